Background: an optimization exercise with open tools, aiming at small area and a short achievable clock period. Do not read the settings as production practice.
Where RTL was checked, it was by simulation tests only, not by an equivalence proof against the original.
The runs stand in the order in which they began. Some may have run side by side, so a run need not build on the results above it, and the first need not be the original design.
Not every run is shown, and edits may drop behaviour that the tests do not exercise.
For runs 2 to 7, 9, 14, 16 and 19 to 21, only the layout was checked, not whether the RTL still works.
Power figures rest on the tool's default switching activity, not on a simulated workload.

==> design/flow/design.v <==
module FPU_Addition #(parameter BITS=32)
                        (input [BITS-1:0]A,
                         input [BITS-1:0]B,
                         input clk,
                         output reg  [BITS-1:0] result);
    reg [23:0] A_Mantissa,B_Mantissa;
    reg [23:0] Temp_Mantissa;
    reg [22:0] Mantissa;
    reg [7:0] Exponent;
    reg Sign;
    wire MSB;
    reg [7:0] A_Exponent,B_Exponent,Temp_Exponent,diff_Exponent;
    reg A_sign,B_sign,Temp_sign;
    reg [32:0] Temp;
    reg carry;
    reg [2:0] one_hot;
    reg comp;
    reg [7:0] exp_adjust;
    integer i;
    always @(posedge clk) begin
        comp =  (A[30:23] >= B[30:23])? 1'b1 : 1'b0;
        A_Mantissa = comp ? {1'b1,A[22:0]} : {1'b1,B[22:0]};
        A_Exponent = comp ? A[30:23] : B[30:23];
        A_sign = comp ? A[31] : B[31];
        B_Mantissa = comp ? {1'b1,B[22:0]} : {1'b1,A[22:0]};
        B_Exponent = comp ? B[30:23] : A[30:23];
        B_sign = comp ? B[31] : A[31];
        diff_Exponent = A_Exponent-B_Exponent;
        B_Mantissa = (B_Mantissa >> diff_Exponent);
        {carry,Temp_Mantissa} =  (A_sign ~^ B_sign)? A_Mantissa + B_Mantissa : A_Mantissa-B_Mantissa ; 
        exp_adjust = A_Exponent;
        if(carry)
            begin
                Temp_Mantissa = Temp_Mantissa>>1;
                exp_adjust = exp_adjust+1'b1;
            end
        else
            begin
            for (i = 0; i < 24; i = i + 1)
                if (!Temp_Mantissa[23])
                begin
                Temp_Mantissa = Temp_Mantissa<<1;
                exp_adjust =  exp_adjust-1'b1;
                end
            end
        Sign = A_sign;
        Mantissa = Temp_Mantissa[22:0];
        Exponent = exp_adjust;
        result = {Sign,Exponent,Mantissa};
    end
endmodule
==> design/flow/run.sh <==
#!/bin/bash
# synth_recipe.tcl (not shown) runs the flow's synth.tcl, then flattens the netlist and writes it again
# the make line also repeats each setting of config.mk as NAME=value (left out here)
make -C /OpenROAD-flow-scripts/flow DESIGN_CONFIG=/design/flow/config.mk WORK_HOME=/design/flow/orfs CLKGATE_MAP_FILE= SYNTH_SCRIPT=/design/flow/synth_recipe.tcl finish
==> design/flow/config.mk <==
export PLATFORM = sky130hd
export DESIGN_NAME = FPU_Addition
export DESIGN_NICKNAME = FPU_Addition
export VERILOG_FILES = /design/flow/design.v
export SDC_FILE = /design/flow/constraint.sdc
export NUM_CORES = 4
export LEC_CHECK = 0
export CAP_MARGIN = 20
export CORE_MARGIN = 2
export CORE_UTILIZATION = 40
export SLEW_MARGIN = 20
==> design/flow/constraint.sdc <==
create_clock -name core_clock -period 30.0 [get_ports {clk}]
set_input_delay 6.0000 -clock core_clock [delete_from_list [all_inputs] [get_ports {clk}]]
set_output_delay 6.0000 -clock core_clock [all_outputs]
set_load 0.01 [all_outputs]
==> summary.txt, run 1 <==
slowest CP cell nor2_1; vias in the first global route 15300; Setup Buffers After CTS 0; multi-input gate area in the final layout 0.0128 mm2; Tmin final 26690 ps; die area 0.0367 mm2; Final Net Count 2177; Buffers on Ports 96; Async SR Flop Fraction 0%; Placer Congestion 0.988; gr busiest metal met2; Primary FF master, synth dfxtp_1; starting density of the core 40.7%; final hold vios 0; area share of the largest cell type after synthesis 7.07%; largest cells by area after synthesis nand2_1 (7.1%), xnor2_1 (5.5%), a21oi_1 (5.2%); Clock Sinks 32; most used cell, CP ha_1; Critical Path RT 30200 ps; status timing/DRC/antenna clean; Vias/cell 6.54; Post-synth EDFFs 0; Die Height 192 um; fmax 0.0375 GHz; Antenna Cells 0; worst slew pin tran 1110 ps; post_cts resized 0; hold-fix buffers at CTS 0; Startpoint Class input port; #FFs+latches synth 32; Rel. slew slack 25.9%; clock buffers created by TritonCTS 5; RSZ-0062 raised after global routing no; routed vias 16400; Routed WL 57000 um; row count 68; HPWL Detailed 45800 um; slowest stage delay, CP 860 ps; Tcrit/Tclk final 89.0%; Die W 192 um; Worst-path clk slew 50 ps; grt ovf 0; met2 GRT Util 46.3%; crit path max fanout 73; CTS Buffer Depth 2; DRC errors left 0; Initial DRC Count 1977; Crit. End Element register; CP Class in2reg; Min-Delay Path Class in2reg; Area Growth Syn to Fin 10.9%; drt wl/cell 22.7 um; Slew Limit Fails 0; Yosys warnings 1; syn avg cell area 6.94 um2; max_cap viols 0; Sum Neg Setup Slack 0 ps; Core ar. 0.0346 mm2; mapped cell area 0.0141 mm2; cell taking the most area after synthesis nand2_1; met1 Usage GRT 44.9%; Distinct cells, synth 127; largest net degree at the start of global routing 74; fillers 3570; Ports 97; Register Area 641 um2; CTS root buf clkbuf_16; sequential element share of the synthesized area 4.55%; gr usage total 30.6%; max FFs per register 32; global-route wire length before repair 88900 um; Cells after Synth 2028; antenna violations before repair 0; layout cell share with drive strength beyond 1 10.2%; Worst EP arrival 26880 ps; Max H-tree Level 2; drt first pass iters 6; DRT antenna net count 0; CTS tree yes; Setup violations, final 0; routing usage on met3 6.21%
==> worst max-delay path: cells and delay by family <==
family	cells	cell delay (ps)
xor gates and xnor gates	5	1250
and+or+nand+nor	32	5920
buffers and inverters	6	1940
muxes	5	1770
adders and majority gates	18	5290
AOI/OAI and AO/OA	25	4670
==> per-stage QoR <==
step | util [%] | hold WS (ps) | std cells | area (um2) | worst slack (ps)
after global routing | 45.1 | 6670 | 2514 | 15600 | 1620
after global placement | 44.7 | 6740 | 2507 | 15500 | 3750
after CTS | 45.1 | 6620 | 2514 | 15600 | 3520
after floorplan | - | 6100 | 2028 | 14100 | 5460
final | 45.1 | 6570 | 2514 | 15600 | 3310
after detailed placement | 44.7 | 6740 | 2507 | 15500 | 3290
==> worst paths after layout <==
check                 slack [ps]  depth (start not counted)                  to  startpoint
worst max-delay path        3310                         91  result[30]$_DFF_P_       B[28]
worst min-delay path        6570                          3  result[31]$_DFF_P_       A[31]
==> cell type report <==
class,count,area share (%)
clock buffer,7,0.977
inverter,43,1.03
multi-input combinational,1839,82.1
sequential,32,4.10
tap,455,3.65
timing repair buffer,138,8.17
==> cell usage after synthesis, types with 17 or more instances <==
cell type and instances:
o31ai_1 18, nand3_1 85, buf_2 20, dfxtp_1 32, mux2i_1 68, or3_1 19
o211ai_1 34, nand4_1 36, a21o_1 28, o21a_1 25, nor4_1 19, o21ai_0 126
xor2_1 35, ha_1 52, nor2_1 188, xnor2_1 89, mux2_2 24, nand2b_1 18
a31oi_1 25, and2_1 27, a211oi_1 24, nand2_1 265, and3_1 20, a21oi_1 146
o21ai_1 17, clkbuf_1 68, inv_1 39, nor3_1 93, mux4_2 29
==> metal layers <==
metal  up-vias  share of wire, %
met5         -                 0
met4         0               1.8
met3        76               9.4
met2       781                42
met1      7821                47
li1       7770                 -
==> cells by family (layout without fill, tap and decap cells) <==
kind of cell | after synthesis | after routing | synth area share (%)
and+or+nand+nor | 858 | 858 | 29.7
AOI/OAI and AO/OA | 653 | 653 | 32.8
buffers and inverters | 157 | 188 | 4.97
xor gates and xnor gates | 148 | 148 | 11.1
muxes | 126 | 126 | 12.0
adders and majority gates | 54 | 54 | 4.84
DFF | 32 | 32 | 4.55
==> layout by cell type, fill, tap and decap left out, types with 9 or more instances in the layout <==
master	count
nor2_1	188
nand2_1	265
dfxtp_1	32
o31ai_1	18
o211ai_1	34
o221ai_1	11
o21a_1	25
nand3_1	85
a211oi_1	24
nor4_1	19
xnor2_1	84
a21boi_0	14
nor2b_1	11
inv_1	39
and2_1	27
o21ai_1	17
nand2b_1	18
or4_1	9
clkdlybuf4s50_1	96
a21o_1	28
mux2_2	24
o211a_1	11
a31oi_1	25
ha_1	52
mux4_2	29
and3_1	20
o21bai_1	9
or2_2	14
o22ai_1	15
a221oi_1	11
buf_4	42
xor2_1	33
xnor2_2	12
nand4_1	36
nor3_1	93
a22oi_1	10
mux2i_1	67
or3_1	19
o21ai_0	126
a21oi_1	145
Power of run 1 is not shown: default switching activity piles up to over one toggle a cycle in this logic, so the estimate is an artifact.
==> run 2: changes to the inputs <==
==> design/flow/design.v (replaced) <==
module fpa_add #(parameter W = 25)
                (input [W-1:0] a,
                 input [W-1:0] b,
                 input cin,
                 output [W-1:0] s,
                 output cout);
    localparam L = $clog2(W);
    wire [W-1:0] g [0:L];
    wire [W-1:0] p [0:L];
    wire [W-1:0] p0 = a ^ b;
    assign g[0] = (a & b) | {{(W-1){1'b0}}, p0[0] & cin};
    assign p[0] = p0;
    genvar l, i;
    generate
        for (l = 0; l < L; l = l + 1) begin : lv
            for (i = 0; i < W; i = i + 1) begin : bt
                if ((i >> l) & 1) begin : cmb
                    localparam J = ((i >> l) << l) - 1;
                    assign g[l+1][i] = g[l][i] | (p[l][i] & g[l][J]);
                    assign p[l+1][i] = p[l][i] & p[l][J];
                end else begin : pas
                    assign g[l+1][i] = g[l][i];
                    assign p[l+1][i] = p[l][i];
                end
            end
        end
    endgenerate
    assign s = p0 ^ {g[L][W-2:0], cin};
    assign cout = g[L][W-1];
endmodule
module FPU_Addition #(parameter BITS=32)
                        (input [BITS-1:0]A,
                         input [BITS-1:0]B,
                         input clk,
                         output [BITS-1:0] result);
    wire [7:0] eA = A[30:23];
    wire [7:0] eB = B[30:23];
    wire [7:0] dAB, dBA;
    wire       cAB, cBA;
    fpa_add #(8) u_dab (.a(eA), .b(~eB), .cin(1'b1), .s(dAB), .cout(cAB));
    fpa_add #(8) u_dba (.a(eB), .b(~eA), .cin(1'b1), .s(dBA), .cout(cBA));
    wire comp = cAB;                              
    wire [7:0] d = comp ? dAB : dBA;
    wire [23:0] mL = comp ? {1'b1, A[22:0]} : {1'b1, B[22:0]};
    wire [23:0] mS = comp ? {1'b1, B[22:0]} : {1'b1, A[22:0]};
    wire [7:0]  eL = comp ? eA : eB;
    wire        sL = comp ? A[31] : B[31];
    wire        sub = A[31] ^ B[31];
    wire [23:0] s0 = d[0] ? {1'b0,  mS[23:1]} : mS;
    wire [23:0] s1 = d[1] ? {2'b0,  s0[23:2]} : s0;
    wire [23:0] s2 = d[2] ? {4'b0,  s1[23:4]} : s1;
    wire [23:0] s3 = d[3] ? {8'b0,  s2[23:8]} : s2;
    wire [23:0] s4 = d[4] ? {16'b0, s3[23:16]} : s3;
    wire [23:0] mSa = (|d[7:5]) ? 24'd0 : s4;
    wire [24:0] T;
    wire        tc;
    fpa_add #(25) u_add (.a({1'b0, mL}), .b({1'b0, mSa} ^ {25{sub}}), .cin(sub),
                         .s(T), .cout(tc));
    reg [24:0] T_r;
    reg [7:0]  eL_r;
    reg        sL_r;
    always @(posedge clk) begin
        T_r  <= T;
        eL_r <= eL;
        sL_r <= sL;
    end
    reg [4:0] lz;
    integer k;
    always @(*) begin
        lz = 5'd24;
        for (k = 0; k < 24; k = k + 1)
            if (T_r[k]) lz = 5'd23 - k[4:0];
    end
    wire [23:0] Tn = T_r[23:0] << lz;
    wire [22:0] mant = T_r[24] ? T_r[23:1] : Tn[22:0];
    wire [7:0]  expo = T_r[24] ? eL_r + 8'd1 : eL_r - {3'd0, lz};
    assign result = {sL_r, expo, mant};
endmodule
==> run 2 against run 1 <==
Synthesized cell count fell by 61%. Die area fell by 52%. Setup slack improved by 14000 ps. First-iteration DRC count fell by 68%. Non-clock buffer count fell by 31. Final area fell by 50%. Via count fell by 60%. Synthesized area fell by 53%. Fmax rose by 110%. Utilization rose by 2.7 points. Wire length fell by 63%. Critical path type unchanged.
==> summary.txt, run 2 <==
Post-synth EDFFs 0 (unchanged); vias in the first global route 6178 (-60%); Die W 133 um (-31%); Synth Area in XOR/XNOR 6.32% (-4.8 points); Setup Buffers After CTS 0 (unchanged); starting density of the core 40.5% (-0.11 points); largest family of logic cells by synthesized area multiplexers; Core ar. 0.0164 mm2 (-53%); routed vias 6542 (-60%); status timing/DRC/antenna clean; drt first pass iters 6 (unchanged); ratio of total power to cell area 98.3 mW/mm2; max_cap viols 0 (unchanged); VDD IR max 0.0659 mV; most common cell after layout, fill and taps aside clkdlybuf4s50_1; Vias/cell 6.05 (-7.6%); Final Net Count 981 (-55%); largest net degree at the start of global routing 40 (-46%); Clock Sinks 34 (+6.3%); Max H-tree Level 2 (unchanged); Worst EP arrival 13020 ps (-13860 ps); DRT antenna net count 0 (unchanged); sequential element share of the synthesized area 10.2% (+5.7 points); placed inst area 0.00771 mm2 (-50%); Worst-path clk slew 50 ps (about the same); drt wl/cell 19.6 um (-13%); Rel. slew slack 37.9% (+12 points); Async SR Flop Fraction 0% (unchanged); finished layout cell area 0.00785 mm2 (-50%); hold-fix buffers at CTS 0 (unchanged); syn avg cell area 8.32 um2 (+20%); hold_ws 6360 ps (-208 ps); Ports 97 (unchanged); layout cell share with drive strength beyond 1 13.3% (+3.1 points); Cells after Synth 799 (-61%); area share of the largest cell type after synthesis 10.2% (+3.2 points); Post-Synth Adder-Cell Area 11.5% (+6.7 points); most frequent cells in the layout clkdlybuf4s50_1 (96), mux2i_1 (66), nor2_1 (63); Routed WL 21200 um (-63%); LEAKAGE 3.21 nW; HPWL Detailed 17300 um (-62%); Crit. End Element register; row count 47 (-31%); Yosys warnings 3 (+2); die area 0.0177 mm2 (-52%); Compound-Gate Fraction of Synth Area 23.5% (-9.3 points); Placer Congestion 0.927 (-6.2%); largest cells by area after synthesis dfxtp_1 (10%), mux2i_1 (9.9%), mux4_2 (8.1%); CTS Buffer Depth 2 (unchanged); grt ovf 0 (unchanged); CTS root buf clkbuf_16; Cells after DPL 1075 (-57%); Layout Cells excl Fill 1082 (-57%); routing usage on met3 2.57% (-3.6 points); DRC errors left 0 (unchanged); final setup margin 17180 ps (+13870 ps); RSZ-0062 raised after global routing no; Tcrit/Tclk final 42.7% (-46 points); Sum Neg Setup Slack 0 ps (unchanged); Die Height 133 um (-31%); Critical Path RT 30200 ps (about the same); simple-gate share of the synthesized area 16.1% (-14 points); Tmin final 12820 ps (-13870 ps); Antenna Cells 0 (unchanged); final hold vios 0 (unchanged); fmax 0.0780 GHz (+110%); antenna violations before repair 0 (unchanged); #FFs+latches synth 34 (+6.3%); Setup violations, final 0 (unchanged); worst slew pin tran 930 ps (-177 ps); most common cell in the synthesized netlist mux2i_1; cell taking the most area after synthesis dfxtp_1; post_cts resized 0 (unchanged); max FFs per register 25 (-22%); gr usage total 24.1% (-6.5 points); Startpoint Class input port; Primary FF master, synth dfxtp_1; mapped cell area 0.00665 mm2 (-53%); crit path max fanout 39 (-47%); CTS tree yes; most frequent cells after synthesis mux2i_1 (66), nor2_1 (63), nand2_1 (60); fillers 1589 (-55%); clock buffers created by TritonCTS 5 (unchanged); met1 Usage GRT 32.0% (-13 points); Area Growth Syn to Fin 18.0%; gr busiest metal met2; Slew Limit Fails 0 (unchanged); worst slack, placed 16990 ps (+13710 ps); multiplexer area fraction after synthesis 26.3% (+14 points); Min-Delay Path Class in2reg; Buffers on Ports 96 (unchanged); Distinct cells, synth 76 (-40%); global-route wire length before repair 34000 um (-62%); met2 GRT Util 40.8% (-5.5 points); Initial DRC Count 632 (-68%); CP Class in2reg
run 2: worst paths after layout:
kind / from / endpoint / cells past startpoint
setup / recovery: A[25] / T_r[24]$_DFF_P_ / 23
hold / removal: A[28] / eL_r[5]$_DFF_P_ / 3
run 2: power breakdown:
group | switching, W | internal, W | leakage [nW] | total, W
clock | 0.0000178 | 0.0000299 | 0.0694 | 0.0000476
sequential | 0.0000417 | 0.0000644 | 0.287 | 0.000106
combinational | 0.000318 | 0.000300 | 2.85 | 0.000618
total | 0.000378 | 0.000394 | 3.21 | 0.000772
run 2: through the flow:
stage | utilization [%] | power (W)
6_report | 47.8 | 0.000772
5_1_grt | 47.8 | 0.000830
4_1_cts | 47.8 | 0.000766
3_5_place_dp | 47.0 | 0.000715
3_3_place_gp | 47.0 | 0.000718
2_1_floorplan | - | 0.000499
run 2: kinds of logic after synthesis:
family / count (synthesis)
mux: 136
flops: 34
xor+xnor: 48
buf+inv: 87
fa+ha+maj: 54
compound gates: 217
simple gates: 223
run 2: layout make-up:
type                       count  area (um2)  area share (%)
sequential                    34         681            8.67
clock inverter                 2        10.0           0.128
timing repair buffer         107        1040            13.3
tap                          220         275            3.51
multi-input combinational    678        5570            71.0
clock buffer                   5         125            1.59
inverter                      36         140            1.79
run 2: critical path, cell delays in order:
cell,delay (ps)
clkdlybuf4s50_1,530
inv_1,110
ha_1,310
nor2b_1,160
o31a_2,310
o221a_4,290
nor2_8,390
buf_4,520
mux2i_4,630
a211oi_1,140
a2111oi_0,530
a221oi_1,140
xnor2_1,190
fa_1,450
a21o_1,180
a21o_1,210
a21oi_1,140
nand2b_1,150
o21ai_0,140
o41ai_1,540
o211ai_1,280
o31ai_1,440
mux2i_1,220
run 2: layer usage:
layer,wire length (um),vias up
li1,-,3128
met1,9310,3083
met2,10100,283
met3,1170,48
met4,628,0
met5,0,-
==> run 3: changes to the inputs <==
==> design/flow/flow/run.sh (new file) <==
#!/bin/bash
# Standard synthesis and layout, with the timing repair steps asked to keep
# extra setup slack so that they size and buffer the critical paths.
set -euo pipefail
MARGIN=$(cat flow/margin.txt)
bash standard.sh finish SETUP_SLACK_MARGIN=$MARGIN > standard.log 2>&1
==> design/flow/flow/margin.txt (new file) <==
19
==> design/flow/standard.sh (new file) <==
#!/bin/bash
# synth_recipe.tcl (not shown) runs the flow's synth.tcl, then flattens the netlist and writes it again
# the make line also repeats each setting of config.mk as NAME=value (left out here)
make -C /OpenROAD-flow-scripts/flow DESIGN_CONFIG=/design/flow/config.mk WORK_HOME=/design/flow/orfs CLKGATE_MAP_FILE= SYNTH_SCRIPT=/design/flow/synth_recipe.tcl "${@:-finish}"
removed: design/flow/run.sh
==> run 3 against run 2 <==
Sequential share of layout area shrank 1.1 points. Synthesized area is the same. Via count rose by 7.6%. Largest power group unchanged. Utilization grew 6.8 points. Sequential power is essentially flat. First-iteration DRC count grew 28%. Setup slack gained 1900 ps. Critical endpoint unchanged. Count of clock-buffer cells in the layout up 2. Still clean on timing, DRC and antenna. Critical path type unchanged.
==> summary.txt, run 3 <==
cell taking the most area after synthesis dfxtp_1; Max H-tree Level 2 (unchanged); HPWL Detailed 17400 um (+0.42%); Crit. End Element register; Ports 97 (unchanged); Tcrit/Tclk final 36.4% (-6.3 points); DRC errors left 0 (unchanged); hold path depth 3 (unchanged); clock buffers created by TritonCTS 5 (unchanged); Die Height 133 um (unchanged); final hold vios 0 (unchanged); max FFs per register 25 (unchanged); most frequent cells after synthesis mux2i_1 (66), nor2_1 (63), nand2_1 (60); Distinct cells, synth 76 (unchanged); most common cell after layout, fill and taps aside clkdlybuf4s50_1; most common cell in the synthesized netlist mux2i_1; Startpoint Class input port; VDD IR max 0.0571 mV (-13%); Layout Cells excl Fill 1139 (+5.3%); area share of the largest cell type after synthesis 10.2% (unchanged); Clock Sinks 34 (unchanged); Cells after DPL 1072 (-0.28%); Critical Path Source A[23]; Worst-path clk slew 50 ps (about the same); LEAKAGE 3.68 nW (+15%); CP Class in2reg; DRT antenna net count 0 (unchanged); Post-synth EDFFs 0 (unchanged); layout cell share with drive strength beyond 1 26.2% (+13 points); Primary FF master, synth dfxtp_1; Buffers on Ports 96 (unchanged); max_cap viols 0 (unchanged); Yosys warnings 3 (unchanged); CTS tree yes; starting density of the core 40.5% (unchanged); Slew Limit Fails 0 (unchanged); Vias/cell 6.18 (+2.2%); RSZ-0062 raised after global routing yes; Core ar. 0.0164 mm2 (unchanged); crit path max fanout 10 (-74%); syn avg cell area 8.32 um2 (unchanged); Sum Neg Setup Slack 0 ps (unchanged); Area Growth Syn to Fin 34.8%; Worst EP arrival 11130 ps (-1890 ps); Antenna Cells 0 (unchanged); grt ovf 0 (unchanged); largest net degree at the start of global routing 33 (-18%); vias in the first global route 6747 (+9.2%); CTS Buffer Depth 2 (unchanged); Routed WL 23900 um (+12%); Critical Path RT 30200 ps (about the same); Cells after Synth 799 (unchanged); largest cells by area after synthesis dfxtp_1 (10%), mux2i_1 (9.9%), mux4_2 (8.1%); die area 0.0177 mm2 (unchanged); ratio of total power to cell area 93.7 mW/mm2 (-4.7%); sequential element share of the synthesized area 10.2% (unchanged); CTS root buf clkbuf_16; Die W 133 um (unchanged); antenna violations before repair 0 (unchanged); Final Net Count 1037 (+5.7%); Initial DRC Count 812 (+28%); global-route wire length before repair 36900 um (+8.4%); Tmin final 10930 ps (-1890 ps); worst slew pin tran 790 ps (-140 ps); routed vias 7041 (+7.6%); Setup violations, final 0 (unchanged); #FFs+latches synth 34 (unchanged); Hold Startpoint B[29]; gr usage total 26.1% (+2.0 points); status timing/DRC/antenna clean; fmax 0.0915 GHz (+17%); drt wl/cell 21.0 um (+6.7%); Hold Path End eL_r[6]$_DFF_P_; Min-Delay Path Class in2reg; drt first pass iters 8 (+2); Async SR Flop Fraction 0% (unchanged); most frequent cells in the layout clkdlybuf4s50_1 (82), nor2_1 (59), nand2_1 (58); row count 47 (unchanged); Rel. slew slack 46.9% (+9.0 points); Placer Congestion 1.01 (+8.7%); mapped cell area 0.00665 mm2 (unchanged)
-- run 3: changes by cell type in the layout (fill, tap and decap cells not counted), moves of 7 or more --
cell             change
mux2i_1             -12
buf_4               +42
o21ai_0              -8
dlymetal6s2s_1       +8
clkdlybuf4s50_1     -14
ha_1                 -7
-- run 3: through the flow --
stage / utilization [%] / hold WS [ps] / total power, W / instance area [um2] / setup slack (ps)
final: 54.6 / 6040 / 0.000840 / 8970 / 19070
after detailed placement: 46.9 / 6650 / 0.000715 / 7700 / 16820
after CTS: 52.1 / 6170 / 0.000809 / 8550 / 18990
after global routing: 54.6 / 6070 / 0.000894 / 8970 / 18850
after global placement: 46.9 / 6650 / 0.000717 / 7700 / 16990
after floorplan: - / 6110 / 0.000499 / 6660 / 19070
-- run 3: what timing repair did --
| action | 4_1_cts | 5_1_grt |
|---|---|---|
| gates resized for setup | 79 | 64 |
| pin swaps | 25 | 30 |
| endpoints found under the hold margin | 0 | 0 |
| setup buffers | 34 | 19 |
| setup endpoints to repair | 26 | 15 |
| gates cloned | 5 | 1 |
| hold buffers | 0 | 0 |
-- run 3: how the worst max path moves through the flow --
| stage | endpoint | slack (ps) |
|---|---|---|
| 6_report | T_r[24]$_DFF_P_ | 19070 |
| 5_1_grt | T_r[24]$_DFF_P_ | 18850 |
| 4_1_cts | T_r[24]$_DFF_P_ | 18990 |
| 3_5_place_dp | T_r[24]$_DFF_P_ | 16820 |
| 3_3_place_gp | T_r[24]$_DFF_P_ | 16990 |
| 2_1_floorplan | T_r[24]$_DFF_P_ | 19070 |
-- run 3: cells by family (layout without fill, tap and decap cells) --
| family | after synthesis | in the layout | synth area share, % |
|---|---|---|---|
| buf+inv | 87 | 204 | 6.08 |
| compound gates | 217 | 217 | 23.5 |
| xor+xnor | 48 | 48 | 6.32 |
| simple gates | 223 | 225 | 16.1 |
| mux | 136 | 137 | 26.3 |
| fa+ha+maj | 54 | 54 | 11.5 |
| flops | 34 | 34 | 10.2 |
-- run 3: worst max-delay path, cell delays in order --
cell,delay (ps)
dlygate4sd2_1,260
inv_2,80
ha_4,120
fa_2,250
nor2b_4,60
o31a_4,290
o221a_4,280
nor2_8,210
buf_12,170
mux2i_4,310
buf_6,160
xor2_4,200
buf_4,150
buf_6,130
nor2_1,60
a211oi_2,220
xnor2_1,100
ha_1,360
a21o_1,210
a21oi_2,150
o21ai_1,120
nand2_1,130
o21ai_4,90
o41ai_4,240
o211ai_1,200
o31ai_2,340
mux2i_1,210
-- run 3: power by group --
group / leakage, nW / switching [W] / internal [W]
combinational: 3.32 / 0.000345 / 0.000336
clock: 0.0739 / 0.0000178 / 0.0000328
sequential: 0.287 / 0.0000439 / 0.0000646
-- run 3: layout make-up --
class | instances | area [um2]
clock buffers | 7 | 143
fillers | 1477 | 7440
multi-input cells | 681 | 6150
well taps | 220 | 275
repair buffers | 160 | 1570
flip-flops and latches | 34 | 682
inverters | 36 | 140
clock inverters | 1 | 5.00
-- run 3: per-layer routing --
layer	track usage [%]	up-vias	share of wire, %
met5	0	-	0
li1	-	3254	-
met1	34.0	3363	41
met4	8.84	0	3.3
met3	2.76	66	6.7
met2	44.9	358	49
==> run 4: changes to the inputs <==
--- a/design/flow/design.v
+++ b/design/flow/design.v
@@ -64,15 +64,20 @@
         eL_r <= eL;
         sL_r <= sL;
     end
-    reg [4:0] lz;
-    integer k;
-    always @(*) begin
-        lz = 5'd24;
-        for (k = 0; k < 24; k = k + 1)
-            if (T_r[k]) lz = 5'd23 - k[4:0];
-    end
-    wire [23:0] Tn = T_r[23:0] << lz;
-    wire [22:0] mant = T_r[24] ? T_r[23:1] : Tn[22:0];
-    wire [7:0]  expo = T_r[24] ? eL_r + 8'd1 : eL_r - {3'd0, lz};
-    assign result = {sL_r, expo, mant};
+    wire        z4 = ~|T_r[24:9];
+    wire [24:0] n4 = z4 ? {T_r[8:0], 16'd0} : T_r;
+    wire        z3 = ~|n4[24:17];
+    wire [24:0] n3 = z3 ? {n4[16:0], 8'd0} : n4;
+    wire        z2 = ~|n3[24:21];
+    wire [24:0] n2 = z2 ? {n3[20:0], 4'd0} : n3;
+    wire        z1 = ~|n2[24:23];
+    wire [24:0] n1 = z1 ? {n2[22:0], 2'd0} : n2;
+    wire        z0 = ~n1[24];
+    wire [23:0] n0 = z0 ? n1[22:0] : n1[23:1];
+    wire        tz = ~|T_r;
+    wire [4:0]  lz = {z4, z3, z2, z1, z0};
+    wire [6:0]  lo = {2'b0, eL_r[4:0]} + 7'd1 - {2'b0, lz};
+    wire [2:0]  hi = lo[6] ? eL_r[7:5] - 3'd1 : eL_r[7:5] + {2'd0, lo[5]};
+    wire [7:0]  expo = tz ? eL_r - 8'd24 : {hi, lo[4:0]};
+    assign result = {sL_r, expo, n0[22:0]};
 endmodule
==> design/flow/run.sh (new file) <==
#!/bin/bash
# synth_recipe.tcl (not shown) runs the flow's synth.tcl, then flattens the netlist and writes it again
# the make line also repeats each setting of config.mk as NAME=value (left out here)
make -C /OpenROAD-flow-scripts/flow DESIGN_CONFIG=/design/flow/config.mk WORK_HOME=/design/flow/orfs CLKGATE_MAP_FILE= SYNTH_SCRIPT=/design/flow/synth_recipe.tcl finish
removed: design/flow/flow/run.sh
removed: design/flow/flow/margin.txt
removed: design/flow/standard.sh
==> run 4 against run 3 <==
Non-clock buffer count down 57. Synthesized area down 4.3%. Fmax down 14%. Power decreased by 23%. Final cell count is 6.4% lower. Combinational power decreased by 28%. Setup slack worse by 1700 ps. Critical path type is now reg2out. Largest cell class unchanged.
==> summary.txt, run 4 <==
drt wl/cell 18.8 um (-10%); Total Power 0.000644 W (-23%); gr usage total 23.7% (-2.3 points); largest net degree at the start of global routing 47 (+42%); sequential fraction of design power 15.1% (+2.2 points); Max H-tree Level 2 (unchanged); Vias/cell 5.82 (-5.9%); hold-fix buffers at CTS 0 (unchanged); status timing/DRC/antenna clean; Clock power frac 8.9% (+2.9 points); Worst-path clk slew 50 ps (about the same); Setup Buffers After CTS 0 (-100%); Distinct cells, synth 88 (+16%); crit-path leading delay family simple AND/OR/NAND/NOR gates; Ports 97 (unchanged); ratio of total power to cell area 84.8 mW/mm2 (-9.5%); Rel. slew slack 36.9% (-10 points); CTS tree yes; Worst EP arrival 6640 ps (-4490 ps); DRT antenna net count 0 (unchanged); Int Pwr 0.000341 W (-21%); slowest stage delay, CP 740 ps (+380 ps); Cells after DPL 1058 (-1.3%); fillers 1538 (+4.1%); most common cell after layout, fill and taps aside nand2_1; worst slew pin tran 944 ps (+155 ps); most frequent cells after synthesis nand2_1 (125), ha_1 (45), nor2_1 (44); Final Net Count 973 (-6.2%); worst slack, placed 17130 ps (+309 ps); Sum Neg Setup Slack 0 ps (unchanged); Setup violations, final 0 (unchanged); #FFs+latches synth 34 (unchanged); area share of the largest cell type after synthesis 10.7% (+0.46 points); layout cell share with drive strength beyond 1 11.4% (-15 points); RSZ-0062 raised after global routing no; Initial DRC Count 453 (-44%); crit path max fanout 23 (+13); Placer Congestion 0.995 (-1.2%); Slew Limit Fails 0 (unchanged); sw frac 47.0% (-1.4 points); worst path buffer plus inverter count 5 (-1); sequential element share of the synthesized area 10.7% (+0.46 points); clock buffers created by TritonCTS 5 (unchanged); routed vias 6204 (-12%); final hold vios 0 (unchanged); HPWL Detailed 16600 um (-4.6%); LEAKAGE 3.15 nW (-14%); Layout Cells excl Fill 1066 (-6.4%); vias in the first global route 6034 (-11%); starting density of the core 40.5% (about the same); CP Class reg2out; hold_ws 6370 ps (+327 ps); Core ar. 0.0157 mm2 (-4.2%); Tcrit/Tclk final 42.1% (+5.7 points); final setup margin 17360 ps (-1710 ps); Critical Path Source T_r[21]$_DFF_P_; fmax 0.0791 GHz (-14%); Area Growth Syn to Fin 19.3%; global-route wire length before repair 31800 um (-14%); Gate power share 76.0% (-5.1 points); Clock Sinks 34 (unchanged); Worst Setup EP result[30]; Psw 0.000303 W (-26%); row count 46 (-2.1%); post_cts resized 0 (-100%); max_cap viols 0 (unchanged); DRC errors left 0 (unchanged); Die Height 130 um (-2.1%); die area 0.0169 mm2 (-4.2%); critical path depth 23 (-15%); Die W 130 um (-2.1%); Cells after Synth 778 (-2.6%); syn avg cell area 8.18 um2 (-1.7%); largest cells by area after synthesis dfxtp_1 (11%), ha_1 (8.8%), mux4_2 (8.8%); Routed WL 20000 um (-16%); Primary FF master, synth dfxtp_1; Tmin final 12640 ps (+1710 ps); Critical Path RT 24000 ps (-6200 ps); Startpoint Class register; worst path cell trace or4_4 > nor2_2 > a31oi_1 > o21a_2 > a21oi_4 > nand2_4 > inv_2 > ha_1 > inv_1 > ha_1 > inv_1 > fa_1 > inv_1 > a21oi_1 > o21bai_1 > xor2_1 > nand2_1 > ha_1 > fa_1 > xnor2_1 > a21o_1 > xnor2_1 > clkdlybuf4s50_1; Antenna Cells 0 (unchanged); Min-Delay Path Class in2reg; VDD IR max 0.0487 mV (-15%); Post-synth EDFFs 0 (unchanged); CTS root buf clkbuf_16; Yosys warnings 3 (unchanged); most common cell in the synthesized netlist nand2_1; drt first pass iters 6 (-2); antenna violations before repair 0 (unchanged); CTS Buffer Depth 2 (unchanged); Async SR Flop Fraction 0% (unchanged); cell taking the most area after synthesis dfxtp_1; grt ovf 0 (unchanged); slowest CP cell nor2_2; Crit. End Element output pin; max FFs per register 25 (unchanged); mapped cell area 0.00636 mm2 (-4.3%); Buffers on Ports 96 (unchanged); most frequent cells in the layout nand2_1 (125), clkdlybuf4s50_1 (96), nor2_1 (44), ha_1 (44)
## run 4: tightest hold or removal path, delay by kind of cell
kind,cells,cell delay (ps)
AO/OA/AOI/OAI,1,100
buffers and inverters,2,480
## run 4: logic make-up (layout without fill, tap and decap cells)
logic type	after synthesis	count (layout)	synth area share (%)
adders and majority gates	59	59	13.2
and+or+nand+nor	273	273	21.3
DFF	34	34	10.7
xor gates and xnor gates	49	49	6.74
muxes	79	79	17.9
AOI/OAI and AO/OA	203	203	24.0
buffers and inverters	81	153	6.13
## run 4: area by class of cell
| cell class | instances | area [um2] | share of cell area [%] |
|---|---|---|---|
| inverters | 42 | 158 | 2.08 |
| clock inverters | 2 | 37.5 | 0.494 |
| well taps | 216 | 270 | 3.56 |
| clock buffers | 6 | 129 | 1.70 |
| multi-input cells | 663 | 5300 | 69.9 |
| flip-flops and latches | 34 | 681 | 8.97 |
| repair buffers | 103 | 1010 | 13.3 |
## run 4: worst min path at each step
stage	start	endpoint	depth (start not counted)	slack, ps
6_report	B[30]	eL_r[7]$_DFF_P_	3	6370
5_1_grt	B[29]	eL_r[6]$_DFF_P_	3	6400
4_1_cts	B[30]	eL_r[7]$_DFF_P_	3	6360
3_5_place_dp	B[30]	eL_r[7]$_DFF_P_	3	6650
3_3_place_gp	B[29]	eL_r[6]$_DFF_P_	3	6650
2_1_floorplan	B[31]	sL_r$_DFF_P_	2	6100
## run 4: metal layers
metal	track usage, %	routed length [um]	vias to the layer above
met1	30.3	8770	2942
met2	42.5	9910	212
met4	9.11	518	0
met3	0.943	790	31
met5	0	0	-
li1	-	-	3019
## run 4: power groups by stage
stage / combinational, W / sequential, W / clock (W)
floorplan: 0.000324 / 0.0000799 / 0
global route: 0.000536 / 0.0000992 / 0.0000599
global placement: 0.000479 / 0.0000981 / 0
finish: 0.000490 / 0.0000974 / 0.0000571
CTS: 0.000488 / 0.0000968 / 0.0000589
detailed placement: 0.000486 / 0.0000978 / 0
## run 4: per-stage QoR
step                utilization, %  area, um2
finish                        48.3       7590
global route                  48.3       7590
CTS                           48.3       7590
detailed placement            47.2       7420
global placement              47.2       7420
floorplan                        -       6360
==> run 5: changes to the inputs <==
==> design/flow/flow/run.sh (new file) <==
#!/bin/bash
# Standard synthesis and layout with two changes: the port buffers are the
# small sky130_fd_sc_hd__buf_1 instead of the delay buffer buffer_ports picks
# by default, and the timing repair steps aim for extra setup slack (the
# margin in flow/margin.txt) so that they size and buffer the critical paths.
set -euo pipefail
MARGIN=$(cat flow/margin.txt)
bash standard.sh finish SETUP_SLACK_MARGIN=$MARGIN \
    "BUFFER_PORTS_ARGS=-buffer_cell sky130_fd_sc_hd__buf_1" > standard.log 2>&1
==> design/flow/flow/margin.txt (new file) <==
0
==> design/flow/standard.sh (new file) <==
#!/bin/bash
# synth_recipe.tcl (not shown) runs the flow's synth.tcl, then flattens the netlist and writes it again
# the make line also repeats each setting of config.mk as NAME=value (left out here)
make -C /OpenROAD-flow-scripts/flow DESIGN_CONFIG=/design/flow/config.mk WORK_HOME=/design/flow/orfs CLKGATE_MAP_FILE= SYNTH_SCRIPT=/design/flow/synth_recipe.tcl "${@:-finish}"
removed: design/flow/run.sh
==> run 5 against run 4 <==
Still clean on timing, DRC and antenna. Synthesized area unchanged. Setup slack better by 510 ps. Critical path depth unchanged. Synthesized cell count unchanged.
==> summary.txt, run 5 <==
Initial DRC Count 482 (+6.4%); CTS Buffer Depth 2 (unchanged); Routed WL 17700 um (-11%); final hold vios 0 (unchanged); DRT antenna net count 0 (unchanged); syn avg cell area 8.18 um2 (unchanged); area share of the largest cell type after synthesis 10.7% (unchanged); Worst EP arrival 6130 ps (-510 ps); Worst-path clk slew 40 ps (about the same); status timing/DRC/antenna clean; Crit. End Element output pin; slowest CP cell nor2_2; multi-input gate area in the final layout 0.00530 mm2 (about the same); crit path max fanout 23 (unchanged); Primary FF master, synth dfxtp_1; largest net degree at the start of global routing 47 (unchanged); max_cap viols 0 (unchanged); fillers 1640 (+6.6%); routed vias 6076 (-2.1%); utilization after layout 44.3% (-4.0 points); antenna violations before repair 0 (unchanged); grt ovf 0 (unchanged); worst slew pin tran 1070 ps (+121 ps); most common cell in the synthesized netlist nand2_1; Async SR Flop Fraction 0% (unchanged); Sum Neg Setup Slack 0 ps (unchanged); CTS tree yes; Rel. slew slack 29.0% (-7.9 points); #FFs+latches synth 34 (unchanged); post_cts resized 0 (unchanged); DR top layer met4; HPWL Detailed 14500 um (-12%); routed length on met1 8420 um (-4.0%); LEAKAGE 2.88 nW (-8.5%); routed wl met3 891 um (+13%); Setup violations, final 0 (unchanged); Setup Buffers After CTS 0 (unchanged); slowest stage delay, CP 720 ps (-20 ps); Distinct cells, synth 88 (unchanged); CTS root buf clkbuf_16; cell taking the most area after synthesis dfxtp_1; drt wl/cell 16.7 um (-11%); worst slack, placed 17630 ps (+501 ps); Placer Congestion 0.939 (-5.6%); Min-Delay Path Class in2reg; Core ar. 0.0157 mm2 (unchanged); most common cell after layout, fill and taps aside nand2_1; hold-fix buffers at CTS 0 (unchanged); starting density of the core 40.5% (unchanged); Clock Sinks 34 (unchanged); DRC errors left 0 (unchanged); Vias/cell 5.71 (-1.9%); mapped cell area 0.00636 mm2 (unchanged); most frequent cells in the layout nand2_1 (125), buf_1 (96), ha_1 (45); Area Growth Syn to Fin 9.38%; fmax 0.0825 GHz (+4.2%); worst path cell trace or4_4 > nor2_2 > a31oi_1 > o21a_2 > a21oi_4 > nand2_4 > inv_2 > ha_1 > inv_1 > ha_1 > inv_1 > fa_1 > inv_1 > a21oi_1 > o21bai_1 > xor2_1 > nand2_1 > ha_1 > fa_1 > xnor2_1 > a21o_1 > xnor2_1 > buf_1; Total Power 0.000557 W (-13%); global-route wire length before repair 28900 um (-9.3%); drt first pass iters 6 (unchanged); Register Area 681 um2 (unchanged); Antenna Cells 0 (unchanged); wire length on met2 8000 um (-19%); die area 0.0169 mm2 (unchanged); Die Height 130 um (unchanged); Post-synth EDFFs 0 (unchanged); Max H-tree Level 2 (unchanged); Buffers on Ports 96 (unchanged); most frequent cells after synthesis nand2_1 (125), ha_1 (45), nor2_1 (44); max FFs per register 25 (unchanged); largest cells by area after synthesis dfxtp_1 (11%), ha_1 (8.8%), mux4_2 (8.8%); vias in the first global route 5508 (-8.7%); Tmin final 12130 ps (-510 ps); Die W 130 um (unchanged); sequential element share of the synthesized area 10.7% (unchanged); clock buffers created by TritonCTS 5 (unchanged); ratio of total power to cell area 80.1 mW/mm2 (-5.6%); Startpoint Class register; Cells after Synth 778 (unchanged); Ports 97 (unchanged); row count 46 (unchanged); VDD IR max 0.0371 mV (-24%); CP Class reg2out; layout cell share with drive strength beyond 1 11.2% (-0.21 points); Yosys warnings 3 (unchanged); gr usage total 21.2% (-2.5 points); Tcrit/Tclk final 40.4% (-1.7 points); Slew Limit Fails 0 (unchanged); Final Net Count 973 (unchanged); final setup margin 17870 ps (+510 ps); Critical Path RT 24000 ps (about the same); RSZ-0062 raised after global routing no
[run 5: cell counts after synthesis]
Identical to the previous run, type by type.
[run 5: per-stage QoR]
step           area, um2  hold WS, ps  cells
2_1_floorplan       6360         6100    778
3_3_place_gp        6820         6290   1058
3_5_place_dp        6820         6290   1058
4_1_cts             6960         6010   1064
5_1_grt             6960         6050   1064
6_report            6960         6020   1064
[run 5: worst max-delay path, delay by kind of cell, from the launching register on]
family / cells / cell delay [ps]
xor gates and xnor gates: 3 / 470
buffers and inverters: 5 / 660
adders and majority gates: 5 / 1490
AOI/OAI and AO/OA: 6 / 1390
and+or+nand+nor: 4 / 1510
DFF: 1 / 330
[run 5: kinds of logic (layout without fill, tap and decap cells)]
logic type | Yosys count | count (layout) | synth area share, %
xor gates and xnor gates | 49 | 49 | 6.74
muxes | 79 | 79 | 17.9
AOI/OAI and AO/OA | 203 | 203 | 24.0
adders and majority gates | 59 | 59 | 13.2
buffers and inverters | 81 | 151 | 6.13
DFF | 34 | 34 | 10.7
and+or+nand+nor | 273 | 273 | 21.3
[run 5: final cells by class]
cell class              count  area share, %
clock buffers               6           1.99
inverters                  42           2.26
multi-input cells         663           76.2
flip-flops and latches     34           9.78
well taps                 216           3.88
repair buffers            103           5.93
[run 5: path summary, 6_finish.rpt]
path / start / to / cells after the start
worst min-delay path: B[29] / eL_r[6]$_DFF_P_ / 3
worst max-delay path: T_r[21]$_DFF_P_ / result[30] / 23
[run 5: where the power goes]
part / total (W) / switching [W] / leakage [nW] / internal [W]
Combinational: 0.000415 / 0.000243 / 2.53 / 0.000172
Sequential: 0.0000949 / 0.0000299 / 0.287 / 0.0000650
Clock: 0.0000475 / 0.0000157 / 0.0688 / 0.0000319
Total: 0.000557 / 0.000289 / 2.88 / 0.000269
[run 5: routing by layer]
layer  vias up  track usage, %
met1      2816            30.3
met3        27            1.15
met2       225            34.5
li1       3008               -
met5         -               0
met4         0            7.02
==> run 6: changes to the inputs <==
==> design/flow/flow/margin.txt (replaced) <==
19
==> run 6 against run 5 <==
Count of clock-buffer cells in the layout fell by 1. Utilization grew 5.9 points. Critical endpoint is now T_r[16]$_DFF_P_. Non-clock buffer count increased by 51. Sequential power is 9.6% higher. Hold slack got worse by 16 ps. Synthesized cell count did not move. Sequential cell count did not move. Setup slack better by 1200 ps. Largest power group unchanged. Combinational power grew 13%.
==> summary.txt, run 6 <==
syn avg cell area 8.18 um2 (unchanged); DRC errors left 0 (unchanged); #FFs+latches synth 34 (unchanged); LEAKAGE 3.26 nW (+13%); Cells after Synth 778 (unchanged); Setup violations, final 0 (unchanged); HPWL Detailed 14600 um (+0.78%); fillers 1533 (-6.5%); Async SR Flop Fraction 0% (unchanged); status timing/DRC/antenna clean; clock buffers created by TritonCTS 5 (unchanged); grt ovf 0 (unchanged); drt wl/cell 17.7 um (+6.0%); layout cell share with drive strength beyond 1 23.0% (+12 points); Slew Limit Fails 0 (unchanged); global-route wire length before repair 31300 um (+8.4%); die area 0.0169 mm2 (unchanged); CTS tree yes; Initial DRC Count 590 (+22%); Core ar. 0.0157 mm2 (unchanged); Vias/cell 5.81 (+1.8%); Antenna Cells 0 (unchanged); row count 46 (unchanged); most frequent cells after synthesis nand2_1 (125), ha_1 (45), nor2_1 (44); Distinct cells, synth 88 (unchanged); most common cell after layout, fill and taps aside nand2_1; Worst-path clk slew 50 ps (about the same); fmax 0.0916 GHz (+11%); Critical Path RT 30220 ps (+6220 ps); Sum Neg Setup Slack 0 ps (unchanged); Final Net Count 1030 (+5.9%); most common cell in the synthesized netlist nand2_1; finished layout cell area 0.00790 mm2 (+13%); Min-Delay Path Class in2reg; antenna violations before repair 0 (unchanged); cell taking the most area after synthesis dfxtp_1; vias in the first global route 6058 (+10%); largest net degree at the start of global routing 41 (-13%); placed inst area 0.00685 mm2 (+0.44%); Yosys warnings 3 (unchanged); drt first pass iters 5 (-1); CTS root buf clkbuf_16; gr usage total 23.1% (+1.9 points); ratio of total power to cell area 81.2 mW/mm2 (+1.4%); RSZ-0062 raised after global routing yes; Primary FF master, synth dfxtp_1; Post-synth EDFFs 0 (unchanged); Placer Congestion 0.907 (-3.4%); Ports 97 (unchanged); Worst EP arrival 11140 ps (+5010 ps); most frequent cells in the layout nand2_1 (122), buf_1 (93), buf_4 (54); Die Height 130 um (unchanged); area share of the largest cell type after synthesis 10.7% (unchanged); Clock Sinks 34 (unchanged); starting density of the core 40.5% (unchanged); Area Growth Syn to Fin 24.1%; Rel. slew slack 62.0% (+33 points); worst slew pin tran 569 ps (-496 ps); Tmin final 10920 ps (-1210 ps); Die W 130 um (unchanged); Crit. End Element register; Startpoint Class input port; largest cells by area after synthesis dfxtp_1 (11%), ha_1 (8.8%), mux4_2 (8.8%); CP Class in2reg; CTS Buffer Depth 2 (unchanged); Buffers on Ports 96 (unchanged); Tcrit/Tclk final 36.4% (-4.0 points); DRT antenna net count 0 (unchanged); final hold vios 0 (unchanged); max_cap viols 0 (unchanged); crit path max fanout 7 (-70%); Max H-tree Level 2 (unchanged); mapped cell area 0.00636 mm2 (unchanged); routed vias 6526 (+7.4%); VDD IR max 0.0429 mV (+16%); Routed WL 19800 um (+12%); max FFs per register 25 (unchanged); sequential element share of the synthesized area 10.7% (unchanged)
## run 6: cells by family (layout without fill, tap and decap cells)
family	Yosys count	in the layout	share of synthesized area (%)
adder cells (fa/ha/maj)	59	59	13.2
XOR/XNOR	49	49	6.74
flip-flops	34	34	10.7
multiplexers	79	79	17.9
AND/OR/NAND/NOR	273	277	21.3
AO/OA/AOI/OAI	203	205	24.0
buffers and inverters	81	204	6.13
## run 6: worst max-delay path, stage by stage
cell and delay, ps:
buf_8 100, ha_4 150, fa_2 390, nand3b_4 210
a211o_4 450, nand2_8 130, mux4_2 550, a222oi_1 370
buf_4 200, nor3_4 50, a221oi_2 210, xnor2_1 140
fa_2 410, a21o_1 190, a21o_1 210, a2111oi_4 350
nor4b_2 110, o21a_2 250, a21oi_4 200, fa_1 410
inv_1 50
## run 6: what timing repair did
| action | CTS | global route |
|---|---|---|
| buffers inserted | 30 | 22 |
| pin swaps | 22 | 38 |
| hold buffers | 0 | 0 |
| endpoints found under the setup margin | 19 | 17 |
| gates resized for setup | 33 | 62 |
| gates cloned | 6 | 0 |
## run 6: final cells by class
cell class / instances / area [um2] / share of cell area [%]
Multi-Input combinational cell: 669 / 5720 / 72.4
Inverter: 42 / 170 / 2.15
Clock buffer: 5 / 125 / 1.58
Sequential cell: 34 / 691 / 8.75
Tap cell: 216 / 270 / 3.42
Clock inverter: 3 / 68.8 / 0.871
Timing Repair Buffer: 154 / 852 / 10.8
## run 6: where the power goes
| part | switching (W) | total, W | internal, W |
|---|---|---|---|
| sequential | 0.0000382 | 0.000104 | 0.0000662 |
| clock | 0.0000175 | 0.0000652 | 0.0000476 |
| combinational | 0.000268 | 0.000471 | 0.000203 |
| total | 0.000324 | 0.000641 | 0.000317 |
## run 6: routing by layer
| layer | routed length (um) | up-vias | GRT usage, % |
|---|---|---|---|
| met3 | 1060 | 59 | 1.07 |
| met5 | 0 | - | 0 |
| met1 | 8680 | 3041 | 30.8 |
| met4 | 688 | 0 | 11.0 |
| met2 | 9410 | 292 | 38.7 |
| li1 | - | 3134 | - |
## run 6: worst paths after layout
| kind | start | to | slack [ps] | cells past startpoint |
|---|---|---|---|---|
| worst max-delay path | B[23] | T_r[16]$_DFF_P_ | 19080 | 21 |
| worst min-delay path | A[30] | eL_r[7]$_DFF_P_ | 6000 | 3 |
## run 6: stage by stage
step | std cells | worst slack, ps | hold slack, ps | utilization, % | total power, W
detailed placement | 1057 | 18180 | 6280 | 43.6 | 0.000514
CTS | 1101 | 18990 | 5990 | 47.6 | 0.000611
finish | 1123 | 19080 | 6000 | 50.3 | 0.000641
global route | 1123 | 18860 | 6040 | 50.3 | 0.000690
floorplan | 778 | 19010 | 6100 | - | 0.000407
global placement | 1057 | 18270 | 6280 | 43.6 | 0.000513
==> run 7: changes to the inputs <==
--- a/design/flow/design.v
+++ b/design/flow/design.v
@@ -74,10 +74,10 @@
     wire [24:0] n1 = z1 ? {n2[22:0], 2'd0} : n2;
     wire        z0 = ~n1[24];
     wire [23:0] n0 = z0 ? n1[22:0] : n1[23:1];
-    wire        tz = ~|T_r;
-    wire [4:0]  lz = {z4, z3, z2, z1, z0};
+    wire        tz = z4 & ~|T_r[8:0];
+    wire [4:0]  lz = {z4, z3, z2 & ~tz, z1 & ~tz, z0};
     wire [6:0]  lo = {2'b0, eL_r[4:0]} + 7'd1 - {2'b0, lz};
     wire [2:0]  hi = lo[6] ? eL_r[7:5] - 3'd1 : eL_r[7:5] + {2'd0, lo[5]};
-    wire [7:0]  expo = tz ? eL_r - 8'd24 : {hi, lo[4:0]};
+    wire [7:0]  expo = {hi, lo[4:0]};
     assign result = {sL_r, expo, n0[22:0]};
 endmodule
==> design/flow/flow/margin.txt (replaced) <==
0
==> run 7 against run 6 <==
Final cell count fell by 16%. Clock power is 25% lower. Sequential power is 7% lower. Die area is 8.0% lower. Wire length down 18%. Critical path depth rose by 2. Power is 14% lower. Global-route usage shrank 2.5 points. Count of clock-buffer cells in the layout up 2. Synthesized area decreased by 8.3%. Setup slack lost 1600 ps.
==> summary.txt, run 7 <==
Max H-tree Level 2 (unchanged); multi-input gate area in the final layout 0.00483 mm2 (-16%); RSZ-0062 raised after global routing no; routed vias 5411 (-17%); Sum Neg Setup Slack 0 ps (unchanged); worst slew pin tran 896 ps (+327 ps); Primary FF master, synth dfxtp_1; #FFs+latches synth 34 (unchanged); final setup margin 17450 ps (-1630 ps); Initial DRC Count 410 (-31%); Area Growth Syn to Fin 11.0%; Tmin final 12550 ps (+1630 ps); Cells after Synth 690 (-11%); hold-fix buffers at CTS 0 (unchanged); Post-synth EDFFs 0 (unchanged); vias in the first global route 5250 (-13%); critical path depth 23 (+9.5%); Clock Sinks 34 (unchanged); largest net degree at the start of global routing 67 (+63%); Setup violations, final 0 (unchanged); HPWL Detailed 13300 um (-8.9%); most common cell after layout, fill and taps aside buf_1; mapped cell area 0.00584 mm2 (-8.3%); hold_ws 6000 ps (-0.980 ps); Placer Congestion 0.913 (+0.62%); Crit. End Element register; CTS Buffer Depth 2 (unchanged); hold path depth 2 (-1); finished layout cell area 0.00648 mm2 (-18%); Final Net Count 885 (-14%); drt first pass iters 5 (unchanged); syn avg cell area 8.46 um2 (+3.4%); Setup Buffers After CTS 0 (-100%); Async SR Flop Fraction 0% (unchanged); worst path buffer plus inverter count 4 (+1); VDD IR max 0.0315 mV (-27%); worst slack, placed 17210 ps (-971 ps); Critical Path RT 30150 ps (-70 ps); Tcrit/Tclk final 41.8% (+5.4 points); DRT antenna net count 0 (unchanged); Ports 97 (unchanged); Total Power 0.000548 W (-14%); max FFs per register 25 (unchanged); Distinct cells, synth 70 (-20%); DRC errors left 0 (unchanged); CTS tree yes; Yosys warnings 3 (unchanged); die area 0.0156 mm2 (-8.0%); Core ar. 0.0144 mm2 (-8.6%); fmax 0.0797 GHz (-13%); final hold vios 0 (unchanged); Worst EP arrival 12700 ps (+1560 ps); Worst-path clk slew 50 ps (about the same); clock buffers created by TritonCTS 5 (unchanged); sequential element share of the synthesized area 11.7% (+0.96 points); gr usage total 20.6% (-2.5 points); Min-Delay Path Class in2reg; max_cap viols 0 (unchanged); area share of the largest cell type after synthesis 12.2% (+1.5 points); Vias/cell 5.71 (-1.7%); layout cell share with drive strength beyond 1 12.2% (-11 points); fillers 1453 (-5.2%); slowest stage delay, CP 680 ps (+130 ps); crit path max fanout 66 (+59); placed inst area 0.00633 mm2 (-7.6%); CTS root buf clkbuf_16; Slew Limit Fails 0 (unchanged); most common cell in the synthesized netlist mux2i_1; Register Area 681 um2 (-1.4%); antenna violations before repair 0 (unchanged); Rel. slew slack 40.3% (-22 points); Die Height 125 um (-4.1%); most frequent cells in the layout buf_1 (96), mux2i_1 (70), a21oi_1 (58); crit-path leading delay family compound AO/OA/AOI/OAI gates; Antenna Cells 0 (unchanged); most frequent cells after synthesis mux2i_1 (71), a21oi_1 (58), nand2_1 (53); Routed WL 16300 um (-18%); cell taking the most area after synthesis mux2i_1; worst path cell trace buf_1 > inv_1 > ha_1 > nor2b_1 > o31a_1 > o21ai_4 > buf_4 > mux2i_4 > buf_4 > o22ai_1 > mux2i_1 > nand2_1 > a21oi_1 > mux2i_1 > fa_1 > a21o_1 > a21o_1 > a31o_2 > a221oi_1 > o31ai_1 > or4_1 > a31oi_1 > mux2_2; Buffers on Ports 96 (unchanged); LEAKAGE 2.77 nW (-15%); largest cells by area after synthesis mux2i_1 (12%), dfxtp_1 (12%), ha_1 (9.4%); starting density of the core 40.6% (+0.12 points); Startpoint Class input port; Die W 125 um (-4.1%); drt wl/cell 17.2 um (-2.4%); global-route wire length before repair 26800 um (-14%); slowest CP cell buf_4; ratio of total power to cell area 84.6 mW/mm2 (+4.2%); CP Class in2reg; status timing/DRC/antenna clean; grt ovf 0 (unchanged); post_cts resized 0 (-100%); row count 44 (-4.3%)
run 7: cell type report:
class	instances	share of cell area, %
inverters	46	2.66
multi-input cells	571	74.5
well taps	184	3.55
clock inverters	1	0.0772
repair buffers	104	6.49
flip-flops and latches	34	10.5
clock buffers	7	2.20
run 7: cell families after synthesis:
logic type      count (synthesis)  synth area share [%]
flops                          34                  11.7
buf+inv                        85                  6.13
mux                           128                  27.8
simple gates                  176                  14.6
fa+ha+maj                      58                  14.2
compound gates                159                  18.1
xor+xnor                       50                  7.50
run 7: final timing paths:
check | startpoint | endpoint | slack [ps]
setup / recovery | A[25] | T_r[24]$_DFF_P_ | 17450
hold / removal | B[30] | eL_r[7]$_DFF_P_ | 6000
run 7: stage by stage:
step,std cells,util (%)
3_3_place_gp,939,44.1
5_1_grt,947,45.1
6_report,947,45.1
4_1_cts,947,45.1
3_5_place_dp,939,44.1
2_1_floorplan,690,-
run 7: per-layer routing:
metal | track usage (%) | wire (um)
met5 | 0 | 0
met4 | 7.58 | 345
met3 | 1.55 | 739
met2 | 35.1 | 7960
met1 | 27.3 | 7290
run 7: power by group:
part	switching, W	internal, W	total, W
clock	0.0000163	0.0000328	0.0000491
sequential	0.0000321	0.0000646	0.0000967
combinational	0.000235	0.000168	0.000402
==> run 8: changes to the inputs <==
--- a/design/flow/design.v
+++ b/design/flow/design.v
@@ -1,10 +1,9 @@
-module fpa_add #(parameter W = 25)
+module fpa_add #(parameter W = 25, parameter L = 5)
                 (input [W-1:0] a,
                  input [W-1:0] b,
                  input cin,
                  output [W-1:0] s,
                  output cout);
-    localparam L = $clog2(W);
     wire [W-1:0] g [0:L];
     wire [W-1:0] p [0:L];
     wire [W-1:0] p0 = a ^ b;
@@ -37,8 +36,8 @@
     wire [7:0] eB = B[30:23];
     wire [7:0] dAB, dBA;
     wire       cAB, cBA;
-    fpa_add #(8) u_dab (.a(eA), .b(~eB), .cin(1'b1), .s(dAB), .cout(cAB));
-    fpa_add #(8) u_dba (.a(eB), .b(~eA), .cin(1'b1), .s(dBA), .cout(cBA));
+    fpa_add #(8, 3) u_dab (.a(eA), .b(~eB), .cin(1'b1), .s(dAB), .cout(cAB));
+    fpa_add #(8, 3) u_dba (.a(eB), .b(~eA), .cin(1'b1), .s(dBA), .cout(cBA));
     wire comp = cAB;                              
     wire [7:0] d = comp ? dAB : dBA;
     wire [23:0] mL = comp ? {1'b1, A[22:0]} : {1'b1, B[22:0]};
@@ -54,7 +53,7 @@
     wire [23:0] mSa = (|d[7:5]) ? 24'd0 : s4;
     wire [24:0] T;
     wire        tc;
-    fpa_add #(25) u_add (.a({1'b0, mL}), .b({1'b0, mSa} ^ {25{sub}}), .cin(sub),
+    fpa_add #(25, 5) u_add (.a({1'b0, mL}), .b({1'b0, mSa} ^ {25{sub}}), .cin(sub),
                          .s(T), .cout(tc));
     reg [24:0] T_r;
     reg [7:0]  eL_r;
==> run 8 against run 7 <==
Fmax unchanged. Hold slack unchanged. Critical path depth unchanged. Non-clock buffer count unchanged. Sequential power about the same. Power unchanged. Critical path type unchanged. Critical endpoint unchanged. Largest cell class unchanged.
==> summary.txt, run 8 <==
Critical Path RT 30150 ps (about the same); post_cts resized 0 (unchanged); placed inst area 0.00633 mm2 (unchanged); HPWL Detailed 13300 um (unchanged); grt ovf 0 (unchanged); Tcrit/Tclk final 41.8% (unchanged); fmax 0.0797 GHz (unchanged); utilization after layout 45.1% (unchanged); Tmin final 12550 ps (unchanged); ratio of total power to cell area 84.6 mW/mm2 (unchanged); LEAKAGE 2.77 nW (unchanged); Post-synth EDFFs 0 (unchanged); max FFs per register 25 (unchanged); Sum Neg Setup Slack 0 ps (unchanged); crit path max fanout 66 (unchanged); CTS root buf clkbuf_16; Async SR Flop Fraction 0% (unchanged); Setup violations, final 0 (unchanged); Synth Area in XOR/XNOR 7.50% (unchanged); Buffers on Ports 96 (unchanged); vias in the first global route 5250 (unchanged); Routed WL 16300 um (unchanged); Post-Synth Adder-Cell Area 14.2% (unchanged); most frequent cells after synthesis mux2i_1 (71), a21oi_1 (58), nand2_1 (53); max_cap viols 0 (unchanged); Gate power share 73.4% (about the same); Layout Cells excl Fill 947 (unchanged); #FFs+latches synth 34 (unchanged); Placer Congestion 0.913 (unchanged); status timing/DRC/antenna clean; global-route wire length before repair 26800 um (unchanged); Setup Buffers After CTS 0 (unchanged); die area 0.0156 mm2 (unchanged); Worst EP arrival 12700 ps (about the same); Psw 0.000283 W (unchanged); clock buffers created by TritonCTS 5 (unchanged); Die Height 125 um (unchanged); CTS Buffer Depth 2 (unchanged); Die W 125 um (unchanged); syn avg cell area 8.46 um2 (unchanged); Min-Delay Path Class in2reg; Cells after Synth 690 (unchanged); Antenna Cells 0 (unchanged); Area Growth Syn to Fin 11.0% (unchanged); Vias/cell 5.71 (unchanged); row count 44 (unchanged); layout cell share with drive strength beyond 1 12.2% (unchanged); CP Class in2reg; largest family of logic cells by synthesized area multiplexers; gr usage total 20.6% (unchanged); sequential fraction of design power 17.6% (about the same); Cells after DPL 939 (unchanged); sw frac 51.7% (unchanged); multiplexer area fraction after synthesis 27.8% (unchanged); Total Power 0.000548 W (unchanged); Primary FF master, synth dfxtp_1; Final Net Count 885 (unchanged); Clock Sinks 34 (unchanged); final hold vios 0 (unchanged); drt first pass iters 5 (unchanged); Int Pwr 0.000265 W (unchanged); Slew Limit Fails 0 (unchanged); Compound-Gate Fraction of Synth Area 18.1% (unchanged); Crit. End Element register; largest cells by area after synthesis mux2i_1 (12%), dfxtp_1 (12%), ha_1 (9.4%); Initial DRC Count 410 (unchanged); fillers 1453 (unchanged); cell taking the most area after synthesis mux2i_1; largest net degree at the start of global routing 67 (unchanged); Ports 97 (unchanged); Rel. slew slack 40.3% (unchanged); RSZ-0062 raised after global routing no; hold-fix buffers at CTS 0 (unchanged); drt wl/cell 17.2 um (unchanged); simple-gate share of the synthesized area 14.6% (unchanged); Clock power frac 8.9% (about the same); most frequent cells in the layout buf_1 (96), mux2i_1 (70), a21oi_1 (58); antenna violations before repair 0 (unchanged); mapped cell area 0.00584 mm2 (unchanged); starting density of the core 40.6% (unchanged); DRT antenna net count 0 (unchanged); VDD IR max 0.0315 mV (unchanged); sequential element share of the synthesized area 11.7% (unchanged); Worst-path clk slew 50 ps (about the same); most common cell after layout, fill and taps aside buf_1; routed vias 5411 (unchanged); Yosys warnings 3 (unchanged); Distinct cells, synth 70 (unchanged); area share of the largest cell type after synthesis 12.2% (unchanged); Max H-tree Level 2 (unchanged); finished layout cell area 0.00648 mm2 (unchanged); CTS tree yes; worst slew pin tran 896 ps (unchanged); most common cell in the synthesized netlist mux2i_1; DRC errors left 0 (unchanged); Core ar. 0.0144 mm2 (unchanged); Startpoint Class input port
==> run 8: layer usage <==
metal	share of wire (%)	GRT usage, %	vias to the layer above
met5	0	0	-
met4	2.1	7.58	0
met3	4.5	1.55	25
met2	49	35.1	195
met1	45	27.3	2528
li1	-	-	2663
==> run 8: layout make-up <==
type	count	area, um2	share of cell area (%)
Clock buffer	7	143	2.20
Clock inverter	1	5.00	0.0772
Inverter	46	173	2.66
Multi-Input combinational cell	571	4830	74.5
Sequential cell	34	681	10.5
Tap cell	184	230	3.55
Timing Repair Buffer	104	420	6.49
==> run 8: cells by family (layout without fill, tap and decap cells) <==
family / Yosys count / after routing
xor gates and xnor gates: 50 / 50
DFF: 34 / 34
muxes: 128 / 128
adders and majority gates: 58 / 58
and+or+nand+nor: 176 / 176
buffers and inverters: 85 / 158
AOI/OAI and AO/OA: 159 / 159
==> run 8: power by group through the flow <==
| stage | clock [W] | combinational [W] | sequential (W) |
|---|---|---|---|
| finish | 0.0000491 | 0.000402 | 0.0000967 |
| global route | 0.0000526 | 0.000446 | 0.0000990 |
| CTS | 0.0000507 | 0.000403 | 0.0000961 |
| detailed placement | 0 | 0.000401 | 0.0000972 |
| global placement | 0 | 0.000395 | 0.0000968 |
| floorplan | 0 | 0.000309 | 0.0000817 |
==> run 8: worst paths after layout <==
| check | from | endpoint | slack (ps) | cells after the start |
|---|---|---|---|---|
| max | A[25] | T_r[24]$_DFF_P_ | 17450 | 23 |
| min | B[30] | eL_r[7]$_DFF_P_ | 6000 | 2 |
==> run 8: through the flow <==
step                setup WS (ps)  hold slack, ps
floorplan                   18680            6110
global placement            17400            6260
detailed placement          17210            6270
CTS                         17480            5990
global route                16920            6030
finish                      17450            6000
==> run 8: worst max-delay path: stages <==
cell and delay (ps):
buf_1 150, inv_1 110, ha_1 320, nor2b_1 150, o31a_1 290, o21ai_4 260, buf_4 680, mux2i_4 330
buf_4 400, o22ai_1 240, mux2i_1 270, nand2_1 90, a21oi_1 300, mux2i_1 150, fa_1 420, a21o_1 180
a21o_1 220, a31o_2 270, a221oi_1 530, o31ai_1 220, or4_1 460, a31oi_1 280, mux2_2 370
==> run 9: changes to the inputs <==
--- a/design/flow/design.v
+++ b/design/flow/design.v
@@ -56,11 +56,11 @@
     fpa_add #(25, 5) u_add (.a({1'b0, mL}), .b({1'b0, mSa} ^ {25{sub}}), .cin(sub),
                          .s(T), .cout(tc));
     reg [24:0] T_r;
-    reg [7:0]  eL_r;
+    reg [7:0]  E_r;                               
     reg        sL_r;
     always @(posedge clk) begin
         T_r  <= T;
-        eL_r <= eL;
+        E_r  <= eL + 8'd1;
         sL_r <= sL;
     end
     wire        z4 = ~|T_r[24:9];
@@ -75,8 +75,35 @@
     wire [23:0] n0 = z0 ? n1[22:0] : n1[23:1];
     wire        tz = z4 & ~|T_r[8:0];
     wire [4:0]  lz = {z4, z3, z2 & ~tz, z1 & ~tz, z0};
-    wire [6:0]  lo = {2'b0, eL_r[4:0]} + 7'd1 - {2'b0, lz};
-    wire [2:0]  hi = lo[6] ? eL_r[7:5] - 3'd1 : eL_r[7:5] + {2'd0, lo[5]};
-    wire [7:0]  expo = {hi, lo[4:0]};
+    wire [2:0]  k3 = lz[2:0];
+    reg  [2:0]  lo3;
+    reg         b3;
+    always @(*) begin
+        case (k3)
+            3'd0: {b3, lo3} = {1'b0, E_r[2:0]};
+            3'd1: {b3, lo3} = {1'b0, E_r[2:0]} - 4'd1;
+            3'd2: {b3, lo3} = {1'b0, E_r[2:0]} - 4'd2;
+            3'd3: {b3, lo3} = {1'b0, E_r[2:0]} - 4'd3;
+            3'd4: {b3, lo3} = {1'b0, E_r[2:0]} - 4'd4;
+            3'd5: {b3, lo3} = {1'b0, E_r[2:0]} - 4'd5;
+            3'd6: {b3, lo3} = {1'b0, E_r[2:0]} - 4'd6;
+            default: {b3, lo3} = {1'b0, E_r[2:0]} - 4'd7;
+        endcase
+    end
+    wire [4:0]  P0 = E_r[7:3];
+    wire [4:0]  P1 = E_r[7:3] - 5'd1;
+    wire [4:0]  P2 = E_r[7:3] - 5'd2;
+    wire [4:0]  P3 = E_r[7:3] - 5'd3;
+    wire [4:0]  P4 = E_r[7:3] - 5'd4;
+    reg  [4:0]  Ua, Ub;
+    always @(*) begin
+        case (lz[4:3])
+            2'd0: begin Ua = P0; Ub = P1; end
+            2'd1: begin Ua = P1; Ub = P2; end
+            2'd2: begin Ua = P2; Ub = P3; end
+            default: begin Ua = P3; Ub = P4; end
+        endcase
+    end
+    wire [7:0]  expo = {b3 ? Ub : Ua, lo3};
     assign result = {sL_r, expo, n0[22:0]};
 endmodule
--- a/design/flow/config.mk
+++ b/design/flow/config.mk
@@ -8,4 +8,5 @@
 export CAP_MARGIN = 20
 export CORE_MARGIN = 2
 export CORE_UTILIZATION = 40
+export CTS_BUF_LIST = sky130_fd_sc_hd__clkbuf_4
 export SLEW_MARGIN = 20
==> run 9 against run 8 <==
Still clean on timing, DRC and antenna. Count of clock-buffer cells in the layout is 1 lower. Final area is 11% higher. Fmax is 0.64% lower. Die area is 13% higher. Power is 6.6% higher. Synthesized cell count is 28% higher. Sequential share of layout area is 1.0 points lower. Hold slack worse by 30 ps. Sequential power is 7% higher. Critical path depth is 1 higher. Global-route usage is 2.0 points higher. Critical endpoint unchanged.
==> summary.txt, run 9 <==
worst slack, placed 17080 ps (-131 ps); VDD IR max 0.0408 mV (+30%); Worst-path clk slew 90 ps (+40 ps); HPWL Detailed 16400 um (+23%); layout cell share with drive strength beyond 1 7.52% (-4.7 points); most common cell after layout, fill and taps aside nand2_1; max_cap viols 0 (unchanged); Area Growth Syn to Fin 9.02%; DRC errors left 0 (unchanged); mapped cell area 0.00661 mm2 (+13%); Async SR Flop Fraction 0% (unchanged); slowest stage delay, CP 590 ps (-90 ps); cell taking the most area after synthesis dfxtp_1; Total Power 0.000584 W (+6.6%); sequential element share of the synthesized area 10.3% (-1.4 points); Distinct cells, synth 70 (unchanged); global-route wire length before repair 32800 um (+23%); crit-path leading delay family compound AO/OA/AOI/OAI gates; worst slew pin tran 806 ps (-90.3 ps); routed vias 6919 (+28%); Clock Sinks 34 (unchanged); worst path cell trace buf_1 > inv_1 > ha_1 > fa_1 > nor2b_1 > o211ai_1 > and3_1 > nor2_4 > buf_4 > mux4_2 > mux2i_1 > a21oi_1 > a221oi_1 > mux2i_1 > fa_1 > a21o_1 > a21o_1 > a21o_1 > a21o_1 > a311oi_1 > nor3_1 > o41a_1 > a31oi_1 > mux2i_1; Initial DRC Count 604 (+47%); most common cell in the synthesized netlist nand2_1; largest net degree at the start of global routing 40 (-40%); slowest CP cell mux4_2; Min-Delay Path Class in2reg; Die W 133 um (+6.2%); die area 0.0176 mm2 (+13%); area share of the largest cell type after synthesis 10.3% (-1.9 points); drt wl/cell 17.7 um (+2.4%); RSZ-0062 raised after global routing no; CTS root buf clkbuf_4; grt ovf 0 (unchanged); Buffers on Ports 96 (unchanged); Vias/cell 5.96 (+4.3%); max FFs per register 25 (unchanged); Setup Buffers After CTS 0 (unchanged); worst path buffer plus inverter count 3 (-1); drt first pass iters 5 (unchanged); ratio of total power to cell area 81.1 mW/mm2 (-4.1%); post_cts resized 0 (unchanged); clock buffers created by TritonCTS 5 (unchanged); Primary FF master, synth dfxtp_1; Critical Path RT 30260 ps (+110 ps); hold-fix buffers at CTS 0 (unchanged); syn avg cell area 7.50 um2 (-11%); Routed WL 20500 um (+26%); CP Class in2reg; Tmin final 12630 ps (+81.0 ps); crit path max fanout 32 (-52%); most frequent cells after synthesis nand2_1 (137), nor2_1 (59), o21ai_0 (55), xnor2_1 (55), a21oi_1 (45); Final Net Count 1064 (+20%); DRT antenna net count 0 (unchanged); final hold vios 0 (unchanged); Setup violations, final 0 (unchanged); Slew Limit Fails 0 (unchanged); Startpoint Class input port; Core ar. 0.0160 mm2 (+11%); CTS tree yes; Post-synth EDFFs 0 (unchanged); antenna violations before repair 1 (+1); gr usage total 22.6% (+2.0 points); finished layout cell area 0.00720 mm2 (+11%); placed inst area 0.00714 mm2 (+13%); Rel. slew slack 44.8% (+4.5 points); largest cells by area after synthesis dfxtp_1 (10%), mux4_2 (8.2%), ha_1 (8.1%); Sum Neg Setup Slack 0 ps (unchanged); Max H-tree Level 2 (unchanged); most used cell, CP a21o_1; utilization after layout 45.0% (-0.11 points); Die Height 133 um (+6.2%); Ports 97 (unchanged); fmax 0.0792 GHz (-0.64%); most frequent cells in the layout nand2_1 (137), buf_1 (96), nor2_1 (56); CTS Buffer Depth 2 (unchanged); Yosys warnings 3 (unchanged); #FFs+latches synth 34 (unchanged); vias in the first global route 6205 (+18%); row count 46 (+4.5%); Tcrit/Tclk final 42.1% (+0.27 points); final setup margin 17370 ps (-81.0 ps); Crit. End Element register; status timing/DRC/antenna clean; Placer Congestion 0.917 (+0.47%); LEAKAGE 2.84 nW (+2.4%); Worst EP arrival 12880 ps (+180 ps); Cells after Synth 881 (+28%); starting density of the core 41.3% (+0.65 points)
run 9: cell types whose count changed in the layout (fill, tap and decap cells not counted), sizes merged, moves of 11 or more:
cell / delta
a21oi: -15
xnor2: +14
nand2: +82
inv: -11
a211oi: +18
o21ai: +34
mux2i: -32
mux2: -27
nand3: +25
run 9: worst paths after layout:
check	from	endpoint	slack (ps)	cells past startpoint
worst max-delay path	A[23]	T_r[24]$_DFF_P_	17370	24
worst min-delay path	B[31]	sL_r$_DFF_P_	5970	3
run 9: where the power goes:
group | internal [W] | switching, W
logic | 0.000186 | 0.000273
registers | 0.0000653 | 0.0000373
clock network | 0.00000969 | 0.0000135
run 9: cell families after synthesis:
| logic type | Yosys count | synth area share, % |
|---|---|---|
| AOI/OAI and AO/OA | 249 | 25.6 |
| xor gates and xnor gates | 64 | 8.49 |
| adders and majority gates | 58 | 12.4 |
| buffers and inverters | 90 | 5.34 |
| DFF | 34 | 10.3 |
| muxes | 69 | 15.1 |
| and+or+nand+nor | 317 | 22.7 |
run 9: routing by layer:
metal / up-vias / track usage [%] / wire length (um)
li1: 3396 / - / -
met3: 33 / 1.72 / 1200
met4: 0 / 6.81 / 461
met1: 3182 / 30.8 / 9230
met2: 308 / 38.3 / 9610
met5: - / 0 / 0
run 9: cell type report:
class | instances | area (um2)
antenna | 1 | 2.50
clock buffer | 6 | 45.0
clock inverter | 2 | 8.76
fill | 1671 | 8800
inverter | 35 | 131
multi-input combinational | 757 | 5600
sequential | 34 | 681
tap | 216 | 270
timing repair buffer | 110 | 465
run 9: tightest hold or removal path, cell delays in order:
cell and delay (ps):
buf_1 140, nand2_1 80, nand2_1 50
run 9: through the flow:
step / hold slack, ps / cells
floorplan: 6130 / 881
global placement: 6310 / 1152
detailed placement: 6320 / 1152
CTS: 5950 / 1160
global route: 5990 / 1161
finish: 5970 / 1161
==> run 10: changes to the inputs <==
--- a/design/flow/design.v
+++ b/design/flow/design.v
@@ -56,11 +56,11 @@
     fpa_add #(25, 5) u_add (.a({1'b0, mL}), .b({1'b0, mSa} ^ {25{sub}}), .cin(sub),
                          .s(T), .cout(tc));
     reg [24:0] T_r;
-    reg [7:0]  E_r;                               
+    reg [7:0]  eL_r;
     reg        sL_r;
     always @(posedge clk) begin
         T_r  <= T;
-        E_r  <= eL + 8'd1;
+        eL_r <= eL;
         sL_r <= sL;
     end
     wire        z4 = ~|T_r[24:9];
@@ -75,35 +75,8 @@
     wire [23:0] n0 = z0 ? n1[22:0] : n1[23:1];
     wire        tz = z4 & ~|T_r[8:0];
     wire [4:0]  lz = {z4, z3, z2 & ~tz, z1 & ~tz, z0};
-    wire [2:0]  k3 = lz[2:0];
-    reg  [2:0]  lo3;
-    reg         b3;
-    always @(*) begin
-        case (k3)
-            3'd0: {b3, lo3} = {1'b0, E_r[2:0]};
-            3'd1: {b3, lo3} = {1'b0, E_r[2:0]} - 4'd1;
-            3'd2: {b3, lo3} = {1'b0, E_r[2:0]} - 4'd2;
-            3'd3: {b3, lo3} = {1'b0, E_r[2:0]} - 4'd3;
-            3'd4: {b3, lo3} = {1'b0, E_r[2:0]} - 4'd4;
-            3'd5: {b3, lo3} = {1'b0, E_r[2:0]} - 4'd5;
-            3'd6: {b3, lo3} = {1'b0, E_r[2:0]} - 4'd6;
-            default: {b3, lo3} = {1'b0, E_r[2:0]} - 4'd7;
-        endcase
-    end
-    wire [4:0]  P0 = E_r[7:3];
-    wire [4:0]  P1 = E_r[7:3] - 5'd1;
-    wire [4:0]  P2 = E_r[7:3] - 5'd2;
-    wire [4:0]  P3 = E_r[7:3] - 5'd3;
-    wire [4:0]  P4 = E_r[7:3] - 5'd4;
-    reg  [4:0]  Ua, Ub;
-    always @(*) begin
-        case (lz[4:3])
-            2'd0: begin Ua = P0; Ub = P1; end
-            2'd1: begin Ua = P1; Ub = P2; end
-            2'd2: begin Ua = P2; Ub = P3; end
-            default: begin Ua = P3; Ub = P4; end
-        endcase
-    end
-    wire [7:0]  expo = {b3 ? Ub : Ua, lo3};
+    wire [6:0]  lo = {2'b0, eL_r[4:0]} + 7'd1 - {2'b0, lz};
+    wire [2:0]  hi = lo[6] ? eL_r[7:5] - 3'd1 : eL_r[7:5] + {2'd0, lo[5]};
+    wire [7:0]  expo = {hi, lo[4:0]};
     assign result = {sL_r, expo, n0[22:0]};
 endmodule
==> design/flow/flow/margin.txt (replaced) <==
18
--- a/design/flow/config.mk
+++ b/design/flow/config.mk
@@ -8,5 +8,4 @@
 export CAP_MARGIN = 20
 export CORE_MARGIN = 2
 export CORE_UTILIZATION = 40
-export CTS_BUF_LIST = sky130_fd_sc_hd__clkbuf_4
 export SLEW_MARGIN = 20
==> run 10 against run 9 <==
Clock power increased by 110%. Die area is 11% lower. Highest routed layer unchanged. Critical path type unchanged. Final area shrank 8.1%. Sequential share of layout area grew 0.83 points. Sequential power down 6%.
==> summary.txt, run 10 <==
CTS tree yes; CP Class in2reg; slowest CP cell mux2_2; worst slew pin tran 915 ps (+109 ps); drt first pass iters 8 (+3); drt wl/cell 17.6 um (-0.53%); clock buffers created by TritonCTS 5 (unchanged); Distinct cells, synth 70 (unchanged); most frequent cells after synthesis mux2i_1 (71), a21oi_1 (58), nand2_1 (53); mapped cell area 0.00584 mm2 (-12%); most frequent cells in the layout buf_1 (96), mux2i_1 (70), a21oi_1 (57); sequential element share of the synthesized area 11.7% (+1.4 points); DRC errors left 0 (unchanged); vias in the first global route 5260 (-15%); Die W 125 um (-5.8%); RSZ-0062 raised after global routing yes; Rel. slew slack 39.0% (-5.7 points); Buffers on Ports 96 (unchanged); fillers 1448 (-13%); CTS Buffer Depth 2 (unchanged); Vias/cell 5.76 (-3.3%); Post-synth EDFFs 0 (unchanged); final setup margin 18330 ps (+961 ps); Tmin final 11670 ps (-961 ps); layout cell share with drive strength beyond 1 13.8% (+6.3 points); DRT antenna net count 0 (unchanged); LEAKAGE 2.84 nW (about the same); max_cap viols 0 (unchanged); Yosys warnings 3 (unchanged); Clock Sinks 34 (unchanged); slowest stage delay, CP 590 ps (about the same); die area 0.0156 mm2 (-11%); routed vias 5518 (-20%); finished layout cell area 0.00662 mm2 (-8.1%); Core ar. 0.0144 mm2 (-10%); crit path max fanout 33 (+3.1%); Ports 97 (unchanged); row count 44 (-4.3%); hold-fix buffers at CTS 0 (unchanged); largest net degree at the start of global routing 67 (+68%); Startpoint Class input port; ratio of total power to cell area 84.9 mW/mm2 (+4.7%); Initial DRC Count 464 (-23%); largest cells by area after synthesis mux2i_1 (12%), dfxtp_1 (12%), ha_1 (9.4%); HPWL Detailed 13300 um (-19%); most common cell after layout, fill and taps aside buf_1; Setup violations, final 0 (unchanged); most common cell in the synthesized netlist mux2i_1; #FFs+latches synth 34 (unchanged); grt ovf 0 (unchanged); worst path cell trace buf_1 > inv_1 > ha_1 > fa_1 > nor2b_1 > o31a_1 > o21ai_4 > buf_12 > mux2_2 > nand3_1 > o22ai_1 > a21oi_1 > a21oi_2 > mux2i_1 > fa_1 > a21o_1 > a21o_1 > a31o_2 > a221oi_2 > o31ai_1 > or4_1 > a31oi_1 > mux2_2; antenna violations before repair 0 (-1); status timing/DRC/antenna clean; Placer Congestion 0.913 (-0.47%); worst slack, placed 17210 ps (+131 ps); cell taking the most area after synthesis mux2i_1; max FFs per register 25 (unchanged); Primary FF master, synth dfxtp_1; Routed WL 16800 um (-18%); CTS root buf clkbuf_16; syn avg cell area 8.46 um2 (+13%); Async SR Flop Fraction 0% (unchanged); Slew Limit Fails 0 (unchanged); Critical Path RT 30150 ps (-110 ps); Area Growth Syn to Fin 13.4%; Tcrit/Tclk final 38.9% (-3.2 points); final hold vios 0 (unchanged); Worst EP arrival 11820 ps (-1060 ps); area share of the largest cell type after synthesis 12.2% (+1.9 points); Sum Neg Setup Slack 0 ps (unchanged); gr usage total 20.6% (-2.0 points); global-route wire length before repair 26800 um (-18%); Antenna Cells 0 (-1); Worst-path clk slew 50 ps (-40 ps); Min-Delay Path Class in2reg; VDD IR max 0.0310 mV (-24%); Die Height 125 um (-5.8%); Crit. End Element register; Max H-tree Level 2 (unchanged); placed inst area 0.00633 mm2 (-11%); Cells after Synth 690 (-22%); fmax 0.0857 GHz (+8.2%); starting density of the core 40.6% (-0.65 points); Final Net Count 896 (-16%)
run 10: changes by cell type after synthesis, moves of 25 or more:
cell      delta
nand2_1     -84
o21ai_0     -36
mux2i_1     +32
clkbuf_1    -30
mux2_2      +26
nand3_1     -25
run 10: repair_timing:
item / 4_1_cts / 5_1_grt
gates cloned: 0 / 1
buffers inserted: 0 / 10
endpoints found under the setup margin: 3 / 4
resized for setup: 4 / 5
pin swaps: 0 / 4
run 10: through the flow:
step / instances / utilization (%) / hold slack, ps / power, W
floorplan: 690 / - / 6110 / 0.000391
global placement: 939 / 44.1 / 6260 / 0.000492
detailed placement: 939 / 44.1 / 6270 / 0.000498
CTS: 947 / 45.2 / 5990 / 0.000551
global route: 958 / 46.1 / 6030 / 0.000611
finish: 958 / 46.1 / 6000 / 0.000562
run 10: cells by family after synthesis:
| family | after synthesis | synth area share [%] |
|---|---|---|
| AND/OR/NAND/NOR | 176 | 14.6 |
| AO/OA/AOI/OAI | 159 | 18.1 |
| multiplexers | 128 | 27.8 |
| buffers and inverters | 85 | 6.13 |
| adder cells (fa/ha/maj) | 58 | 14.2 |
| XOR/XNOR | 50 | 7.50 |
| flip-flops | 34 | 11.7 |
run 10: layout make-up:
class / count / area, um2 / area share (%)
clock inverter: 1 / 5.00 / 0.0756
timing repair buffer: 115 / 537 / 8.11
inverter: 46 / 173 / 2.61
multi-input combinational: 571 / 4850 / 73.3
clock buffer: 7 / 143 / 2.15
tap: 184 / 230 / 3.48
sequential: 34 / 681 / 10.3
run 10: worst paths after layout:
check              from              end  slack, ps  cells after the start
setup / recovery  A[23]  T_r[24]$_DFF_P_      18330                     23
hold / removal    B[30]  eL_r[7]$_DFF_P_       6000                      2
run 10: power breakdown:
group / leakage, nW / internal (W) / switching [W] / total (W)
Clock: 0.0739 / 0.0000328 / 0.0000163 / 0.0000491
Combinational: 2.48 / 0.000176 / 0.000240 / 0.000416
Sequential: 0.287 / 0.0000646 / 0.0000323 / 0.0000969
run 10: worst max-delay path, delay by kind of cell:
kind | cells | cell delay, ps
AOI/OAI and AO/OA | 11 | 2330
muxes | 3 | 1080
adders and majority gates | 3 | 1050
and+or+nand+nor | 3 | 940
buffers and inverters | 3 | 400
run 10: metal layers:
layer,GRT usage (%),up-vias,part of all wire [%]
met5,0,-,0
met4,7.45,0,2.4
met3,1.55,32,5.1
met2,35.4,201,49
met1,27.3,2599,44
li1,-,2686,-
==> run 11: changes to the inputs <==
==> design/flow/flow/margin.txt (replaced) <==
18.7
==> run 11 against run 10 <==
Still clean. Count of clock-buffer cells in the layout did not move. Setup slack improved by 500 ps. Sequential share of layout area down 0.89 points. Clock power is essentially flat. Synthesized area unchanged. Die area is the same. Via count rose by 4.9%. Wire length grew 4.4%. Global-route usage increased by 0.30 points. Final cell count grew 3.4%. Critical path type unchanged. Critical endpoint unchanged. Largest cell class unchanged.
==> summary.txt, run 11 <==
status timing/DRC/antenna clean; most frequent cells after synthesis mux2i_1 (71), a21oi_1 (58), nand2_1 (53); die area 0.0156 mm2 (unchanged); layout cell share with drive strength beyond 1 21.8% (+8.0 points); CTS root buf clkbuf_16; HPWL Detailed 13100 um (-1.6%); Hold Startpoint B[30]; largest cells by area after synthesis mux2i_1 (12%), dfxtp_1 (12%), ha_1 (9.4%); Sum Neg Setup Slack 0 ps (unchanged); DR top layer met4; DRC errors left 0 (unchanged); worst slew pin tran 566 ps (-349 ps); Critical Path RT 30160 ps (about the same); Max H-tree Level 2 (unchanged); Hold Path End eL_r[7]$_DFF_P_; Worst EP arrival 11320 ps (-500 ps); crit path max fanout 18 (-45%); routed length on met1 7630 um (+4.0%); max FFs per register 25 (unchanged); Vias/cell 5.84 (+1.4%); vias in the first global route 5521 (+5.0%); Clock Sinks 34 (unchanged); Yosys warnings 3 (unchanged); Area Growth Syn to Fin 24.4%; Worst-path clk slew 50 ps (about the same); Initial DRC Count 460 (-0.86%); starting density of the core 40.6% (unchanged); syn avg cell area 8.46 um2 (unchanged); routed wl met3 1010 um (+17%); final hold vios 0 (unchanged); max_cap viols 0 (unchanged); fillers 1378 (-4.8%); Clock power frac 8.1% (-0.6 points); Startpoint Class input port; Gate power share 75.7% (+1.7 points); Async SR Flop Fraction 0% (unchanged); Ports 97 (unchanged); Die W 125 um (unchanged); utilization after layout 50.5% (+4.5 points); cell taking the most area after synthesis mux2i_1; Buffers on Ports 96 (unchanged); most common cell after layout, fill and taps aside buf_1; #FFs+latches synth 34 (unchanged); sequential fraction of design power 16.2% (-1.0 points); Rel. slew slack 62.3% (+23 points); Primary FF master, synth dfxtp_1; CTS tree yes; ratio of total power to cell area 84.0 mW/mm2 (-1.1%); global-route wire length before repair 27200 um (+1.5%); Register Area 682 um2 (+0.18%); RSZ-0062 raised after global routing yes; Min-Delay Path Class in2reg; area share of the largest cell type after synthesis 12.2% (unchanged); row count 44 (unchanged); Placer Congestion 0.976 (+6.9%); LEAKAGE 3.10 nW (+8.9%); VDD IR max 0.0348 mV (+12%); antenna violations before repair 0 (unchanged); clock buffers created by TritonCTS 5 (unchanged); wire length on met2 8380 um (+1.9%); Psw 0.000309 W (+6.9%); routed vias 5789 (+4.9%); multi-input gate area in the final layout 0.00515 mm2 (+6.2%); drt wl/cell 17.7 um (+0.91%); CP Class in2reg; gr usage total 20.9% (+0.30 points); Crit. End Element register; Slew Limit Fails 0 (unchanged); Routed WL 17600 um (+4.4%); Die Height 125 um (unchanged); Int Pwr 0.000301 W (+10%); Setup violations, final 0 (unchanged); drt first pass iters 6 (-2); Cells after Synth 690 (unchanged); Final Net Count 929 (+3.7%); Distinct cells, synth 70 (unchanged); most frequent cells in the layout buf_1 (94), mux2i_1 (62), a21oi_1 (56); Core ar. 0.0144 mm2 (unchanged); Tmin final 11160 ps (-505 ps); most common cell in the synthesized netlist mux2i_1; fmax 0.0896 GHz (+4.5%); grt ovf 0 (unchanged); sequential element share of the synthesized area 11.7% (unchanged); Tcrit/Tclk final 37.2% (-1.7 points); sw frac 50.7% (-0.70 points); mapped cell area 0.00584 mm2 (unchanged); Post-synth EDFFs 0 (unchanged); DRT antenna net count 0 (unchanged); hold path depth 2 (unchanged); CTS Buffer Depth 2 (unchanged); largest net degree at the start of global routing 37 (-45%); Antenna Cells 0 (unchanged)
run 11: changes by cell type in the layout (fill, tap and decap cells not counted), moves of 3 or more:
cell and change:
mux2i_4 +3, buf_12 +3, mux2i_2 +5, mux2i_1 -8
buf_4 +26
run 11: how the worst max path moves through the flow:
| stage | start | endpoint | slack [ps] |
|---|---|---|---|
| after floorplan | A[23] | T_r[24]$_DFF_P_ | 18730 |
| after global placement | A[25] | T_r[24]$_DFF_P_ | 17530 |
| after detailed placement | A[25] | T_r[24]$_DFF_P_ | 17390 |
| after CTS | A[23] | T_r[24]$_DFF_P_ | 18700 |
| after global routing | A[25] | T_r[24]$_DFF_P_ | 18640 |
| final | B[30] | T_r[24]$_DFF_P_ | 18840 |
run 11: what timing repair did:
item                                    4_1_cts  5_1_grt
setup buffers                                12       28
pin swaps                                     8       15
cloned                                        2        1
endpoints found under the setup margin       14        4
gates resized for setup                      22       48
hold buffers                                  0        0
run 11: per-layer routing:
layer	up-vias	track usage [%]
li1	2769	-
met1	2728	27.2
met2	246	36.2
met3	46	2.06
met4	0	7.65
met5	-	0
run 11: power groups by stage:
| stage | clock network (W) | logic [W] | registers [W] |
|---|---|---|---|
| 3_5_place_dp | 0 | 0.000403 | 0.0000965 |
| 5_1_grt | 0.0000528 | 0.000504 | 0.000100 |
| 4_1_cts | 0.0000504 | 0.000424 | 0.0000975 |
| 3_3_place_gp | 0 | 0.000394 | 0.0000961 |
| 2_1_floorplan | 0 | 0.000309 | 0.0000817 |
| 6_report | 0.0000491 | 0.000462 | 0.0000988 |
run 11: final cells by class:
class / count / area share, %
Clock inverter: 1 / 0.0689
Multi-Input combinational cell: 572 / 71.0
Tap cell: 184 / 3.17
Timing Repair Buffer: 147 / 12.0
Sequential cell: 34 / 9.39
Clock buffer: 7 / 1.96
Inverter: 46 / 2.48
run 11: through the flow:
step                      hold WS [ps]  power [W]  setup WS, ps  cell area, um2  cells
after floorplan                   6110   0.000391         18730            5840    690
after global placement            6260   0.000490         17530            6330    939
after detailed placement          6270   0.000499         17390            6360    940
after CTS                         5990   0.000572         18700            6810    962
after global routing              5990   0.000657         18640            7260    991
final                             6000   0.000610         18840            7260    991
run 11: critical path: stages:
cell and delay, ps:
buf_1 90, inv_1 50, ha_1 340, a21oi_1 360
o21ai_0 240, o21ai_4 140, buf_12 150, mux2i_4 290
buf_12 160, buf_16 160, mux2i_1 240, o22ai_1 130
a21oi_1 200, a21oi_2 110, mux2i_1 150, fa_2 380
a21o_1 160, a21o_1 210, a31o_2 280, a221oi_4 340
o31ai_4 130, or4_4 450, a31oi_4 200, mux2_2 350
run 11: cells by family after synthesis:
| logic type | Yosys count | synth area share, % |
|---|---|---|
| muxes | 128 | 27.8 |
| DFF | 34 | 11.7 |
| xor gates and xnor gates | 50 | 7.50 |
| and+or+nand+nor | 176 | 14.6 |
| adders and majority gates | 58 | 14.2 |
| AOI/OAI and AO/OA | 159 | 18.1 |
| buffers and inverters | 85 | 6.13 |
==> run 12: changes to the inputs <==
--- a/design/flow/design.v
+++ b/design/flow/design.v
@@ -34,12 +34,12 @@
                          output [BITS-1:0] result);
     wire [7:0] eA = A[30:23];
     wire [7:0] eB = B[30:23];
-    wire [7:0] dAB, dBA;
-    wire       cAB, cBA;
-    fpa_add #(8, 3) u_dab (.a(eA), .b(~eB), .cin(1'b1), .s(dAB), .cout(cAB));
-    fpa_add #(8, 3) u_dba (.a(eB), .b(~eA), .cin(1'b1), .s(dBA), .cout(cBA));
-    wire comp = cAB;                              
-    wire [7:0] d = comp ? dAB : dBA;
+    wire [7:0] X;
+    wire       comp;                              
+    fpa_add #(8, 3) u_dab (.a(eA), .b(~eB), .cin(1'b1), .s(X), .cout(comp));
+    wire [4:0] Xn = ~X[4:0] + 5'd1;
+    wire [4:0] d = comp ? X[4:0] : Xn;
+    wire       big = comp ? |X[7:5] : ~(&X[7:5] & |X[4:0]);
     wire [23:0] mL = comp ? {1'b1, A[22:0]} : {1'b1, B[22:0]};
     wire [23:0] mS = comp ? {1'b1, B[22:0]} : {1'b1, A[22:0]};
     wire [7:0]  eL = comp ? eA : eB;
@@ -50,7 +50,7 @@
     wire [23:0] s2 = d[2] ? {4'b0,  s1[23:4]} : s1;
     wire [23:0] s3 = d[3] ? {8'b0,  s2[23:8]} : s2;
     wire [23:0] s4 = d[4] ? {16'b0, s3[23:16]} : s3;
-    wire [23:0] mSa = (|d[7:5]) ? 24'd0 : s4;
+    wire [23:0] mSa = big ? 24'd0 : s4;
     wire [24:0] T;
     wire        tc;
     fpa_add #(25, 5) u_add (.a({1'b0, mL}), .b({1'b0, mSa} ^ {25{sub}}), .cin(sub),
==> design/flow/flow/margin.txt (replaced) <==
18
--- a/design/flow/config.mk
+++ b/design/flow/config.mk
@@ -9,3 +9,4 @@
 export CORE_MARGIN = 2
 export CORE_UTILIZATION = 40
 export SLEW_MARGIN = 20
+export SYNTH_HIERARCHICAL = 1
==> run 12 against run 11 <==
Critical endpoint is now result[30]. Wire length fell by 9.7%. Highest routed layer unchanged. Fmax decreased by 4.5%. Clock power shrank 6.1%. Synthesized area grew 2.0%. Utilization fell by 5.2 points. First-iteration DRC count shrank 18%. Hold slack got worse by 10 ps. Sequential power grew 4%.
==> summary.txt, run 12 <==
status timing/DRC/antenna clean; fillers 1531 (+11%); mapped cell area 0.00595 mm2 (+2.0%); Initial DRC Count 376 (-18%); routed wl met3 643 um (-36%); final hold vios 0 (unchanged); Clock power frac 8.5% (+0.4 points); Clock Sinks 34 (unchanged); Worst EP arrival 5690 ps (-5630 ps); worst slack, placed 17930 ps (+540 ps); hold-fix buffers at CTS 0 (unchanged); LEAKAGE 2.61 nW (-16%); HPWL Detailed 12800 um (-2.1%); global-route wire length before repair 26200 um (-4.0%); Slew Limit Fails 0 (unchanged); routed length on met1 7600 um (-0.39%); row count 44 (unchanged); Sum Neg Setup Slack 0 ps (unchanged); Gate power share 72.6% (-3.1 points); Yosys warnings 9 (+6); Vias/cell 5.66 (-3.0%); VDD IR max 0.0271 mV (-22%); crit path max fanout 16 (-2); CTS tree yes; sw frac 52.0% (+1.4 points); Startpoint Class register; crit-path leading delay family adder cells; DRC errors left 0 (unchanged); Setup violations, final 0 (unchanged); largest net degree at the start of global routing 67 (+81%); DR top layer met4; layout cell share with drive strength beyond 1 15.2% (-6.6 points); Final Net Count 901 (-3.0%); RSZ-0062 raised after global routing yes; CP Class reg2out; Cells after Synth 707 (+2.5%); Area Growth Syn to Fin 10.6%; Core ar. 0.0145 mm2 (+1.1%); slowest stage delay, CP 580 ps (+130 ps); Crit. End Element output pin; Tcrit/Tclk final 39.0% (+1.8 points); syn avg cell area 8.42 um2 (-0.48%); wire length on met2 7210 um (-14%); Critical Path RT 24000 ps (-6160 ps); max_cap viols 0 (unchanged); Ports 97 (unchanged); Max H-tree Level 2 (unchanged); CTS root buf clkbuf_16; Worst-path clk slew 50 ps (about the same); Min-Delay Path Class in2reg; sequential fraction of design power 18.9% (+2.7 points); most common cell after layout, fill and taps aside buf_1; clock buffers created by TritonCTS 5 (unchanged); ratio of total power to cell area 82.4 mW/mm2 (-1.9%); CTS Buffer Depth 2 (unchanged); grt ovf 0 (unchanged); fmax 0.0856 GHz (-4.5%); Die Height 126 um (+0.95%); worst slew pin tran 1020 ps (+450 ps); most frequent cells in the layout buf_1 (96), nand2_1 (64), nor2_1 (49); DRT antenna net count 0 (unchanged); Routed WL 15900 um (-9.7%); Buffers on Ports 96 (unchanged); slowest CP cell nor4_2; final setup margin 18310 ps (-525 ps); drt wl/cell 16.4 um (-7.5%); worst path buffer plus inverter count 3 (-2); Placer Congestion 0.968 (-0.86%); antenna violations before repair 0 (unchanged); max FFs per register 25 (unchanged); routed vias 5477 (-5.4%); die area 0.0159 mm2 (+1.9%); Antenna Cells 0 (unchanged); Tmin final 11690 ps (+525 ps); Setup Buffers After CTS 0 (-12); Die W 126 um (+0.95%); worst path cell trace nor4_2 > nand2_1 > a21oi_2 > inv_2 > o221ai_4 > nor2_8 > o31a_1 > ha_1 > inv_1 > ha_1 > fa_1 > a21oi_1 > nor2_1 > nor2_1 > xnor2_1 > nand2_1 > ha_1 > fa_1 > xnor2_1 > xnor2_1 > buf_1; Psw 0.000282 W (-8.7%); Rel. slew slack 32.1% (-30 points); starting density of the core 41.0% (+0.33 points); vias in the first global route 5195 (-5.9%); post_cts resized 0 (-100%); gr usage total 20.0% (-0.97 points); drt first pass iters 5 (-1); Int Pwr 0.000260 W (-14%)
run 12: cell count changes in the layout (fill, tap and decap cells not counted), moves of 5 or more:
cell	change
a211oi_1	+10
a21oi_1	-10
buf_4	-35
inv_1	+5
mux2_2	+11
mux2i_1	-21
nand2_1	+12
nand3_1	+9
o21ai_0	+7
o21ai_1	+5
o22ai_1	-6
run 12: layer usage:
metal  GRT usage (%)  vias up
li1                -     2769
met1            27.8     2512
met2            32.6      168
met3            1.10       28
met4            7.82        0
met5               0        -
run 12: worst paths after layout:
kind,startpoint,endpoint,slack [ps],cells past startpoint
setup / recovery,T_r[1]$_DFF_P_,result[30],18310,21
hold / removal,A[23],eL_r[0]$_DFF_P_,5990,3
run 12: power groups by stage:
| stage | sequential, W | clock, W | combinational [W] |
|---|---|---|---|
| finish | 0.000103 | 0.0000461 | 0.000394 |
| global route | 0.000105 | 0.0000491 | 0.000438 |
| CTS | 0.000101 | 0.0000477 | 0.000394 |
| detailed placement | 0.000102 | 0 | 0.000391 |
| global placement | 0.000102 | 0 | 0.000389 |
| floorplan | 0.0000851 | 0 | 0.000310 |
run 12: final cells by class:
type / count / area (um2) / area share, %
multi-input cells: 585 / 4910 / 74.6
flip-flops and latches: 34 / 681 / 10.3
repair buffers: 104 / 424 / 6.44
well taps: 184 / 230 / 3.50
inverters: 53 / 203 / 3.08
clock buffers: 5 / 125 / 1.90
clock inverters: 2 / 10.0 / 0.152
run 12: through the flow:
stage | util (%) | cell area [um2] | std cells | hold WS (ps) | power [W]
3_5_place_dp | 44.3 | 6430 | 960 | 6270 | 0.000494
6_report | 45.3 | 6580 | 967 | 5990 | 0.000542
5_1_grt | 45.3 | 6580 | 967 | 6020 | 0.000592
2_1_floorplan | - | 5960 | 708 | 6110 | 0.000395
4_1_cts | 45.2 | 6570 | 967 | 5980 | 0.000543
3_3_place_gp | 44.3 | 6430 | 960 | 6270 | 0.000492
==> run 13: changes to the inputs <==
--- a/design/flow/config.mk
+++ b/design/flow/config.mk
@@ -9,4 +9,3 @@
 export CORE_MARGIN = 2
 export CORE_UTILIZATION = 40
 export SLEW_MARGIN = 20
-export SYNTH_HIERARCHICAL = 1
==> run 13 against run 12 <==
Setup slack better by 37 ps. Wire length increased by 7.4%. Synthesized area is 2.4% lower. Still clean. Critical path type unchanged. Utilization grew 0.39 points.
==> summary.txt, run 13 <==
Int Pwr 0.000294 W (+13%); Worst EP arrival 5650 ps (-40 ps); CP Class reg2out; worst path buffer plus inverter count 4 (+1); VDD IR max 0.0353 mV (+31%); most common cell after layout, fill and taps aside nand2_1; Routed WL 17000 um (+7.4%); RSZ-0062 raised after global routing yes; met2 GRT Util 34.8% (+2.2 points); crit-path leading delay family simple AND/OR/NAND/NOR gates; most frequent cells in the layout nand2_1 (122), buf_1 (96), nor2_1 (43), mux2i_1 (43), inv_1 (41); Rel. slew slack 47.6% (+16 points); status timing/DRC/antenna clean; crit path max fanout 32 (+16); most common cell in the synthesized netlist nand2_1; Vias/cell 5.89 (+4.0%); final setup margin 18350 ps (+37.5 ps); Sum Neg Setup Slack 0 ps (unchanged); routing usage on met3 1.29% (+0.18 points); DRC errors left 0 (unchanged); die area 0.0155 mm2 (-2.3%); worst slew pin tran 775 ps (-240 ps); finished layout cell area 0.00657 mm2 (-0.28%); HPWL Detailed 13800 um (+8.0%); Tmin final 11650 ps (-37.5 ps); Yosys warnings 3 (-6); Slew Limit Fails 0 (unchanged); drt first pass iters 7 (+2); Area Growth Syn to Fin 13.0%; sequential fraction of design power 15.9% (-3.0 points); row count 44 (unchanged); cell taking the most area after synthesis dfxtp_1; antenna violations before repair 0 (unchanged); Antenna Cells 0 (unchanged); slowest stage delay, CP 770 ps (+190 ps); grt ovf 0 (unchanged); Die W 125 um (-1.2%); Max H-tree Level 2 (unchanged); Psw 0.000326 W (+15%); max_cap viols 0 (unchanged); Clock power frac 7.4% (-1.1 points); most frequent cells after synthesis nand2_1 (122), nor2_1 (45), mux2i_1 (43); Buffers on Ports 96 (unchanged); LEAKAGE 2.80 nW (+7.2%); hold path depth 3 (unchanged); Min-Delay Path Class in2reg; Async SR Flop Fraction 0%; CTS tree yes; Ports 97 (unchanged); final hold vios 0 (unchanged); hold-fix buffers at CTS 0 (unchanged); Setup violations, final 0 (unchanged); met1 Usage GRT 30.3% (+2.5 points); ratio of total power to cell area 94.4 mW/mm2 (+15%); CTS root buf clkbuf_16; largest cells by area after synthesis dfxtp_1 (12%), ha_1 (8.6%), mux4_2 (8.5%); Die Height 125 um (-1.2%); mapped cell area 0.00581 mm2 (-2.4%); slowest CP cell or4_1; DRT antenna net count 0 (unchanged); worst slack, placed 17820 ps (-105 ps); syn avg cell area 7.73 um2 (-8.3%); #FFs+latches synth 34; Distinct cells, synth 75; placed inst area 0.00634 mm2 (-1.5%); Placer Congestion 0.898 (-7.2%); max FFs per register 25 (unchanged); layout cell share with drive strength beyond 1 8.41% (-6.8 points); vias in the first global route 5470 (+5.3%); worst path cell trace or4_1 > nor2_1 > buf_4 > a311o_1 > a221oi_1 > or4_1 > buf_6 > a21oi_1 > ha_1 > inv_1 > ha_1 > fa_1 > a21oi_1 > nor2_1 > nor2_1 > xnor2_1 > a21bo_2 > ha_1 > fa_1 > xnor2_1 > xnor2_1 > buf_1; Final Net Count 948 (+5.2%); Worst-path clk slew 50 ps (about the same); largest net degree at the start of global routing 41 (-39%); Core ar. 0.0144 mm2 (-1.1%); routed vias 5982 (+9.2%); Startpoint Class register; Total Power 0.000620 W (+14%); Gate power share 76.7% (+4.1 points); fmax 0.0858 GHz (+0.32%); Crit. End Element output pin; sequential element share of the synthesized area 11.7%; Cells after Synth 752 (+6.4%); Clock Sinks 34 (unchanged); critical path depth 22 (+4.8%); gr usage total 21.6% (+1.6 points); drt wl/cell 16.8 um (+2.3%); CTS Buffer Depth 2 (unchanged); hold_ws 5980 ps (-11.3 ps); Initial DRC Count 407 (+8.2%); global-route wire length before repair 28100 um (+7.3%); clock buffers created by TritonCTS 5 (unchanged); Critical Path RT 24000 ps (about the same); Post-synth EDFFs 0; Primary FF master, synth dfxtp_1; gr busiest metal met2; area share of the largest cell type after synthesis 11.7%; starting density of the core 40.4% (-0.53 points); Tcrit/Tclk final 38.8% (-0.12 points); sw frac 52.6% (+0.55 points)
[run 13: cell types whose count changed in the layout (fill, tap and decap cells not counted), moves of 9 or more]
cell,previous run,this run
a22oi_1,4,33
buf_4,7,16
mux2_2,41,1
nand2_1,64,122
[run 13: metal layers]
| layer | vias up | wire, um |
|---|---|---|
| met4 | 0 | 478 |
| met5 | - | 0 |
| met1 | 2783 | 7960 |
| met3 | 36 | 744 |
| li1 | 2952 | - |
| met2 | 211 | 7860 |
[run 13: area by class of cell]
cell class / instances / area, um2
clock buffer: 7 / 133
fill: 1515 / 7800
inverter: 42 / 158
multi-input combinational: 634 / 4840
sequential: 34 / 681
tap: 184 / 230
timing repair buffer: 115 / 523
[run 13: timing repair]
action / 4_1_cts / 5_1_grt
buffers inserted: 0 / 6
resized for setup: 1 / 10
pin swaps: 0 / 2
endpoints found under the setup margin: 1 / 15
[run 13: path summary, 6_finish.rpt]
check / slack, ps / startpoint / to
worst min-delay path: 5980 / A[28] / eL_r[5]$_DFF_P_
worst max-delay path: 18350 / T_r[17]$_DFF_P_ / result[30]
[run 13: cells by family (layout without fill, tap and decap cells)]
| family | after synthesis | after routing | synth area share [%] |
|---|---|---|---|
| XOR/XNOR | 50 | 50 | 7.54 |
| flip-flops | 34 | 34 | 11.7 |
| adder cells (fa/ha/maj) | 51 | 51 | 12.4 |
| buffers and inverters | 84 | 164 | 5.90 |
| AND/OR/NAND/NOR | 254 | 254 | 20.1 |
| AO/OA/AOI/OAI | 211 | 211 | 25.8 |
| multiplexers | 68 | 68 | 16.5 |
[run 13: power by group through the flow]
stage / Combinational, W / Clock [W] / Sequential (W)
after floorplan: 0.000362 / 0 / 0.0000810
after global placement: 0.000467 / 0 / 0.0000996
after detailed placement: 0.000469 / 0 / 0.0000987
after CTS: 0.000471 / 0.0000472 / 0.0000978
after global routing: 0.000530 / 0.0000489 / 0.000101
final: 0.000475 / 0.0000458 / 0.0000982
[run 13: per-stage QoR]
| stage | utilization, % | cells |
|---|---|---|
| final | 45.7 | 1016 |
| after global routing | 45.7 | 1016 |
| after CTS | 45.1 | 1010 |
| after detailed placement | 44.1 | 1003 |
| after global placement | 44.1 | 1003 |
| after floorplan | - | 752 |
==> run 14: changes to the inputs <==
--- a/design/flow/design.v
+++ b/design/flow/design.v
@@ -34,11 +34,29 @@
                          output [BITS-1:0] result);
     wire [7:0] eA = A[30:23];
     wire [7:0] eB = B[30:23];
+    wire [7:0] gt0 = eA & ~eB;
+    wire [7:0] eq0 = ~(eA ^ eB);
+    wire [3:0] gt1, eq1;
+    wire [1:0] gt2, eq2;
+    genvar r;
+    generate
+        for (r = 0; r < 4; r = r + 1) begin : c1
+            assign gt1[r] = gt0[2*r+1] | (eq0[2*r+1] & gt0[2*r]);
+            assign eq1[r] = eq0[2*r+1] & eq0[2*r];
+        end
+        for (r = 0; r < 2; r = r + 1) begin : c2
+            assign gt2[r] = gt1[2*r+1] | (eq1[2*r+1] & gt1[2*r]);
+            assign eq2[r] = eq1[2*r+1] & eq1[2*r];
+        end
+    endgenerate
+    wire comp = gt2[1] | (eq2[1] & (gt2[0] | eq2[0]));    
     wire [7:0] X;
-    wire       comp;                              
-    fpa_add #(8, 3) u_dab (.a(eA), .b(~eB), .cin(1'b1), .s(X), .cout(comp));
-    wire [4:0] Xn = ~X[4:0] + 5'd1;
-    wire [4:0] d = comp ? X[4:0] : Xn;
+    wire       xc;
+    fpa_add #(8, 3) u_dab (.a(eA), .b(~eB), .cin(1'b1), .s(X), .cout(xc));
+    wire [4:0] Y;
+    wire       yc;
+    fpa_add #(5, 3) u_dba (.a(eB[4:0]), .b(~eA[4:0]), .cin(1'b1), .s(Y), .cout(yc));
+    wire [4:0] d = comp ? X[4:0] : Y;
     wire       big = comp ? |X[7:5] : ~(&X[7:5] & |X[4:0]);
     wire [23:0] mL = comp ? {1'b1, A[22:0]} : {1'b1, B[22:0]};
     wire [23:0] mS = comp ? {1'b1, B[22:0]} : {1'b1, A[22:0]};
==> run 14 against run 13 <==
Synthesized area increased by 0.26%. Wire length up 1.6%. Combinational power down 16%. Setup slack improved by 42 ps. Fmax up 0.36%. Count of clock-buffer cells in the layout stayed put. Sequential power up 0.4%. Via count is 7.4% lower. First-iteration DRC count is 2.5% lower. Final area rose by 0.84%.
==> summary.txt, run 14 <==
Cells after Synth 687 (-8.6%); final hold vios 0 (unchanged); most used cell, CP a21o_1; Clock Sinks 34 (unchanged); mapped cell area 0.00582 mm2 (+0.26%); Min-Delay Path Class in2reg; Startpoint Class input port; starting density of the core 40.5% (+0.10 points); Slew Limit Fails 0 (unchanged); most frequent cells after synthesis nand2_1 (67), mux2i_1 (66), ha_1 (45); HPWL Detailed 14000 um (+0.98%); worst path buffer plus inverter count 6 (+2); most common cell after layout, fill and taps aside buf_1; drt first pass iters 4 (-3); die area 0.0155 mm2 (+0.26%); Area Growth Syn to Fin 13.7%; Crit. End Element register; CP Class in2reg; VDD IR max 0.0381 mV (+7.9%); Primary FF master, synth dfxtp_1; Antenna Cells 0 (unchanged); CTS root buf clkbuf_16; Die W 125 um (+0.13%); fillers 1456 (-3.9%); global-route wire length before repair 28200 um (+0.30%); Core ar. 0.0144 mm2 (unchanged); status timing/DRC/antenna clean; layout cell share with drive strength beyond 1 14.1% (+5.6 points); worst slack, placed 17490 ps (-335 ps); largest net degree at the start of global routing 71 (+73%); DRC errors left 0 (unchanged); Worst EP arrival 11740 ps (+6090 ps); #FFs+latches synth 34 (unchanged); Routed WL 17300 um (+1.6%); routed vias 5539 (-7.4%); Yosys warnings 4 (+1); Placer Congestion 0.966 (+7.6%); RSZ-0062 raised after global routing no; Buffers on Ports 96 (unchanged); area share of the largest cell type after synthesis 11.7% (-0.030 points); Distinct cells, synth 72 (-4.0%); gr usage total 21.6% (+0.075 points); final setup margin 18390 ps (+42.1 ps); clock buffers created by TritonCTS 5 (unchanged); most common cell in the synthesized netlist nand2_1; vias in the first global route 5444 (-0.48%); Max H-tree Level 2 (unchanged); Final Net Count 890 (-6.1%); max FFs per register 25 (unchanged); largest cells by area after synthesis dfxtp_1 (12%), mux2i_1 (11%), ha_1 (9.7%); Vias/cell 5.82 (-1.2%); CTS tree yes; LEAKAGE 2.76 nW (-1.5%); most frequent cells in the layout buf_1 (96), nand2_1 (67), mux2i_1 (63); Rel. slew slack 28.2% (-19 points); Post-synth EDFFs 0 (unchanged); antenna violations before repair 0 (unchanged); syn avg cell area 8.48 um2 (+9.7%); multi-input gate area in the final layout 0.00491 mm2 (+1.3%); slowest CP cell mux2i_2; fmax 0.0861 GHz (+0.36%); Register Area 681 um2 (unchanged); ratio of total power to cell area 82.3 mW/mm2 (-13%); Tcrit/Tclk final 38.7% (-0.14 points); Critical Path RT 30130 ps (+6130 ps); drt wl/cell 18.2 um (+8.5%); Async SR Flop Fraction 0% (unchanged); Worst-path clk slew 50 ps (about the same); grt ovf 0 (unchanged); Ports 97 (unchanged); crit path max fanout 70 (+120%); slowest stage delay, CP 450 ps (-320 ps); sequential element share of the synthesized area 11.7% (-0.030 points); Die Height 125 um (+0.13%); Sum Neg Setup Slack 0 ps (unchanged); max_cap viols 0 (unchanged); Setup violations, final 0 (unchanged); Tmin final 11610 ps (-42.1 ps); cell taking the most area after synthesis dfxtp_1; crit-path leading delay family compound AO/OA/AOI/OAI gates; DRT antenna net count 0 (unchanged); Initial DRC Count 397 (-2.5%); row count 44 (unchanged); worst slew pin tran 1070 ps (+298 ps); CTS Buffer Depth 2 (unchanged)
## run 14: layout make-up
type | count | share of cell area, %
clock inverter | 1 | 0.0756
tap | 184 | 3.48
clock buffer | 7 | 2.15
inverter | 40 | 2.27
timing repair buffer | 111 | 7.64
sequential | 34 | 10.3
multi-input combinational | 575 | 74.1
## run 14: metal layers
metal,share of wire [%],vias up,global-route usage [%]
met5,0,-,0
met3,4.1,31,1.59
met4,2.4,0,8.26
met1,44,2653,28.3
li1,-,2688,-
met2,50,167,37.2
## run 14: what timing repair did
item                                   CTS  global route
gates resized for setup                  2            10
setup endpoints to repair                2            10
buffers inserted                         0             7
endpoints found under the hold margin    0             0
pin swaps                                0             2
hold buffers                             0             0
gates cloned                             1             0
## run 14: final timing paths
check,from,end,slack [ps],cells past startpoint
max,A[23],T_r[19]$_DFF_P_,18390,26
min,B[30],eL_r[7]$_DFF_P_,5990,2
## run 14: cells by family (layout without fill, tap and decap cells)
logic type	count (synthesis)	count (layout)	share of synthesized area (%)
adder cells (fa/ha/maj)	58	58	14.1
AND/OR/NAND/NOR	184	184	15.3
flip-flops	34	34	11.7
AO/OA/AOI/OAI	156	156	18.1
buffers and inverters	79	159	5.86
XOR/XNOR	50	50	7.52
multiplexers	126	127	27.4
## run 14: stage by stage
step | util (%) | total power (W) | instances | area (um2) | hold WS (ps)
after floorplan | - | 0.000380 | 687 | 5820 | 6110
final | 46.1 | 0.000545 | 952 | 6620 | 5990
after global routing | 46.1 | 0.000592 | 952 | 6620 | 6000
after global placement | 43.9 | 0.000479 | 936 | 6310 | 6260
after detailed placement | 43.9 | 0.000484 | 936 | 6310 | 6270
after CTS | 45.2 | 0.000537 | 945 | 6490 | 5980
## run 14: where the power goes
group / internal [W] / switching, W
combinational: 0.000166 / 0.000231
clock: 0.0000328 / 0.0000161
sequential: 0.0000645 / 0.0000341
total: 0.000264 / 0.000281
==> run 15: changes to the inputs <==
--- a/design/flow/design.v
+++ b/design/flow/design.v
@@ -31,7 +31,7 @@
                         (input [BITS-1:0]A,
                          input [BITS-1:0]B,
                          input clk,
-                         output [BITS-1:0] result);
+                         output reg [BITS-1:0] result);
     wire [7:0] eA = A[30:23];
     wire [7:0] eB = B[30:23];
     wire [7:0] gt0 = eA & ~eB;
@@ -73,14 +73,9 @@
     wire        tc;
     fpa_add #(25, 5) u_add (.a({1'b0, mL}), .b({1'b0, mSa} ^ {25{sub}}), .cin(sub),
                          .s(T), .cout(tc));
-    reg [24:0] T_r;
-    reg [7:0]  eL_r;
-    reg        sL_r;
-    always @(posedge clk) begin
-        T_r  <= T;
-        eL_r <= eL;
-        sL_r <= sL;
-    end
+    wire [24:0] T_r = T;
+    wire [7:0]  eL_r = eL;
+    wire        sL_r = sL;
     wire        z4 = ~|T_r[24:9];
     wire [24:0] n4 = z4 ? {T_r[8:0], 16'd0} : T_r;
     wire        z3 = ~|n4[24:17];
@@ -96,5 +91,6 @@
     wire [6:0]  lo = {2'b0, eL_r[4:0]} + 7'd1 - {2'b0, lz};
     wire [2:0]  hi = lo[6] ? eL_r[7:5] - 3'd1 : eL_r[7:5] + {2'd0, lo[5]};
     wire [7:0]  expo = {hi, lo[4:0]};
-    assign result = {sL_r, expo, n0[22:0]};
+    always @(posedge clk)
+        result <= {sL_r, expo, n0[22:0]};
 endmodule
==> design/flow/flow/margin.txt (replaced) <==
14
==> run 15 against run 14 <==
Still clean. Critical path depth rose by 18. Fmax decreased by 25%. Final cell count grew 24%. Combinational power up 11%. First-iteration DRC count is 33% higher. Setup slack got worse by 3800 ps. Final area increased by 14%. Die area up 14%. Non-clock buffer count increased by 4. Sequential power down 27%. Wire length rose by 23%. Largest power group unchanged.
==> summary.txt, run 15 <==
status timing/DRC/antenna clean; DRC errors left 0 (unchanged); fillers 1723 (+18%); Tcrit/Tclk final 51.4% (+13 points); crit path max fanout 19 (-73%); Placer Congestion 0.943 (-2.5%); Antenna Cells 0 (unchanged); Cells after Synth 882 (+28%); Post-synth EDFFs 0 (unchanged); Async SR Flop Fraction 0% (unchanged); slowest stage delay, CP 500 ps (+50 ps); max_cap viols 0 (unchanged); Tmin final 15410 ps (+3800 ps); row count 47 (+6.8%); Crit. End Element register; VDD IR max 0.0483 mV (+27%); most common cell in the synthesized netlist nand2_1; grt ovf 0 (unchanged); Buffers on Ports 96 (unchanged); max FFs per register 32 (+28%); Critical Path RT 30160 ps (+30 ps); CTS root buf clkbuf_16; placed inst area 0.00713 mm2 (+13%); Clock Sinks 32 (-5.9%); Worst EP arrival 15560 ps (+3820 ps); layout cell share with drive strength beyond 1 10.4% (-3.6 points); most used cell, CP fa_1; mapped cell area 0.00667 mm2 (+15%); DRT antenna net count 0 (unchanged); largest net degree at the start of global routing 56 (-21%); most frequent cells after synthesis nand2_1 (156), mux2i_1 (86), nor2_1 (54); CTS tree yes; antenna violations before repair 0 (unchanged); routed vias 6877 (+24%); hold-fix buffers at CTS 0 (unchanged); Core ar. 0.0165 mm2 (+15%); drt wl/cell 18.2 um (-0.19%); vias in the first global route 6400 (+18%); final setup margin 14590 ps (-3800 ps); Die Height 133 um (+6.8%); Area Growth Syn to Fin 13.6% (about the same); Rel. slew slack 28.2% (about the same); Distinct cells, synth 83 (+15%); die area 0.0177 mm2 (+14%); RSZ-0062 raised after global routing no; Worst-path clk slew 50 ps (about the same); Routed WL 21400 um (+23%); met2 GRT Util 39.1% (+1.9 points); CTS Buffer Depth 2 (unchanged); Initial DRC Count 527 (+33%); routing usage on met3 1.22% (-0.37 points); worst slack, placed 12460 ps (-5030 ps); most common cell after layout, fill and taps aside nand2_1; global-route wire length before repair 33400 um (+19%); gr usage total 23.1% (+1.5 points); ratio of total power to cell area 74.2 mW/mm2 (-9.9%); Vias/cell 5.84 (+0.42%); fmax 0.0649 GHz (-25%); Critical Path Source A[23]; sequential element share of the synthesized area 9.61% (-2.1 points); largest cells by area after synthesis mux2i_1 (13%), dfxtp_1 (9.6%), nand2_1 (8.8%); Slew Limit Fails 0 (unchanged); hold path depth 3 (+1); starting density of the core 40.5% (about the same); worst slew pin tran 1080 ps (+3.62 ps); final hold vios 0 (unchanged); Yosys warnings 4 (unchanged); slowest CP cell or3_1; area share of the largest cell type after synthesis 12.9% (+1.2 points); Final Net Count 1079 (+21%); Max H-tree Level 2 (unchanged); Min-Delay Path Class in2reg; gr busiest metal met2; Worst Setup EP result[30]$_DFF_P_; most frequent cells in the layout nand2_1 (156), buf_1 (96), mux2i_1 (85); HPWL Detailed 16500 um (+18%); #FFs+latches synth 32 (-5.9%); cell taking the most area after synthesis mux2i_1; Setup violations, final 0 (unchanged); Startpoint Class input port; hold_ws 6080 ps (+91.5 ps); LEAKAGE 3.24 nW (+17%); Primary FF master, synth dfxtp_1; finished layout cell area 0.00757 mm2 (+14%); Die W 133 um (+6.8%); Ports 97 (unchanged); CP Class in2reg; Sum Neg Setup Slack 0 ps (unchanged); drt first pass iters 6 (+2); met1 Usage GRT 31.5% (+3.2 points); Hold Startpoint A[31]; syn avg cell area 7.56 um2 (-11%); clock buffers created by TritonCTS 5 (unchanged); utilization after layout 46.0% (-0.077 points)
run 15: critical path: cells and delay by family:
family,cells,cell delay (ps)
AO/OA/AOI/OAI,11,1850
XOR/XNOR,4,630
adder cells (fa/ha/maj),9,3230
buffers and inverters,7,560
multiplexers,2,680
AND/OR/NAND/NOR,11,2570
run 15: layout make-up:
cell class                 instances  area (um2)  share of cell area (%)
inverter                          43         164                    2.16
timing repair buffer             115         582                    7.68
tap                              220         275                    3.63
sequential                        32         641                    8.46
multi-input combinational        759        5770                    76.1
clock buffer                       8         146                    1.93
run 15: per-layer routing:
metal	vias to the layer above	routed length, um
met4	0	546
met2	247	10000
met5	-	0
met1	3250	9650
li1	3340	-
met3	40	1140
run 15: timing repair:
item / in CTS / in global routing
buffers inserted: 2 / 11
hold endpoints to repair: 0 / 0
setup endpoints to repair: 6 / 3
pin swaps: 2 / 4
resized for setup: 9 / 17
cloned: 1 / 1
run 15: worst min-delay path by stage:
stage	end	slack [ps]
2_1_floorplan	result[31]$_DFF_P_	6100
3_3_place_gp	result[31]$_DFF_P_	6360
3_5_place_dp	result[31]$_DFF_P_	6360
4_1_cts	result[31]$_DFF_P_	6070
5_1_grt	result[31]$_DFF_P_	6090
6_report	result[31]$_DFF_P_	6080
run 15: power breakdown:
group | switching [W] | internal, W | total [W]
clock network | 0.0000157 | 0.0000329 | 0.0000486
logic | 0.000266 | 0.000175 | 0.000441
registers | 0.00000493 | 0.0000671 | 0.0000721
run 15: logic make-up after synthesis:
logic type	Yosys count	synth area share, %
buffers and inverters	92	6.04
DFF	32	9.61
AOI/OAI and AO/OA	208	22.9
and+or+nand+nor	316	21.7
xor gates and xnor gates	54	7.09
muxes	122	20.4
adders and majority gates	58	12.3
run 15: stage by stage:
stage,std cells,total power [W]
floorplan,882,0.000389
global placement,1154,0.000488
detailed placement,1154,0.000488
CTS,1165,0.000547
global route,1177,0.000607
finish,1177,0.000562
==> run 16: changes to the inputs <==
--- a/design/flow/design.v
+++ b/design/flow/design.v
@@ -31,7 +31,7 @@
                         (input [BITS-1:0]A,
                          input [BITS-1:0]B,
                          input clk,
-                         output reg [BITS-1:0] result);
+                         output [BITS-1:0] result);
     wire [7:0] eA = A[30:23];
     wire [7:0] eB = B[30:23];
     wire [7:0] gt0 = eA & ~eB;
@@ -73,9 +73,14 @@
     wire        tc;
     fpa_add #(25, 5) u_add (.a({1'b0, mL}), .b({1'b0, mSa} ^ {25{sub}}), .cin(sub),
                          .s(T), .cout(tc));
-    wire [24:0] T_r = T;
-    wire [7:0]  eL_r = eL;
-    wire        sL_r = sL;
+    reg [24:0] T_r;
+    reg [7:0]  eL_r;
+    reg        sL_r;
+    always @(posedge clk) begin
+        T_r  <= T;
+        eL_r <= eL;
+        sL_r <= sL;
+    end
     wire        z4 = ~|T_r[24:9];
     wire [24:0] n4 = z4 ? {T_r[8:0], 16'd0} : T_r;
     wire        z3 = ~|n4[24:17];
@@ -91,6 +96,5 @@
     wire [6:0]  lo = {2'b0, eL_r[4:0]} + 7'd1 - {2'b0, lz};
     wire [2:0]  hi = lo[6] ? eL_r[7:5] - 3'd1 : eL_r[7:5] + {2'd0, lo[5]};
     wire [7:0]  expo = {hi, lo[4:0]};
-    always @(posedge clk)
-        result <= {sL_r, expo, n0[22:0]};
+    assign result = {sL_r, expo, n0[22:0]};
 endmodule
==> design/flow/flow/margin.txt (replaced) <==
18
--- a/design/flow/config.mk
+++ b/design/flow/config.mk
@@ -8,4 +8,5 @@
 export CAP_MARGIN = 20
 export CORE_MARGIN = 2
 export CORE_UTILIZATION = 40
+export CTS_BUF_LIST = sky130_fd_sc_hd__clkbuf_8
 export SLEW_MARGIN = 20
==> run 16 against run 15 <==
Still clean. Wire length fell by 19%. Critical path depth fell by 18. Fmax rose by 33%. Sequential cell count rose by 2. Die area fell by 12%. Combinational power fell by about 10%. Synthesized area fell by 13%. Setup slack improved by 3800 ps. First-iteration DRC count fell by 35%. Final cell count fell by 19%. Hold slack got worse by 100 ps. Largest power group unchanged.
==> summary.txt, run 16 <==
hold-fix buffers at CTS 0 (unchanged); Hold Startpoint B[30]; Routed WL 17200 um (-19%); Buffers on Ports 96 (unchanged); drt first pass iters 5 (-1); die area 0.0155 mm2 (-12%); Worst EP arrival 11750 ps (-3810 ps); Rel. slew slack 29.9% (+1.7 points); Critical Path Source A[23]; most common cell in the synthesized netlist nand2_1; Post-synth EDFFs 0 (unchanged); gr usage total 21.6% (-1.5 points); crit-path leading delay family compound AO/OA/AOI/OAI gates; antenna violations before repair 0 (unchanged); CP Class in2reg; HPWL Detailed 14000 um (-15%); Slew Limit Fails 0 (unchanged); max_cap viols 0 (unchanged); most frequent cells after synthesis nand2_1 (67), mux2i_1 (66), ha_1 (45); crit path max fanout 70 (+51); Initial DRC Count 343 (-35%); Tcrit/Tclk final 38.7% (-13 points); utilization after layout 45.7% (-0.34 points); final setup margin 18400 ps (+3810 ps); Area Growth Syn to Fin 12.6%; worst slew pin tran 1050 ps (-29.7 ps); layout cell share with drive strength beyond 1 13.9% (+3.5 points); Max H-tree Level 2 (unchanged); Final Net Count 890 (-18%); Clock Sinks 34 (+6.3%); max FFs per register 25 (-22%); LEAKAGE 2.74 nW (-15%); largest cells by area after synthesis dfxtp_1 (12%), mux2i_1 (11%), ha_1 (9.7%); Min-Delay Path Class in2reg; Crit. End Element register; syn avg cell area 8.48 um2 (+12%); largest net degree at the start of global routing 71 (+27%); Die Height 125 um (-6.3%); mapped cell area 0.00582 mm2 (-13%); Die W 125 um (-6.3%); Vias/cell 5.85 (+0.16%); DRC errors left 0 (unchanged); slowest CP cell mux2i_2; CTS Buffer Depth 2 (unchanged); Antenna Cells 0 (unchanged); most used cell, CP a21o_1; Sum Neg Setup Slack 0 ps (unchanged); Tmin final 11600 ps (-3810 ps); Worst-path clk slew 60 ps (about the same); vias in the first global route 5448 (-15%); hold_ws 5980 ps (-104 ps); Critical Path RT 30150 ps (about the same); RSZ-0062 raised after global routing no; Cells after Synth 687 (-22%); Yosys warnings 4 (unchanged); final hold vios 0 (unchanged); CTS root buf clkbuf_8; routed vias 5571 (-19%); #FFs+latches synth 34 (+6.3%); worst slack, placed 17490 ps (+5030 ps); VDD IR max 0.0381 mV (-21%); sequential element share of the synthesized area 11.7% (+2.1 points); slowest stage delay, CP 450 ps (-50 ps); Startpoint Class input port; most frequent cells in the layout buf_1 (96), nand2_1 (67), mux2i_1 (64); area share of the largest cell type after synthesis 11.7% (-1.2 points); CTS tree yes; Total Power 0.000528 W (-6.0%); Ports 97 (unchanged); Setup violations, final 0 (unchanged); clock buffers created by TritonCTS 5 (unchanged); Async SR Flop Fraction 0% (unchanged); fmax 0.0862 GHz (+33%); DRT antenna net count 0 (unchanged); starting density of the core 40.5% (about the same); Core ar. 0.0144 mm2 (-13%); ratio of total power to cell area 80.5 mW/mm2 (+8.5%); Placer Congestion 0.966 (+2.5%); drt wl/cell 18.1 um (-0.24%); most common cell after layout, fill and taps aside buf_1; row count 44 (-6.4%); Primary FF master, synth dfxtp_1; grt ovf 0 (unchanged); cell taking the most area after synthesis dfxtp_1; worst path buffer plus inverter count 6 (-1); global-route wire length before repair 28100 um (-16%); status timing/DRC/antenna clean; Distinct cells, synth 72 (-13%)
run 16: final timing paths:
check,end,slack [ps],cells past startpoint
max,T_r[19]$_DFF_P_,18400,26
min,eL_r[7]$_DFF_P_,5980,2
run 16: cell type report:
class,count,area (um2)
Multi-Input combinational cell,575,4900
Clock inverter,2,8.76
Tap cell,184,230
Timing Repair Buffer,111,505
Fill cell,1462,7810
Sequential cell,34,681
Clock buffer,6,82.6
Inverter,40,150
run 16: metrics by stage:
step / area (um2) / instances
5_1_grt: 6560 / 952
3_5_place_dp: 6310 / 936
3_3_place_gp: 6310 / 936
2_1_floorplan: 5820 / 687
6_report: 6560 / 952
4_1_cts: 6430 / 945
run 16: layer usage:
layer	GRT usage [%]	part of all wire, %
met2	37.3	49
met1	28.2	44
met3	1.59	4.6
met5	0	0
met4	8.26	2.5
run 16: logic make-up after synthesis:
kind of cell	after synthesis	synth area share (%)
AO/OA/AOI/OAI	156	18.1
XOR/XNOR	50	7.52
adder cells (fa/ha/maj)	58	14.1
buffers and inverters	79	5.86
flip-flops	34	11.7
multiplexers	126	27.4
AND/OR/NAND/NOR	184	15.3
run 16: where the power goes:
group	total [W]	switching [W]	internal [W]	leakage, nW
Clock	0.0000328	0.0000147	0.0000181	0.0524
Combinational	0.000397	0.000231	0.000166	2.40
Sequential	0.0000982	0.0000338	0.0000644	0.287
Total	0.000528	0.000279	0.000249	2.74
run 16: timing repair:
item / CTS / global route
setup buffers: 0 / 7
pin swaps: 0 / 2
gates cloned: 1 / 0
resized for setup: 2 / 9
endpoints found under the setup margin: 1 / 9
==> run 17: changes to the inputs <==
--- a/design/flow/design.v
+++ b/design/flow/design.v
@@ -34,29 +34,11 @@
                          output [BITS-1:0] result);
     wire [7:0] eA = A[30:23];
     wire [7:0] eB = B[30:23];
-    wire [7:0] gt0 = eA & ~eB;
-    wire [7:0] eq0 = ~(eA ^ eB);
-    wire [3:0] gt1, eq1;
-    wire [1:0] gt2, eq2;
-    genvar r;
-    generate
-        for (r = 0; r < 4; r = r + 1) begin : c1
-            assign gt1[r] = gt0[2*r+1] | (eq0[2*r+1] & gt0[2*r]);
-            assign eq1[r] = eq0[2*r+1] & eq0[2*r];
-        end
-        for (r = 0; r < 2; r = r + 1) begin : c2
-            assign gt2[r] = gt1[2*r+1] | (eq1[2*r+1] & gt1[2*r]);
-            assign eq2[r] = eq1[2*r+1] & eq1[2*r];
-        end
-    endgenerate
-    wire comp = gt2[1] | (eq2[1] & (gt2[0] | eq2[0]));    
     wire [7:0] X;
-    wire       xc;
-    fpa_add #(8, 3) u_dab (.a(eA), .b(~eB), .cin(1'b1), .s(X), .cout(xc));
-    wire [4:0] Y;
-    wire       yc;
-    fpa_add #(5, 3) u_dba (.a(eB[4:0]), .b(~eA[4:0]), .cin(1'b1), .s(Y), .cout(yc));
-    wire [4:0] d = comp ? X[4:0] : Y;
+    wire       comp;                              
+    fpa_add #(8, 3) u_dab (.a(eA), .b(~eB), .cin(1'b1), .s(X), .cout(comp));
+    wire [4:0] Xn = ~X[4:0] + 5'd1;
+    wire [4:0] d = comp ? X[4:0] : Xn;
     wire       big = comp ? |X[7:5] : ~(&X[7:5] & |X[4:0]);
     wire [23:0] mL = comp ? {1'b1, A[22:0]} : {1'b1, B[22:0]};
     wire [23:0] mS = comp ? {1'b1, B[22:0]} : {1'b1, A[22:0]};
--- a/design/flow/config.mk
+++ b/design/flow/config.mk
@@ -7,6 +7,6 @@
 export LEC_CHECK = 0
 export CAP_MARGIN = 20
 export CORE_MARGIN = 2
-export CORE_UTILIZATION = 40
+export CORE_UTILIZATION = 65
 export CTS_BUF_LIST = sky130_fd_sc_hd__clkbuf_8
 export SLEW_MARGIN = 20
==> run 17 against run 16 <==
Still clean on timing, DRC and antenna. Synthesized cell count rose by 9.5%. Fmax fell by 1.2%. Hold slack improved by 21 ps. Power rose by 19%. Global-route usage rose by 14 points. Via count rose by 15%. Critical endpoint is now result[30]. Largest power group unchanged.
==> summary.txt, run 17 <==
crit-path leading delay family simple AND/OR/NAND/NOR gates; max FFs per register 25 (unchanged); slowest stage delay, CP 570 ps (+120 ps); Area Growth Syn to Fin 11.9%; LEAKAGE 2.82 nW (+2.9%); CTS Buffer Depth 2 (unchanged); CP Class reg2out; clock buffers created by TritonCTS 5 (unchanged); max_cap viols 0 (unchanged); Cells after Synth 752 (+9.5%); Distinct cells, synth 75 (+4.2%); Layout Cells excl Fill 944 (-0.84%); syn avg cell area 7.73 um2 (-8.9%); worst slew pin tran 1040 ps (-11.7 ps); Async SR Flop Fraction 0% (unchanged); RSZ-0062 raised after global routing no; sequential element share of the synthesized area 11.7% (+0.030 points); Sum Neg Setup Slack 0 ps (unchanged); global-route wire length before repair 29100 um (+3.6%); Critical Path RT 24000 ps (-6150 ps); most frequent cells in the layout nand2_1 (121), buf_1 (96), mux2i_1 (43); status timing/DRC/antenna clean; crit path max fanout 32 (-54%); antenna violations before repair 0 (unchanged); VDD IR max 0.0591 mV (+55%); Placer Congestion 1.05 (+8.3%); vias in the first global route 6107 (+12%); hold path depth 3 (+1); Int Pwr 0.000287 W (+15%); Final Net Count 951 (+6.9%); fillers 659 (-55%); slowest CP cell or4_4; Psw 0.000342 W (+22%); drt wl/cell 19.3 um (+6.6%); CTS tree yes; hold-fix buffers at CTS 0 (unchanged); Routed WL 18200 um (+5.7%); Buffers on Ports 96 (unchanged); Primary FF master, synth dfxtp_1; #FFs+latches synth 34 (unchanged); Worst EP arrival 5740 ps (-6010 ps); Antenna Cells 0 (unchanged); Rel. slew slack 31.0% (+1.0 points); area share of the largest cell type after synthesis 11.7% (+0.030 points); row count 34 (-23%); Setup violations, final 0 (unchanged); CTS root buf clkbuf_8; sequential fraction of design power 15.8% (-2.8 points); Core ar. 0.00868 mm2 (-40%); HPWL Detailed 14400 um (+2.7%); Max H-tree Level 2 (unchanged); Die W 98.5 um (-21%); ratio of total power to cell area 96.7 mW/mm2 (+20%); Initial DRC Count 625 (+82%); most frequent cells after synthesis nand2_1 (122), nor2_1 (45), mux2i_1 (43); Tmin final 11740 ps (+144 ps); starting density of the core 66.9% (+26 points); drt first pass iters 5 (unchanged); cell taking the most area after synthesis dfxtp_1; Vias/cell 6.78 (+16%); most used cell, CP ha_1; Crit. End Element output pin; Yosys warnings 3 (-1); Worst-path clk slew 60 ps (about the same); mapped cell area 0.00581 mm2 (-0.26%); Cells after DPL 924 (-1.3%); largest net degree at the start of global routing 41 (-42%); gr usage total 36.1% (+14 points); fmax 0.0852 GHz (-1.2%); Startpoint Class register; final hold vios 0 (unchanged); most common cell after layout, fill and taps aside nand2_1; grt ovf 0 (unchanged); critical path depth 22 (-15%); Slew Limit Fails 0 (unchanged); Die Height 98.5 um (-21%); Min-Delay Path Class in2reg; Tcrit/Tclk final 39.1% (+0.48 points); Gate power share 78.9% (+3.7 points); Ports 97 (unchanged); Post-synth EDFFs 0 (unchanged); most common cell in the synthesized netlist nand2_1; routed vias 6403 (+15%); DRC errors left 0 (unchanged); layout cell share with drive strength beyond 1 10.0% (-3.9 points); Clock power frac 5.3% (-0.9 points); DRT antenna net count 0 (unchanged); largest cells by area after synthesis dfxtp_1 (12%), ha_1 (8.6%), mux4_2 (8.5%); worst path cell trace or4_4 > or3_4 > o31ai_4 > buf_4 > a221oi_1 > or4_1 > buf_6 > a21oi_1 > ha_1 > inv_1 > ha_1 > fa_1 > a21oi_1 > nor2_1 > nor2_1 > xnor2_1 > a21bo_2 > ha_1 > fa_1 > xnor2_2 > xnor2_1 > buf_1; Clock Sinks 34 (unchanged); worst path buffer plus inverter count 4 (-2); sw frac 54.3% (+1.4 points); die area 0.00971 mm2 (-38%)
run 17: kinds of logic (layout without fill, tap and decap cells):
family / count (synthesis) / count (layout) / share of synthesized area (%)
flops: 34 / 34 / 11.7
compound gates: 211 / 211 / 25.8
fa+ha+maj: 51 / 51 / 12.4
buf+inv: 84 / 168 / 5.90
xor+xnor: 50 / 50 / 7.54
mux: 68 / 68 / 16.5
simple gates: 254 / 254 / 20.1
run 17: stage by stage:
stage	area, um2	power (W)	hold WS [ps]	setup WS, ps	util [%]
after global placement	6220	0.000553	6250	18050	71.7
after CTS	6340	0.000606	5990	18060	73.0
after detailed placement	6220	0.000570	6280	17800	71.7
after global routing	6500	0.000677	6000	18010	74.9
final	6500	0.000629	6000	18260	74.9
after floorplan	5810	0.000443	6100	18640	-
run 17: what timing repair did:
item | in CTS | in global routing
buffers inserted | 1 | 11
pin swaps | 1 | 6
endpoints found under the setup margin | 2 | 15
cloned | 0 | 0
gates resized for setup | 4 | 24
run 17: worst min-delay path, cell delays in order:
cell and delay (ps):
buf_1 70, inv_1 70, o21ai_0 80
run 17: final timing paths:
kind,startpoint,endpoint,slack [ps]
setup / recovery,T_r[12]$_DFF_P_,result[30],18260
hold / removal,B[28],eL_r[5]$_DFF_P_,6000
run 17: area by class of cell:
cell class,count,area (um2),area share (%)
clock buffers,6,82.6,1.27
clock inverters,2,8.76,0.135
inverters,42,158,2.42
multi-input cells,634,4890,75.2
flip-flops and latches,34,681,10.5
well taps,108,135,2.08
repair buffers,118,548,8.43
run 17: power by group through the flow:
stage          registers [W]  logic, W  clock network [W]
2_1_floorplan      0.0000810  0.000362                  0
3_3_place_gp       0.0000992  0.000454                  0
3_5_place_dp       0.0000980  0.000472                  0
4_1_cts            0.0000972  0.000475          0.0000339
5_1_grt             0.000101  0.000541          0.0000352
6_report           0.0000994  0.000496          0.0000333
run 17: metal layers:
layer | routed length (um) | track usage, %
met4 | 805 | 16.3
met5 | 0 | 0
met2 | 8890 | 64.4
met1 | 6840 | 44.1
met3 | 1690 | 3.33
==> run 18: changes to the inputs <==
--- a/design/flow/config.mk
+++ b/design/flow/config.mk
@@ -7,6 +7,8 @@
 export LEC_CHECK = 0
 export CAP_MARGIN = 20
 export CORE_MARGIN = 2
-export CORE_UTILIZATION = 65
+export CORE_UTILIZATION = 40
 export CTS_BUF_LIST = sky130_fd_sc_hd__clkbuf_8
+export CTS_CLUSTER_DIAMETER = 200
+export CTS_CLUSTER_SIZE = 40
 export SLEW_MARGIN = 20
==> run 18 against run 17 <==
Still clean on timing, DRC and antenna. Wire length shrank 6.0%. First-iteration DRC count down 30%. Critical path depth shrank 1. Fmax rose by 0.83%. Synthesized cell count did not move. Power down 3.9%. Sequential power is 0.6% lower. Utilization down 30 points. Combinational power fell by 4.0%.
==> summary.txt, run 18 <==
status timing/DRC/antenna clean; Post-synth EDFFs 0 (unchanged); layout cell share with drive strength beyond 1 8.43% (-1.6 points); critical path depth 21 (-4.5%); row count 44 (+29%); Critical Path Source T_r[11]$_DFF_P_; Routed WL 17100 um (-6.0%); mapped cell area 0.00581 mm2 (unchanged); Antenna Cells 0 (unchanged); antenna violations before repair 0 (unchanged); Clock Sinks 34 (unchanged); CTS tree yes; crit path max fanout 32 (unchanged); Compound-Gate Fraction of Synth Area 25.8% (unchanged); drt first pass iters 8 (+3); CTS Buffer Depth 2 (unchanged); grt ovf 0 (unchanged); DRT antenna net count 0 (unchanged); worst path buffer plus inverter count 3 (-1); starting density of the core 40.4% (-27 points); Total Power 0.000604 W (-3.9%); Async SR Flop Fraction 0% (unchanged); RSZ-0062 raised after global routing no; Post-Synth Adder-Cell Area 12.4% (unchanged); largest net degree at the start of global routing 41 (unchanged); HPWL Detailed 13800 um (-3.6%); Clock power frac 4.8% (-0.5 points); Cells after Synth 752 (unchanged); Gate power share 78.9% (about the same); LEAKAGE 2.77 nW (-1.6%); CP Class reg2out; final setup margin 18350 ps (+97.0 ps); Die Height 125 um (+26%); Worst-path clk slew 60 ps (about the same); sequential fraction of design power 16.4% (+0.6 points); clock buffers created by TritonCTS 5 (unchanged); hold-fix buffers at CTS 0 (unchanged); Vias/cell 5.91 (-13%); Ports 97 (unchanged); Startpoint Class register; Critical Path RT 24000 ps (about the same); most common cell after layout, fill and taps aside nand2_1; die area 0.0155 mm2 (+60%); DRC errors left 0 (unchanged); most frequent cells after synthesis nand2_1 (122), nor2_1 (45), mux2i_1 (43); worst path cell trace or4_4 > or3_1 > o31ai_4 > a221oi_1 > or4_1 > buf_6 > a21oi_1 > ha_1 > inv_1 > ha_1 > fa_1 > a21oi_1 > nor2_1 > nor2_1 > xnor2_1 > a21bo_2 > ha_1 > fa_1 > xnor2_1 > xnor2_1 > buf_1; Sum Neg Setup Slack 0 ps (unchanged); gr usage total 21.5% (-15 points); fmax 0.0859 GHz (+0.83%); Yosys warnings 3 (unchanged); global-route wire length before repair 28000 um (-4.0%); largest family of logic cells by synthesized area compound AO/OA/AOI/OAI gates; Tmin final 11650 ps (-97.0 ps); #FFs+latches synth 34 (unchanged); crit-path leading delay family simple AND/OR/NAND/NOR gates; Tcrit/Tclk final 38.8% (-0.32 points); simple-gate share of the synthesized area 20.1% (unchanged); area share of the largest cell type after synthesis 11.7% (unchanged); Final Net Count 946 (-0.53%); Area Growth Syn to Fin 11.9% (about the same); worst slack, placed 17820 ps (+24.4 ps); Initial DRC Count 440 (-30%); VDD IR max 0.0352 mV (-40%); Max H-tree Level 2 (unchanged); Primary FF master, synth dfxtp_1; Worst EP arrival 5650 ps (-90 ps); slowest stage delay, CP 590 ps (+20 ps); Rel. slew slack 48.3% (+17 points); ratio of total power to cell area 92.9 mW/mm2 (-3.9%); worst slew pin tran 765 ps (-271 ps); Buffers on Ports 96 (unchanged); largest cells by area after synthesis dfxtp_1 (12%), ha_1 (8.6%), mux4_2 (8.5%); sequential element share of the synthesized area 11.7% (unchanged); drt wl/cell 16.9 um (-12%); Synth Area in XOR/XNOR 7.54% (unchanged); hold path depth 3 (unchanged); Hold Startpoint A[28]; max FFs per register 25 (unchanged); most frequent cells in the layout nand2_1 (122), buf_1 (96), inv_1 (43), nor2_1 (43), mux2i_1 (43); vias in the first global route 5462 (-11%); Psw 0.000325 W (-4.9%); Slew Limit Fails 0 (unchanged); Placer Congestion 0.898 (-14%); multiplexer area fraction after synthesis 16.5% (unchanged); syn avg cell area 7.73 um2 (unchanged); Die W 125 um (+26%); Min-Delay Path Class in2reg; Core ar. 0.0144 mm2 (+66%); slowest CP cell or4_4; hold_ws 5970 ps (-27.8 ps); routed vias 5995 (-6.4%); final hold vios 0 (unchanged); Crit. End Element output pin; CTS root buf clkbuf_8; cell taking the most area after synthesis dfxtp_1; most common cell in the synthesized netlist nand2_1; sw frac 53.8% (-0.53 points); max_cap viols 0 (unchanged); Setup violations, final 0 (unchanged); Distinct cells, synth 75 (unchanged); Int Pwr 0.000279 W (-2.8%)
==> run 18: cell counts after synthesis <==
No cell type changed its count.
==> run 18: kinds of logic after synthesis <==
family                     count (synthesis)
muxes                                     68
AOI/OAI and AO/OA                        211
DFF                                       34
and+or+nand+nor                          254
buffers and inverters                     84
xor gates and xnor gates                  50
adders and majority gates                 51
==> run 18: layout make-up <==
cell class                 instances  area [um2]
tap                              184         230
timing repair buffer             113         508
clock inverter                     2        7.51
clock buffer                       5        68.8
inverter                          42         158
fill                            1522        7870
sequential                        34         681
multi-input combinational        634        4850
==> run 18: worst paths after layout <==
path	end
setup / recovery	result[30]
hold / removal	eL_r[5]$_DFF_P_
==> run 18: timing repair <==
item	in CTS	in global routing
endpoints found under the setup margin	1	15
setup buffers	0	4
hold endpoints to repair	0	0
resized for setup	2	11
pin swaps	0	2
==> run 18: power by group through the flow <==
stage / combinational [W] / clock [W] / sequential [W]
floorplan: 0.000362 / 0 / 0.0000810
global placement: 0.000467 / 0 / 0.0000996
detailed placement: 0.000469 / 0 / 0.0000987
CTS: 0.000471 / 0.0000305 / 0.0000977
global route: 0.000530 / 0.0000320 / 0.000101
finish: 0.000476 / 0.0000288 / 0.0000988
==> run 18: metrics by stage <==
stage | cells | cell area (um2) | util, %
after floorplan | 752 | 5810 | -
after global placement | 1003 | 6340 | 44.1
after detailed placement | 1003 | 6340 | 44.1
after CTS | 1010 | 6420 | 44.7
after global routing | 1014 | 6500 | 45.2
final | 1014 | 6500 | 45.2
==> run 18: metal layers <==
layer,GRT usage (%),part of all wire [%],vias up
met5,0,0,-
li1,-,-,2952
met3,1.16,5.6,34
met2,34.7,46,241
met1,30.3,46,2768
met4,8.13,2.7,0
==> run 19: changes to the inputs <==
--- a/design/flow/design.v
+++ b/design/flow/design.v
@@ -34,11 +34,29 @@
                          output [BITS-1:0] result);
     wire [7:0] eA = A[30:23];
     wire [7:0] eB = B[30:23];
+    wire [7:0] gt0 = eA & ~eB;
+    wire [7:0] eq0 = ~(eA ^ eB);
+    wire [3:0] gt1, eq1;
+    wire [1:0] gt2, eq2;
+    genvar r;
+    generate
+        for (r = 0; r < 4; r = r + 1) begin : c1
+            assign gt1[r] = gt0[2*r+1] | (eq0[2*r+1] & gt0[2*r]);
+            assign eq1[r] = eq0[2*r+1] & eq0[2*r];
+        end
+        for (r = 0; r < 2; r = r + 1) begin : c2
+            assign gt2[r] = gt1[2*r+1] | (eq1[2*r+1] & gt1[2*r]);
+            assign eq2[r] = eq1[2*r+1] & eq1[2*r];
+        end
+    endgenerate
+    wire comp = gt2[1] | (eq2[1] & (gt2[0] | eq2[0]));    
     wire [7:0] X;
-    wire       comp;                              
-    fpa_add #(8, 3) u_dab (.a(eA), .b(~eB), .cin(1'b1), .s(X), .cout(comp));
-    wire [4:0] Xn = ~X[4:0] + 5'd1;
-    wire [4:0] d = comp ? X[4:0] : Xn;
+    wire       xc;
+    fpa_add #(8, 3) u_dab (.a(eA), .b(~eB), .cin(1'b1), .s(X), .cout(xc));
+    wire [4:0] Y;
+    wire       yc;
+    fpa_add #(5, 3) u_dba (.a(eB[4:0]), .b(~eA[4:0]), .cin(1'b1), .s(Y), .cout(yc));
+    wire [4:0] d = comp ? X[4:0] : Y;
     wire       big = comp ? |X[7:5] : ~(&X[7:5] & |X[4:0]);
     wire [23:0] mL = comp ? {1'b1, A[22:0]} : {1'b1, B[22:0]};
     wire [23:0] mS = comp ? {1'b1, B[22:0]} : {1'b1, A[22:0]};
==> design/flow/flow/margin.txt (replaced) <==
18.4
--- a/design/flow/config.mk
+++ b/design/flow/config.mk
@@ -9,6 +9,4 @@
 export CORE_MARGIN = 2
 export CORE_UTILIZATION = 40
 export CTS_BUF_LIST = sky130_fd_sc_hd__clkbuf_8
-export CTS_CLUSTER_DIAMETER = 200
-export CTS_CLUSTER_SIZE = 40
 export SLEW_MARGIN = 20
==> run 19 against run 18 <==
Synthesized area is 0.26% higher. First-iteration DRC count is 13% lower. Die area is 0.26% higher. Largest power group unchanged.
==> summary.txt, run 19 <==
Yosys warnings 4 (+1); Area Growth Syn to Fin 16.8%; Crit. End Element register; antenna violations before repair 0 (unchanged); fmax 0.0880 GHz (+2.5%); largest cells by area after synthesis dfxtp_1 (12%), mux2i_1 (11%), ha_1 (9.7%); Async SR Flop Fraction 0% (unchanged); hold_ws 5980 ps (+5.73 ps); row count 44 (unchanged); Min-Delay Path Class in2reg; sequential element share of the synthesized area 11.7% (-0.030 points); crit path max fanout 7 (-78%); Vias/cell 5.93 (+0.22%); Clock Sinks 34 (unchanged); most common cell after layout, fill and taps aside buf_1; Cells after Synth 687 (-8.6%); Placer Congestion 0.966 (+7.6%); max FFs per register 25 (unchanged); mapped cell area 0.00582 mm2 (+0.26%); final hold vios 0 (unchanged); Register Area 682 um2 (+0.18%); drt wl/cell 18.8 um (+11%); CTS root buf clkbuf_8; fillers 1447 (-4.9%); drt first pass iters 5 (-3); LEAKAGE 2.82 nW (+1.7%); syn avg cell area 8.48 um2 (+9.7%); global-route wire length before repair 28300 um (+1.1%); Worst EP arrival 11510 ps (+5860 ps); Sum Neg Setup Slack 0 ps (unchanged); Synth Area in XOR/XNOR 7.52% (-0.019 points); Tcrit/Tclk final 37.9% (-0.95 points); vias in the first global route 5490 (+0.51%); Primary FF master, synth dfxtp_1; multiplexer area fraction after synthesis 27.4% (+11 points); VDD IR max 0.0373 mV (+5.7%); die area 0.0155 mm2 (+0.26%); routed wl met3 731 um (-24%); worst slew pin tran 1030 ps (+270 ps); Routed WL 18100 um (+5.6%); layout cell share with drive strength beyond 1 17.6% (+9.1 points); RSZ-0062 raised after global routing no; largest net degree at the start of global routing 71 (+73%); Buffers on Ports 96 (unchanged); simple-gate share of the synthesized area 15.3% (-4.8 points); DRT antenna net count 0 (unchanged); Startpoint Class input port; DR top layer met4; Setup violations, final 0 (unchanged); CTS tree yes; Die Height 125 um (+0.13%); multi-input gate area in the final layout 0.00506 mm2 (+4.4%); status timing/DRC/antenna clean; Worst Setup EP T_r[19]$_DFF_P_; wire length on met2 8970 um (+14%); HPWL Detailed 14000 um (+0.98%); max_cap viols 0 (unchanged); Tmin final 11360 ps (-285 ps); cell taking the most area after synthesis dfxtp_1; CTS Buffer Depth 2 (unchanged); Die W 125 um (+0.13%); Post-synth EDFFs 0 (unchanged); Max H-tree Level 2 (unchanged); Post-Synth Adder-Cell Area 14.1% (+1.7 points); most frequent cells in the layout buf_1 (96), nand2_1 (66), mux2i_1 (63); most common cell in the synthesized netlist nand2_1; most frequent cells after synthesis nand2_1 (67), mux2i_1 (66), ha_1 (45); Antenna Cells 0 (unchanged); gr usage total 21.8% (+0.27 points); #FFs+latches synth 34 (unchanged); Core ar. 0.0144 mm2 (unchanged); Worst-path clk slew 60 ps (about the same); Final Net Count 902 (-4.7%); Critical Path RT 30150 ps (+6150 ps); Distinct cells, synth 72 (-4.0%); Rel. slew slack 31.0% (-17 points); Slew Limit Fails 0 (unchanged); Ports 97 (unchanged); Compound-Gate Fraction of Synth Area 18.1% (-7.7 points); grt ovf 0 (unchanged); largest family of logic cells by synthesized area multiplexers; ratio of total power to cell area 80.3 mW/mm2 (-14%); area share of the largest cell type after synthesis 11.7% (-0.030 points); Initial DRC Count 383 (-13%); Critical Path Source A[23]; starting density of the core 40.5% (+0.10 points); CP Class in2reg; routed vias 5712 (-4.7%); clock buffers created by TritonCTS 5 (unchanged); routed length on met1 7850 um (about the same); DRC errors left 0 (unchanged)
run 19: changes by cell type after synthesis, sizes merged, moves of 8 or more:
cell	before	now
a22oi	33	11
mux2	3	37
mux2i	43	66
nand2	122	67
nor3	22	9
o21ai	36	28
run 19: how the worst min path moves through the flow:
stage          start               to  slack (ps)  cells past startpoint
6_report       B[30]  eL_r[7]$_DFF_P_        5980                      2
5_1_grt        B[30]  eL_r[7]$_DFF_P_        5990                      2
4_1_cts        B[30]  eL_r[7]$_DFF_P_        5970                      2
3_5_place_dp   B[30]  eL_r[7]$_DFF_P_        6270                      2
3_3_place_gp   B[28]  eL_r[5]$_DFF_P_        6260                      2
2_1_floorplan  B[23]  eL_r[0]$_DFF_P_        6110                      2
run 19: area by class of cell:
type / count / area share, %
clock inverter: 2 / 0.129
tap: 184 / 3.39
inverter: 40 / 2.28
sequential: 34 / 10.0
timing repair buffer: 121 / 8.56
clock buffer: 6 / 1.21
multi-input combinational: 577 / 74.4
run 19: kinds of logic (layout without fill, tap and decap cells):
kind of cell	after synthesis	after routing
flops	34	34
mux	126	127
compound gates	156	157
simple gates	184	185
buf+inv	79	169
fa+ha+maj	58	58
xor+xnor	50	50
run 19: metrics by stage:
| step | std cells | area [um2] | utilization, % | power, W | setup WS [ps] |
|---|---|---|---|---|---|
| 4_1_cts | 952 | 6550 | 45.6 | 0.000527 | 18370 |
| 3_5_place_dp | 936 | 6310 | 43.9 | 0.000484 | 17490 |
| 2_1_floorplan | 687 | 5820 | - | 0.000380 | 18830 |
| 6_report | 964 | 6800 | 47.3 | 0.000546 | 18640 |
| 5_1_grt | 964 | 6800 | 47.3 | 0.000593 | 18390 |
| 3_3_place_gp | 936 | 6310 | 43.9 | 0.000479 | 17660 |
run 19: where the power goes:
group / switching, W / total, W / leakage, nW / internal [W]
clock: 0.0000148 / 0.0000329 / 0.0524 / 0.0000181
combinational: 0.000238 / 0.000412 / 2.48 / 0.000174
sequential: 0.0000364 / 0.000101 / 0.287 / 0.0000646
run 19: worst max-delay path, cell delays in order:
cell	delay, ps
buf_1	130
inv_1	70
ha_1	210
fa_2	370
nand2b_4	170
a21oi_4	170
fa_1	470
o31a_1	310
and4_1	230
mux2_2	290
and2_1	250
nand2_1	170
o211ai_1	180
xnor2_1	300
ha_1	300
and3_1	170
a22o_1	260
a311o_1	370
and3_4	200
a21bo_2	200
a21o_1	170
a21o_1	200
a211oi_2	240
nor3_1	70
run 19: layer usage:
metal  GRT usage, %  up-vias
li1               -     2711
met1           28.2     2722
met2           37.7      231
met3           1.55       48
met4           8.66        0
met5              0        -
run 19: timing repair:
item | in CTS | in global routing
pin swaps | 2 | 5
setup buffers | 7 | 9
hold endpoints to repair | 0 | 0
setup endpoints to repair | 14 | 10
resized for setup | 12 | 29
cloned | 1 | 3
hold buffers | 0 | 0
==> run 20: changes to the inputs <==
--- a/design/flow/design.v
+++ b/design/flow/design.v
@@ -50,14 +50,17 @@
         end
     endgenerate
     wire comp = gt2[1] | (eq2[1] & (gt2[0] | eq2[0]));    
-    wire [7:0] X;
+    wire [4:0] X;
     wire       xc;
-    fpa_add #(8, 3) u_dab (.a(eA), .b(~eB), .cin(1'b1), .s(X), .cout(xc));
+    fpa_add #(5, 3) u_dab (.a(eA[4:0]), .b(~eB[4:0]), .cin(1'b1), .s(X), .cout(xc));
     wire [4:0] Y;
     wire       yc;
     fpa_add #(5, 3) u_dba (.a(eB[4:0]), .b(~eA[4:0]), .cin(1'b1), .s(Y), .cout(yc));
-    wire [4:0] d = comp ? X[4:0] : Y;
-    wire       big = comp ? |X[7:5] : ~(&X[7:5] & |X[4:0]);
+    wire [4:0] d = comp ? X : Y;
+    wire [4:0] K;
+    wire       kc;                                
+    fpa_add #(5, 3) u_k (.a(eA[7:3]), .b(~eB[7:3]), .cin(1'b1), .s(K), .cout(kc));
+    wire       big = kc ? |K[4:2] : ~(&K[4:2] & |K[1:0]);
     wire [23:0] mL = comp ? {1'b1, A[22:0]} : {1'b1, B[22:0]};
     wire [23:0] mS = comp ? {1'b1, B[22:0]} : {1'b1, A[22:0]};
     wire [7:0]  eL = comp ? eA : eB;
--- a/design/flow/config.mk
+++ b/design/flow/config.mk
@@ -9,4 +9,6 @@
 export CORE_MARGIN = 2
 export CORE_UTILIZATION = 40
 export CTS_BUF_LIST = sky130_fd_sc_hd__clkbuf_8
+export CTS_CLUSTER_DIAMETER = 200
+export CTS_CLUSTER_SIZE = 40
 export SLEW_MARGIN = 20
==> run 20 against run 19 <==
Non-clock buffer count is 8 higher. Die area is 3.9% higher. Power is 3.4% higher. Final cell count is 0.52% lower. Critical path depth is 3 lower. Count of clock-buffer cells in the layout is 1 lower. Sequential share of layout area is 0.24 points lower. Synthesized cell count is 1.6% lower. Via count is 2.6% lower. Combinational power is 6.1% higher. Synthesized area is 4.1% higher.
==> summary.txt, run 20 <==
Gate power share 77.5% (+2.0 points); most common cell in the synthesized netlist mux2i_1; Clock power frac 5.3% (-0.7 points); crit path max fanout 15 (+8); ratio of total power to cell area 81.0 mW/mm2 (+0.92%); clock buffers created by TritonCTS 5 (unchanged); Slew Limit Fails 0 (unchanged); row count 44 (unchanged); routed vias 5561 (-2.6%); Post-synth EDFFs 0 (unchanged); most frequent cells in the layout buf_1 (95), mux2i_1 (76), nand2_1 (54); Clock Sinks 34 (unchanged); placed inst area 0.00646 mm2 (+2.3%); Antenna Cells 0 (unchanged); grt ovf 0 (unchanged); fmax 0.0886 GHz (+0.64%); HPWL Detailed 13200 um (-5.8%); Worst EP arrival 5290 ps (-6220 ps); Routed WL 17000 um (-6.2%); drt first pass iters 5 (unchanged); Tmin final 11290 ps (-72.7 ps); Critical Path RT 24000 ps (-6150 ps); starting density of the core 41.4% (+0.85 points); Sum Neg Setup Slack 0 ps (unchanged); Ports 97 (unchanged); Max H-tree Level 2 (unchanged); status timing/DRC/antenna clean; Primary FF master, synth dfxtp_1; final setup margin 18710 ps (+72.7 ps); largest net degree at the start of global routing 59 (-17%); max FFs per register 25 (unchanged); most frequent cells after synthesis mux2i_1 (76), nand2_1 (55), a21oi_1 (48); max_cap viols 0 (unchanged); Crit. End Element output pin; Startpoint Class register; final hold vios 0 (unchanged); Rel. slew slack 42.4% (+11 points); vias in the first global route 5286 (-3.7%); VDD IR max 0.0405 mV (+8.7%); Final Net Count 900 (-0.22%); cell taking the most area after synthesis mux2i_1; area share of the largest cell type after synthesis 12.6% (+0.87 points); Psw 0.000295 W (+2.2%); Tcrit/Tclk final 37.6% (-0.24 points); Core ar. 0.0146 mm2 (+1.9%); #FFs+latches synth 34 (unchanged); Die W 127 um (+1.9%); syn avg cell area 8.97 um2 (+5.8%); Buffers on Ports 96 (unchanged); Yosys warnings 3 (-1); Vias/cell 5.80 (-2.1%); global-route wire length before repair 26300 um (-7.1%); DRC errors left 0 (unchanged); Async SR Flop Fraction 0% (unchanged); worst slew pin tran 857 ps (-177 ps); layout cell share with drive strength beyond 1 19.2% (+1.7 points); Area Growth Syn to Fin 15.0%; largest cells by area after synthesis mux2i_1 (13%), dfxtp_1 (11%), ha_1 (9.3%); most common cell after layout, fill and taps aside buf_1; sequential fraction of design power 17.3% (-1.2 points); Cells after Synth 676 (-1.6%); sequential element share of the synthesized area 11.2% (-0.46 points); Layout Cells excl Fill 959 (-0.52%); Worst-path clk slew 60 ps (about the same); antenna violations before repair 0 (unchanged); Int Pwr 0.000269 W (+4.8%); Min-Delay Path Class in2reg; Cells after DPL 923 (-1.4%); sw frac 52.3% (-0.62 points); finished layout cell area 0.00697 mm2 (+2.5%); worst slack, placed 17560 ps (+68.7 ps); Initial DRC Count 411 (+7.3%); Setup violations, final 0 (unchanged); DRT antenna net count 0 (unchanged); CP Class reg2out; Distinct cells, synth 89 (+24%); CTS tree yes; drt wl/cell 17.7 um (-5.7%); CTS root buf clkbuf_8; mapped cell area 0.00606 mm2 (+4.1%); Die Height 127 um (+1.9%); RSZ-0062 raised after global routing yes; CTS Buffer Depth 2 (unchanged); Placer Congestion 0.952 (-1.5%); LEAKAGE 2.94 nW (+4.1%); gr usage total 19.6% (-2.2 points); die area 0.0162 mm2 (+3.9%)
## run 20: per-stage QoR
step	util [%]	power, W	hold slack [ps]
final	47.6	0.000565	6000
after global routing	47.6	0.000612	6020
after CTS	45.3	0.000534	5980
after detailed placement	44.1	0.000494	6270
after global placement	44.1	0.000486	6270
after floorplan	-	0.000396	6110
## run 20: critical path, cell delays in order, from the launching register on
cell and delay (ps):
dfxtp_1 350, nor4_4 390, nand4b_4 220, o21a_1 260, o21ai_4 290, nor2_4 160
a221o_1 370, a21oi_4 200, buf_12 170, inv_2 100, ha_1 210, ha_1 200
fa_1 400, a21o_1 170, a21oi_1 160, xnor2_1 150, o21ai_1 100, ha_1 220
fa_1 440, xnor2_2 170, xnor2_1 130, clkbuf_2 150
## run 20: kinds of logic (layout without fill, tap and decap cells)
| kind of cell | count (synthesis) | in the layout | share of synthesized area, % |
|---|---|---|---|
| fa+ha+maj | 60 | 60 | 14.2 |
| flops | 34 | 34 | 11.2 |
| compound gates | 156 | 157 | 18.7 |
| xor+xnor | 52 | 52 | 7.76 |
| buf+inv | 80 | 178 | 6.42 |
| simple gates | 161 | 161 | 13.8 |
| mux | 133 | 133 | 27.8 |
## run 20: layout make-up
| cell class | instances | area (um2) |
|---|---|---|
| fill | 1452 | 7680 |
| clock inverter | 2 | 10.0 |
| timing repair buffer | 129 | 691 |
| inverter | 42 | 159 |
| sequential | 34 | 682 |
| multi-input combinational | 563 | 5130 |
| tap | 184 | 230 |
| clock buffer | 5 | 68.8 |
## run 20: metal layers
layer  part of all wire (%)  GRT usage, %  vias up
met5                      0             0        -
met4                    2.3          6.72        0
met3                    4.8         0.670       33
met2                     48          33.2      214
met1                     45          26.9     2635
li1                       -             -     2679
## run 20: path summary, 6_finish.rpt
check / startpoint / to / slack (ps) / cells after the start
setup / recovery: T_r[13]$_DFF_P_ / result[30] / 18710 / 21
hold / removal: B[29] / eL_r[6]$_DFF_P_ / 6000 / 2
## run 20: power by group through the flow
stage | logic (W) | clock network [W] | registers (W)
floorplan | 0.000316 | 0 | 0.0000799
global placement | 0.000391 | 0 | 0.0000956
detailed placement | 0.000399 | 0 | 0.0000957
CTS | 0.000408 | 0.0000312 | 0.0000952
global route | 0.000480 | 0.0000326 | 0.0000991
finish | 0.000437 | 0.0000298 | 0.0000975
## run 20: timing repair
item,4_1_cts,5_1_grt
gates cloned,1,3
setup endpoints to repair,12,7
hold buffers,0,0
hold endpoints to repair,0,0
setup buffers,3,22
resized for setup,15,23
pin swaps,4,11
==> run 21: changes to the inputs <==
==> design/flow/flow/margin.txt (replaced) <==
18
==> run 21 against run 20 <==
Wire length is 5.0% lower. Sequential power down 2%. Synthesized cell count unchanged. Sequential cell count unchanged. Global-route usage down 0.37 points. Fmax fell by 2.3%. Count of clock-buffer cells in the layout unchanged. Sequential share of layout area is 0.45 points higher. Largest cell class unchanged. Setup slack lost 270 ps. Critical endpoint unchanged. Still clean. First-iteration DRC count down 0.24%. Critical path type unchanged. Highest routed layer unchanged.
==> summary.txt, run 21 <==
Tcrit/Tclk final 38.5% (+0.90 points); Cells after DPL 923 (unchanged); Crit. End Element output pin; antenna violations before repair 0 (unchanged); Worst EP arrival 5560 ps (+270 ps); worst slew pin tran 799 ps (-58.3 ps); final setup margin 18440 ps (-269 ps); CTS root buf clkbuf_8; Ports 97 (unchanged); VDD IR max 0.0335 mV (-17%); Sum Neg Setup Slack 0 ps (unchanged); Final Net Count 875 (-2.8%); CTS Buffer Depth 2 (unchanged); status timing/DRC/antenna clean; critical path depth 21 (unchanged); Layout Cells excl Fill 934 (-2.6%); Area Growth Syn to Fin 9.76%; fmax 0.0865 GHz (-2.3%); worst slack, placed 17560 ps (unchanged); Routed WL 16100 um (-5.0%); Clock Sinks 34 (unchanged); final hold vios 0 (unchanged); Rel. slew slack 46.1% (+3.7 points); Worst-path clk slew 60 ps (about the same); mapped cell area 0.00606 mm2 (unchanged); slowest stage delay, CP 450 ps (about the same); cell taking the most area after synthesis mux2i_1; Placer Congestion 0.952 (unchanged); Antenna Cells 0 (unchanged); Worst Setup EP result[30]; Core ar. 0.0146 mm2 (unchanged); Min-Delay Path Class in2reg; Yosys warnings 3 (unchanged); syn avg cell area 8.97 um2 (unchanged); utilization after layout 45.4% (-2.2 points); Initial DRC Count 410 (-0.24%); slowest CP cell or3_1; most common cell after layout, fill and taps aside buf_1; Die W 127 um (unchanged); crit-path leading delay family adder cells; Setup violations, final 0 (unchanged); LEAKAGE 2.76 nW (-6.0%); largest cells by area after synthesis mux2i_1 (13%), dfxtp_1 (11%), ha_1 (9.3%); area share of the largest cell type after synthesis 12.6% (unchanged); drt first pass iters 6 (+1); routed vias 5377 (-3.3%); max_cap viols 0 (unchanged); DRT antenna net count 0 (unchanged); most frequent cells after synthesis mux2i_1 (76), nand2_1 (55), a21oi_1 (48); Tmin final 11560 ps (+269 ps); largest net degree at the start of global routing 59 (unchanged); Buffers on Ports 96 (unchanged); #FFs+latches synth 34 (unchanged); RSZ-0062 raised after global routing no; most frequent cells in the layout buf_1 (96), mux2i_1 (76), nand2_1 (54); max FFs per register 25 (unchanged); Startpoint Class register; crit path max fanout 29 (+14); Distinct cells, synth 89 (unchanged); worst path cell trace nor4_2 > nand3_2 > or3_1 > a21oi_4 > nor2_4 > a221o_1 > a21oi_2 > buf_8 > inv_2 > ha_1 > ha_1 > fa_1 > a21o_1 > a21oi_1 > xnor2_1 > o21ai_0 > ha_1 > fa_1 > xnor2_1 > xnor2_1 > buf_1; gr usage total 19.2% (-0.37 points); Max H-tree Level 2 (unchanged); Cells after Synth 676 (unchanged); layout cell share with drive strength beyond 1 15.5% (-3.8 points); drt wl/cell 17.3 um (-2.5%); row count 44 (unchanged); Primary FF master, synth dfxtp_1; grt ovf 0 (unchanged); worst path buffer plus inverter count 3 (unchanged); Vias/cell 5.76 (-0.72%); CP Class reg2out; die area 0.0162 mm2 (unchanged); Post-synth EDFFs 0 (unchanged); Slew Limit Fails 0 (unchanged); Hold Startpoint B[29]; sequential element share of the synthesized area 11.2% (unchanged); ratio of total power to cell area 80.4 mW/mm2 (-0.76%); Async SR Flop Fraction 0% (unchanged); DRC errors left 0 (unchanged); Die Height 127 um (unchanged); most common cell in the synthesized netlist mux2i_1; CTS tree yes; HPWL Detailed 13200 um (unchanged); global-route wire length before repair 25800 um (-1.9%); clock buffers created by TritonCTS 5 (unchanged); vias in the first global route 5222 (-1.2%); starting density of the core 41.4% (unchanged); hold path depth 2 (unchanged); Critical Path Source T_r[2]$_DFF_P_; Critical Path RT 24000 ps (about the same)
==> run 21: per-layer routing <==
layer / wire (um) / vias to the layer above / track usage (%)
met5: 0 / - / 0
met4: 331 / 0 / 6.92
met3: 668 / 26 / 0.670
met2: 7630 / 181 / 32.6
met1: 7510 / 2538 / 26.3
li1: - / 2632 / -
==> run 21: area by class of cell <==
cell class | count | area (um2)
inverters | 42 | 158
clock buffers | 5 | 68.8
multi-input cells | 563 | 5060
clock inverters | 2 | 10.0
fillers | 1467 | 7990
flip-flops and latches | 34 | 681
repair buffers | 104 | 440
well taps | 184 | 230
==> run 21: logic make-up after synthesis <==
logic type	Yosys count	synth area share, %
muxes	133	27.8
adders and majority gates	60	14.2
buffers and inverters	80	6.42
AOI/OAI and AO/OA	156	18.7
xor gates and xnor gates	52	7.76
DFF	34	11.2
and+or+nand+nor	161	13.8
==> run 21: worst min-delay path by stage <==
stage	slack, ps	endpoint
CTS	5980	eL_r[6]$_DFF_P_
floorplan	6110	eL_r[0]$_DFF_P_
global placement	6270	eL_r[6]$_DFF_P_
finish	6000	eL_r[6]$_DFF_P_
global route	6020	sL_r$_DFF_P_
detailed placement	6270	eL_r[6]$_DFF_P_
==> run 21: where the power goes <==
| group | internal (W) | switching, W |
|---|---|---|
| clock network | 0.0000155 | 0.0000142 |
| logic | 0.000170 | 0.000239 |
| registers | 0.0000645 | 0.0000315 |
==> run 21: metrics by stage <==
| step | area (um2) | hold slack [ps] | total power, W |
|---|---|---|---|
| 3_3_place_gp | 6460 | 6270 | 0.000486 |
| 2_1_floorplan | 6060 | 6110 | 0.000396 |
| 4_1_cts | 6550 | 5980 | 0.000527 |
| 5_1_grt | 6650 | 6020 | 0.000583 |
| 6_report | 6650 | 6000 | 0.000535 |
| 3_5_place_dp | 6460 | 6270 | 0.000494 |
==> run 21: repair_timing <==
action                                  CTS  global route
buffers inserted                          1             2
hold buffers                              0             0
pin swaps                                 1             3
endpoints found under the setup margin    4             7
gates cloned                              0             1
gates resized for setup                   3            15
==> run 22: changes to the inputs <==
--- a/design/flow/design.v
+++ b/design/flow/design.v
@@ -34,33 +34,12 @@
                          output [BITS-1:0] result);
     wire [7:0] eA = A[30:23];
     wire [7:0] eB = B[30:23];
-    wire [7:0] gt0 = eA & ~eB;
-    wire [7:0] eq0 = ~(eA ^ eB);
-    wire [3:0] gt1, eq1;
-    wire [1:0] gt2, eq2;
-    genvar r;
-    generate
-        for (r = 0; r < 4; r = r + 1) begin : c1
-            assign gt1[r] = gt0[2*r+1] | (eq0[2*r+1] & gt0[2*r]);
-            assign eq1[r] = eq0[2*r+1] & eq0[2*r];
-        end
-        for (r = 0; r < 2; r = r + 1) begin : c2
-            assign gt2[r] = gt1[2*r+1] | (eq1[2*r+1] & gt1[2*r]);
-            assign eq2[r] = eq1[2*r+1] & eq1[2*r];
-        end
-    endgenerate
-    wire comp = gt2[1] | (eq2[1] & (gt2[0] | eq2[0]));    
-    wire [4:0] X;
-    wire       xc;
-    fpa_add #(5, 3) u_dab (.a(eA[4:0]), .b(~eB[4:0]), .cin(1'b1), .s(X), .cout(xc));
-    wire [4:0] Y;
-    wire       yc;
-    fpa_add #(5, 3) u_dba (.a(eB[4:0]), .b(~eA[4:0]), .cin(1'b1), .s(Y), .cout(yc));
-    wire [4:0] d = comp ? X : Y;
-    wire [4:0] K;
-    wire       kc;                                
-    fpa_add #(5, 3) u_k (.a(eA[7:3]), .b(~eB[7:3]), .cin(1'b1), .s(K), .cout(kc));
-    wire       big = kc ? |K[4:2] : ~(&K[4:2] & |K[1:0]);
+    wire [7:0] X;
+    wire       comp;                              
+    fpa_add #(8, 3) u_dab (.a(eA), .b(~eB), .cin(1'b1), .s(X), .cout(comp));
+    wire [4:0] Xn = ~X[4:0] + 5'd1;
+    wire [4:0] d = comp ? X[4:0] : Xn;
+    wire       big = comp ? |X[7:5] : ~(&X[7:5] & |X[4:0]);
     wire [23:0] mL = comp ? {1'b1, A[22:0]} : {1'b1, B[22:0]};
     wire [23:0] mS = comp ? {1'b1, B[22:0]} : {1'b1, A[22:0]};
     wire [7:0]  eL = comp ? eA : eB;
==> design/flow/flow/margin.txt (replaced) <==
17.6
==> run 22 against run 21 <==
Sequential share of layout area increased by 0.33 points. Clock power decreased by 3%. Wire length rose by 5.5%. Count of clock-buffer cells in the layout is the same. Critical path depth is 6 higher. Setup slack worse by 350 ps. Die area fell by 4.0%. Fmax fell by 3.0%. Largest power group unchanged. Highest routed layer unchanged.
==> summary.txt, run 22 <==
most frequent cells after synthesis nand2_1 (122), nor2_1 (45), mux2i_1 (43); LEAKAGE 2.75 nW (-0.19%); Post-synth EDFFs 0 (unchanged); die area 0.0155 mm2 (-4.0%); area share of the largest cell type after synthesis 11.7% (-0.84 points); CTS root buf clkbuf_8; slowest stage delay, CP 480 ps (+30 ps); Async SR Flop Fraction 0% (unchanged); fmax 0.0840 GHz (-3.0%); layout cell share with drive strength beyond 1 7.37% (-8.1 points); HPWL Detailed 13800 um (+5.2%); crit-path leading delay family compound AO/OA/AOI/OAI gates; crit path max fanout 8 (-72%); #FFs+latches synth 34 (unchanged); VDD IR max 0.0352 mV (+5.3%); Ports 97 (unchanged); finished layout cell area 0.00644 mm2 (-3.1%); Total Power 0.000599 W (+12%); hold path depth 3 (+1); most common cell in the synthesized netlist nand2_1; Startpoint Class input port; DRC errors left 0 (unchanged); max_cap viols 0 (unchanged); Tcrit/Tclk final 39.7% (+1.2 points); most frequent cells in the layout nand2_1 (122), buf_1 (96), nor2_1 (44); global-route wire length before repair 27900 um (+8.3%); most common cell after layout, fill and taps aside nand2_1; Slew Limit Fails 0 (unchanged); status timing/DRC/antenna clean; antenna violations before repair 0 (unchanged); routed vias 5979 (+11%); critical path depth 27 (+29%); CTS tree yes; Sum Neg Setup Slack 0 ps (unchanged); grt ovf 0 (unchanged); drt first pass iters 6 (unchanged); Distinct cells, synth 75 (-16%); sequential element share of the synthesized area 11.7% (+0.49 points); DRT antenna net count 0 (unchanged); Layout Cells excl Fill 1012 (+8.4%); syn avg cell area 7.73 um2 (-14%); CP Class in2reg; Yosys warnings 3 (unchanged); Setup violations, final 0 (unchanged); mapped cell area 0.00581 mm2 (-4.1%); Rel. slew slack 35.2% (-11 points); Placer Congestion 0.898 (-5.7%); Min-Delay Path Class in2reg; Final Net Count 944 (+7.9%); Vias/cell 5.91 (+2.6%); largest cells by area after synthesis dfxtp_1 (12%), ha_1 (8.6%), mux4_2 (8.5%); Critical Path RT 30200 ps (+6200 ps); Buffers on Ports 96 (unchanged); Cells after Synth 752 (+11%); Max H-tree Level 2 (unchanged); row count 44 (unchanged); Tmin final 11910 ps (+353 ps); slowest CP cell fa_1; Worst-path clk slew 60 ps (about the same); utilization after layout 44.9% (-0.58 points); CTS Buffer Depth 2 (unchanged); Primary FF master, synth dfxtp_1; starting density of the core 40.4% (-0.96 points); Die W 125 um (-2.0%); gr usage total 21.5% (+2.3 points); hold-fix buffers at CTS 0 (unchanged); fillers 1521 (+3.7%); worst path buffer plus inverter count 4 (+1); most used cell, CP a21o_1; cell taking the most area after synthesis dfxtp_1; RSZ-0062 raised after global routing no; Critical Path Source A[23]; Cells after DPL 1003 (+8.7%); Routed WL 17000 um (+5.5%); clock buffers created by TritonCTS 5 (unchanged); Core ar. 0.0144 mm2 (-1.9%); Initial DRC Count 415 (+1.2%); Register Area 681 um2 (unchanged); Crit. End Element register; Worst EP arrival 12110 ps (+6550 ps); Die Height 125 um (-2.0%); multi-input gate area in the final layout 0.00482 mm2 (-4.8%); max FFs per register 25 (unchanged); vias in the first global route 5459 (+4.5%); Antenna Cells 0 (unchanged); placed inst area 0.00634 mm2 (-1.9%); Clock Sinks 34 (unchanged); final hold vios 0 (unchanged); worst slew pin tran 948 ps (+149 ps); Area Growth Syn to Fin 10.9%; Worst Setup EP T_r[21]$_DFF_P_; ratio of total power to cell area 92.9 mW/mm2 (+16%); drt wl/cell 16.8 um (-2.6%); largest net degree at the start of global routing 41 (-31%)
## run 22: cell count changes after synthesis, moves of 7 or more
cell,before,now
a21oi_1,48,41
a22oi_1,5,33
and3_1,2,11
clkbuf_1,10,25
mux2_2,31,1
mux2i_1,76,43
nand2_1,55,122
nor3_1,9,21
o21ai_0,15,26
## run 22: where the power goes
| part | switching (W) | internal, W |
|---|---|---|
| registers | 0.0000317 | 0.0000663 |
| logic | 0.000277 | 0.000195 |
| clock network | 0.0000135 | 0.0000152 |
## run 22: metrics by stage
| stage | worst slack (ps) | hold WS (ps) |
|---|---|---|
| 2_1_floorplan | 18640 | 6100 |
| 3_3_place_gp | 17880 | 6250 |
| 3_5_place_dp | 17820 | 6250 |
| 4_1_cts | 17820 | 5960 |
| 5_1_grt | 17630 | 5980 |
| 6_report | 18090 | 5970 |
## run 22: logic make-up (layout without fill, tap and decap cells)
logic type,after synthesis,after routing,share of synthesized area (%)
buffers and inverters,84,160,5.90
and+or+nand+nor,254,254,20.1
adders and majority gates,51,51,12.4
xor gates and xnor gates,50,50,7.54
AOI/OAI and AO/OA,211,211,25.8
DFF,34,34,11.7
muxes,68,68,16.5
## run 22: worst min-delay path by stage
stage / from / endpoint / slack (ps)
floorplan: A[31] / sL_r$_DFF_P_ / 6100
global placement: A[28] / eL_r[5]$_DFF_P_ / 6250
detailed placement: A[28] / eL_r[5]$_DFF_P_ / 6250
CTS: A[28] / eL_r[5]$_DFF_P_ / 5960
global route: A[28] / eL_r[5]$_DFF_P_ / 5980
finish: A[28] / eL_r[5]$_DFF_P_ / 5970
## run 22: cell type report
cell class | instances | share of cell area [%]
clock buffer | 5 | 1.07
sequential | 34 | 10.6
timing repair buffer | 111 | 7.40
clock inverter | 2 | 0.116
multi-input combinational | 634 | 74.8
tap | 184 | 3.57
inverter | 42 | 2.45
## run 22: per-layer routing
layer  share of wire, %  global-route usage, %  up-vias
met5                  0                      0        -
met2                 46                   34.7      209
met3                5.2                   1.16       32
met4                2.6                   8.13        0
li1                   -                      -     2947
met1                 46                   30.2     2791
## run 22: worst min-delay path, delay by kind of cell
kind | cells | cell delay (ps)
buf+inv | 1 | 100
simple gates | 1 | 50
compound gates | 1 | 60
## run 22: what timing repair did
action,CTS,global route
resized for setup,0,2
setup buffers,0,2
endpoints found under the setup margin,0,4
==> run 23: changes to the inputs <==
==> design/flow/flow/margin.txt (replaced) <==
18
--- a/design/flow/config.mk
+++ b/design/flow/config.mk
@@ -5,10 +5,10 @@
 export SDC_FILE = /design/flow/constraint.sdc
 export NUM_CORES = 4
 export LEC_CHECK = 0
-export CAP_MARGIN = 20
+export CAP_MARGIN = 0
 export CORE_MARGIN = 2
 export CORE_UTILIZATION = 40
 export CTS_BUF_LIST = sky130_fd_sc_hd__clkbuf_8
 export CTS_CLUSTER_DIAMETER = 200
 export CTS_CLUSTER_SIZE = 40
-export SLEW_MARGIN = 20
+export SLEW_MARGIN = 0
==> run 23 against run 22 <==
Utilization is 0.44 points higher. Die area stayed put. Clock power hardly changed. Final cell count is 0.20% higher. Synthesized cell count stayed put. Hold slack better by 1.1 ps. Fmax is 2.3% higher. Via count is 0.52% lower. Final area is 0.99% higher. Critical path type is now reg2out. Largest cell class unchanged.
==> summary.txt, run 23 <==
status timing/DRC/antenna clean; routed vias 5948 (-0.52%); CTS root buf clkbuf_8; Crit. End Element output pin; crit path max fanout 32 (+24); Yosys warnings 3 (unchanged); max_cap viols 0 (unchanged); Buffers on Ports 96 (unchanged); Tcrit/Tclk final 38.8% (-0.88 points); most frequent cells after synthesis nand2_1 (122), nor2_1 (45), mux2i_1 (43); CTS tree yes; Setup violations, final 0 (unchanged); worst path cell trace or4_4 > or3_1 > o31ai_4 > a221oi_1 > or4_1 > buf_6 > a21oi_1 > ha_1 > inv_1 > ha_1 > fa_1 > a21oi_1 > nor2_1 > nor2_1 > xnor2_1 > a21bo_2 > ha_1 > fa_1 > xnor2_1 > xnor2_1 > buf_1; die area 0.0155 mm2 (unchanged); vias in the first global route 5462 (+0.055%); worst path buffer plus inverter count 3 (-1); largest net degree at the start of global routing 41 (unchanged); Hold Startpoint A[28]; Die W 125 um (unchanged); VDD IR max 0.0353 mV (about the same); Post-synth EDFFs 0 (unchanged); Critical Path Source T_r[11]$_DFF_P_; Clock Sinks 34 (unchanged); worst slew pin tran 795 ps (-153 ps); DRC errors left 0 (unchanged); Tmin final 11640 ps (-265 ps); layout cell share with drive strength beyond 1 8.55% (+1.2 points); max FFs per register 25 (unchanged); Placer Congestion 0.898 (unchanged); Sum Neg Setup Slack 0 ps (unchanged); mapped cell area 0.00581 mm2 (unchanged); RSZ-0062 raised after global routing no; Startpoint Class register; final hold vios 0 (unchanged); gr usage total 21.5% (about the same); Area Growth Syn to Fin 12.0%; Core ar. 0.0144 mm2 (unchanged); largest cells by area after synthesis dfxtp_1 (12%), ha_1 (8.6%), mux4_2 (8.5%); Cells after Synth 752 (unchanged); area share of the largest cell type after synthesis 11.7% (unchanged); slowest stage delay, CP 590 ps (+110 ps); #FFs+latches synth 34 (unchanged); row count 44 (unchanged); cell taking the most area after synthesis dfxtp_1; CP Class reg2out; Max H-tree Level 2 (unchanged); CTS Buffer Depth 2 (unchanged); ratio of total power to cell area 92.9 mW/mm2 (about the same); syn avg cell area 7.73 um2 (unchanged); grt ovf 0 (unchanged); starting density of the core 40.4% (unchanged); worst slack, placed 17820 ps (unchanged); global-route wire length before repair 28000 um (+0.15%); Worst-path clk slew 60 ps (about the same); final setup margin 18360 ps (+265 ps); fmax 0.0859 GHz (+2.3%); Slew Limit Fails 0 (unchanged); HPWL Detailed 13800 um (unchanged); antenna violations before repair 0 (unchanged); Die Height 125 um (unchanged); Primary FF master, synth dfxtp_1; most common cell in the synthesized netlist nand2_1; DRT antenna net count 0 (unchanged); Ports 97 (unchanged); crit-path leading delay family simple AND/OR/NAND/NOR gates; Antenna Cells 0 (unchanged); Rel. slew slack 46.3% (+11 points); Distinct cells, synth 75 (unchanged); Async SR Flop Fraction 0% (unchanged); LEAKAGE 2.77 nW (+0.66%); Vias/cell 5.87 (-0.71%); Min-Delay Path Class in2reg; Final Net Count 946 (+0.21%); utilization after layout 45.3% (+0.44 points); clock buffers created by TritonCTS 5 (unchanged); Worst EP arrival 5640 ps (-6470 ps); drt wl/cell 16.9 um (+0.33%); slowest CP cell or4_4; drt first pass iters 5 (-1); Critical Path RT 24000 ps (-6200 ps); most common cell after layout, fill and taps aside nand2_1; Initial DRC Count 412 (-0.72%); sequential element share of the synthesized area 11.7% (unchanged); most frequent cells in the layout nand2_1 (122), buf_1 (96), inv_1 (43), nor2_1 (43), mux2i_1 (43); fillers 1518 (-0.20%); Routed WL 17100 um (+0.53%)
## run 23: cell counts after synthesis
No cell type changed its count.
## run 23: report_power, final
part           internal, W  switching, W  leakage, nW
Combinational     0.000198      0.000280         2.44
Clock            0.0000152     0.0000135       0.0466
Sequential       0.0000663     0.0000325        0.287
## run 23: logic make-up after synthesis
kind of cell | after synthesis | share of synthesized area (%)
buffers and inverters | 84 | 5.90
muxes | 68 | 16.5
and+or+nand+nor | 254 | 20.1
adders and majority gates | 51 | 12.4
xor gates and xnor gates | 50 | 7.54
AOI/OAI and AO/OA | 211 | 25.8
DFF | 34 | 11.7
## run 23: final cells by class
cell class,instances,area [um2],area share [%]
clock buffer,5,68.8,1.06
clock inverter,2,7.51,0.115
inverter,42,158,2.42
multi-input combinational,634,4860,74.6
sequential,34,681,10.5
tap,184,230,3.54
timing repair buffer,113,508,7.80
## run 23: final timing paths
| kind | endpoint | cells after the start | slack, ps |
|---|---|---|---|
| max | result[30] | 21 | 18360 |
| min | eL_r[5]$_DFF_P_ | 3 | 5970 |
## run 23: timing repair
action / in CTS / in global routing
setup endpoints to repair: 1 / 16
buffers inserted: 0 / 4
hold buffers: 0 / 0
pin swaps: 0 / 2
resized for setup: 2 / 14
cloned: 0 / 0
## run 23: metal layers
metal | track usage, % | part of all wire [%] | vias up
met5 | 0 | 0 | -
met4 | 8.13 | 2.1 | 0
met3 | 1.16 | 4.6 | 25
met2 | 34.7 | 46 | 212
met1 | 30.3 | 47 | 2759
li1 | - | - | 2952
## run 23: stage by stage
stage               std cells  cell area, um2  power (W)  hold WS, ps
CTS                      1010            6420   0.000599         5960
global placement         1003            6340   0.000567         6250
floorplan                 752            5810   0.000443         6100
detailed placement       1003            6340   0.000568         6250
global route             1014            6510   0.000663         5980
finish                   1014            6510   0.000605         5970
==> run 24: changes to the inputs <==
--- a/design/flow/design.v
+++ b/design/flow/design.v
@@ -31,7 +31,7 @@
                         (input [BITS-1:0]A,
                          input [BITS-1:0]B,
                          input clk,
-                         output [BITS-1:0] result);
+                         output reg [BITS-1:0] result);
     wire [7:0] eA = A[30:23];
     wire [7:0] eB = B[30:23];
     wire [7:0] X;
@@ -55,28 +55,42 @@
     wire        tc;
     fpa_add #(25, 5) u_add (.a({1'b0, mL}), .b({1'b0, mSa} ^ {25{sub}}), .cin(sub),
                          .s(T), .cout(tc));
-    reg [24:0] T_r;
-    reg [7:0]  eL_r;
-    reg        sL_r;
-    always @(posedge clk) begin
-        T_r  <= T;
-        eL_r <= eL;
-        sL_r <= sL;
-    end
-    wire        z4 = ~|T_r[24:9];
-    wire [24:0] n4 = z4 ? {T_r[8:0], 16'd0} : T_r;
-    wire        z3 = ~|n4[24:17];
-    wire [24:0] n3 = z3 ? {n4[16:0], 8'd0} : n4;
-    wire        z2 = ~|n3[24:21];
-    wire [24:0] n2 = z2 ? {n3[20:0], 4'd0} : n3;
-    wire        z1 = ~|n2[24:23];
-    wire [24:0] n1 = z1 ? {n2[22:0], 2'd0} : n2;
-    wire        z0 = ~n1[24];
-    wire [23:0] n0 = z0 ? n1[22:0] : n1[23:1];
-    wire        tz = z4 & ~|T_r[8:0];
-    wire [4:0]  lz = {z4, z3, z2 & ~tz, z1 & ~tz, z0};
+    wire [24:0] T_r = T;
+    wire [7:0]  eL_r = eL;
+    wire        sL_r = sL;
+    wire [31:0] V = {T_r, 7'h7f};
+    wire [15:0] v1;  wire [15:0] c1;
+    wire [7:0]  v2;  wire [15:0] c2;
+    wire [3:0]  v3;  wire [11:0] c3;
+    wire [1:0]  v4;  wire [7:0]  c4;
+    genvar q;
+    generate
+        for (q = 0; q < 16; q = q + 1) begin : l1
+            assign v1[q] = V[2*q+1] | V[2*q];
+            assign c1[q] = ~V[2*q+1];
+        end
+        for (q = 0; q < 8; q = q + 1) begin : l2
+            assign v2[q] = v1[2*q+1] | v1[2*q];
+            assign c2[2*q+1:2*q] = v1[2*q+1] ? {1'b0, c1[2*q+1]} : {1'b1, c1[2*q]};
+        end
+        for (q = 0; q < 4; q = q + 1) begin : l3
+            assign v3[q] = v2[2*q+1] | v2[2*q];
+            assign c3[3*q+2:3*q] = v2[2*q+1] ? {1'b0, c2[4*q+3:4*q+2]} : {1'b1, c2[4*q+1:4*q]};
+        end
+        for (q = 0; q < 2; q = q + 1) begin : l4
+            assign v4[q] = v3[2*q+1] | v3[2*q];
+            assign c4[4*q+3:4*q] = v3[2*q+1] ? {1'b0, c3[6*q+5:6*q+3]} : {1'b1, c3[6*q+2:6*q]};
+        end
+    endgenerate
+    wire [4:0]  lz = v4[1] ? {1'b0, c4[7:4]} : {1'b1, c4[3:0]};
+    wire [24:0] n4 = lz[4] ? {T_r[8:0], 16'd0} : T_r;
+    wire [24:0] n3 = lz[3] ? {n4[16:0], 8'd0} : n4;
+    wire [24:0] n2 = lz[2] ? {n3[20:0], 4'd0} : n3;
+    wire [24:0] n1 = lz[1] ? {n2[22:0], 2'd0} : n2;
+    wire [23:0] n0 = lz[0] ? n1[22:0] : n1[23:1];
     wire [6:0]  lo = {2'b0, eL_r[4:0]} + 7'd1 - {2'b0, lz};
     wire [2:0]  hi = lo[6] ? eL_r[7:5] - 3'd1 : eL_r[7:5] + {2'd0, lo[5]};
     wire [7:0]  expo = {hi, lo[4:0]};
-    assign result = {sL_r, expo, n0[22:0]};
+    always @(posedge clk)
+        result <= {sL_r, expo, n0[22:0]};
 endmodule
==> design/flow/flow/margin.txt (replaced) <==
14.8
--- a/design/flow/config.mk
+++ b/design/flow/config.mk
@@ -5,10 +5,10 @@
 export SDC_FILE = /design/flow/constraint.sdc
 export NUM_CORES = 4
 export LEC_CHECK = 0
-export CAP_MARGIN = 0
+export CAP_MARGIN = 20
 export CORE_MARGIN = 2
 export CORE_UTILIZATION = 40
 export CTS_BUF_LIST = sky130_fd_sc_hd__clkbuf_8
 export CTS_CLUSTER_DIAMETER = 200
 export CTS_CLUSTER_SIZE = 40
-export SLEW_MARGIN = 0
+export SLEW_MARGIN = 20
==> run 24 against run 23 <==
Clock power rose by about 20%. Non-clock buffer count rose by 19. Fmax shrank 21%. Final area increased by 16%. Critical path type is now in2reg.
==> summary.txt, run 24 <==
Ports 97 (unchanged); Async SR Flop Fraction 0% (unchanged); mapped cell area 0.00652 mm2 (+12%); Tcrit/Tclk final 49.3% (+10 points); Die Height 132 um (+5.7%); Final Net Count 1000 (+5.7%); Core ar. 0.0159 mm2 (+11%); die area 0.0173 mm2 (+12%); worst path buffer plus inverter count 7 (+4); Clock Sinks 32 (-5.9%); ratio of total power to cell area 95.7 mW/mm2 (+3.0%); largest cells by area after synthesis mux2i_1 (10%), dfxtp_1 (9.8%), ha_1 (7.7%); grt ovf 0 (unchanged); Primary FF master, synth dfxtp_1; Antenna Cells 0 (unchanged); gr usage total 22.8% (+1.3 points); Crit. End Element register; syn avg cell area 8.30 um2 (+7.5%); routed vias 6798 (+14%); Rel. slew slack 42.3% (-4.0 points); cell taking the most area after synthesis mux2i_1; crit path max fanout 17 (-47%); Setup violations, final 0 (unchanged); Area Growth Syn to Fin 16.1%; Initial DRC Count 814 (+98%); Distinct cells, synth 92 (+23%); starting density of the core 41.0% (+0.61 points); most frequent cells after synthesis nand2_1 (79), mux2i_1 (68), a21oi_1 (49); Placer Congestion 0.937 (+4.4%); Slew Limit Fails 0 (unchanged); VDD IR max 0.0543 mV (+54%); CTS Buffer Depth 2 (unchanged); Cells after Synth 785 (+4.4%); LEAKAGE 2.95 nW (+6.5%); Sum Neg Setup Slack 0 ps (unchanged); status timing/DRC/antenna clean; Buffers on Ports 96 (unchanged); vias in the first global route 6100 (+12%); Die W 132 um (+5.7%); clock buffers created by TritonCTS 5 (unchanged); CP Class in2reg; fmax 0.0676 GHz (-21%); Max H-tree Level 2 (unchanged); CTS tree yes; drt first pass iters 6 (+1); worst slew pin tran 863 ps (+68.8 ps); DRC errors left 0 (unchanged); Min-Delay Path Class in2reg; Critical Path Source A[23]; area share of the largest cell type after synthesis 10.4% (-1.3 points); Startpoint Class input port; final hold vios 0 (unchanged); fillers 1584 (+4.3%); #FFs+latches synth 32 (-5.9%); row count 46 (+4.5%); RSZ-0062 raised after global routing no; HPWL Detailed 15900 um (+15%); Worst EP arrival 15020 ps (+9380 ps); slowest stage delay, CP 670 ps (+80 ps); Critical Path RT 30230 ps (+6230 ps); most common cell in the synthesized netlist nand2_1; Tmin final 14790 ps (+3150 ps); most frequent cells in the layout buf_1 (96), nand2_1 (79), mux2i_1 (62); sequential element share of the synthesized area 9.83% (-1.9 points); drt wl/cell 19.2 um (+14%); utilization after layout 47.6% (+2.3 points); antenna violations before repair 0 (unchanged); max FFs per register 32 (+28%); Worst-path clk slew 60 ps (about the same); crit-path leading delay family compound AO/OA/AOI/OAI gates; Vias/cell 6.17 (+5.3%); CTS root buf clkbuf_8; largest net degree at the start of global routing 49 (+20%); Hold Startpoint B[30]; global-route wire length before repair 32300 um (+15%); Routed WL 21100 um (+23%); most common cell after layout, fill and taps aside buf_1; Post-synth EDFFs 0 (unchanged); slowest CP cell mux4_1; max_cap viols 0 (unchanged); DRT antenna net count 0 (unchanged); layout cell share with drive strength beyond 1 17.4% (+8.8 points); Yosys warnings 3 (unchanged)
run 24: cell count changes after synthesis, moves of 8 or more:
| cell | previous run | this run |
|---|---|---|
| a22oi_1 | 33 | 5 |
| nor3_1 | 21 | 13 |
| mux2_2 | 1 | 32 |
| inv_1 | 41 | 24 |
| o22ai_1 | 1 | 11 |
| a21oi_1 | 41 | 49 |
| nand2b_1 | 4 | 14 |
| nand3_1 | 15 | 27 |
| nand2_1 | 122 | 79 |
| a31oi_1 | 6 | 16 |
| mux2i_1 | 43 | 68 |
run 24: logic make-up after synthesis:
kind of cell               share of synthesized area (%)
DFF                                                 9.83
AOI/OAI and AO/OA                                   24.8
xor gates and xnor gates                            8.20
muxes                                               23.6
buffers and inverters                               4.68
and+or+nand+nor                                     17.9
adders and majority gates                           11.1
run 24: layout make-up:
| type | count | area [um2] | area share, % |
|---|---|---|---|
| clock buffer | 6 | 82.6 | 1.09 |
| clock inverter | 2 | 10.0 | 0.132 |
| inverter | 26 | 114 | 1.50 |
| multi-input combinational | 687 | 5770 | 76.3 |
| sequential | 32 | 641 | 8.46 |
| tap | 216 | 270 | 3.57 |
| timing repair buffer | 132 | 678 | 8.96 |
run 24: path summary, 6_finish.rpt:
kind / end / slack [ps] / cells after the start
max: result[30]$_DFF_P_ / 15210 / 41
min: result[30]$_DFF_P_ / 6080 / 3
run 24: routing by layer:
metal	vias up	GRT usage, %	share of wire, %
met2	350	36.4	45
met1	3206	32.3	44
met5	-	0	0
li1	3179	-	-
met3	63	3.13	7.5
met4	0	5.56	2.7
run 24: stage by stage:
step | instances | instance area (um2) | power, W | setup WS (ps) | hold WS (ps)
final | 1101 | 7570 | 0.000725 | 15210 | 6080
after global routing | 1101 | 7570 | 0.000776 | 14770 | 6110
after CTS | 1076 | 7210 | 0.000680 | 14890 | 6080
after detailed placement | 1064 | 7030 | 0.000632 | 13330 | 6380
after global placement | 1064 | 7030 | 0.000638 | 13450 | 6370
after floorplan | 785 | 6520 | 0.000495 | 15350 | 6140
run 24: what timing repair did:
item | 4_1_cts | 5_1_grt
hold buffers | 0 | 0
cloned | 1 | 3
setup buffers | 3 | 22
gates resized for setup | 12 | 37
setup endpoints to repair | 3 | 3
pin swaps | 3 | 6
run 24: power breakdown:
part / leakage [nW] / total [W] / internal (W) / switching, W
Sequential: 0.270 / 0.0000728 / 0.0000676 / 0.00000517
Combinational: 2.63 / 0.000617 / 0.000238 / 0.000379
Clock: 0.0510 / 0.0000346 / 0.0000183 / 0.0000163
==> run 25: changes to the inputs <==
==> design/flow/flow/margin.txt (replaced) <==
14
==> run 25 against run 24 <==
Via count fell by 2.9%. Synthesized area unchanged. Power fell by 4.2%. Largest power group unchanged. Combinational power down 4.9%. Sequential share of layout area is 0.33 points higher. Utilization shrank 1.8 points. Synthesized cell count is the same. Sequential power is essentially flat. Global-route usage shrank 0.17 points. First-iteration DRC count decreased by 14%. Largest cell class unchanged. Fmax fell by 3.5%. Clock power about the same.
==> summary.txt, run 25 <==
largest cells by area after synthesis mux2i_1 (10%), dfxtp_1 (9.8%), ha_1 (7.7%); Slew Limit Fails 0 (unchanged); Setup violations, final 0 (unchanged); Initial DRC Count 702 (-14%); sequential element share of the synthesized area 9.83% (unchanged); Core ar. 0.0159 mm2 (unchanged); worst slack, placed 13330 ps (unchanged); Die W 132 um (unchanged); CTS root buf clkbuf_8; RSZ-0062 raised after global routing no; row count 46 (unchanged); worst path buffer plus inverter count 6 (-1); Worst EP arrival 15560 ps (+540 ps); met1 Usage GRT 32.3% (+0.040 points); sequential fraction of design power 10.5% (+0.5 points); DRC errors left 0 (unchanged); Startpoint Class input port; LEAKAGE 2.88 nW (-2.5%); Sum Neg Setup Slack 0 ps (unchanged); crit path max fanout 18 (+1); global-route wire length before repair 32000 um (-0.79%); grt ovf 0 (unchanged); largest net degree at the start of global routing 49 (unchanged); CTS Buffer Depth 2 (unchanged); most frequent cells in the layout buf_1 (96), nand2_1 (79), mux2i_1 (66); ratio of total power to cell area 95.3 mW/mm2 (-0.45%); most used cell, CP fa_1; most common cell after layout, fill and taps aside buf_1; HPWL Detailed 15900 um (unchanged); Routed WL 20200 um (-4.1%); vias in the first global route 6040 (-0.98%); sw frac 55.2% (-0.11 points); Int Pwr 0.000311 W (-4.0%); Layout Cells excl Fill 1086 (-1.4%); mapped cell area 0.00652 mm2 (unchanged); Ports 97 (unchanged); status timing/DRC/antenna clean; Gate power share 84.6% (-0.6 points); Min-Delay Path Class in2reg; Async SR Flop Fraction 0% (unchanged); Cells after DPL 1064 (unchanged); antenna violations before repair 0 (unchanged); Buffers on Ports 96 (unchanged); drt wl/cell 18.6 um (-2.8%); max_cap viols 0 (unchanged); Tmin final 15330 ps (+538 ps); Primary FF master, synth dfxtp_1; starting density of the core 41.0% (unchanged); hold-fix buffers at CTS 0 (unchanged); Placer Congestion 0.937 (unchanged); #FFs+latches synth 32 (unchanged); drt first pass iters 6 (unchanged); die area 0.0173 mm2 (unchanged); Crit. End Element register; Post-synth EDFFs 0 (unchanged); Clock Sinks 32 (unchanged); routed vias 6601 (-2.9%); fmax 0.0652 GHz (-3.5%); Tcrit/Tclk final 51.1% (+1.8 points); Die Height 132 um (unchanged); met2 GRT Util 36.0% (-0.49 points); Max H-tree Level 2 (unchanged); routing usage on met3 2.93% (-0.19 points); cell taking the most area after synthesis mux2i_1; Critical Path RT 30230 ps (about the same); gr usage total 22.6% (-0.17 points); Vias/cell 6.08 (-1.6%); slowest CP cell fa_1; clock buffers created by TritonCTS 5 (unchanged); CTS tree yes; crit-path leading delay family adder cells; syn avg cell area 8.30 um2 (unchanged); Rel. slew slack 32.1% (-10 points); worst slew pin tran 992 ps (+129 ps); Antenna Cells 0 (unchanged); Worst-path clk slew 60 ps (about the same); CP Class in2reg; max FFs per register 32 (unchanged); Yosys warnings 3 (unchanged); VDD IR max 0.0545 mV (+0.38%); most frequent cells after synthesis nand2_1 (79), mux2i_1 (68), a21oi_1 (49); Final Net Count 985 (-1.5%); DRT antenna net count 0 (unchanged); final hold vios 0 (unchanged); slowest stage delay, CP 510 ps (-160 ps); Clock power frac 4.9% (about the same); area share of the largest cell type after synthesis 10.4% (unchanged); Psw 0.000383 W (-4.4%); Area Growth Syn to Fin 11.7%; utilization after layout 45.8% (-1.8 points); final setup margin 14670 ps (-538 ps); Distinct cells, synth 92 (unchanged); layout cell share with drive strength beyond 1 13.0% (-4.4 points); gr busiest metal met2; Cells after Synth 785 (unchanged); most common cell in the synthesized netlist nand2_1
==> run 25: cell counts after synthesis <==
Identical to the previous run, type by type.
==> run 25: power groups by stage <==
stage	clock network, W	registers, W	logic (W)
floorplan	0	0.0000858	0.000409
global placement	0	0.0000738	0.000564
detailed placement	0	0.0000735	0.000558
CTS	0.0000356	0.0000731	0.000565
global route	0.0000375	0.0000745	0.000638
finish	0.0000343	0.0000728	0.000587
==> run 25: layout make-up <==
cell class	count	area [um2]
tap	216	270
sequential	32	641
multi-input combinational	686	5630
clock inverter	2	10.0
fill	1604	8600
inverter	26	100
timing repair buffer	118	551
clock buffer	6	82.6
==> run 25: cells by family after synthesis <==
group,count (synthesis),share of synthesized area [%]
AOI/OAI and AO/OA,221,24.8
xor gates and xnor gates,58,8.20
adders and majority gates,51,11.1
buffers and inverters,68,4.68
DFF,32,9.83
muxes,121,23.6
and+or+nand+nor,234,17.9
==> run 25: path summary, 6_finish.rpt <==
| check | start | endpoint | cells past startpoint |
|---|---|---|---|
| max | A[23] | result[30]$_DFF_P_ | 41 |
| min | B[30] | result[30]$_DFF_P_ | 3 |
==> run 25: through the flow <==
step                power [W]  hold slack (ps)  instance area (um2)
global route         0.000750             6110                 7280
floorplan            0.000495             6140                 6520
global placement     0.000638             6370                 7030
detailed placement   0.000632             6380                 7030
finish               0.000694             6080                 7280
CTS                  0.000673             6080                 7140
==> run 25: per-layer routing <==
layer  up-vias  wire length (um)
li1       3145                 -
met1      3118              9280
met2       297              9230
met3        41              1320
met4         0               420
met5         -                 0
==> run 25: timing repair <==
action	in CTS	in global routing
gates resized for setup	2	9
gates cloned	1	0
endpoints found under the setup margin	2	3
buffers inserted	0	13
pin swaps	2	3

[port drivers added, routing unchanged]
Ports are ideal in the flow. The routed layouts listed here were re-timed in OpenROAD.
Step 1, drivers: a clkbuf_16 drives clk and a buf_2 each remaining input, both assumed.
Step 2 adds t to the input delays and takes it off the output delays; t is the mean of the earliest and latest rising clock arrival at the registers after step 1. Input paths then give back, and output paths get back, about the clock's delay inside the block.
Slacks: no drivers / after step 1 / after step 2; pairs: no drivers / after step 1.
run	t, ns	setup slack, ns	worst setup path at the end	slew at the worst register clock pin (ns)
run 1	0.304	3.315 / 3.324 / 3.020	input to register	0.06 / 0.06
run 2	0.315	17.180 / 17.193 / 16.879	input to register	0.05 / 0.05
run 3	0.318	19.073 / 19.096 / 18.778	input to register	0.06 / 0.06
run 4	0.312	17.362 / 17.325 / 17.067	input to register	0.05 / 0.05
run 5	0.303	17.872 / 17.840 / 17.587	input to register	0.05 / 0.05
run 6	0.304	19.081 / 19.064 / 18.760	input to register	0.05 / 0.05
run 7	0.302	17.453 / 17.460 / 17.158	input to register	0.05 / 0.05
run 8	0.302	17.453 / 17.460 / 17.158	input to register	0.05 / 0.05
run 9	0.348	17.372 / 17.379 / 17.031	input to register	0.09 / 0.09
run 10	0.302	18.333 / 18.344 / 18.042	input to register	0.05 / 0.05
run 11	0.303	18.837 / 18.850 / 18.546	input to register	0.05 / 0.05
run 12	0.305	18.312 / 18.278 / 18.138	input to register	0.05 / 0.05
run 13	0.301	18.350 / 18.318 / 18.070	input to register	0.05 / 0.05
run 14	0.300	18.392 / 18.383 / 18.101	input to register	0.05 / 0.05
run 15	0.304	14.595 / 14.609 / 14.305	input to register	0.05 / 0.05
run 16	0.307	18.401 / 18.402 / 18.099	input to register	0.06 / 0.06
run 17	0.302	18.257 / 18.232 / 17.991	input to register	0.07 / 0.07
run 18	0.301	18.354 / 18.326 / 18.087	input to register	0.06 / 0.06
run 19	0.307	18.639 / 18.644 / 18.337	input to register	0.06 / 0.06
run 20	0.303	18.712 / 18.686 / 18.456	input to register	0.06 / 0.06
run 21	0.303	18.443 / 18.418 / 18.205	input to register	0.06 / 0.06
run 22	0.301	18.090 / 18.073 / 17.796	input to register	0.06 / 0.06
run 23	0.301	18.356 / 18.328 / 18.093	input to register	0.06 / 0.06
run 24	0.321	15.206 / 15.213 / 14.893	input to register	0.07 / 0.07
run 25	0.321	14.668 / 14.675 / 14.354	input to register	0.07 / 0.07
After both steps setup and hold are still met in every run listed. The setup slack of run 9, which loses most, moves by +0.007 ns with the drivers and by -0.341 ns with both steps.
